What follows belongs to an exercise in optimizing a design on an open flow for small area, a short achievable clock period and few clock cycles per item; a production flow would make more cautious choices. In this exercise RTL edits were held to simulation tests only and were not proved equivalent to the original. Order is by start time. A run may have started before the one above it ended, and the first run may already hold edits. Not every run is shown, and edits may drop behaviour that the tests do not exercise. Power is estimated from default activity; no workload was simulated.

**design/flow/design.v**
```verilog
module qoi_decompressor (
    input  wire        rstn,
    input  wire        clk,
    output wire        i_tready,
    input  wire        i_tvalid,
    input  wire        i_tlast,
    input  wire [31:0] i_tdata,      
    input  wire        o_tready,
    output reg         o_tvalid,
    output reg         o_tlast,
    output reg  [ 7:0] o_R, o_G, o_B,
    output wire [31:0] o_width, o_height
);
localparam [2:0] S_INIT   = 3'd0,
                 S_IDLE   = 3'd1,
                 S_WIDTH  = 3'd2,
                 S_HEIGHT = 3'd3,
                 S_2BYTE  = 3'd4,
                 S_WORK   = 3'd5,
                 S_RUN    = 3'd6;
reg  [ 2:0] state;
reg         finished;  
reg  [ 6:0] cnt;
reg  [ 5:0] run;
reg  [31:0] width, height;
assign {o_width, o_height} = {width, height};
reg  [ 1:0] rem_cnt;          
reg  [23:0] rem_bytes;        
reg         code_en;
reg  [31:0] code;
wire [55:0] m_bytes = (rem_cnt == 2'd0) ? {24'h0, i_tdata                 } :
                      (rem_cnt == 2'd1) ? {16'h0, i_tdata, rem_bytes[ 7:0]} :
                      (rem_cnt == 2'd2) ? { 8'h0, i_tdata, rem_bytes[15:0]} :
                                          {       i_tdata, rem_bytes      } ;
reg  [ 2:0] consume_cnt;    
always @(*) begin
    if      (m_bytes[7:6] == 2'b00) consume_cnt = 3'd1;   
    else if (m_bytes[7:6] == 2'b01) consume_cnt = 3'd1;   
    else if (m_bytes[7:6] == 2'b10) consume_cnt = 3'd2;   
    else if (m_bytes[5:0] <  6'h3E) consume_cnt = 3'd1;   
    else                            consume_cnt = 3'd4;   
end
wire [23:0] new_rem_bytes = (consume_cnt==3'd1) ? m_bytes[31: 8] :
                            (consume_cnt==3'd2) ? m_bytes[39:16] :
                                                  m_bytes[55:32] ;
wire is_run = (m_bytes[7:6] == 2'b11 && m_bytes[5:0] < 6'h3E);
wire enough = ({1'b0,rem_cnt} >= consume_cnt);   
always @ (posedge clk or negedge rstn)
    if (~rstn) begin
        state     <= S_INIT;
        finished  <= 1'b0;
        cnt       <= 7'd0;
        width     <= 0;
        height    <= 0;
        run       <= 6'd0;
        rem_cnt   <= 2'd0;
        rem_bytes <= 24'h0;
        code_en   <= 1'b0;
        code      <= 0;
    end else begin
        if (~o_tvalid | o_tready)
            code_en <= 1'b0;
        case (state)
            S_INIT : begin     
                if (cnt < 7'd72) begin
                    cnt <= cnt + 7'd1;
                end else begin
                    cnt <= 7'd0;
                    state <= S_IDLE;
                end
                code[5:0] <= cnt[5:0] + 6'd1;   
            end
            S_IDLE :
                if (i_tvalid && i_tdata==32'h66_69_6f_71)   
                    state <= i_tlast ? S_IDLE : S_WIDTH;
            S_WIDTH : begin
                if (i_tvalid)
                    state <= i_tlast ? S_IDLE : S_HEIGHT;
                width  <= {i_tdata[7:0], i_tdata[15:8], i_tdata[23:16], i_tdata[31:24]};
            end
            S_HEIGHT : begin
                if (i_tvalid)
                    state <= i_tlast ? S_IDLE : S_2BYTE;
                height <= {i_tdata[7:0], i_tdata[15:8], i_tdata[23:16], i_tdata[31:24]};
            end
            S_2BYTE : begin
                if (i_tvalid)
                    state <= i_tlast ? S_IDLE : S_WORK;
                rem_cnt   <= 2'd2;
                rem_bytes <= {8'h0, i_tdata[31:16]};
                finished  <= 1'b0;
            end
            S_WORK :
                if (enough) begin                
                    if  (~code_en | ~o_tvalid | o_tready) begin
                        if (is_run) begin
                            run <= m_bytes[5:0];
                            if (m_bytes[5:0]>6'd0) state <= S_RUN;
                        end
                        rem_cnt   <= rem_cnt - consume_cnt[1:0];
                        rem_bytes <= new_rem_bytes;
                        code_en   <= 1'b1;
                        code      <= m_bytes[31:0];
                    end
                end else if (~finished) begin    
                    if  (~code_en | ~o_tvalid | o_tready) begin
                        if (i_tvalid) begin
                            finished <= i_tlast;
                            if (is_run) begin
                                run <= m_bytes[5:0];
                                if (m_bytes[5:0]>6'd0) state <= S_RUN;
                            end
                            rem_cnt   <= rem_cnt - consume_cnt[1:0];
                            rem_bytes <= new_rem_bytes;
                            code_en   <= 1'b1;
                            code      <= m_bytes[31:0];
                        end
                    end
                end else begin
                    if (~code_en & ~o_tvalid)
                        state <= S_INIT;
                end
            default    :
                if (~code_en | ~o_tvalid | o_tready) begin
                    code_en   <= 1'b1;
                    if (run > 6'd1) run <= run - 6'd1;
                    else            state <= S_WORK;
                end
        endcase
    end
assign i_tready = (state == S_IDLE  ) ? 1'b1 :
                  (state == S_WIDTH ) ? 1'b1 :
                  (state == S_HEIGHT) ? 1'b1 :
                  (state == S_2BYTE ) ? 1'b1 :
                  (state == S_WORK  ) ? (~enough & ~finished & (~code_en | ~o_tvalid | o_tready)) :
                                        1'b0;
reg  [23:0] HASH_TAB [63:0];
wire [ 7:0] dR = o_R + code[5:4] - 8'd2;
wire [ 7:0] dG = o_G + code[3:2] - 8'd2;
wire [ 7:0] dB = o_B + code[1:0] - 8'd2;
wire [ 7:0] xG = o_G + code[5:0]               - 8'd32;
wire [ 7:0] xR = o_R + code[5:0] + code[15:12] - 8'd40;
wire [ 7:0] xB = o_B + code[5:0] + code[11: 8] - 8'd40;
wire [ 7:0] R, G, B;
assign {R, G, B} = (code[7] == 1'b0) ? {dR, dG, dB}  :
                   (code[6] == 1'b0) ? {xR, xG, xB}  :
                   (code[5:0]<6'h3E) ? {o_R,o_G,o_B} :
                                       {code[15:8], code[23:16], code[31:24]} ;
wire [ 5:0] hash = 6'd53 +
                   R[5:0] + {R[4:0],1'b0} +                  
                   G[5:0] + {G[3:0],2'b0} +                  
                   B[5:0] + {B[4:0],1'b0} + {B[3:0],2'b0};   
reg  [31:0] xpos, ypos;
always @ (posedge clk)
    if (state == S_INIT) begin
        HASH_TAB[code[5:0]] <= 24'h0;
        {o_R, o_G, o_B} <= 24'h0;
        xpos <= 1;
        ypos <= 1;
        o_tvalid <= 1'b0;
        o_tlast  <= 1'b0;
    end else if (~o_tvalid | o_tready) begin
        o_tvalid <= code_en && (ypos <= height);
        if (code_en) begin
            o_tlast <= (ypos == height) && (xpos == width);
            if (xpos < width) begin
                xpos <= xpos + 1;
            end else begin
                xpos <= 1;
                ypos <= (ypos<=height) ? (ypos+1) : ypos;
            end
            if (code[7:6] == 2'd0) begin
                {o_R, o_G, o_B} <= HASH_TAB[code[5:0]];
            end else begin
                {o_R, o_G, o_B} <= {R, G, B};
                HASH_TAB[hash]  <= {R, G, B};
            end
        end
    end
endmodule
```
**design/flow/run.sh**
```bash
#!/bin/bash
# synth_recipe.tcl (not shown) runs the flow's synth.tcl, then flattens the netlist and writes it again
# the make line also repeats each setting of config.mk as NAME=value (left out here)
make -C /OpenROAD-flow-scripts/flow DESIGN_CONFIG=/design/flow/config.mk WORK_HOME=/design/flow/orfs CLKGATE_MAP_FILE= SYNTH_SCRIPT=/design/flow/synth_recipe.tcl finish
```
**design/flow/config.mk**
```make
export PLATFORM = sky130hd
export DESIGN_NAME = qoi_decompressor
export DESIGN_NICKNAME = qoi_decompressor
export VERILOG_FILES = /design/flow/design.v
export SDC_FILE = /design/flow/constraint.sdc
export NUM_CORES = 4
export LEC_CHECK = 0
export CAP_MARGIN = 20
export CORE_MARGIN = 2
export CORE_UTILIZATION = 40
export SLEW_MARGIN = 20
```
**design/flow/constraint.sdc**
```tcl
create_clock -name core_clock -period 10.0 [get_ports {clk}]
set_input_delay 2.0000 -clock core_clock [delete_from_list [all_inputs] [get_ports {clk}]]
set_output_delay 2.0000 -clock core_clock [all_outputs]
set_load 0.01 [all_outputs]
```
==> flow_metrics.py, run 1 <==
metrics = {
    "logic_synthesis": {
        "synth_compound_area_share_pct": 3.95,
        "synth_top_family_by_area": "multiplexers",
        "synthAdderAreaFrac_pct": 3.21,
        "synth_top_flop_cell": "edfxtp_1",
        "synth_common_cells": "1536 x edfxtp_1, 504 x mux4_2, 233 x nor2_1",
        "yosys_warnings": 1,
        "muxShareOfSynthArea_pct": 16.9,
        "yosys.area_share.simple_pct": 4.11,
        "ys_seq_elements": 1766,
        "synth_area_leaders": "edfxtp_1 62%, mux4_2 15%, dfrtp_1 4.7%",
        "synth_top_area_share_pct": 61.6,
        "synth-async-reset-ratio_pct": 7.93,
        "synth_xor_area_share_pct": 1.13,
        "syn_area_sq_um": 74900,
        "synth.most_common_cell": "edfxtp_1",
        "netlist_instances": 4186,
        "synth_top_cell_by_area": "edfxtp_1",
        "ys_seq_area_share_pct": 68.7,
        "synthDistinctLibCells": 80,
        "avgSynthCellArea_sq_um": 17.9,
        "synth-edff-count": 1536,
    },
    "cts": {
        "htreeDepth": 4,
        "cts.path.max_buffers": 3,
        "worstSkewPairLatency_ns": 0.82,
        "cts_tree": "yes",
        "postCtsSetupRepairBufs": 0,
        "cts_made_buffers": 182,
        "hold_buffers": 0,
        "cts_root_buf": "clkbuf_16",
        "postCtsResizedCells": 0,
        "cts.sinks": 1766,
        "clk_pin_slew_ns": 0.06,
    },
    "routing": {
        "drt-initial-drc-count": 4801,
        "drc": 0,
        "drtPass1Iterations": 6,
        "ant_nets": 0,
        "wire_per_inst_um": 29.5,
        "via_count": 40400,
        "vias_per_cell": 5.78,
        "wl_mm": 206,
    },
    "floorplan": {
        "die_area_sq_um": 191000,
        "rows": 158,
        "ioPinCount": 128,
        "initial_utilization_pct": 40.3,
        "core_sq_um": 186000,
        "floorplan.die.width_um": 437,
        "die_y_um": 437,
    },
    "sta": {
        "period_minus_slack_ns": 8.65,
        "tns_ns": 0,
        "final-max-slew-violation-count": 0,
        "tightest_slew_ns": 1.11,
        "slew_headroom_pct": 25.8,
        "fmax_mhz": 116,
        "final_hold_viol_count": 0,
        "rsz0062_at_grt": "false",
        "setup_violations": 0,
        "fin_worst_skew_ns": 0.0666,
        "fin_ws_ns": 1.35,
        "period_share_pct": 86.5,
    },
    "critical_path": {
        "r2r_cells": 27,
        "startpoint": "code[2]$_DFFE_PN0P_",
        "r2r-start": "code[2]$_DFFE_PN0P_",
        "crit_fanout": 30,
        "end_kind": "flop",
        "crit_end": "HASH_TAB[12][9]$_DFFE_PP_",
        "worstSetupPathType": "reg -> reg",
        "cp-start-kind": "flop",
        "reg2reg_slack_ns": 1.35,
        "required_ns": 10.41,
        "r2r_end": "HASH_TAB[12][9]$_DFFE_PP_",
        "timing.critical_path.arrival_ns": 9.07,
    },
    "global_routing": {
        "track_usage_pct": 21.5,
        "overflow": 0,
        "grt_pass1_wl_mm": 296,
        "grt_pass1_vias": 39600,
        "antenna_found_initial": 15,
        "grt_max_degree": 119,
    },
    "run": {
        "drv_cap": 0,
    },
    "cells_and_area": {
        "nets": 4577,
        "area_growth_pct": 14.4,
        "drive_above_1_share_pct": 23.0,
    },
    "place": {
        "globalplace.congestion": 0.872,
        "io_buffers": 127,
        "pre_cts_slack_ns": 1.36,
        "dpl.hpwl_mm": 134,
    },
    "worst_hold_path": {
        "min_path_type": "reg -> reg",
    },
    "run_status": {
        "outcome": "complete, no violations",
    },
}
critical path: stages (launching register included):
cell and delay [ns]:
dfrtp_4 0.73, inv_1 0.22, fa_1 0.54, inv_1 0.04, ha_1 0.26, ha_1 0.15, inv_1 0.06, fa_1 0.53
mux2i_1 0.12, a21oi_1 0.49, inv_1 0.14, ha_1 0.30, inv_1 0.05, fa_1 0.51, fa_1 0.52, fa_1 0.50
inv_1 0.07, ha_1 0.14, inv_1 0.04, fa_1 0.37, xnor2_1 0.14, xnor2_1 0.21, xnor2_1 0.16, xnor2_1 0.10
xnor2_1 0.25, xor3_1 0.38, a21oi_2 0.90, nor2_4 0.36
routing by layer:
layer / routed length (um) / vias to the layer above / GRT usage (%)
met3: 16000 / 300 / 4.16
met5: 112 / - / 0
met2: 96700 / 1631 / 33.8
met4: 5850 / 10 / 6.14
li1: - / 17000 / -
met1: 87600 / 21400 / 30.6
sequential cells by signal, indices dropped and copies added, names as in the netlist:
| signal | flops |
|---|---|
| rem_bytes | 24 |
| o_R | 8 |
| finished | 1 |
| o_tvalid | 1 |
| width | 32 |
| xpos | 32 |
| ypos | 32 |
| rem_cnt | 2 |
| code_en | 1 |
| height | 32 |
| cnt | 7 |
| run | 6 |
| o_B | 8 |
| o_tlast | 1 |
| HASH_TAB | 1536 |
| code | 32 |
| state | 3 |
| o_G | 8 |
logic make-up after synthesis:
group / Yosys count
buffers and inverters: 383
XOR/XNOR: 93
multiplexers: 624
adder cells (fa/ha/maj): 176
AO/OA/AOI/OAI: 472
AND/OR/NAND/NOR: 672
flip-flops: 1766
area by class of cell:
class | count | area, sq um
Fill cell | 15700 | 100000
Sequential cell | 1766 | 51400
Multi-Input combinational cell | 2037 | 22600
Clock buffer | 237 | 4860
Tap cell | 2480 | 3100
Timing Repair Buffer | 205 | 1940
Clock inverter | 90 | 1010
Inverter | 172 | 653
Antenna cell | 6 | 15.0
layout by cell type, fill, tap and decap left out, types with 22 or more instances in the layout:
cell type,n
a21o_1,34
a21oi_1,132
and3_1,22
buf_4,72
clkbuf_1,46
clkbuf_16,183
clkdlybuf4s50_1,126
clkinv_1,32
dfrtp_1,134
dfxtp_1,90
edfxtp_1,1536
fa_1,27
ha_1,149
inv_1,170
mux2_2,60
mux2i_1,59
mux4_2,504
nand2_1,194
nand3_1,57
nand4_1,22
nor2_1,147
nor2_4,85
nor3_1,25
o211ai_1,35
o21ai_0,150
xnor2_1,46
xor2_1,45
worst min path at each step:
stage | startpoint | to | slack [ns] | cells past startpoint
CTS | rem_bytes[13]$_DFFE_PN0P_ | rem_bytes[13]$_DFFE_PN0P_ | 0.48 | 2
global route | rem_bytes[19]$_DFFE_PN0P_ | rem_bytes[19]$_DFFE_PN0P_ | 0.51 | 2
detailed placement | rem_bytes[13]$_DFFE_PN0P_ | rem_bytes[13]$_DFFE_PN0P_ | 0.47 | 2
floorplan | rem_bytes[21]$_DFFE_PN0P_ | rem_bytes[21]$_DFFE_PN0P_ | 0.44 | 2
finish | rem_bytes[13]$_DFFE_PN0P_ | rem_bytes[13]$_DFFE_PN0P_ | 0.48 | 2
global placement | rem_bytes[11]$_DFFE_PN0P_ | rem_bytes[11]$_DFFE_PN0P_ | 0.46 | 2
per-stage QoR:
step                std cells  hold slack [ns]  utilization, %  instance area, sq um
floorplan                4186            0.443               -                 74900
global placement         6658            0.462            42.9                 79700
detailed placement       6659            0.466            43.0                 79700
CTS                      6986            0.480            46.1                 85600
global route             6987            0.506            46.1                 85600
finish                   6993            0.477            46.1                 85600
Testbench counts, summed over its fixed seeds: cycles 56,922, pixels 48,510.
Power of run 1 is not shown: the default activity estimate is doubtful for this run.
==> run 2: changes to the inputs <==
==> design/flow/design.v (replaced) <==
module qoi_decompressor (
    input  wire        rstn,
    input  wire        clk,
    output wire        i_tready,
    input  wire        i_tvalid,
    input  wire        i_tlast,
    input  wire [31:0] i_tdata,      
    input  wire        o_tready,
    output reg         o_tvalid,
    output reg         o_tlast,
    output reg  [ 7:0] o_R, o_G, o_B,
    output wire [31:0] o_width, o_height
);
localparam [2:0] H_MAGIC = 3'd0,
                 H_WIDTH = 3'd1,
                 H_HEIGHT= 3'd2,
                 H_2BYTE = 3'd3,
                 S_DATA  = 3'd4,
                 S_FLUSH = 3'd5;
reg  [ 2:0] state;
reg         finished;       
reg  [15:0] width, height;
assign o_width  = {16'd0, width};
assign o_height = {16'd0, height};
reg  [23:0] prev;           
reg  [ 5:0] hp;             
reg  [15:0] xr, yr;         
reg         done;           
reg         skid_v, skid_last;
reg         c1v;
reg  [31:0] c1;             
reg         c2v;
reg         c2_add;         
reg         c2_idx;         
reg  [23:0] c2_opnd;
reg  [ 5:0] c2_hv;          
reg  [ 5:0] c2_run;         
wire fire    = c2v & ~skid_v & ~done;
wire run0    = (c2_run == 6'd0);
wire c2_take = fire & run0;
wire c2_free = ~c2v | c2_take;
wire s2_adv  = c1v & c2_free;
wire c1_free = ~c1v | s2_adv;
reg  [ 1:0] rem_cnt;
reg  [23:0] rem;
function [2:0] clen_of(input [7:0] b);
    clen_of = (b[7:6] == 2'b10) ? 3'd2 :
              (b[7:1] == 7'b1111111) ? 3'd4 : 3'd1;
endfunction
wire [2:0] clen_rem = clen_of(rem[7:0]);
wire       enough   = ({1'b0, rem_cnt} >= clen_rem);
wire [55:0] m = (rem_cnt == 2'd0) ? {24'h0, i_tdata                } :
                (rem_cnt == 2'd1) ? {16'h0, i_tdata, rem[ 7:0]} :
                (rem_cnt == 2'd2) ? { 8'h0, i_tdata, rem[15:0]} :
                                    {       i_tdata, rem      } ;
wire [2:0] clen = clen_of(m[7:0]);
wire data_rdy = ~finished & ~enough & c1_free & ~done;
assign i_tready = (state == H_WIDTH) ? ~o_tvalid :
                  (state == S_DATA ) ? data_rdy  : 1'b1;
wire in_take = i_tvalid & i_tready;
wire s1_fire = (state == S_DATA) & ~done & c1_free & (enough | (i_tvalid & data_rdy));
wire [15:0] in_be = {i_tdata[23:16], i_tdata[31:24]};    
always @(posedge clk or negedge rstn)
    if (~rstn) begin
        state    <= H_MAGIC;
        finished <= 1'b0;
        rem_cnt  <= 2'd0;
        c1v      <= 1'b0;
    end else begin
        if (s1_fire)     c1v <= 1'b1;
        else if (s2_adv) c1v <= 1'b0;
        case (state)
            H_MAGIC : if (in_take) state <= H_WIDTH;
            H_WIDTH : if (in_take) state <= H_HEIGHT;
            H_HEIGHT: if (in_take) state <= H_2BYTE;
            H_2BYTE : if (in_take) begin
                state    <= S_DATA;
                rem_cnt  <= 2'd2;
                finished <= 1'b0;
            end
            S_DATA  : if (done) begin
                state   <= finished ? H_MAGIC : S_FLUSH;
                rem_cnt <= 2'd0;
                c1v     <= 1'b0;
            end else if (s1_fire) begin
                rem_cnt <= rem_cnt - clen[1:0];    
                if (~enough) finished <= i_tlast;
            end
            default : if (in_take & i_tlast) state <= H_MAGIC;    
        endcase
    end
always @(posedge clk) begin
    if (state == H_WIDTH && in_take) width  <= in_be;
    if (state == H_HEIGHT && in_take) height <= in_be;
    if (state == H_2BYTE) rem <= {8'h0, i_tdata[31:16]};
    else if (s1_fire) begin
        c1  <= m[31:0];
        rem <= (clen == 3'd1) ? m[31: 8] :
               (clen == 3'd2) ? m[39:16] : m[55:32];
    end
end
reg  [17:0] tab [0:63];     
function [5:0] hash6(input [23:0] p);
    hash6 = p[21:16] * 6'd3 + p[13:8] * 6'd5 + p[5:0] * 6'd7 + 6'd53;
endfunction
wire [ 7:0] t0 = c1[7:0];
wire [ 5:0] ci = t0[5:0];
wire [17:0] te = tab[ci];
wire [ 5:0] tb6 = (ci - 6'd53 - te[17:10] * 6'd3 - te[9:2] * 6'd5) * 6'd55;
wire [23:0] tv  = (ci == hp) ? prev : {te[17:2], te[1:0], tb6};
wire [ 7:0] df_r = {6'd0, t0[5:4]} - 8'd2;
wire [ 7:0] df_g = {6'd0, t0[3:2]} - 8'd2;
wire [ 7:0] df_b = {6'd0, t0[1:0]} - 8'd2;
wire [ 7:0] lu_g = {2'd0, t0[5:0]} - 8'd32;
wire [ 7:0] lu_r = lu_g + {4'd0, c1[15:12]} - 8'd8;
wire [ 7:0] lu_b = lu_g + {4'd0, c1[11: 8]} - 8'd8;
wire [23:0] rgb_lit = {c1[15:8], c1[23:16], c1[31:24]};
always @(posedge clk or negedge rstn)
    if (~rstn) c2v <= 1'b0;
    else if (done) c2v <= 1'b0;
    else if (s2_adv) c2v <= 1'b1;
    else if (c2_take) c2v <= 1'b0;
always @(posedge clk)
    if (s2_adv) begin
        c2_run <= 6'd0;
        case (t0[7:6])
            2'b00: begin
                c2_add <= 1'b0; c2_idx <= 1'b1;
                c2_opnd <= tv;
                c2_hv <= ci;
            end
            2'b01: begin
                c2_add <= 1'b1; c2_idx <= 1'b0;
                c2_opnd <= {df_r, df_g, df_b};
                c2_hv <= df_r[5:0] * 6'd3 + df_g[5:0] * 6'd5 + df_b[5:0] * 6'd7;
            end
            2'b10: begin
                c2_add <= 1'b1; c2_idx <= 1'b0;
                c2_opnd <= {lu_r, lu_g, lu_b};
                c2_hv <= lu_r[5:0] * 6'd3 + lu_g[5:0] * 6'd5 + lu_b[5:0] * 6'd7;
            end
            default: if (t0[5:1] != 5'b11111) begin
                c2_add <= 1'b1; c2_idx <= 1'b0;
                c2_opnd <= 24'd0;
                c2_hv <= 6'd0;
                c2_run <= ci;
            end else begin
                c2_add <= 1'b0; c2_idx <= 1'b0;
                c2_opnd <= rgb_lit;
                c2_hv <= hash6(rgb_lit);
            end
        endcase
    end else if (fire & ~run0)
        c2_run <= c2_run - 6'd1;
wire [ 7:0] a_r = prev[23:16] + c2_opnd[23:16];
wire [ 7:0] a_g = prev[15: 8] + c2_opnd[15: 8];
wire [ 7:0] a_b = prev[ 7: 0] + c2_opnd[ 7: 0];
wire        fwd = c2_idx & (c2_hv == hp);
wire [23:0] p   = c2_add ? {a_r, a_g, a_b} : fwd ? prev : c2_opnd;
wire [ 5:0] hpn = c2_add ? hp + c2_hv : c2_hv;
wire        xz  = (xr == 16'd0);
wire        last = xz & (yr == 16'd0);
always @(posedge clk)
    if (state == H_HEIGHT && in_take) begin
        prev <= 24'd0;
        hp   <= 6'd53;
        xr   <= width - 16'd1;
        yr   <= in_be - 16'd1;
    end else if (fire) begin
        prev <= p;
        hp   <= hpn;
        if (xz) begin
            xr <= width - 16'd1;
            yr <= yr - 16'd1;
        end else
            xr <= xr - 16'd1;
    end
always @(posedge clk or negedge rstn)
    if (~rstn) done <= 1'b1;
    else if (state == H_HEIGHT && in_take) done <= 1'b0;
    else if (fire & last) done <= 1'b1;
always @(posedge clk)
    tab[hp] <= {prev[23:8], prev[7:6]};
wire o_free = ~o_tvalid | o_tready;
always @(posedge clk or negedge rstn)
    if (~rstn) begin
        o_tvalid <= 1'b0;
        skid_v   <= 1'b0;
    end else if (o_free) begin
        o_tvalid <= skid_v | fire;
        skid_v   <= 1'b0;
    end else if (fire)
        skid_v   <= 1'b1;
always @(posedge clk)
    if (o_free) begin
        {o_R, o_G, o_B} <= skid_v ? prev : p;
        o_tlast         <= skid_v ? skid_last : last;
    end else if (fire)
        skid_last <= last;
endmodule
==> flow_metrics.py, run 2 <==
metrics = {
    "run_status": {
        "outcome": "complete, no violations",
    },
    "floorplan": {
        "die_area_sq_um": 156000,
        "ioPinCount": 128,
        "core_sq_um": 152000,
        "die_y_um": 394,
        "initial_utilization_pct": 40.2,
        "rows": 143,
        "floorplan.die.width_um": 394,
    },
    "critical_path": {
        "crit_fanout": 28,
        "cp-start-kind": "flop",
        "cp_slowest_cell": "dfxtp_4",
        "end_kind": "flop",
        "critPathMaxStageDelay_ns": 0.76,
        "worstSetupPathType": "reg -> reg",
        "timing.critical_path.arrival_ns": 9.21,
        "required_ns": 10.52,
    },
    "cells_and_area": {
        "nFillCells": 13000,
        "largest_reg_flops": 1152,
        "top_register": "tab",
        "final_area_sq_um": 69600,
        "largest_registers": "tab x1152, c1 x32",
        "area_growth_pct": 14.2,
        "mostFrequentLayoutCell": "edfxtp_1",
        "nets": 3901,
        "layout_common_cells": "1328 x edfxtp_1, 353 x mux4_2, 172 x nand2_1",
        "multi_input_area_sq_um": 18800,
        "seq_area_sq_um": 41100,
        "drive_above_1_share_pct": 21.4,
    },
    "sta": {
        "period_minus_slack_ns": 8.69,
        "final-max-slew-violation-count": 0,
        "fin_worst_skew_ns": 0.0729,
        "slew_headroom_pct": 28.0,
        "tns_ns": 0,
        "period_share_pct": 86.9,
        "fin_ws_ns": 1.31,
        "fmax_mhz": 115,
        "tightest_slew_ns": 1.07,
        "rsz0062_at_grt": "false",
        "setup_violations": 0,
        "final_hold_viol_count": 0,
    },
    "global_routing": {
        "antenna_found_initial": 9,
        "use_met2_pct": 32.4,
        "grt_pass1_vias": 32900,
        "top_usage_layer": "met2",
        "grt_max_degree": 74,
        "grt_use_met1_pct": 29.2,
        "grt_util_met3_pct": 3.48,
        "track_usage_pct": 20.5,
        "grt_pass1_wl_mm": 232,
        "overflow": 0,
    },
    "place": {
        "dpl-instance-area_sq_um": 64800,
        "io_buffers": 95,
        "globalplace.congestion": 0.872,
        "pre_cts_slack_ns": 1.22,
        "dpl.hpwl_mm": 96.2,
    },
    "logic_synthesis": {
        "ys_seq_area_share_pct": 67.3,
        "yosys_warnings": 1,
        "synth.most_common_cell": "edfxtp_1",
        "synth_compound_area_share_pct": 4.23,
        "muxShareOfSynthArea_pct": 15.3,
        "synth_top_flop_cell": "edfxtp_1",
        "netlist_instances": 3521,
        "yosys.area_share.simple_pct": 4.10,
        "synth_top_family_by_area": "multiplexers",
        "synth_common_cells": "1328 x edfxtp_1, 353 x mux4_2, 210 x nor2_1",
        "synth_top_cell_by_area": "edfxtp_1",
        "synth_area_leaders": "edfxtp_1 65%, mux4_2 13%, ha_1 2.5%",
        "syn_area_sq_um": 61000,
        "avgSynthCellArea_sq_um": 17.3,
        "synthDistinctLibCells": 67,
        "synth_xor_area_share_pct": 2.07,
        "synth_top_area_share_pct": 65.4,
        "synth-async-reset-ratio_pct": 0.795,
        "synthAdderAreaFrac_pct": 4.40,
        "synth-edff-count": 1328,
        "ys_seq_elements": 1383,
    },
    "routing": {
        "vias_per_cell": 5.68,
        "drc": 0,
        "via_count": 33200,
        "drt-initial-drc-count": 3901,
        "drtPass1Iterations": 8,
        "ant_nets": 0,
        "wire_per_inst_um": 27.3,
        "wl_mm": 159,
    },
    "cts": {
        "hold_buffers": 0,
        "cts_tree": "yes",
        "htreeDepth": 4,
        "cts.path.max_buffers": 3,
        "cts_root_buf": "clkbuf_16",
        "worstSkewPairLatency_ns": 0.81,
        "cts.sinks": 1383,
        "postCtsSetupRepairBufs": 0,
        "cts_made_buffers": 148,
        "clk_pin_slew_ns": 0.06,
        "postCtsResizedCells": 0,
    },
    "run": {
        "drv_cap": 0,
    },
    "worst_hold_path": {
        "min_path_type": "reg -> reg",
    },
}
[run 2: metrics by stage]
step	hold WS [ns]	instances	utilization, %
after floorplan	0.444	3552	-
after global placement	0.457	5565	42.7
after detailed placement	0.464	5565	42.7
after CTS	0.476	5834	45.9
after global routing	0.500	5834	45.9
final	0.473	5838	45.9
[run 2: worst paths after layout]
kind | end | depth (start not counted) | startpoint | slack (ns)
hold / removal | rem[22]$_SDFFE_PP0P_ | 2 | rem[22]$_SDFFE_PP0P_ | 0.47
setup reg to reg | c2_opnd[5]$_DFFE_PP_ | 28 | flop | 1.31
hold reg to reg | rem[22]$_SDFFE_PP0P_ | 2 | rem[22]$_SDFFE_PP0P_ | 0.47
min in group asynchronous | rem_cnt[1]$_DFFE_PN0P_ | 1 | rstn | 1.58
setup / recovery | c2_opnd[5]$_DFFE_PP_ | 28 | flop | 1.31
max in group asynchronous | rem_cnt[0]$_DFFE_PN0P_ | 1 | rstn | 8.00
[run 2: cells by family after synthesis]
kind of cell	after synthesis
AO/OA/AOI/OAI	427
XOR/XNOR	142
AND/OR/NAND/NOR	557
flip-flops	1383
adder cells (fa/ha/maj)	179
buffers and inverters	358
multiplexers	474
other	1
[run 2: layout make-up]
cell class	count	area share [%]
sequential	1383	59.0
clock buffer	188	5.61
tap	2030	3.65
inverter	137	0.739
clock inverter	81	1.27
antenna	4	0.0144
timing repair buffer	204	2.67
multi-input combinational	1811	27.1
[run 2: critical path: cells and delay by family, from the launching register on]
family	cells	cell delay, ns
XOR/XNOR	9	1.74
AO/OA/AOI/OAI	4	0.92
adder cells (fa/ha/maj)	8	3.23
buffers and inverters	4	0.89
multiplexers	1	0.55
AND/OR/NAND/NOR	2	0.28
flip-flops	1	0.76
[run 2: layer usage]
| layer | up-vias | wire length (um) |
|---|---|---|
| li1 | 14100 | - |
| met3 | 226 | 12100 |
| met2 | 1441 | 75600 |
| met5 | - | 19 |
| met4 | 2 | 3900 |
| met1 | 17400 | 67600 |
Testbench counts for the RTL of run 2, summed over its fixed seeds: cycles 49,317, pixels 48,510.
Power of run 2 is not shown: the default activity estimate is doubtful for this run.
==> run 3: changes to the inputs <==
--- a/design/flow/design.v
+++ b/design/flow/design.v
@@ -33,11 +33,20 @@
 reg         c2_add;         
 reg         c2_idx;         
+reg         c2_rec;         
 reg  [23:0] c2_opnd;
 reg  [ 5:0] c2_hv;          
+reg  [ 5:0] c2_hv2;
 reg  [ 5:0] c2_run;         
-wire fire    = c2v & ~skid_v & ~done;
-wire run0    = (c2_run == 6'd0);
-wire c2_take = fire & run0;
-wire c2_free = ~c2v | c2_take;
+reg         c3v;
+reg         c3_add, c3_idx;
+reg  [23:0] c3_opnd;
+reg  [ 5:0] c3_hv;
+reg  [ 5:0] c3_run;         
+reg         c3_run0;        
+wire fire    = c3v & ~skid_v & ~done;
+wire c3_take = fire & c3_run0;
+wire c3_free = ~c3v | c3_take;
+wire c2_adv  = c2v & c3_free;
+wire c2_free = ~c2v | c3_free;
 wire s2_adv  = c1v & c2_free;
 wire c1_free = ~c1v | s2_adv;
@@ -101,30 +110,37 @@
 end
 reg  [17:0] tab [0:63];     
-function [5:0] hash6(input [23:0] p);
-    hash6 = p[21:16] * 6'd3 + p[13:8] * 6'd5 + p[5:0] * 6'd7 + 6'd53;
-endfunction
 wire [ 7:0] t0 = c1[7:0];
 wire [ 5:0] ci = t0[5:0];
 wire [17:0] te = tab[ci];
-wire [ 5:0] tb6 = (ci - 6'd53 - te[17:10] * 6'd3 - te[9:2] * 6'd5) * 6'd55;
-wire [23:0] tv  = (ci == hp) ? prev : {te[17:2], te[1:0], tb6};
+wire        f2 = (ci == hp);
+wire [23:0] tv = f2 ? prev : {te, ci - 6'd53};
 wire [ 7:0] df_r = {6'd0, t0[5:4]} - 8'd2;
 wire [ 7:0] df_g = {6'd0, t0[3:2]} - 8'd2;
 wire [ 7:0] df_b = {6'd0, t0[1:0]} - 8'd2;
-wire [ 7:0] lu_g = {2'd0, t0[5:0]} - 8'd32;
-wire [ 7:0] lu_r = lu_g + {4'd0, c1[15:12]} - 8'd8;
-wire [ 7:0] lu_b = lu_g + {4'd0, c1[11: 8]} - 8'd8;
+wire [ 5:0] df_h = {4'd0, t0[5:4]} * 6'd3 + {4'd0, t0[3:2]} * 6'd5 + {4'd0, t0[1:0]} * 6'd7 + 6'd34;
+wire [ 5:0] lu_u = t0[5:0];
+wire [ 3:0] lu_1 = c1[15:12];
+wire [ 3:0] lu_2 = c1[11: 8];
+wire [ 7:0] lu_g = {2'd0, lu_u} - 8'd32;
+wire [ 7:0] lu_r = {2'd0, lu_u} + {4'd0, lu_1} - 8'd40;
+wire [ 7:0] lu_b = {2'd0, lu_u} + {4'd0, lu_2} - 8'd40;
+wire [ 5:0] lu_h1 = lu_u * 6'd15 + 6'd16;
+wire [ 5:0] lu_h2 = {2'd0, lu_1} * 6'd3 + {2'd0, lu_2} * 6'd7;
 wire [23:0] rgb_lit = {c1[15:8], c1[23:16], c1[31:24]};
+wire [ 5:0] rgb_h1 = c1[13:8] * 6'd3 + c1[21:16] * 6'd5;
+wire [ 5:0] rgb_h2 = c1[29:24] * 6'd7 + 6'd53;
 always @(posedge clk or negedge rstn)
     if (~rstn) c2v <= 1'b0;
     else if (done) c2v <= 1'b0;
     else if (s2_adv) c2v <= 1'b1;
-    else if (c2_take) c2v <= 1'b0;
+    else if (c2_adv) c2v <= 1'b0;
 always @(posedge clk)
     if (s2_adv) begin
         c2_run <= 6'd0;
+        c2_rec <= 1'b0;
+        c2_hv2 <= 6'd0;
         case (t0[7:6])
             2'b00: begin
-                c2_add <= 1'b0; c2_idx <= 1'b1;
+                c2_add <= 1'b0; c2_idx <= 1'b1; c2_rec <= ~f2;
                 c2_opnd <= tv;
                 c2_hv <= ci;
@@ -133,10 +149,10 @@
                 c2_add <= 1'b1; c2_idx <= 1'b0;
                 c2_opnd <= {df_r, df_g, df_b};
-                c2_hv <= df_r[5:0] * 6'd3 + df_g[5:0] * 6'd5 + df_b[5:0] * 6'd7;
+                c2_hv <= df_h;
             end
             2'b10: begin
                 c2_add <= 1'b1; c2_idx <= 1'b0;
                 c2_opnd <= {lu_r, lu_g, lu_b};
-                c2_hv <= lu_r[5:0] * 6'd3 + lu_g[5:0] * 6'd5 + lu_b[5:0] * 6'd7;
+                c2_hv <= lu_h1; c2_hv2 <= lu_h2;
             end
             default: if (t0[5:1] != 5'b11111) begin
@@ -148,28 +164,52 @@
                 c2_add <= 1'b0; c2_idx <= 1'b0;
                 c2_opnd <= rgb_lit;
-                c2_hv <= hash6(rgb_lit);
+                c2_hv <= rgb_h1; c2_hv2 <= rgb_h2;
             end
         endcase
-    end else if (fire & ~run0)
-        c2_run <= c2_run - 6'd1;
-wire [ 7:0] a_r = prev[23:16] + c2_opnd[23:16];
-wire [ 7:0] a_g = prev[15: 8] + c2_opnd[15: 8];
-wire [ 7:0] a_b = prev[ 7: 0] + c2_opnd[ 7: 0];
-wire        fwd = c2_idx & (c2_hv == hp);
-wire [23:0] p   = c2_add ? {a_r, a_g, a_b} : fwd ? prev : c2_opnd;
-wire [ 5:0] hpn = c2_add ? hp + c2_hv : c2_hv;
-wire        xz  = (xr == 16'd0);
-wire        last = xz & (yr == 16'd0);
+    end
+wire [ 5:0] e_l1 = c2_opnd[21:16];
+wire [ 5:0] e_l2 = c2_opnd[13: 8];
+wire [ 5:0] e_h  = c2_opnd[ 5: 0];
+wire [ 5:0] e_r  = {e_h[4:0], 1'b0} - {e_l1[3:0], 2'b0} - e_l2;
+wire [ 5:0] e_g  = e_l1 + {e_l2[4:0], 1'b0} - e_h;
+wire [ 5:0] e_b  = e_l1 - e_l2;
+wire [23:0] e_v  = {c2_opnd[23:22], e_r, c2_opnd[15:14], e_g, c2_opnd[7:6], e_b};
+wire        f3  = c2_idx & (c2_hv == hp);
+always @(posedge clk or negedge rstn)
+    if (~rstn) c3v <= 1'b0;
+    else if (done) c3v <= 1'b0;
+    else if (c2_adv) c3v <= 1'b1;
+    else if (c3_take) c3v <= 1'b0;
+always @(posedge clk)
+    if (c2_adv) begin
+        c3_add  <= c2_add;
+        c3_idx  <= c2_idx;
+        c3_hv   <= c2_hv + c2_hv2;
+        c3_run  <= c2_run;
+        c3_run0 <= (c2_run == 6'd0);
+        c3_opnd <= f3 ? prev : c2_rec ? e_v : c2_opnd;
+    end else if (fire & ~c3_run0) begin
+        c3_run  <= c3_run - 6'd1;
+        c3_run0 <= (c3_run == 6'd1);
+    end
+wire [ 7:0] a_r = prev[23:16] + c3_opnd[23:16];
+wire [ 7:0] a_g = prev[15: 8] + c3_opnd[15: 8];
+wire [ 7:0] a_b = prev[ 7: 0] + c3_opnd[ 7: 0];
+wire        fwd = c3_idx & (c3_hv == hp);
+wire [23:0] p   = c3_add ? {a_r, a_g, a_b} : fwd ? prev : c3_opnd;
+wire [ 5:0] hpn = c3_add ? hp + c3_hv : c3_hv;
+wire        x1  = (xr == 16'd1);
+wire        last = x1 & (yr == 16'd1);
 always @(posedge clk)
     if (state == H_HEIGHT && in_take) begin
         prev <= 24'd0;
         hp   <= 6'd53;
-        xr   <= width - 16'd1;
-        yr   <= in_be - 16'd1;
+        xr   <= width;
+        yr   <= in_be;
     end else if (fire) begin
         prev <= p;
         hp   <= hpn;
-        if (xz) begin
-            xr <= width - 16'd1;
+        if (x1) begin
+            xr <= width;
             yr <= yr - 16'd1;
         end else
@@ -180,6 +220,8 @@
     else if (state == H_HEIGHT && in_take) done <= 1'b0;
     else if (fire & last) done <= 1'b1;
-always @(posedge clk)
-    tab[hp] <= {prev[23:8], prev[7:6]};
+wire [ 5:0] w_l2 = prev[21:16] + {prev[12:8] + prev[4:0], 1'b0};
+wire [ 5:0] w_l1 = w_l2 + prev[5:0];
+always @(posedge clk)
+    tab[hp] <= {prev[23:22], w_l1, prev[15:14], w_l2, prev[7:6]};
 wire o_free = ~o_tvalid | o_tready;
 always @(posedge clk or negedge rstn)
==> flow_metrics.py, run 3 <==
metrics = {
    "cells_and_area": {
        "multi_input_area_sq_um": 19600,
        "diodes": 0,
        "largest_registers": "tab x1152, c1 x32",
        "nFillCells": 13600,
        "drive_above_1_share_pct": 20.0,
        "largest_reg_flops": 1152,
        "area_growth_pct": 13.9,
        "mostFrequentLayoutCell": "edfxtp_1",
        "seq_area_sq_um": 42500,
        "top_register": "tab",
        "layout_common_cells": "1374 x edfxtp_1, 288 x mux4_2, 178 x nand2_1",
        "nets": 4258,
    },
    "critical_path": {
        "cp_slowest_cell": "clkdlybuf4s50_1",
        "critPathMaxStageDelay_ns": 0.53,
        "cp_common_cell": "a21oi_1",
        "startpoint": "rem_cnt[0]$_DFFE_PN0P_",
        "end_kind": "output port",
        "worstSetupPathType": "reg -> out",
        "cp-start-kind": "flop",
        "required_ns": 8.00,
        "critPathBufInv": 3,
        "reg2reg_slack_ns": 5.24,
        "r2r-start": "prev[0]$_SDFFE_PP0P_",
        "crit_family": "buffers and inverters",
        "timing.critical_path.arrival_ns": 4.08,
        "critical_path.cell_chain": "buf_4 -> inv_1 -> ha_1 -> nand2b_1 -> a21oi_1 -> a21oi_1 -> or2_2 -> or3b_2 -> nand3b_1 -> a21o_1 -> clkdlybuf4s50_1",
        "crit_fanout": 36,
    },
    "global_routing": {
        "grt_pass1_wl_mm": 243,
        "antenna_found_initial": 3,
        "grt_pass1_vias": 34800,
        "track_usage_pct": 20.4,
        "grt_max_degree": 97,
        "overflow": 0,
    },
    "cts": {
        "postCtsSetupRepairBufs": 0,
        "worstSkewPairLatency_ns": 0.78,
        "clk_pin_slew_ns": 0.06,
        "cts.path.max_buffers": 3,
        "cts.sinks": 1430,
        "hold_buffers": 0,
        "htreeDepth": 4,
        "cts_tree": "yes",
        "postCtsResizedCells": 0,
        "cts_root_buf": "clkbuf_16",
        "cts_made_buffers": 156,
    },
    "floorplan": {
        "die_y_um": 402,
        "initial_utilization_pct": 40.2,
        "die_area_sq_um": 162000,
        "floorplan.die.width_um": 402,
        "core_sq_um": 158000,
        "ioPinCount": 128,
        "rows": 146,
    },
    "sta": {
        "fmax_mhz": 165,
        "final-max-slew-violation-count": 0,
        "final_hold_viol_count": 0,
        "fin_worst_skew_ns": 0.0353,
        "tightest_slew_ns": 1.15,
        "rsz0062_at_grt": "false",
        "tns_ns": 0,
        "slew_headroom_pct": 23.1,
        "period_share_pct": 60.8,
        "setup_violations": 0,
        "period_minus_slack_ns": 6.08,
    },
    "routing": {
        "wl_mm": 165,
        "vias_per_cell": 5.64,
        "wire_per_inst_um": 26.6,
        "drt-initial-drc-count": 3879,
        "ant_nets": 0,
        "drc": 0,
        "via_count": 35100,
        "drtPass1Iterations": 6,
    },
    "logic_synthesis": {
        "synth_common_cells": "1374 x edfxtp_1, 288 x mux4_2, 200 x nor2_1",
        "yosys_warnings": 1,
        "synth-async-reset-ratio_pct": 0.839,
        "synth-edff-count": 1374,
        "ys_seq_area_share_pct": 66.9,
        "ys_seq_elements": 1430,
        "syn_area_sq_um": 63500,
        "synth_top_area_share_pct": 65.0,
        "avgSynthCellArea_sq_um": 16.5,
        "synth.most_common_cell": "edfxtp_1",
        "synth_top_flop_cell": "edfxtp_1",
        "netlist_instances": 3834,
        "synth_top_cell_by_area": "edfxtp_1",
        "synthDistinctLibCells": 78,
        "synth_area_leaders": "edfxtp_1 65%, mux4_2 10%, ha_1 2.8%",
    },
    "run": {
        "drv_cap": 0,
    },
    "place": {
        "globalplace.congestion": 0.876,
        "dpl.hpwl_mm": 103,
        "io_buffers": 95,
    },
    "run_status": {
        "outcome": "complete, no violations",
    },
    "worst_hold_path": {
        "min_path_type": "reg -> reg",
        "holdCritStartpoint": "c2_add$_DFFE_PP_",
    },
}
-- run 3: worst paths after layout --
kind / end / cells past startpoint
max: i_tready / 11
min: c3_add$_DFFE_PP_ / 0
min in group asynchronous: state[1]$_DFFE_PN0P_ / 1
max reg2reg: tab[61][13]$_DFFE_PP_ / 9
min reg2reg: c3_add$_DFFE_PP_ / 0
max in group asynchronous: o_tvalid$_DFFE_PN0N_ / 1
-- run 3: kinds of logic after synthesis --
group | count (synthesis) | synth area share [%]
XOR/XNOR | 135 | 1.86
multiplexers | 492 | 13.6
other | 1 | 0.00591
flip-flops | 1430 | 66.9
buffers and inverters | 390 | 2.87
AO/OA/AOI/OAI | 606 | 6.16
adder cells (fa/ha/maj) | 193 | 4.39
AND/OR/NAND/NOR | 587 | 4.26
-- run 3: through the flow --
stage,utilization (%),area (sq um),setup slack (ns),hold slack (ns),std cells
finish,45.7,72300,3.92,0.439,6227
detailed placement,42.6,67300,4.76,0.407,5940
floorplan,-,63600,3.47,0.400,3865
global placement,42.6,67300,4.71,0.407,5940
global route,45.7,72300,3.70,0.452,6227
CTS,45.7,72200,3.87,0.437,6225
-- run 3: cell type report --
cell class | count | share of cell area (%)
clock inverters | 98 | 1.28
flip-flops and latches | 1430 | 58.8
clock buffers | 187 | 5.58
repair buffers | 238 | 2.88
multi-input cells | 2045 | 27.1
well taps | 2072 | 3.59
inverters | 157 | 0.816
-- run 3: layer usage --
layer  vias up  track usage, %  share of wire (%)
met5         -               0                  0
met4         0            5.88                2.7
met3       244            3.97                7.6
met2      1365            32.3                 47
met1     18100            28.7                 43
li1      15400               -                  -
Testbench counts for the RTL of run 3, summed over its fixed seeds: cycles 49,382, pixels 48,510.
Power of run 3 is not shown: the default activity estimate is doubtful for this run.
==> run 4: changes to the inputs <==
--- a/design/flow/config.mk
+++ b/design/flow/config.mk
@@ -9,3 +9,4 @@
 export CORE_MARGIN = 2
 export CORE_UTILIZATION = 40
+export SETUP_SLACK_MARGIN = 5
 export SLEW_MARGIN = 20
==> flow_metrics.py, run 4 <==
metrics = {
    "logic_synthesis": {
        "synthDistinctLibCells": 78,
        "synth-async-reset-ratio_pct": 0.839,
        "ys_seq_area_share_pct": 66.9,
        "yosys_warnings": 1,
        "synth_common_cells": "1374 x edfxtp_1, 288 x mux4_2, 200 x nor2_1",
        "syn_area_sq_um": 63500,
        "synth_top_flop_cell": "edfxtp_1",
        "ys_seq_elements": 1430,
        "muxShareOfSynthArea_pct": 13.6,
        "synth_top_area_share_pct": 65.0,
        "synth_area_leaders": "edfxtp_1 65%, mux4_2 10%, ha_1 2.8%",
        "synth_top_family_by_area": "multiplexers",
        "synth_xor_area_share_pct": 1.86,
        "avgSynthCellArea_sq_um": 16.5,
        "synth.most_common_cell": "edfxtp_1",
        "synth-edff-count": 1374,
        "yosys.area_share.simple_pct": 4.26,
        "synth_compound_area_share_pct": 6.16,
        "netlist_instances": 3834,
        "synthAdderAreaFrac_pct": 4.39,
        "synth_top_cell_by_area": "edfxtp_1",
    },
    "critical_path": {
        "r2r_end": "tab[44][15]$_DFFE_PP_",
        "timing.critical_path.arrival_ns": 3.11,
        "required_ns": 8.00,
        "r2r_cells": 12,
        "crit_fanout": 3,
        "r2r-start": "prev[0]$_SDFFE_PP0P_",
        "worstSetupPathType": "reg -> out",
        "startpoint": "rem[7]$_DFFE_PP_",
        "crit_end": "i_tready",
        "end_kind": "output port",
        "reg2reg_slack_ns": 5.25,
        "cp-start-kind": "flop",
    },
    "cells_and_area": {
        "largest_registers": "tab x1152, c1 x32",
        "fin_cells": 6208,
        "mostFrequentLayoutCell": "edfxtp_1",
        "top_register": "tab",
        "layout_common_cells": "1374 x edfxtp_1, 288 x mux4_2, 178 x nand2_1",
        "nets": 4251,
        "drive_above_1_share_pct": 20.0,
        "largest_reg_flops": 1152,
        "area_growth_pct": 14.0,
    },
    "sta": {
        "period_minus_slack_ns": 5.11,
        "fin_ws_ns": 4.89,
        "tns_ns": 0,
        "rsz0062_at_grt": "true",
        "final_hold_viol_count": 0,
        "tightest_slew_ns": 1.04,
        "holdWs_ns": 0.422,
        "fmax_mhz": 196,
        "setup_violations": 0,
        "period_share_pct": 51.1,
        "final-max-slew-violation-count": 0,
        "slew_headroom_pct": 30.3,
        "fin_worst_skew_ns": 0.0401,
    },
    "global_routing": {
        "grt_max_degree": 96,
        "top_usage_layer": "met2",
        "grt_util_met3_pct": 3.64,
        "grt_use_met1_pct": 28.9,
        "overflow": 0,
        "grt_pass1_wl_mm": 243,
        "track_usage_pct": 20.4,
        "grt_pass1_vias": 34900,
        "antenna_found_initial": 4,
        "use_met2_pct": 32.4,
    },
    "cts": {
        "cts.sinks": 1430,
        "worstSkewPairLatency_ns": 0.78,
        "clk_pin_slew_ns": 0.06,
        "htreeDepth": 4,
        "hold_buffers": 0,
        "cts_tree": "yes",
        "cts.path.max_buffers": 3,
        "cts_root_buf": "clkbuf_16",
        "cts_made_buffers": 151,
    },
    "floorplan": {
        "floorplan.die.width_um": 402,
        "die_y_um": 402,
        "die_area_sq_um": 162000,
        "rows": 146,
        "initial_utilization_pct": 40.2,
        "core_sq_um": 158000,
        "ioPinCount": 128,
    },
    "place": {
        "placed_cells": 5934,
        "pre_cts_slack_ns": 4.79,
        "dpl.hpwl_mm": 103,
        "io_buffers": 95,
        "globalplace.congestion": 0.853,
    },
    "routing": {
        "drtPass1Iterations": 6,
        "wire_per_inst_um": 26.8,
        "ant_nets": 0,
        "drt-initial-drc-count": 3797,
        "vias_per_cell": 5.69,
        "via_count": 35300,
        "wl_mm": 166,
        "drc": 0,
    },
    "run_status": {
        "outcome": "complete, no violations",
    },
    "run": {
        "drv_cap": 0,
    },
    "worst_hold_path": {
        "min_path_type": "reg -> reg",
    },
}
## run 4: critical path, stage by stage (launching register included)
cell and delay (ns):
edfxtp_1 0.40, nand4_1 0.17, nor2_4 0.14, a21boi_2 0.06, ha_1 0.27, nand2b_4 0.14
a21oi_2 0.12, a21oi_2 0.07, or2_4 0.24, or3b_4 0.37, nand3b_1 0.10, a21o_1 0.11
buf_2 0.12
## run 4: cells by family after synthesis
| logic type | count (synthesis) |
|---|---|
| other | 1 |
| AND/OR/NAND/NOR | 587 |
| buffers and inverters | 390 |
| flip-flops | 1430 |
| multiplexers | 492 |
| AO/OA/AOI/OAI | 606 |
| adder cells (fa/ha/maj) | 193 |
| XOR/XNOR | 135 |
## run 4: how the worst min path moves through the flow
stage,slack [ns],cells after the start,startpoint,to
floorplan,0.40,0,c2_add$_DFFE_PP_,c3_add$_DFFE_PP_
detailed placement,0.41,0,c2_add$_DFFE_PP_,c3_add$_DFFE_PP_
global route,0.44,0,c2_add$_DFFE_PP_,c3_add$_DFFE_PP_
global placement,0.41,0,c2_add$_DFFE_PP_,c3_add$_DFFE_PP_
CTS,0.42,0,c2_add$_DFFE_PP_,c3_add$_DFFE_PP_
finish,0.42,0,c2_add$_DFFE_PP_,c3_add$_DFFE_PP_
## run 4: layer usage
metal  routed length (um)  vias to the layer above
met1                71700                    18400
met5                    0                        -
met2                78300                     1336
met3                11700                      269
met4                 4710                        0
li1                     -                    15300
## run 4: timing repair
item	in CTS	in global routing
buffers inserted	3	1
gates cloned	1	0
resized for setup	16	2
endpoints found under the setup margin	1	1
endpoints found under the hold margin	0	0
pin swaps	3	3
## run 4: stage by stage
stage / util [%] / cell area, sq um
2_1_floorplan: - / 63600
3_3_place_gp: 42.6 / 67300
3_5_place_dp: 42.6 / 67300
4_1_cts: 45.7 / 72300
5_1_grt: 45.8 / 72300
6_report: 45.8 / 72300
## run 4: layout make-up
type                    instances  area (sq um)
repair buffers                236          2100
clock buffers                 196          4090
flip-flops and latches       1430         42500
inverters                     157           589
well taps                    2072          2590
clock inverters                71           764
diodes                          1          2.50
multi-input cells            2045         19700
fillers                     13500         85700
Power of run 4 is not shown: the default activity estimate is doubtful for this run.
==> run 5: changes to the inputs <==
==> design/flow/flow/run.sh (new file) <==
#!/bin/bash
set -euo pipefail
bash standard.sh SETUP_SLACK_MARGIN=6.5 finish > flow_make.log 2>&1
==> design/flow/standard.sh (new file) <==
#!/bin/bash
# synth_recipe.tcl (not shown) runs the flow's synth.tcl, then flattens the netlist and writes it again
# the make line also repeats each setting of config.mk as NAME=value (left out here)
make -C /OpenROAD-flow-scripts/flow DESIGN_CONFIG=/design/flow/config.mk WORK_HOME=/design/flow/orfs CLKGATE_MAP_FILE= SYNTH_SCRIPT=/design/flow/synth_recipe.tcl "${@:-finish}"
--- a/design/flow/config.mk
+++ b/design/flow/config.mk
@@ -9,4 +9,3 @@
 export CORE_MARGIN = 2
 export CORE_UTILIZATION = 40
-export SETUP_SLACK_MARGIN = 5
 export SLEW_MARGIN = 20
removed: design/flow/run.sh
==> flow_metrics.py, run 5 <==
metrics = {
    "run_status": {
        "outcome": "complete, no violations",
    },
    "logic_synthesis": {
        "synth_top_flop_cell": "edfxtp_1",
        "synth-async-reset-ratio_pct": 0.839,
        "synth_top_cell_by_area": "edfxtp_1",
        "netlist_instances": 3834,
        "synth_area_leaders": "edfxtp_1 65%, mux4_2 10%, ha_1 2.8%",
        "synth_common_cells": "1374 x edfxtp_1, 288 x mux4_2, 200 x nor2_1",
        "synth-edff-count": 1374,
        "ys_seq_area_share_pct": 66.9,
        "syn_area_sq_um": 63500,
        "yosys_warnings": 1,
        "synth.most_common_cell": "edfxtp_1",
        "ys_seq_elements": 1430,
        "avgSynthCellArea_sq_um": 16.5,
        "synth_top_area_share_pct": 65.0,
        "synthDistinctLibCells": 78,
    },
    "sta": {
        "final_hold_viol_count": 0,
        "fin_worst_skew_ns": 0.0502,
        "final-max-slew-violation-count": 0,
        "tightest_slew_ns": 1.03,
        "tns_ns": 0,
        "slew_headroom_pct": 31.4,
        "period_share_pct": 50.8,
        "setup_violations": 0,
        "rsz0062_at_grt": "true",
        "fmax_mhz": 197,
        "period_minus_slack_ns": 5.08,
    },
    "cts": {
        "hold_buffers": 0,
        "worstSkewPairLatency_ns": 0.82,
        "clk_pin_slew_ns": 0.06,
        "cts_tree": "yes",
        "cts.sinks": 1430,
        "htreeDepth": 4,
        "cts.path.max_buffers": 3,
        "cts_made_buffers": 152,
        "cts_root_buf": "clkbuf_16",
    },
    "floorplan": {
        "die_y_um": 402,
        "die_area_sq_um": 162000,
        "core_sq_um": 158000,
        "rows": 146,
        "initial_utilization_pct": 40.2,
        "floorplan.die.width_um": 402,
        "ioPinCount": 128,
    },
    "cells_and_area": {
        "nets": 4311,
        "largest_registers": "tab x1152, c1 x32",
        "nFillCells": 13400,
        "area_growth_pct": 15.5,
        "diodes": 0,
        "drive_above_1_share_pct": 22.7,
        "top_register": "tab",
        "layout_common_cells": "1374 x edfxtp_1, 288 x mux4_2, 176 x nand2_1",
        "mostFrequentLayoutCell": "edfxtp_1",
        "largest_reg_flops": 1152,
    },
    "routing": {
        "wire_per_inst_um": 27.2,
        "ant_nets": 0,
        "wl_mm": 170,
        "drtPass1Iterations": 6,
        "vias_per_cell": 5.72,
        "via_count": 35900,
        "drc": 0,
        "drt-initial-drc-count": 4105,
    },
    "global_routing": {
        "overflow": 0,
        "track_usage_pct": 20.9,
        "grt_pass1_vias": 34700,
        "grt_pass1_wl_mm": 247,
        "antenna_found_initial": 6,
        "grt_max_degree": 85,
    },
    "worst_hold_path": {
        "min_path_type": "reg -> reg",
    },
    "critical_path": {
        "cp-start-kind": "flop",
        "timing.critical_path.arrival_ns": 3.08,
        "required_ns": 8.00,
        "worstSetupPathType": "reg -> out",
        "crit_fanout": 2,
        "end_kind": "output port",
    },
    "place": {
        "dpl.hpwl_mm": 104,
        "io_buffers": 95,
        "globalplace.congestion": 0.853,
    },
    "run": {
        "drv_cap": 0,
    },
}
[run 5: cell counts after synthesis]
No cell type changed its count.
[run 5: layout make-up]
type                       count  area, sq um  area share (%)
clock buffer                 190         4020            5.48
tap                         2072         2590            3.54
inverter                     157          612           0.835
clock inverter                89          848            1.16
timing repair inverter         3         20.0          0.0273
sequential                  1430        42500            57.9
timing repair buffer         292         2760            3.76
multi-input combinational   2045        20000            27.3
[run 5: timing repair]
item                       in CTS  in global routing
setup endpoints to repair     502                236
buffers inserted               36                 20
pin swaps                      10                 11
resized for setup             205                 31
cloned                          6                  2
[run 5: per-stage QoR]
step	cell area (sq um)	utilization (%)	cells	hold WS, ns	worst slack (ns)
floorplan	63900	-	3865	0.400	5.80
global placement	67500	42.7	5935	0.404	5.10
detailed placement	67500	42.7	5935	0.406	5.08
CTS	73000	46.2	6256	0.419	4.91
global route	73300	46.4	6278	0.427	4.79
finish	73300	46.4	6278	0.419	4.92
[run 5: path summary, 6_finish.rpt]
| check | from | to | slack (ns) | cells past startpoint |
|---|---|---|---|---|
| worst max-delay path | rem[7]$_DFFE_PP_ | i_tready | 4.92 | 12 |
| worst min-delay path | c2_add$_DFFE_PP_ | c3_add$_DFFE_PP_ | 0.42 | 0 |
| worst max register to register | c1[1]$_DFFE_PP_ | c2_hv[5]$_DFFE_PP_ | 6.20 | 15 |
| worst min register to register | c2_add$_DFFE_PP_ | c3_add$_DFFE_PP_ | 0.42 | 0 |
| max in group asynchronous | rstn | rem_cnt[0]$_DFFE_PN0P_ | 7.97 | 1 |
| min in group asynchronous | rstn | rem_cnt[1]$_DFFE_PN0P_ | 1.59 | 1 |
[run 5: cells by family (layout without fill, tap and decap cells)]
kind of cell,count (synthesis),count (layout),share of synthesized area (%)
compound gates,606,606,6.16
xor+xnor,135,135,1.86
fa+ha+maj,193,193,4.39
buf+inv,390,731,2.87
flops,1430,1430,66.9
mux,492,492,13.6
other cells,1,32,0.00591
simple gates,587,587,4.26
[run 5: worst max-delay path: stages, from the launching register on]
cell	delay [ns]
edfxtp_1	0.42
buf_6	0.15
nand2b_4	0.05
a21boi_2	0.15
ha_1	0.24
nand2b_4	0.14
a21oi_2	0.14
a21oi_2	0.06
or2_4	0.24
or3b_4	0.37
nand3b_1	0.09
a21o_1	0.11
buf_2	0.12
[run 5: metal layers]
layer,global-route usage [%],wire (um),vias to the layer above
met1,30.3,73300,18600
met4,5.92,4350,0
met5,0,0,-
met3,3.53,13100,235
li1,-,-,15500
met2,32.5,79700,1573
Power of run 5 is not shown: the default activity estimate is doubtful for this run.
==> run 6: changes to the inputs <==
--- a/design/flow/design.v
+++ b/design/flow/design.v
@@ -36,5 +36,5 @@
 reg  [23:0] c2_opnd;
 reg  [ 5:0] c2_hv;          
-reg  [ 5:0] c2_hv2;
+reg  [ 5:0] c2_hv2, c2_hv3;
 reg  [ 5:0] c2_run;         
 reg         c3v;
@@ -57,6 +57,7 @@
               (b[7:1] == 7'b1111111) ? 3'd4 : 3'd1;
 endfunction
-wire [2:0] clen_rem = clen_of(rem[7:0]);
-wire       enough   = ({1'b0, rem_cnt} >= clen_rem);
+wire       rem_rgb  = (rem[7:1] == 7'b1111111);
+wire       rem_luma = (rem[7:6] == 2'b10);
+wire       enough   = ~rem_rgb & (rem_luma ? rem_cnt[1] : (rem_cnt != 2'd0));
 wire [55:0] m = (rem_cnt == 2'd0) ? {24'h0, i_tdata                } :
                 (rem_cnt == 2'd1) ? {16'h0, i_tdata, rem[ 7:0]} :
@@ -64,9 +65,10 @@
                                     {       i_tdata, rem      } ;
 wire [2:0] clen = clen_of(m[7:0]);
-wire data_rdy = ~finished & ~enough & c1_free & ~done;
-assign i_tready = (state == H_WIDTH) ? ~o_tvalid :
-                  (state == S_DATA ) ? data_rdy  : 1'b1;
+reg         st_any, st_w, st_d;    
+wire c1_free_d = ~c1v | ~c2v | ~c3v | (~skid_v & c3_run0);
+wire data_rdy = st_d & ~enough & c1_free_d;
+assign i_tready = st_any | (st_w & ~o_tvalid) | data_rdy;
 wire in_take = i_tvalid & i_tready;
-wire s1_fire = (state == S_DATA) & ~done & c1_free & (enough | (i_tvalid & data_rdy));
+wire s1_fire = (state == S_DATA) & ~done & c1_free & (enough | (i_tvalid & ~finished));
 wire [15:0] in_be = {i_tdata[23:16], i_tdata[31:24]};    
 always @(posedge clk or negedge rstn)
@@ -77,25 +79,40 @@
         c1v      <= 1'b0;
     end else begin
-        if (s1_fire)     c1v <= 1'b1;
-        else if (s2_adv) c1v <= 1'b0;
-        case (state)
-            H_MAGIC : if (in_take) state <= H_WIDTH;
-            H_WIDTH : if (in_take) state <= H_HEIGHT;
-            H_HEIGHT: if (in_take) state <= H_2BYTE;
-            H_2BYTE : if (in_take) begin
-                state    <= S_DATA;
-                rem_cnt  <= 2'd2;
-                finished <= 1'b0;
-            end
-            S_DATA  : if (done) begin
-                state   <= finished ? H_MAGIC : S_FLUSH;
+        if (c1_free) c1v <= s1_fire;
+        state    <= state_n;
+        finished <= finished_n;
+        if (state == H_2BYTE) rem_cnt <= 2'd2;
+        else if (state == S_DATA) begin
+            if (done) begin
                 rem_cnt <= 2'd0;
                 c1v     <= 1'b0;
-            end else if (s1_fire) begin
+            end else if (s1_fire)
                 rem_cnt <= rem_cnt - clen[1:0];    
-                if (~enough) finished <= i_tlast;
-            end
-            default : if (in_take & i_tlast) state <= H_MAGIC;    
-        endcase
+        end
+    end
+reg  [2:0] state_n;
+reg        finished_n;
+always @(*) begin
+    state_n    = state;
+    finished_n = finished;
+    case (state)
+        H_MAGIC : if (in_take) state_n = H_WIDTH;
+        H_WIDTH : if (in_take) state_n = H_HEIGHT;
+        H_HEIGHT: if (in_take) state_n = H_2BYTE;
+        H_2BYTE : if (in_take) begin state_n = S_DATA; finished_n = 1'b0; end
+        S_DATA  : if (done) state_n = finished ? H_MAGIC : S_FLUSH;
+                  else if (s1_fire & ~enough) finished_n = i_tlast;
+        default : if (in_take & i_tlast) state_n = H_MAGIC;
+    endcase
+end
+always @(posedge clk or negedge rstn)
+    if (~rstn) begin
+        st_any <= 1'b1;
+        st_w   <= 1'b0;
+        st_d   <= 1'b0;
+    end else begin
+        st_any <= (state_n != H_WIDTH) & (state_n != S_DATA);
+        st_w   <= (state_n == H_WIDTH);
+        st_d   <= (state_n == S_DATA) & ~finished_n & ~(done | (fire & last));
     end
 always @(posedge clk) begin
@@ -103,9 +120,8 @@
     if (state == H_HEIGHT && in_take) height <= in_be;
     if (state == H_2BYTE) rem <= {8'h0, i_tdata[31:16]};
-    else if (s1_fire) begin
-        c1  <= m[31:0];
+    else if (s1_fire)
         rem <= (clen == 3'd1) ? m[31: 8] :
                (clen == 3'd2) ? m[39:16] : m[55:32];
-    end
+    if (c1_free) c1 <= m[31:0];
 end
 reg  [17:0] tab [0:63];     
@@ -118,5 +134,7 @@
 wire [ 7:0] df_g = {6'd0, t0[3:2]} - 8'd2;
 wire [ 7:0] df_b = {6'd0, t0[1:0]} - 8'd2;
-wire [ 5:0] df_h = {4'd0, t0[5:4]} * 6'd3 + {4'd0, t0[3:2]} * 6'd5 + {4'd0, t0[1:0]} * 6'd7 + 6'd34;
+wire [ 5:0] df_h1 = {3'd0, t0[5:4], 1'b0} + {4'd0, t0[5:4]};                 
+wire [ 5:0] df_h2 = {2'd0, t0[3:2], 2'b0} + {4'd0, t0[3:2]};                 
+wire [ 5:0] df_h3 = {1'b0, t0[1:0], 3'b0} + 6'd34 - {4'd0, t0[1:0]};         
 wire [ 5:0] lu_u = t0[5:0];
 wire [ 3:0] lu_1 = c1[15:12];
@@ -125,9 +143,11 @@
 wire [ 7:0] lu_r = {2'd0, lu_u} + {4'd0, lu_1} - 8'd40;
 wire [ 7:0] lu_b = {2'd0, lu_u} + {4'd0, lu_2} - 8'd40;
-wire [ 5:0] lu_h1 = lu_u * 6'd15 + 6'd16;
-wire [ 5:0] lu_h2 = {2'd0, lu_1} * 6'd3 + {2'd0, lu_2} * 6'd7;
+wire [ 5:0] lu_h1 = {lu_u[1:0] + 2'd1, 4'd0} - lu_u;                        
+wire [ 5:0] lu_h2 = {1'b0, lu_1, 1'b0} + {2'd0, lu_1};                       
+wire [ 5:0] lu_h3 = {lu_2[2:0], 3'd0} - {2'd0, lu_2};                        
 wire [23:0] rgb_lit = {c1[15:8], c1[23:16], c1[31:24]};
-wire [ 5:0] rgb_h1 = c1[13:8] * 6'd3 + c1[21:16] * 6'd5;
-wire [ 5:0] rgb_h2 = c1[29:24] * 6'd7 + 6'd53;
+wire [ 5:0] rgb_h1 = {c1[12:8], 1'b0} + c1[13:8];                           
+wire [ 5:0] rgb_h2 = {c1[19:16], 2'b0} + c1[21:16];                         
+wire [ 5:0] rgb_h3 = {c1[26:24] + 3'd6, 3'd5} - c1[29:24];                  
 always @(posedge clk or negedge rstn)
     if (~rstn) c2v <= 1'b0;
@@ -136,8 +156,9 @@
     else if (c2_adv) c2v <= 1'b0;
 always @(posedge clk)
-    if (s2_adv) begin
+    if (c2_free) begin
         c2_run <= 6'd0;
         c2_rec <= 1'b0;
         c2_hv2 <= 6'd0;
+        c2_hv3 <= 6'd0;
         case (t0[7:6])
             2'b00: begin
@@ -149,10 +170,10 @@
                 c2_add <= 1'b1; c2_idx <= 1'b0;
                 c2_opnd <= {df_r, df_g, df_b};
-                c2_hv <= df_h;
+                c2_hv <= df_h1; c2_hv2 <= df_h2; c2_hv3 <= df_h3;
             end
             2'b10: begin
                 c2_add <= 1'b1; c2_idx <= 1'b0;
                 c2_opnd <= {lu_r, lu_g, lu_b};
-                c2_hv <= lu_h1; c2_hv2 <= lu_h2;
+                c2_hv <= lu_h1; c2_hv2 <= lu_h2; c2_hv3 <= lu_h3;
             end
             default: if (t0[5:1] != 5'b11111) begin
@@ -164,5 +185,5 @@
                 c2_add <= 1'b0; c2_idx <= 1'b0;
                 c2_opnd <= rgb_lit;
-                c2_hv <= rgb_h1; c2_hv2 <= rgb_h2;
+                c2_hv <= rgb_h1; c2_hv2 <= rgb_h2; c2_hv3 <= rgb_h3;
             end
         endcase
@@ -182,8 +203,8 @@
     else if (c3_take) c3v <= 1'b0;
 always @(posedge clk)
-    if (c2_adv) begin
+    if (c3_free) begin
         c3_add  <= c2_add;
         c3_idx  <= c2_idx;
-        c3_hv   <= c2_hv + c2_hv2;
+        c3_hv   <= c2_hv + c2_hv2 + c2_hv3;
         c3_run  <= c2_run;
         c3_run0 <= (c2_run == 6'd0);
==> flow_metrics.py, run 6 <==
metrics = {
    "sta": {
        "setup_violations": 0,
        "fmax_mhz": 249,
        "fin_ws_ns": 5.98,
        "fin_worst_skew_ns": 0.0530,
        "period_share_pct": 40.2,
        "tightest_slew_ns": 1.03,
        "final-max-slew-violation-count": 0,
        "rsz0062_at_grt": "true",
        "slew_headroom_pct": 31.3,
        "final_hold_viol_count": 0,
        "tns_ns": 0,
        "period_minus_slack_ns": 4.02,
    },
    "critical_path": {
        "r2r-start": "prev[0]$_SDFFE_PP0P_",
        "timing.critical_path.arrival_ns": 2.02,
        "end_kind": "output port",
        "required_ns": 8.00,
        "critPathBufInv": 2,
        "reg2reg_slack_ns": 6.44,
        "crit_fanout": 4,
        "r2r_end": "tab[60][15]$_DFFE_PP_",
        "critPathMaxStageDelay_ns": 0.40,
        "worstSetupPathType": "reg -> out",
        "cp_slowest_cell": "edfxtp_1",
        "cp-start-kind": "flop",
        "critical_path.cell_chain": "nand4_1 -> nor3_4 -> buf_6 -> o21ai_4 -> nand2_1 -> buf_2",
        "crit_family": "flip-flops",
        "r2r_cells": 14,
    },
    "cts": {
        "cts_made_buffers": 151,
        "cts.path.max_buffers": 3,
        "worstSkewPairLatency_ns": 0.81,
        "htreeDepth": 4,
        "cts.sinks": 1439,
        "cts_tree": "yes",
        "cts_root_buf": "clkbuf_16",
        "hold_buffers": 0,
        "clk_pin_slew_ns": 0.06,
    },
    "floorplan": {
        "die_y_um": 400,
        "die_area_sq_um": 160000,
        "rows": 145,
        "initial_utilization_pct": 40.2,
        "ioPinCount": 128,
        "floorplan.die.width_um": 400,
        "core_sq_um": 156000,
    },
    "run_status": {
        "outcome": "complete, no violations",
    },
    "place": {
        "dpl-instance-area_sq_um": 66600,
        "io_buffers": 95,
        "pre_cts_slack_ns": 5.33,
        "globalplace.congestion": 0.874,
        "dpl.hpwl_mm": 98.7,
    },
    "global_routing": {
        "grt_pass1_vias": 34600,
        "grt_max_degree": 108,
        "overflow": 0,
        "grt_pass1_wl_mm": 244,
        "track_usage_pct": 20.7,
        "antenna_found_initial": 4,
    },
    "cells_and_area": {
        "layout_common_cells": "1380 x edfxtp_1, 308 x mux4_2, 205 x nand2_1",
        "largest_registers": "tab x1152, c1 x32",
        "nets": 4163,
        "utilization_pct": 46.6,
        "top_register": "tab",
        "mostFrequentLayoutCell": "edfxtp_1",
        "drive_above_1_share_pct": 22.5,
        "diodes": 0,
        "final_area_sq_um": 72800,
        "area_growth_pct": 15.9,
        "largest_reg_flops": 1152,
    },
    "logic_synthesis": {
        "yosys_warnings": 1,
        "synth_top_flop_cell": "edfxtp_1",
        "synth-edff-count": 1380,
        "synth-async-reset-ratio_pct": 1.04,
        "synth_top_cell_by_area": "edfxtp_1",
        "ys_seq_area_share_pct": 68.0,
        "synth_common_cells": "1380 x edfxtp_1, 308 x mux4_2, 225 x nor2_1",
        "ys_seq_elements": 1439,
        "synth_area_leaders": "edfxtp_1 66%, mux4_2 11%, ha_1 2.2%",
        "avgSynthCellArea_sq_um": 16.6,
        "synth_top_area_share_pct": 66.0,
        "netlist_instances": 3778,
        "syn_area_sq_um": 62800,
        "synth.most_common_cell": "edfxtp_1",
        "synthDistinctLibCells": 80,
    },
    "routing": {
        "wl_mm": 168,
        "drtPass1Iterations": 6,
        "via_count": 35400,
        "vias_per_cell": 5.73,
        "drt-initial-drc-count": 4058,
        "wire_per_inst_um": 27.2,
        "drc": 0,
        "ant_nets": 0,
    },
    "worst_hold_path": {
        "holdPathEnd": "c3_idx$_DFFE_PP_",
        "min_path_type": "reg -> reg",
        "min_path_cells": 0,
        "holdCritStartpoint": "c2_idx$_DFFE_PP_",
    },
    "run": {
        "drv_cap": 0,
    },
}
==> run 6: cell types whose count changed after synthesis, moves of 14 or more <==
cell	change
ha_1	-35
o21ai_0	+14
nor2_1	+25
mux4_2	+20
a211oi_1	-18
buf_2	+21
a22o_1	+17
fa_1	-21
mux2i_1	-24
inv_1	-43
and3_1	-20
nand2_1	+31
==> run 6: metal layers <==
| layer | wire [um] | track usage [%] | vias to the layer above |
|---|---|---|---|
| li1 | - | - | 15300 |
| met4 | 4580 | 6.17 | 2 |
| met5 | 11 | 0 | - |
| met2 | 79600 | 32.9 | 1432 |
| met1 | 72200 | 29.4 | 18400 |
| met3 | 11800 | 3.40 | 239 |
==> run 6: through the flow <==
stage                     hold slack, ns  instances
after floorplan                    0.400       3809
after global placement             0.433       5840
after detailed placement           0.434       5840
after CTS                          0.457       6158
after global routing               0.471       6173
final                              0.462       6173
==> run 6: worst max path at each step <==
| stage | startpoint | slack, ns | cells past startpoint | to |
|---|---|---|---|---|
| 5_1_grt | rem[2]$_DFFE_PP_ | 5.89 | 6 | i_tready |
| 3_3_place_gp | i_tvalid | 5.37 | 7 | xr[0]$_DFFE_PP_ |
| 4_1_cts | rem[1]$_DFFE_PP_ | 5.84 | 5 | i_tready |
| 6_report | rem[2]$_DFFE_PP_ | 5.98 | 6 | i_tready |
| 2_1_floorplan | prev[0]$_SDFFE_PP0P_ | 4.60 | 11 | tab[0][15]$_DFFE_PP_ |
| 3_5_place_dp | i_tvalid | 5.33 | 7 | xr[0]$_DFFE_PP_ |
==> run 6: cell families (layout without fill, tap and decap cells) <==
family / count (synthesis) / count (layout) / share of synthesized area, %
muxes: 479 / 479 / 13.9
adders and majority gates: 137 / 137 / 3.06
other: 1 / 32 / 0.00597
DFF: 1439 / 1439 / 68.0
xor gates and xnor gates: 121 / 121 / 1.69
buffers and inverters: 350 / 655 / 2.64
AOI/OAI and AO/OA: 583 / 583 / 5.85
and+or+nand+nor: 668 / 669 / 4.87
==> run 6: layout make-up <==
cell class | instances | area, sq um
clock buffer | 189 | 3990
clock inverter | 90 | 1050
sequential | 1439 | 42700
tap | 2058 | 2570
timing repair buffer | 261 | 2710
multi-input combinational | 2021 | 19300
inverter | 115 | 435
fill | 13100 | 83200
==> run 6: repair_timing <==
action,in CTS,in global routing
endpoints found under the setup margin,408,222
gates resized for setup,215,33
cloned,10,4
buffers inserted,29,11
endpoints found under the hold margin,0,0
pin swaps,13,9
Testbench counts for the RTL of run 6, summed over its fixed seeds: cycles 49,382, pixels 48,510.
Power of run 6 is not shown: the default activity estimate is doubtful for this run.
==> run 7: changes to the inputs <==
==> design/flow/flow/run.sh (replaced) <==
#!/bin/bash
set -euo pipefail
bash standard.sh SETUP_SLACK_MARGIN=7 finish > flow_make.log 2>&1
--- a/design/flow/config.mk
+++ b/design/flow/config.mk
@@ -9,3 +9,4 @@
 export CORE_MARGIN = 2
 export CORE_UTILIZATION = 40
+export CTS_CLUSTER_SIZE = 24
 export SLEW_MARGIN = 20
==> flow_metrics.py, run 7 <==
metrics = {
    "run_status": {
        "outcome": "complete, no violations",
    },
    "routing": {
        "drc": 0,
        "drtPass1Iterations": 6,
        "ant_nets": 0,
        "wl_mm": 175,
        "via_count": 36000,
        "vias_per_cell": 5.73,
        "drt-initial-drc-count": 4222,
        "wire_per_inst_um": 27.8,
    },
    "place": {
        "dpl-instance-area_sq_um": 66800,
        "dpl.hpwl_mm": 98.6,
        "globalplace.congestion": 0.870,
        "io_buffers": 95,
        "placed_cells": 5846,
    },
    "sta": {
        "final-max-slew-violation-count": 0,
        "holdWs_ns": 0.444,
        "rsz0062_at_grt": "true",
        "fin_worst_skew_ns": 0.0568,
        "period_minus_slack_ns": 3.98,
        "tns_ns": 0,
        "fmax_mhz": 251,
        "slew_headroom_pct": 31.0,
        "tightest_slew_ns": 1.03,
        "final_hold_viol_count": 0,
        "setup_violations": 0,
        "period_share_pct": 39.8,
    },
    "floorplan": {
        "core_sq_um": 156000,
        "rows": 145,
        "initial_utilization_pct": 40.2,
        "die_area_sq_um": 160000,
        "die_y_um": 400,
        "floorplan.die.width_um": 400,
        "ioPinCount": 128,
    },
    "critical_path": {
        "crit_fanout": 2,
        "worstSetupPathType": "reg -> out",
        "timing.critical_path.arrival_ns": 1.98,
        "end_kind": "output port",
        "required_ns": 8.00,
        "cp-start-kind": "flop",
    },
    "worst_hold_path": {
        "min_path_type": "reg -> reg",
    },
    "logic_synthesis": {
        "ys_seq_area_share_pct": 68.0,
        "synth.most_common_cell": "edfxtp_1",
        "synth_top_cell_by_area": "edfxtp_1",
        "synth_common_cells": "1380 x edfxtp_1, 308 x mux4_2, 225 x nor2_1",
        "synth_top_area_share_pct": 66.0,
        "synth_top_flop_cell": "edfxtp_1",
        "syn_area_sq_um": 62800,
        "yosys_warnings": 1,
        "avgSynthCellArea_sq_um": 16.6,
        "ys_seq_elements": 1439,
        "synth-edff-count": 1380,
        "synthDistinctLibCells": 80,
        "synth-async-reset-ratio_pct": 1.04,
        "synth_area_leaders": "edfxtp_1 66%, mux4_2 11%, ha_1 2.2%",
        "netlist_instances": 3778,
    },
    "cts": {
        "worstSkewPairLatency_ns": 0.81,
        "cts_tree": "yes",
        "clk_pin_slew_ns": 0.06,
        "cts.path.max_buffers": 3,
        "cts_made_buffers": 151,
        "htreeDepth": 4,
        "cts.sinks": 1439,
        "hold_buffers": 0,
        "cts_root_buf": "clkbuf_16",
    },
    "global_routing": {
        "antenna_found_initial": 6,
        "grt_pass1_vias": 35600,
        "grt_pass1_wl_mm": 251,
        "grt_max_degree": 107,
        "track_usage_pct": 21.4,
        "overflow": 0,
    },
    "cells_and_area": {
        "layout_common_cells": "1380 x edfxtp_1, 308 x mux4_2, 203 x nand2_1",
        "final_area_sq_um": 74700,
        "drive_above_1_share_pct": 26.6,
        "nets": 4272,
        "area_growth_pct": 18.9,
        "largest_reg_flops": 1152,
        "fin_cells": 6280,
        "top_register": "tab",
        "mostFrequentLayoutCell": "edfxtp_1",
        "largest_registers": "tab x1152, c1 x32",
    },
    "run": {
        "drv_cap": 0,
    },
}
[run 7: changes by cell type in the layout (fill, tap and decap cells not counted), sizes merged]
| cell | delta |
|---|---|
| dlymetal6s2s | +5 |
| bufinv | +1 |
| dlygate4sd2 | +1 |
| clkdlybuf4s50 | -18 |
| a21oi | +1 |
| buf | +143 |
| clkinvlp | +3 |
| clkbuf | -1 |
| bufbuf | +3 |
| diode | +2 |
| clkdlybuf4s15 | -36 |
| clkinv | +3 |
[run 7: worst paths after layout]
path | start | endpoint | slack, ns | cells after the start
max | rem[2]$_DFFE_PP_ | i_tready | 6.02 | 6
min | c2_idx$_DFFE_PP_ | c3_idx$_DFFE_PP_ | 0.44 | 0
max reg2reg | prev[8]$_SDFFE_PP0P_ | tab[32][15]$_DFFE_PP_ | 6.50 | 14
min reg2reg | c2_idx$_DFFE_PP_ | c3_idx$_DFFE_PP_ | 0.44 | 0
max in group asynchronous | rstn | rem_cnt[1]$_DFFE_PN0P_ | 7.76 | 1
min in group asynchronous | rstn | state[2]$_DFF_PN0_ | 1.68 | 1
[run 7: critical path, stage by stage (launching register included)]
cell and delay (ns):
edfxtp_1 0.43, nand4_1 0.22, nor3_4 0.06, buf_12 0.13, o21ai_4 0.14, nand2_2 0.07
buf_6 0.14
[run 7: cells by family (layout without fill, tap and decap cells)]
| group | after synthesis | count (layout) | synth area share [%] |
|---|---|---|---|
| muxes | 479 | 479 | 13.9 |
| buffers and inverters | 350 | 759 | 2.64 |
| AOI/OAI and AO/OA | 583 | 584 | 5.85 |
| and+or+nand+nor | 668 | 669 | 4.87 |
| other | 1 | 34 | 0.00597 |
| xor gates and xnor gates | 121 | 121 | 1.69 |
| adders and majority gates | 137 | 137 | 3.06 |
| DFF | 1439 | 1439 | 68.0 |
[run 7: what timing repair did]
| action | CTS | global route |
|---|---|---|
| endpoints found under the setup margin | 714 | 418 |
| gates resized for setup | 425 | 60 |
| pin swaps | 26 | 20 |
| buffers inserted | 80 | 30 |
| gates cloned | 38 | 9 |
[run 7: area by class of cell]
type                       count  area (sq um)
multi-input combinational   2022         19600
timing repair inverter         2          15.0
timing repair buffer         367          4260
tap                         2058          2570
clock buffer                 180          3930
antenna                        2          5.00
clock inverter                95          1110
fill                       13000         81300
sequential                  1439         42700
inverter                     115           450
[run 7: stage by stage]
step | worst slack, ns | util [%]
after floorplan | 4.60 | -
after global placement | 5.06 | 42.8
after detailed placement | 5.02 | 42.8
after CTS | 5.91 | 47.5
after global routing | 5.93 | 47.9
final | 6.02 | 47.9
[run 7: per-layer routing]
metal	vias to the layer above	wire length, um	track usage (%)
met3	304	13200	3.75
met4	2	5520	6.71
met2	1575	83400	34.2
li1	15500	-	-
met5	-	13	0
met1	18600	72600	29.8
Power of run 7 is not shown: the default activity estimate is doubtful for this run.
==> run 8: changes to the inputs <==
--- a/design/flow/design.v
+++ b/design/flow/design.v
@@ -57,7 +57,8 @@
               (b[7:1] == 7'b1111111) ? 3'd4 : 3'd1;
 endfunction
-wire       rem_rgb  = (rem[7:1] == 7'b1111111);
-wire       rem_luma = (rem[7:6] == 2'b10);
-wire       enough   = ~rem_rgb & (rem_luma ? rem_cnt[1] : (rem_cnt != 2'd0));
+function enough_of(input [7:0] b, input [1:0] n);    
+    enough_of = (b[7:1] != 7'b1111111) & ((b[7:6] == 2'b10) ? n[1] : (n != 2'd0));
+endfunction
+reg         enough;         
 wire [55:0] m = (rem_cnt == 2'd0) ? {24'h0, i_tdata                } :
                 (rem_cnt == 2'd1) ? {16'h0, i_tdata, rem[ 7:0]} :
@@ -69,7 +70,37 @@
 wire data_rdy = st_d & ~enough & c1_free_d;
 assign i_tready = st_any | (st_w & ~o_tvalid) | data_rdy;
-wire in_take = i_tvalid & i_tready;
 wire s1_fire = (state == S_DATA) & ~done & c1_free & (enough | (i_tvalid & ~finished));
 wire [15:0] in_be = {i_tdata[23:16], i_tdata[31:24]};    
+reg  [ 2:0] state_n;
+reg         finished_n;
+reg  [ 1:0] rem_cnt_n;
+reg  [23:0] rem_n;
+always @(*) begin
+    state_n    = state;
+    finished_n = finished;
+    rem_cnt_n  = rem_cnt;
+    rem_n      = rem;
+    case (state)
+        H_MAGIC : if (i_tvalid) state_n = H_WIDTH;
+        H_WIDTH : if (i_tvalid & ~o_tvalid) state_n = H_HEIGHT;
+        H_HEIGHT: if (i_tvalid) state_n = H_2BYTE;
+        H_2BYTE : if (i_tvalid) begin
+            state_n    = S_DATA;
+            finished_n = 1'b0;
+            rem_cnt_n  = 2'd2;
+            rem_n      = {8'h0, i_tdata[31:16]};
+        end
+        S_DATA  : if (done) begin
+            state_n   = finished ? H_MAGIC : S_FLUSH;
+            rem_cnt_n = 2'd0;
+        end else if (s1_fire) begin
+            if (~enough) finished_n = i_tlast;
+            rem_cnt_n = rem_cnt - clen[1:0];    
+            rem_n     = (clen == 3'd1) ? m[31: 8] :
+                        (clen == 3'd2) ? m[39:16] : m[55:32];
+        end
+        default : if (i_tvalid & i_tlast) state_n = H_MAGIC;    
+    endcase
+end
 always @(posedge clk or negedge rstn)
     if (~rstn) begin
@@ -77,50 +108,24 @@
         finished <= 1'b0;
         rem_cnt  <= 2'd0;
+        enough   <= 1'b0;
         c1v      <= 1'b0;
+        st_any   <= 1'b1;
+        st_w     <= 1'b0;
+        st_d     <= 1'b0;
     end else begin
-        if (c1_free) c1v <= s1_fire;
         state    <= state_n;
         finished <= finished_n;
-        if (state == H_2BYTE) rem_cnt <= 2'd2;
-        else if (state == S_DATA) begin
-            if (done) begin
-                rem_cnt <= 2'd0;
-                c1v     <= 1'b0;
-            end else if (s1_fire)
-                rem_cnt <= rem_cnt - clen[1:0];    
-        end
-    end
-reg  [2:0] state_n;
-reg        finished_n;
-always @(*) begin
-    state_n    = state;
-    finished_n = finished;
-    case (state)
-        H_MAGIC : if (in_take) state_n = H_WIDTH;
-        H_WIDTH : if (in_take) state_n = H_HEIGHT;
-        H_HEIGHT: if (in_take) state_n = H_2BYTE;
-        H_2BYTE : if (in_take) begin state_n = S_DATA; finished_n = 1'b0; end
-        S_DATA  : if (done) state_n = finished ? H_MAGIC : S_FLUSH;
-                  else if (s1_fire & ~enough) finished_n = i_tlast;
-        default : if (in_take & i_tlast) state_n = H_MAGIC;
-    endcase
-end
-always @(posedge clk or negedge rstn)
-    if (~rstn) begin
-        st_any <= 1'b1;
-        st_w   <= 1'b0;
-        st_d   <= 1'b0;
-    end else begin
-        st_any <= (state_n != H_WIDTH) & (state_n != S_DATA);
-        st_w   <= (state_n == H_WIDTH);
-        st_d   <= (state_n == S_DATA) & ~finished_n & ~(done | (fire & last));
+        rem_cnt  <= rem_cnt_n;
+        enough   <= enough_of(rem_n[7:0], rem_cnt_n);
+        if (c1_free) c1v <= s1_fire;
+        if (state == S_DATA && done) c1v <= 1'b0;
+        st_any   <= (state_n != H_WIDTH) & (state_n != S_DATA);
+        st_w     <= (state_n == H_WIDTH);
+        st_d     <= (state_n == S_DATA) & ~finished_n & ~(done | (fire & last));
     end
 always @(posedge clk) begin
-    if (state == H_WIDTH && in_take) width  <= in_be;
-    if (state == H_HEIGHT && in_take) height <= in_be;
-    if (state == H_2BYTE) rem <= {8'h0, i_tdata[31:16]};
-    else if (s1_fire)
-        rem <= (clen == 3'd1) ? m[31: 8] :
-               (clen == 3'd2) ? m[39:16] : m[55:32];
+    if (state == H_WIDTH && i_tvalid && ~o_tvalid) width <= in_be;
+    if (state == H_HEIGHT && i_tvalid) height <= in_be;
+    rem <= rem_n;
     if (c1_free) c1 <= m[31:0];
 end
@@ -223,5 +228,5 @@
 wire        last = x1 & (yr == 16'd1);
 always @(posedge clk)
-    if (state == H_HEIGHT && in_take) begin
+    if (state == H_HEIGHT && i_tvalid) begin
         prev <= 24'd0;
         hp   <= 6'd53;
@@ -239,5 +244,5 @@
 always @(posedge clk or negedge rstn)
     if (~rstn) done <= 1'b1;
-    else if (state == H_HEIGHT && in_take) done <= 1'b0;
+    else if (state == H_HEIGHT && i_tvalid) done <= 1'b0;
     else if (fire & last) done <= 1'b1;
 wire [ 5:0] w_l2 = prev[21:16] + {prev[12:8] + prev[4:0], 1'b0};
==> design/flow/flow/run.sh (replaced) <==
#!/bin/bash
set -euo pipefail
bash standard.sh SETUP_SLACK_MARGIN=6.5 finish > flow_make.log 2>&1
--- a/design/flow/config.mk
+++ b/design/flow/config.mk
@@ -9,4 +9,3 @@
 export CORE_MARGIN = 2
 export CORE_UTILIZATION = 40
-export CTS_CLUSTER_SIZE = 24
 export SLEW_MARGIN = 20
==> flow_metrics.py, run 8 <==
metrics = {
    "sta": {
        "period_share_pct": 39.0,
        "slew_headroom_pct": 27.5,
        "tightest_slew_ns": 1.08,
        "setup_violations": 0,
        "fmax_mhz": 256,
        "rsz0062_at_grt": "true",
        "final-max-slew-violation-count": 0,
        "fin_worst_skew_ns": 0.0307,
        "period_minus_slack_ns": 3.90,
        "holdWs_ns": 0.437,
        "tns_ns": 0,
        "final_hold_viol_count": 0,
    },
    "cts": {
        "cts_made_buffers": 151,
        "worstSkewPairLatency_ns": 0.81,
        "htreeDepth": 4,
        "hold_buffers": 0,
        "clk_pin_slew_ns": 0.06,
        "cts.path.max_buffers": 3,
        "cts.sinks": 1440,
        "cts_root_buf": "clkbuf_16",
        "cts_tree": "yes",
    },
    "floorplan": {
        "ioPinCount": 128,
        "die_area_sq_um": 159000,
        "die_y_um": 399,
        "core_sq_um": 154000,
        "rows": 144,
        "initial_utilization_pct": 40.4,
        "floorplan.die.width_um": 399,
    },
    "cells_and_area": {
        "largest_reg_flops": 1152,
        "area_growth_pct": 15.0,
        "nets": 3927,
        "top_register": "tab",
        "mostFrequentLayoutCell": "edfxtp_1",
        "drive_above_1_share_pct": 23.9,
        "layout_common_cells": "1381 x edfxtp_1, 361 x mux4_2, 155 x clkbuf_16",
        "largest_registers": "tab x1152, c1 x32",
    },
    "global_routing": {
        "track_usage_pct": 20.2,
        "grt_pass1_vias": 33100,
        "overflow": 0,
        "grt_pass1_wl_mm": 233,
        "grt_max_degree": 73,
        "antenna_found_initial": 6,
    },
    "logic_synthesis": {
        "synth_area_leaders": "edfxtp_1 67%, mux4_2 13%, ha_1 2.2%",
        "yosys_warnings": 1,
        "synth-async-reset-ratio_pct": 1.11,
        "synth-edff-count": 1381,
        "avgSynthCellArea_sq_um": 17.5,
        "netlist_instances": 3552,
        "synthDistinctLibCells": 75,
        "synth_common_cells": "1381 x edfxtp_1, 361 x mux4_2, 219 x nor2_1",
        "synth_top_cell_by_area": "edfxtp_1",
        "ys_seq_area_share_pct": 68.6,
        "ys_seq_elements": 1440,
        "synth_top_flop_cell": "edfxtp_1",
        "syn_area_sq_um": 62300,
        "synth.most_common_cell": "edfxtp_1",
        "synth_top_area_share_pct": 66.6,
    },
    "routing": {
        "via_count": 33600,
        "drtPass1Iterations": 5,
        "vias_per_cell": 5.69,
        "drt-initial-drc-count": 3940,
        "ant_nets": 0,
        "wl_mm": 161,
        "drc": 0,
        "wire_per_inst_um": 27.2,
    },
    "critical_path": {
        "required_ns": 8.00,
        "timing.critical_path.arrival_ns": 1.90,
        "worstSetupPathType": "reg -> out",
        "cp-start-kind": "flop",
        "end_kind": "output port",
        "crit_fanout": 2,
        "r2r_cells": 7,
    },
    "worst_hold_path": {
        "min_path_cells": 0,
        "min_path_type": "reg -> reg",
    },
    "place": {
        "io_buffers": 95,
        "globalplace.congestion": 0.873,
        "dpl.hpwl_mm": 92.9,
    },
    "run": {
        "drv_cap": 0,
    },
    "run_status": {
        "outcome": "complete, no violations",
    },
}
## run 8: cell types whose count changed after synthesis, sizes merged, moves of 22 or more
cell / change
mux2i: -64
buf: -41
o21ai: -32
nand3: -22
mux4: +53
mux2: +34
nand2: -59
## run 8: area by class of cell
cell class	instances	area, sq um
Clock buffer	204	4060
Fill cell	13100	82600
Tap cell	2044	2560
Clock inverter	60	573
Antenna cell	2	5.00
Inverter	133	515
Timing Repair Buffer	224	2270
Sequential cell	1440	42800
Multi-Input combinational cell	1801	18800
Timing Repair inverter	2	12.5
## run 8: cells by family after synthesis
group	share of synthesized area [%]
XOR/XNOR	1.65
multiplexers	15.5
AO/OA/AOI/OAI	4.66
AND/OR/NAND/NOR	4.02
flip-flops	68.6
adder cells (fa/ha/maj)	3.09
other	0.00602
buffers and inverters	2.44
## run 8: critical path, cell delays in order, from the launching register on
cell	delay (ns)
dfrtp_2	0.38
buf_12	0.10
nand2b_4	0.11
nand2b_1	0.06
a311o_1	0.33
buf_2	0.15
## run 8: repair_timing
item                                    CTS  global route
setup buffers                            24            10
pin swaps                                 6             6
gates resized for setup                 166            39
cloned                                   11             3
endpoints found under the setup margin  433           197
## run 8: final timing paths
check                           slack [ns]                    end               start
worst min-delay path                  0.44       c3_add$_DFFE_PP_    c2_add$_DFFE_PP_
worst min register to register        0.44       c3_add$_DFFE_PP_    c2_add$_DFFE_PP_
min in group asynchronous             1.68   rem_cnt[0]$_DFF_PN0_                rstn
max in group asynchronous             7.73        c3v$_DFFE_PN0P_                rstn
worst max register to register        6.56  c2_opnd[16]$_DFFE_PP_                flop
worst max-delay path                  6.10               i_tready  skid_v$_DFFE_PN0P_
## run 8: metal layers
metal  share of wire [%]  track usage, %
met5                   0               0
met4                 2.4            5.48
met3                 6.9            3.21
met2                  47            31.9
met1                  43            29.2
## run 8: metrics by stage
stage	setup WS (ns)	util (%)	area, sq um	std cells
after floorplan	6.03	-	62600	3583
after global placement	4.88	42.9	66200	5596
after detailed placement	4.85	42.9	66200	5596
after CTS	6.05	46.3	71400	5895
after global routing	6.02	46.4	71600	5908
final	6.10	46.4	71600	5910
Testbench counts for the RTL of run 8, summed over its fixed seeds: cycles 49,382, pixels 48,510.
Power of run 8 is not shown: the default activity estimate is doubtful for this run.
==> run 9: changes to the inputs <==
--- a/design/flow/config.mk
+++ b/design/flow/config.mk
@@ -9,3 +9,4 @@
 export CORE_MARGIN = 2
 export CORE_UTILIZATION = 40
+export CTS_BUF_LIST = sky130_fd_sc_hd__clkbuf_8
 export SLEW_MARGIN = 20
==> flow_metrics.py, run 9 <==
metrics = {
    "sta": {
        "tightest_slew_ns": 1.10,
        "rsz0062_at_grt": "true",
        "period_share_pct": 40.8,
        "holdWs_ns": 0.419,
        "final-max-slew-violation-count": 0,
        "tns_ns": 0,
        "slew_headroom_pct": 26.5,
        "setup_violations": 0,
        "final_hold_viol_count": 0,
        "fmax_mhz": 245,
        "fin_worst_skew_ns": 0.0720,
        "period_minus_slack_ns": 4.08,
    },
    "cells_and_area": {
        "largest_reg_flops": 1152,
        "top_register": "tab",
        "seq_area_sq_um": 42800,
        "multi_input_area_sq_um": 18800,
        "area_growth_pct": 14.4,
        "layout_common_cells": "1381 x edfxtp_1, 361 x mux4_2, 234 x clkbuf_8",
        "final_area_sq_um": 71200,
        "drive_above_1_share_pct": 26.9,
        "nets": 4006,
        "nFillCells": 13200,
        "utilization_pct": 46.2,
        "mostFrequentLayoutCell": "edfxtp_1",
        "largest_registers": "tab x1152, c1 x32",
    },
    "logic_synthesis": {
        "synth_top_flop_cell": "edfxtp_1",
        "synth_top_area_share_pct": 66.6,
        "avgSynthCellArea_sq_um": 17.5,
        "netlist_instances": 3552,
        "synth-async-reset-ratio_pct": 1.11,
        "muxShareOfSynthArea_pct": 15.5,
        "syn_area_sq_um": 62300,
        "synth_compound_area_share_pct": 4.66,
        "synthAdderAreaFrac_pct": 3.09,
        "yosys.area_share.simple_pct": 4.02,
        "ys_seq_elements": 1440,
        "synth_area_leaders": "edfxtp_1 67%, mux4_2 13%, ha_1 2.2%",
        "yosys_warnings": 1,
        "synth_xor_area_share_pct": 1.65,
        "synth_top_family_by_area": "multiplexers",
        "synth_common_cells": "1381 x edfxtp_1, 361 x mux4_2, 219 x nor2_1",
        "synth_top_cell_by_area": "edfxtp_1",
        "ys_seq_area_share_pct": 68.6,
        "synth.most_common_cell": "edfxtp_1",
        "synthDistinctLibCells": 75,
        "synth-edff-count": 1381,
    },
    "worst_hold_path": {
        "min_path_type": "reg -> reg",
        "min_path_cells": 0,
    },
    "global_routing": {
        "track_usage_pct": 20.2,
        "overflow": 0,
        "antenna_found_initial": 9,
        "grt_util_met3_pct": 3.52,
        "top_usage_layer": "met2",
        "grt_use_met1_pct": 29.0,
        "grt_pass1_vias": 33700,
        "grt_max_degree": 73,
        "grt_pass1_wl_mm": 233,
        "use_met2_pct": 31.7,
    },
    "floorplan": {
        "initial_utilization_pct": 40.4,
        "core_sq_um": 154000,
        "rows": 144,
        "ioPinCount": 128,
        "die_area_sq_um": 159000,
        "die_y_um": 399,
        "floorplan.die.width_um": 399,
    },
    "critical_path": {
        "worstSetupPathType": "reg -> out",
        "critical_path.cell_chain": "buf_12 -> nand2b_4 -> nand2b_1 -> a311o_1 -> buf_2",
        "r2r_cells": 10,
        "cp_slowest_cell": "dfrtp_2",
        "critPathMaxStageDelay_ns": 0.38,
        "cp-start-kind": "flop",
        "end_kind": "output port",
        "crit_fanout": 2,
        "critPathBufInv": 2,
        "crit_family": "flip-flops",
        "timing.critical_path.arrival_ns": 2.08,
        "required_ns": 8.00,
        "critical_path_depth": 5,
    },
    "routing": {
        "ant_nets": 0,
        "drc": 0,
        "vias_per_cell": 5.61,
        "drtPass1Iterations": 6,
        "via_count": 34000,
        "wire_per_inst_um": 26.6,
        "drt-initial-drc-count": 3539,
        "wl_mm": 161,
    },
    "cts": {
        "cts_root_buf": "clkbuf_8",
        "hold_buffers": 0,
        "cts.sinks": 1440,
        "cts_tree": "yes",
        "clk_pin_slew_ns": 0.06,
        "cts_made_buffers": 228,
        "cts.path.max_buffers": 3,
        "htreeDepth": 4,
        "worstSkewPairLatency_ns": 0.99,
    },
    "run_status": {
        "outcome": "complete, no violations",
    },
    "place": {
        "globalplace.congestion": 0.873,
        "dpl.hpwl_mm": 92.9,
        "dpl-instance-area_sq_um": 66200,
        "io_buffers": 95,
    },
    "run": {
        "drv_cap": 0,
    },
}
==> run 9: cell counts after synthesis <==
No cell type changed its count.
==> run 9: final cells by class <==
class	count	share of cell area (%)
Sequential cell	1440	60.1
Multi-Input combinational cell	1801	26.5
Clock buffer	234	4.52
Tap cell	2044	3.59
Timing Repair Buffer	226	2.89
Clock inverter	183	1.72
Inverter	133	0.721
Timing Repair inverter	2	0.0176
Antenna cell	1	0.00352
==> run 9: kinds of logic (layout without fill, tap and decap cells) <==
kind of cell             Yosys count  after routing
AO/OA/AOI/OAI                    462            463
XOR/XNOR                         117            117
adder cells (fa/ha/maj)          137            137
buffers and inverters            345            778
flip-flops                      1440           1440
multiplexers                     502            502
other                              1             33
AND/OR/NAND/NOR                  548            550
==> run 9: final timing paths <==
path                                    endpoint                 start  slack (ns)
max                                     i_tready    skid_v$_DFFE_PN0P_        5.92
min                             c3_add$_DFFE_PP_      c2_add$_DFFE_PP_        0.42
max reg2reg                tab[30][15]$_DFFE_PP_  prev[0]$_SDFFE_PP0P_        6.59
min reg2reg                     c3_add$_DFFE_PP_      c2_add$_DFFE_PP_        0.42
max in group asynchronous        c3v$_DFFE_PN0P_                  rstn        7.91
min in group asynchronous     state[0]$_DFF_PN0_                  rstn        1.51
==> run 9: worst register-to-register path: stages (launching register included) <==
cell	delay (ns)
dfxtp_2	0.49
ha_4	0.19
fa_1	0.45
ha_1	0.29
a21o_1	0.18
a21oi_1	0.35
xnor2_4	0.17
ha_1	0.32
a21oi_2	0.26
xnor2_4	0.12
bufbuf_16	0.33
==> run 9: metal layers <==
| layer | wire [um] | vias up |
|---|---|---|
| met5 | 0 | - |
| met1 | 69600 | 17700 |
| met2 | 76300 | 1383 |
| met4 | 4060 | 0 |
| li1 | - | 14700 |
| met3 | 11500 | 238 |
==> run 9: through the flow <==
stage | setup slack, ns | std cells
2_1_floorplan | 6.03 | 3583
6_report | 5.92 | 6064
5_1_grt | 5.83 | 6064
3_3_place_gp | 4.88 | 5596
4_1_cts | 5.82 | 6043
3_5_place_dp | 4.85 | 5596
==> run 9: what timing repair did <==
action / in CTS / in global routing
gates resized for setup: 287 / 20
buffers inserted: 22 / 16
gates cloned: 8 / 4
endpoints found under the setup margin: 402 / 204
pin swaps: 3 / 6
endpoints found under the hold margin: 0 / 0
Power of run 9 is not shown: the default activity estimate is doubtful for this run.
==> run 10: changes to the inputs <==
--- a/design/flow/design.v
+++ b/design/flow/design.v
@@ -66,7 +66,18 @@
                                     {       i_tdata, rem      } ;
 wire [2:0] clen = clen_of(m[7:0]);
-reg         st_any, st_w, st_d;    
+wire [6:0] m_rgb, m_luma;
+genvar gi;
+generate for (gi = 0; gi < 7; gi = gi + 1) begin : g_tag
+    assign m_rgb[gi]  = (m[8*gi+7:8*gi+1] == 7'b1111111);
+    assign m_luma[gi] = (m[8*gi+7:8*gi+6] == 2'b10);
+end endgenerate
+wire [1:0] cnt_f = rem_cnt - clen[1:0];    
+wire       rgb_f  = (clen == 3'd1) ? m_rgb[1]  : (clen == 3'd2) ? m_rgb[2]  : m_rgb[4];
+wire       luma_f = (clen == 3'd1) ? m_luma[1] : (clen == 3'd2) ? m_luma[2] : m_luma[4];
+wire       enough_f = ~rgb_f & (luma_f ? cnt_f[1] : (cnt_f != 2'd0));
+reg         st_any, st_w;    
+reg         st_dn;           
 wire c1_free_d = ~c1v | ~c2v | ~c3v | (~skid_v & c3_run0);
-wire data_rdy = st_d & ~enough & c1_free_d;
+wire data_rdy = st_dn & c1_free_d;
 assign i_tready = st_any | (st_w & ~o_tvalid) | data_rdy;
 wire s1_fire = (state == S_DATA) & ~done & c1_free & (enough | (i_tvalid & ~finished));
@@ -76,4 +87,5 @@
 reg  [ 1:0] rem_cnt_n;
 reg  [23:0] rem_n;
+reg         enough_n;
 always @(*) begin
     state_n    = state;
@@ -81,4 +93,5 @@
     rem_cnt_n  = rem_cnt;
     rem_n      = rem;
+    enough_n   = enough;
     case (state)
         H_MAGIC : if (i_tvalid) state_n = H_WIDTH;
@@ -90,8 +103,10 @@
             rem_cnt_n  = 2'd2;
             rem_n      = {8'h0, i_tdata[31:16]};
+            enough_n   = enough_of(i_tdata[23:16], 2'd2);
         end
         S_DATA  : if (done) begin
             state_n   = finished ? H_MAGIC : S_FLUSH;
             rem_cnt_n = 2'd0;
+            enough_n  = 1'b0;
         end else if (s1_fire) begin
             if (~enough) finished_n = i_tlast;
@@ -99,4 +114,5 @@
             rem_n     = (clen == 3'd1) ? m[31: 8] :
                         (clen == 3'd2) ? m[39:16] : m[55:32];
+            enough_n  = enough_f;
         end
         default : if (i_tvalid & i_tlast) state_n = H_MAGIC;    
@@ -112,19 +128,19 @@
         st_any   <= 1'b1;
         st_w     <= 1'b0;
-        st_d     <= 1'b0;
+        st_dn    <= 1'b0;
     end else begin
         state    <= state_n;
         finished <= finished_n;
         rem_cnt  <= rem_cnt_n;
-        enough   <= enough_of(rem_n[7:0], rem_cnt_n);
+        enough   <= enough_n;
         if (c1_free) c1v <= s1_fire;
         if (state == S_DATA && done) c1v <= 1'b0;
         st_any   <= (state_n != H_WIDTH) & (state_n != S_DATA);
         st_w     <= (state_n == H_WIDTH);
-        st_d     <= (state_n == S_DATA) & ~finished_n & ~(done | (fire & last));
+        st_dn    <= (state_n == S_DATA) & ~finished_n & ~(done | (fire & last)) & ~enough_n;
     end
 always @(posedge clk) begin
-    if (state == H_WIDTH && i_tvalid && ~o_tvalid) width <= in_be;
-    if (state == H_HEIGHT && i_tvalid) height <= in_be;
+    if (state == H_WIDTH && ~o_tvalid) width <= in_be;
+    if (state == H_HEIGHT) height <= in_be;
     rem <= rem_n;
     if (c1_free) c1 <= m[31:0];
@@ -228,5 +244,5 @@
 wire        last = x1 & (yr == 16'd1);
 always @(posedge clk)
-    if (state == H_HEIGHT && i_tvalid) begin
+    if (state == H_HEIGHT) begin
         prev <= 24'd0;
         hp   <= 6'd53;
@@ -244,5 +260,5 @@
 always @(posedge clk or negedge rstn)
     if (~rstn) done <= 1'b1;
-    else if (state == H_HEIGHT && i_tvalid) done <= 1'b0;
+    else if (state == H_HEIGHT) done <= 1'b0;
     else if (fire & last) done <= 1'b1;
 wire [ 5:0] w_l2 = prev[21:16] + {prev[12:8] + prev[4:0], 1'b0};
==> flow_metrics.py, run 10 <==
metrics = {
    "logic_synthesis": {
        "synth_area_leaders": "edfxtp_1 67%, mux4_2 11%, ha_1 2.2%",
        "syn_area_sq_um": 62600,
        "avgSynthCellArea_sq_um": 16.6,
        "synth.most_common_cell": "edfxtp_1",
        "ys_seq_elements": 1440,
        "yosys_warnings": 1,
        "synth_top_flop_cell": "edfxtp_1",
        "synth_top_cell_by_area": "edfxtp_1",
        "synthDistinctLibCells": 78,
        "ys_seq_area_share_pct": 68.4,
        "synth-edff-count": 1388,
        "synth_top_area_share_pct": 66.6,
        "netlist_instances": 3762,
        "synth_common_cells": "1388 x edfxtp_1, 301 x mux4_2, 258 x nand2_1",
        "synth-async-reset-ratio_pct": 1.11,
    },
    "sta": {
        "fmax_mhz": 250,
        "slew_headroom_pct": 24.1,
        "rsz0062_at_grt": "true",
        "tns_ns": 0,
        "tightest_slew_ns": 1.13,
        "fin_worst_skew_ns": 0.0933,
        "period_share_pct": 40.1,
        "final_hold_viol_count": 0,
        "final-max-slew-violation-count": 0,
        "period_minus_slack_ns": 4.01,
        "setup_violations": 0,
    },
    "floorplan": {
        "rows": 145,
        "die_area_sq_um": 160000,
        "die_y_um": 400,
        "core_sq_um": 156000,
        "ioPinCount": 128,
        "floorplan.die.width_um": 400,
        "initial_utilization_pct": 40.2,
    },
    "global_routing": {
        "grt_pass1_vias": 35900,
        "overflow": 0,
        "grt_pass1_wl_mm": 248,
        "antenna_found_initial": 6,
        "grt_max_degree": 94,
        "track_usage_pct": 21.4,
    },
    "critical_path": {
        "timing.critical_path.arrival_ns": 2.01,
        "cp-start-kind": "flop",
        "r2r_cells": 15,
        "worstSetupPathType": "reg -> out",
        "end_kind": "output port",
        "critPathMaxStageDelay_ns": 0.42,
        "crit_fanout": 2,
        "critical_path.cell_chain": "buf_12 -> clkinvlp_4 -> a21oi_4 -> o21ai_2 -> buf_2",
        "cp_slowest_cell": "dfrtp_2",
        "required_ns": 8.00,
    },
    "cells_and_area": {
        "mostFrequentLayoutCell": "edfxtp_1",
        "area_growth_pct": 15.3,
        "top_register": "tab",
        "largest_registers": "tab x1152, c1 x32",
        "layout_common_cells": "1388 x edfxtp_1, 301 x mux4_2, 256 x nand2_1",
        "nFillCells": 13300,
        "drive_above_1_share_pct": 25.1,
        "nets": 4293,
        "largest_reg_flops": 1152,
    },
    "cts": {
        "cts.sinks": 1440,
        "clk_pin_slew_ns": 0.06,
        "cts_root_buf": "clkbuf_8",
        "cts_made_buffers": 228,
        "htreeDepth": 4,
        "worstSkewPairLatency_ns": 0.99,
        "cts.path.max_buffers": 3,
        "cts_tree": "yes",
    },
    "place": {
        "globalplace.congestion": 0.877,
        "io_buffers": 95,
        "dpl.hpwl_mm": 99.1,
    },
    "run": {
        "drv_cap": 0,
    },
    "routing": {
        "vias_per_cell": 5.72,
        "wl_mm": 173,
        "wire_per_inst_um": 27.2,
        "ant_nets": 0,
        "drc": 0,
        "drtPass1Iterations": 6,
        "via_count": 36400,
        "drt-initial-drc-count": 4256,
    },
    "run_status": {
        "outcome": "complete, no violations",
    },
    "worst_hold_path": {
        "min_path_cells": 0,
        "min_path_type": "reg -> reg",
    },
}
## run 10: cell type report
class                      instances  area (sq um)  share of cell area, %
sequential                      1440         42800                   59.3
inverter                         110           420                  0.582
antenna                            3          7.51                 0.0104
clock inverter                   186          1070                   1.48
timing repair buffer             333          3320                   4.60
tap                             2058          2570                   3.57
multi-input combinational       2006         18800                   26.0
clock buffer                     232          3190                   4.42
## run 10: metrics by stage
step	cell area (sq um)	util, %	worst slack (ns)	instances	hold slack (ns)
global route	72200	46.3	5.90	6367	0.483
floorplan	62900	-	4.56	3793	0.400
CTS	71800	46.1	5.90	6337	0.464
global placement	66500	42.7	5.11	5847	0.440
detailed placement	66500	42.7	5.18	5847	0.448
finish	72200	46.3	5.99	6368	0.466
## run 10: layer usage
layer	up-vias	part of all wire (%)	wire length [um]	track usage (%)
met1	18900	41	71000	29.6
li1	15600	-	-	-
met3	280	8.4	14600	4.12
met5	-	0	0	0
met2	1690	48	82400	34.2
met4	0	2.9	5010	6.93
## run 10: timing repair
action / CTS / global route
buffers inserted: 53 / 23
setup endpoints to repair: 345 / 215
gates cloned: 19 / 5
hold buffers: 0 / 0
gates resized for setup: 309 / 31
pin swaps: 13 / 11
## run 10: kinds of logic after synthesis
group | count (synthesis) | synth area share [%]
AO/OA/AOI/OAI | 644 | 6.73
flip-flops | 1440 | 68.4
adder cells (fa/ha/maj) | 137 | 3.07
multiplexers | 403 | 12.6
AND/OR/NAND/NOR | 662 | 4.83
other | 1 | 0.00599
XOR/XNOR | 127 | 1.78
buffers and inverters | 348 | 2.69
## run 10: final timing paths
path	from	to	slack [ns]
min in group asynchronous	rstn	skid_v$_DFFE_PN0P_	1.50
setup reg to reg	prev[0]$_SDFFE_PP0P_	tab[6][15]$_DFFE_PP_	6.38
max in group asynchronous	rstn	o_tvalid$_DFFE_PN0N_	7.94
hold reg to reg	c2_idx$_DFFE_PP_	c3_idx$_DFFE_PP_	0.47
hold / removal	c2_idx$_DFFE_PP_	c3_idx$_DFFE_PP_	0.47
setup / recovery	skid_v$_DFFE_PN0P_	i_tready	5.99
## run 10: critical path: cells and delay by family (launching register included)
kind	cells	cell delay, ns
AOI/OAI and AO/OA	2	0.21
DFF	1	0.42
buffers and inverters	3	0.38
Testbench counts for the RTL of run 10, summed over its fixed seeds: cycles 49,382, pixels 48,510.
Power of run 10 is not shown: the default activity estimate is doubtful for this run.
==> run 11: changes to the inputs <==
--- a/design/flow/config.mk
+++ b/design/flow/config.mk
@@ -9,4 +9,3 @@
 export CORE_MARGIN = 2
 export CORE_UTILIZATION = 40
-export CTS_BUF_LIST = sky130_fd_sc_hd__clkbuf_8
 export SLEW_MARGIN = 20
==> flow_metrics.py, run 11 <==
metrics = {
    "run_status": {
        "outcome": "complete, no violations",
    },
    "cells_and_area": {
        "largest_registers": "tab x1152, c1 x32",
        "layout_common_cells": "1388 x edfxtp_1, 301 x mux4_2, 256 x nand2_1",
        "utilization_pct": 46.8,
        "drive_above_1_share_pct": 23.1,
        "area_growth_pct": 16.5,
        "mostFrequentLayoutCell": "edfxtp_1",
        "top_register": "tab",
        "nets": 4210,
        "largest_reg_flops": 1152,
        "final_area_sq_um": 73000,
    },
    "logic_synthesis": {
        "synthAdderAreaFrac_pct": 3.07,
        "ys_seq_area_share_pct": 68.4,
        "synth_common_cells": "1388 x edfxtp_1, 301 x mux4_2, 258 x nand2_1",
        "synth_top_family_by_area": "multiplexers",
        "muxShareOfSynthArea_pct": 12.6,
        "synth.most_common_cell": "edfxtp_1",
        "synthDistinctLibCells": 78,
        "synth_area_leaders": "edfxtp_1 67%, mux4_2 11%, ha_1 2.2%",
        "syn_area_sq_um": 62600,
        "ys_seq_elements": 1440,
        "netlist_instances": 3762,
        "avgSynthCellArea_sq_um": 16.6,
        "yosys_warnings": 1,
        "synth_top_flop_cell": "edfxtp_1",
        "synth_xor_area_share_pct": 1.78,
        "synth_compound_area_share_pct": 6.73,
        "synth_top_cell_by_area": "edfxtp_1",
        "synth-edff-count": 1388,
        "synth_top_area_share_pct": 66.6,
        "synth-async-reset-ratio_pct": 1.11,
        "yosys.area_share.simple_pct": 4.83,
    },
    "critical_path": {
        "required_ns": 8.00,
        "end_kind": "output port",
        "crit_family": "flip-flops",
        "timing.critical_path.arrival_ns": 1.80,
        "critPathBufInv": 3,
        "crit_fanout": 2,
        "critPathMaxStageDelay_ns": 0.42,
        "worstSetupPathType": "reg -> out",
        "critical_path.cell_chain": "buf_12 -> clkinvlp_4 -> a21oi_4 -> o21ai_2 -> buf_2",
        "cp-start-kind": "flop",
        "cp_slowest_cell": "dfrtp_2",
    },
    "sta": {
        "rsz0062_at_grt": "true",
        "tightest_slew_ns": 1.03,
        "tns_ns": 0,
        "period_minus_slack_ns": 3.80,
        "final-max-slew-violation-count": 0,
        "fin_worst_skew_ns": 0.0460,
        "final_hold_viol_count": 0,
        "slew_headroom_pct": 31.1,
        "setup_violations": 0,
        "period_share_pct": 38.0,
        "fmax_mhz": 263,
    },
    "floorplan": {
        "die_area_sq_um": 160000,
        "floorplan.die.width_um": 400,
        "core_sq_um": 156000,
        "initial_utilization_pct": 40.2,
        "ioPinCount": 128,
        "rows": 145,
        "die_y_um": 400,
    },
    "cts": {
        "htreeDepth": 4,
        "cts_tree": "yes",
        "cts_made_buffers": 153,
        "cts.sinks": 1440,
        "cts_root_buf": "clkbuf_16",
        "worstSkewPairLatency_ns": 0.80,
        "clk_pin_slew_ns": 0.06,
        "cts.path.max_buffers": 3,
        "hold_buffers": 0,
    },
    "routing": {
        "drc": 0,
        "ant_nets": 0,
        "drtPass1Iterations": 6,
        "drt-initial-drc-count": 3989,
        "wl_mm": 172,
        "vias_per_cell": 5.77,
        "wire_per_inst_um": 27.7,
        "via_count": 35800,
    },
    "run": {
        "drv_cap": 0,
    },
    "global_routing": {
        "grt_max_degree": 94,
        "overflow": 0,
        "grt_pass1_wl_mm": 246,
        "track_usage_pct": 21.2,
        "grt_pass1_vias": 35300,
        "antenna_found_initial": 2,
    },
    "place": {
        "io_buffers": 95,
        "globalplace.congestion": 0.877,
        "dpl.hpwl_mm": 99.1,
        "dpl-instance-area_sq_um": 66500,
    },
    "worst_hold_path": {
        "min_path_type": "reg -> reg",
    },
}
run 11: timing repair:
item                                    in CTS  in global routing
endpoints found under the setup margin     349                180
pin swaps                                   14                 14
gates resized for setup                    193                 46
cloned                                      19                  6
endpoints found under the hold margin        0                  0
buffers inserted                            55                 12
run 11: per-layer routing:
layer	vias to the layer above	GRT usage, %	share of wire, %
met1	18600	29.3	41
met5	-	0	0
met4	0	7.00	3.1
met2	1549	33.8	48
met3	292	4.14	8.0
li1	15400	-	-
run 11: worst paths after layout:
kind / to / cells after the start / from / slack (ns)
min reg2reg: c3_idx$_DFFE_PP_ / 0 / c2_idx$_DFFE_PP_ / 0.48
max reg2reg: tab[13][15]$_DFFE_PP_ / 16 / prev[8]$_SDFFE_PP0P_ / 6.23
min: c3_idx$_DFFE_PP_ / 0 / c2_idx$_DFFE_PP_ / 0.48
min in group asynchronous: state[0]$_DFF_PN0_ / 1 / rstn / 1.68
max: i_tready / 5 / skid_v$_DFFE_PN0P_ / 6.20
max in group asynchronous: o_tvalid$_DFFE_PN0N_ / 1 / rstn / 7.75
run 11: cell type report:
class                      instances  area [sq um]
sequential                      1440         42800
clock inverter                    69           688
inverter                         110           420
timing repair buffer             324          3420
clock buffer                     201          4170
fill                           13100         82900
multi-input combinational       2007         18900
antenna                            1          2.50
tap                             2058          2570
run 11: worst reg2reg max path, cell delays in order (launching register included):
cell and delay (ns):
dfxtp_4 0.37, ha_4 0.17, fa_1 0.53, inv_2 0.05, fa_2 0.56, clkinvlp_4 0.11, buf_12 0.14, ha_4 0.22
a21oi_4 0.12, o21bai_1 0.11, a21oi_2 0.18, xor2_2 0.28, xnor2_4 0.12, buf_12 0.16, buf_4 0.15, buf_6 0.11
buf_16 0.13
run 11: cell families (layout without fill, tap and decap cells):
group                      count (synthesis)  after routing
adders and majority gates                137            137
AOI/OAI and AO/OA                        644            644
and+or+nand+nor                          662            664
muxes                                    403            403
buffers and inverters                    348            704
xor gates and xnor gates                 127            127
DFF                                     1440           1440
other                                      1             33
run 11: stage by stage:
step                      worst slack, ns  std cells  hold WS [ns]
after floorplan                      4.56       3793         0.400
after global placement               5.11       5847         0.440
after detailed placement             5.18       5847         0.448
after CTS                            6.15       6191         0.473
after global routing                 6.11       6209         0.486
final                                6.20       6210         0.475
Power of run 11 is not shown: the default activity estimate is doubtful for this run.
==> run 12: changes to the inputs <==
--- a/design/flow/config.mk
+++ b/design/flow/config.mk
@@ -8,4 +8,5 @@
 export CAP_MARGIN = 20
 export CORE_MARGIN = 2
-export CORE_UTILIZATION = 40
+export CORE_UTILIZATION = 55
+export PLACE_DENSITY = 0.65
 export SLEW_MARGIN = 20
==> flow_metrics.py, run 12 <==
metrics = {
    "floorplan": {
        "floorplan.die.width_um": 341,
        "core_sq_um": 113000,
        "die_y_um": 341,
        "initial_utilization_pct": 55.6,
        "ioPinCount": 128,
        "die_area_sq_um": 117000,
        "rows": 123,
    },
    "routing": {
        "wl_met2_mm": 80.5,
        "met1_length_mm": 70.2,
        "ant_nets": 0,
        "drt-initial-drc-count": 4751,
        "via_count": 36300,
        "drtPass1Iterations": 8,
        "highest_layer": "met5",
        "wire_per_inst_um": 30.1,
        "wl_met3_mm": 14.7,
        "drc": 0,
        "vias_per_cell": 6.44,
        "wl_mm": 170,
    },
    "logic_synthesis": {
        "netlist_instances": 3762,
        "synth_top_cell_by_area": "edfxtp_1",
        "synth_top_flop_cell": "edfxtp_1",
        "synth-async-reset-ratio_pct": 1.11,
        "avgSynthCellArea_sq_um": 16.6,
        "synth_top_area_share_pct": 66.6,
        "synth_common_cells": "1388 x edfxtp_1, 301 x mux4_2, 258 x nand2_1",
        "ys_seq_area_share_pct": 68.4,
        "yosys_warnings": 1,
        "syn_area_sq_um": 62600,
        "synth-edff-count": 1388,
        "synth.most_common_cell": "edfxtp_1",
        "ys_seq_elements": 1440,
        "synth_area_leaders": "edfxtp_1 67%, mux4_2 11%, ha_1 2.2%",
        "synthDistinctLibCells": 78,
    },
    "sta": {
        "tightest_slew_ns": 1.06,
        "setup_violations": 0,
        "final-max-slew-violation-count": 0,
        "period_minus_slack_ns": 3.77,
        "fin_worst_skew_ns": 0.0290,
        "tns_ns": 0,
        "rsz0062_at_grt": "true",
        "holdWs_ns": 0.451,
        "slew_headroom_pct": 29.4,
        "final_hold_viol_count": 0,
        "fmax_mhz": 265,
        "period_share_pct": 37.7,
    },
    "cells_and_area": {
        "final_area_sq_um": 71900,
        "seq_area_sq_um": 42800,
        "multi_input_area_sq_um": 18800,
        "nFillCells": 7927,
        "top_register": "tab",
        "drive_above_1_share_pct": 22.3,
        "area_growth_pct": 14.8,
        "fin_cells": 5636,
        "mostFrequentLayoutCell": "edfxtp_1",
        "largest_reg_flops": 1152,
        "largest_registers": "tab x1152, c1 x32",
        "nets": 4195,
        "layout_common_cells": "1388 x edfxtp_1, 301 x mux4_2, 256 x nand2_1",
    },
    "place": {
        "globalplace.congestion": 0.892,
        "dpl-instance-area_sq_um": 65800,
        "dpl.hpwl_mm": 97.4,
        "io_buffers": 95,
        "placed_cells": 5288,
    },
    "cts": {
        "hold_buffers": 0,
        "worstSkewPairLatency_ns": 0.76,
        "clk_pin_slew_ns": 0.06,
        "htreeDepth": 4,
        "cts.path.max_buffers": 3,
        "cts.sinks": 1440,
        "cts_tree": "yes",
        "cts_root_buf": "clkbuf_16",
        "cts_made_buffers": 149,
    },
    "worst_hold_path": {
        "holdCritStartpoint": "c2_add$_DFFE_PP_",
        "min_path_type": "reg -> reg",
    },
    "global_routing": {
        "antenna_found_initial": 10,
        "grt_pass1_wl_mm": 244,
        "track_usage_pct": 29.0,
        "overflow": 0,
        "grt_pass1_vias": 34900,
        "grt_max_degree": 92,
    },
    "critical_path": {
        "crit_fanout": 2,
        "worstSetupPathType": "reg -> out",
        "r2r-start": "prev[0]$_SDFFE_PP0P_",
        "cp-start-kind": "flop",
        "startpoint": "skid_v$_DFFE_PN0P_",
        "required_ns": 8.00,
        "end_kind": "output port",
        "timing.critical_path.arrival_ns": 1.77,
    },
    "power": {
        "leakagePower_nw": 24.5,
        "powerDensity_nw_per_um2": 377,
        "report.power.total_mw": 27.1,
        "ir_worst_vdd_mv": 0.642,
    },
    "run": {
        "drv_cap": 0,
    },
    "run_status": {
        "outcome": "complete, no violations",
    },
}
## run 12: cell counts after synthesis
No cell type changed its count.
## run 12: area by class of cell
cell class                      instances  area share (%)
Multi-Input combinational cell       2007            26.1
Clock inverter                         66           0.826
Tap cell                             1500            2.61
Sequential cell                      1440            59.6
Timing Repair Buffer                  313            4.69
Antenna cell                            2         0.00696
Clock buffer                          198            5.59
Inverter                              110           0.588
## run 12: critical path: stages (launching register included)
cell	delay, ns
dfrtp_2	0.38
buf_12	0.12
clkinvlp_4	0.13
a21oi_4	0.17
o21ai_1	0.07
buf_2	0.14
## run 12: final timing paths
kind                                               to  slack, ns  depth (start not counted)
worst min register to register       c3_add$_DFFE_PP_       0.45                          0
max in group asynchronous        o_tvalid$_DFFE_PN0N_       7.80                          1
worst max register to register  tab[61][15]$_DFFE_PP_       6.32                         15
worst min-delay path                 c3_add$_DFFE_PP_       0.45                          0
worst max-delay path                         i_tready       6.23                          5
min in group asynchronous              st_w$_DFF_PN0_       1.68                          1
## run 12: cell families (layout without fill, tap and decap cells)
group                    after synthesis  count (layout)  synth area share [%]
multiplexers                         403             403                  12.6
AND/OR/NAND/NOR                      662             664                  4.83
adder cells (fa/ha/maj)              137             137                  3.07
buffers and inverters                348             687                  2.69
AO/OA/AOI/OAI                        644             644                  6.73
flip-flops                          1440            1440                  68.4
XOR/XNOR                             127             127                  1.78
other                                  1              34               0.00599
## run 12: where the power goes
group | switching, mW | internal [mW] | total, mW
Sequential | 0.547 | 10.3 | 10.8
Combinational | 6.56 | 4.38 | 10.9
Clock | 2.29 | 3.03 | 5.32
## run 12: per-stage QoR
step | util (%) | setup slack, ns
after floorplan | - | 4.56
after global placement | 58.4 | 5.15
after detailed placement | 58.4 | 5.17
after CTS | 63.5 | 6.15
after global routing | 63.8 | 6.17
final | 63.8 | 6.23
## run 12: metal layers
| metal | GRT usage, % | up-vias |
|---|---|---|
| met5 | 0 | - |
| met4 | 7.60 | 2 |
| met3 | 4.48 | 224 |
| met2 | 45.8 | 1841 |
| met1 | 42.7 | 18900 |
| li1 | - | 15400 |
## run 12: what timing repair did
action                                  4_1_cts  5_1_grt
pin swaps                                    12       14
cloned                                       19        6
buffers inserted                             41       16
endpoints found under the setup margin      343      293
gates resized for setup                     142       36
==> run 13: changes to the inputs <==
--- a/design/flow/config.mk
+++ b/design/flow/config.mk
@@ -8,5 +8,5 @@
 export CAP_MARGIN = 20
 export CORE_MARGIN = 2
-export CORE_UTILIZATION = 55
-export PLACE_DENSITY = 0.65
+export CORE_UTILIZATION = 65
+export PLACE_DENSITY = 0.72
 export SLEW_MARGIN = 20
==> flow_metrics.py, run 13 <==
metrics = {
    "power": {
        "switching_share_pct": 35.4,
        "p_comb_share_pct": 38.8,
        "switchingPower_mw": 9.33,
        "leakagePower_nw": 24.2,
        "p_int_mw": 17.0,
        "p_clk_share_pct": 19.8,
        "sequentialPowerShare_pct": 41.3,
        "ir_worst_vdd_mv": 0.890,
        "report.power.total_mw": 26.3,
        "powerDensity_nw_per_um2": 371,
    },
    "floorplan": {
        "initial_utilization_pct": 65.7,
        "rows": 113,
        "floorplan.die.width_um": 314,
        "die_area_sq_um": 98800,
        "core_sq_um": 95300,
        "die_y_um": 314,
        "ioPinCount": 128,
    },
    "cells_and_area": {
        "utilization_pct": 74.5,
        "nFillCells": 5612,
        "mostFrequentLayoutCell": "edfxtp_1",
        "largest_reg_flops": 1152,
        "largest_registers": "tab x1152, c1 x32",
        "nets": 4167,
        "area_growth_pct": 13.4,
        "top_register": "tab",
        "layout_common_cells": "1388 x edfxtp_1, 301 x mux4_2, 255 x nand2_1",
        "drive_above_1_share_pct": 21.4,
    },
    "cts": {
        "cts_root_buf": "clkbuf_16",
        "htreeDepth": 4,
        "cts_made_buffers": 144,
        "cts.sinks": 1440,
        "cts_tree": "yes",
        "cts.path.max_buffers": 3,
        "hold_buffers": 0,
        "worstSkewPairLatency_ns": 0.78,
        "clk_pin_slew_ns": 0.06,
    },
    "sta": {
        "final-max-slew-violation-count": 0,
        "rsz0062_at_grt": "true",
        "final_hold_viol_count": 0,
        "tightest_slew_ns": 1.13,
        "setup_violations": 0,
        "fin_worst_skew_ns": 0.0318,
        "fin_ws_ns": 6.24,
        "tns_ns": 0,
        "fmax_mhz": 266,
        "period_minus_slack_ns": 3.76,
        "period_share_pct": 37.6,
        "slew_headroom_pct": 24.6,
    },
    "logic_synthesis": {
        "syn_area_sq_um": 62600,
        "synth_top_cell_by_area": "edfxtp_1",
        "synth.most_common_cell": "edfxtp_1",
        "synth_top_flop_cell": "edfxtp_1",
        "ys_seq_area_share_pct": 68.4,
        "avgSynthCellArea_sq_um": 16.6,
        "synth_area_leaders": "edfxtp_1 67%, mux4_2 11%, ha_1 2.2%",
        "synth-async-reset-ratio_pct": 1.11,
        "yosys_warnings": 1,
        "ys_seq_elements": 1440,
        "synth-edff-count": 1388,
        "synthDistinctLibCells": 78,
        "netlist_instances": 3762,
        "synth_top_area_share_pct": 66.6,
        "synth_common_cells": "1388 x edfxtp_1, 301 x mux4_2, 258 x nand2_1",
    },
    "routing": {
        "vias_per_cell": 6.89,
        "wire_per_inst_um": 31.9,
        "via_count": 37000,
        "drt-initial-drc-count": 5207,
        "ant_nets": 0,
        "drtPass1Iterations": 7,
        "wl_mm": 171,
        "drc": 0,
    },
    "critical_path": {
        "critPathMaxStageDelay_ns": 0.38,
        "crit_family": "buffers and inverters",
        "end_kind": "output port",
        "worstSetupPathType": "reg -> out",
        "critPathBufInv": 3,
        "cp-start-kind": "flop",
        "crit_fanout": 2,
        "required_ns": 8.00,
        "timing.critical_path.arrival_ns": 1.76,
        "critical_path.cell_chain": "buf_12 -> clkinvlp_4 -> a21oi_4 -> o21ai_1 -> buf_2",
        "cp_slowest_cell": "dfrtp_2",
    },
    "place": {
        "dpl.hpwl_mm": 97.6,
        "pre_cts_slack_ns": 5.17,
        "globalplace.congestion": 0.927,
        "io_buffers": 95,
    },
    "run": {
        "drv_cap": 0,
    },
    "global_routing": {
        "grt_pass1_vias": 37100,
        "track_usage_pct": 35.1,
        "grt_max_degree": 73,
        "overflow": 0,
        "antenna_found_initial": 3,
        "grt_pass1_wl_mm": 249,
    },
    "run_status": {
        "outcome": "complete, no violations",
    },
    "worst_hold_path": {
        "min_path_type": "reg -> reg",
    },
}
==> run 13: power groups by stage <==
stage	clock network (mW)	registers [mW]	logic, mW
final	5.22	10.9	10.2
after global routing	5.48	10.9	10.8
after CTS	5.25	10.9	9.45
after detailed placement	0	11.0	8.18
after global placement	0	11.0	7.74
after floorplan	0	11.0	5.04
==> run 13: stage by stage <==
step	cells	hold WS [ns]	area (sq um)
2_1_floorplan	3793	0.400	62900
3_3_place_gp	5046	0.443	65400
3_5_place_dp	5047	0.452	65400
4_1_cts	5353	0.470	70700
5_1_grt	5370	0.470	71000
6_report	5371	0.463	71000
==> run 13: kinds of logic (layout without fill, tap and decap cells) <==
group	count (synthesis)	after routing	synth area share (%)
and+or+nand+nor	662	664	4.83
DFF	1440	1440	68.4
other	1	33	0.00599
adders and majority gates	137	137	3.07
buffers and inverters	348	656	2.69
xor gates and xnor gates	127	127	1.78
AOI/OAI and AO/OA	644	646	6.73
muxes	403	403	12.6
==> run 13: layer usage <==
| layer | vias to the layer above | part of all wire, % | global-route usage, % |
|---|---|---|---|
| li1 | 15300 | - | - |
| met1 | 18900 | 37 | 48.3 |
| met2 | 2468 | 49 | 56.3 |
| met3 | 408 | 11 | 6.86 |
| met4 | 4 | 3.8 | 13.9 |
| met5 | - | 0.016 | 0 |
==> run 13: worst paths after layout <==
check                      slack [ns]               endpoint                 start  depth (start not counted)
max reg2reg                      6.46  tab[24][15]$_DFFE_PP_  prev[0]$_SDFFE_PP0P_                         13
min reg2reg                      0.46       c3_idx$_DFFE_PP_      c2_idx$_DFFE_PP_                          0
max in group asynchronous        7.79     skid_v$_DFFE_PN0P_                  rstn                          1
min in group asynchronous        1.69   o_tvalid$_DFFE_PN0N_                  rstn                          1
min                              0.46       c3_idx$_DFFE_PP_      c2_idx$_DFFE_PP_                          0
max                              6.24               i_tready    skid_v$_DFFE_PN0P_                          5
==> run 13: area by class of cell <==
cell class                 count  area [sq um]  area share, %
multi-input combinational   2009         18800           26.5
sequential                  1440         42800           60.3
timing repair inverter         2          12.5         0.0176
timing repair buffer         286          2900           4.08
clock inverter                75           644          0.907
antenna                        1          2.50        0.00352
inverter                     110           420          0.592
tap                         1265          1580           2.23
clock buffer                 183          3840           5.41
==> run 13: what timing repair did <==
item                                    CTS  global route
setup buffers                            31            10
endpoints found under the setup margin  360           136
gates cloned                             17             7
gates resized for setup                 136            38
pin swaps                                14            15
==> run 14: changes to the inputs <==
--- a/design/flow/design.v
+++ b/design/flow/design.v
@@ -51,4 +51,11 @@
 wire s2_adv  = c1v & c2_free;
 wire c1_free = ~c1v | s2_adv;
+wire o_free  = ~o_tvalid | o_tready;
+wire c1v_n      = (state == S_DATA && done) ? 1'b0 : c1_free ? s1_fire : c1v;
+wire c2v_n      = done ? 1'b0 : s2_adv ? 1'b1 : c2_adv ? 1'b0 : c2v;
+wire c3v_n      = done ? 1'b0 : c2_adv ? 1'b1 : c3_take ? 1'b0 : c3v;
+wire c3_run0_n  = c3_free ? (c2_run == 6'd0) : (fire & ~c3_run0) ? (c3_run == 6'd1) : c3_run0;
+wire skid_v_n   = o_free ? 1'b0 : fire ? 1'b1 : skid_v;
+wire o_tvalid_n = o_free ? (skid_v | fire) : o_tvalid;
 reg  [ 1:0] rem_cnt;
 reg  [23:0] rem;
@@ -78,7 +85,7 @@
 reg         st_any, st_w;    
 reg         st_dn;           
-wire c1_free_d = ~c1v | ~c2v | ~c3v | (~skid_v & c3_run0);
-wire data_rdy = st_dn & c1_free_d;
-assign i_tready = st_any | (st_w & ~o_tvalid) | data_rdy;
+reg         stw_r;           
+reg         c1fd_r;          
+assign i_tready = st_any | stw_r | (st_dn & c1fd_r);
 wire s1_fire = (state == S_DATA) & ~done & c1_free & (enough | (i_tvalid & ~finished));
 wire [15:0] in_be = {i_tdata[23:16], i_tdata[31:24]};    
@@ -129,4 +136,6 @@
         st_w     <= 1'b0;
         st_dn    <= 1'b0;
+        stw_r    <= 1'b0;
+        c1fd_r   <= 1'b1;
     end else begin
         state    <= state_n;
@@ -134,8 +143,9 @@
         rem_cnt  <= rem_cnt_n;
         enough   <= enough_n;
-        if (c1_free) c1v <= s1_fire;
-        if (state == S_DATA && done) c1v <= 1'b0;
+        c1v      <= c1v_n;
         st_any   <= (state_n != H_WIDTH) & (state_n != S_DATA);
         st_w     <= (state_n == H_WIDTH);
+        stw_r    <= (state_n == H_WIDTH) & ~o_tvalid_n;
+        c1fd_r   <= ~c1v_n | ~c2v_n | ~c3v_n | (~skid_v_n & c3_run0_n);
         st_dn    <= (state_n == S_DATA) & ~finished_n & ~(done | (fire & last)) & ~enough_n;
     end
@@ -173,7 +183,5 @@
 always @(posedge clk or negedge rstn)
     if (~rstn) c2v <= 1'b0;
-    else if (done) c2v <= 1'b0;
-    else if (s2_adv) c2v <= 1'b1;
-    else if (c2_adv) c2v <= 1'b0;
+    else c2v <= c2v_n;
 always @(posedge clk)
     if (c2_free) begin
@@ -220,7 +228,5 @@
 always @(posedge clk or negedge rstn)
     if (~rstn) c3v <= 1'b0;
-    else if (done) c3v <= 1'b0;
-    else if (c2_adv) c3v <= 1'b1;
-    else if (c3_take) c3v <= 1'b0;
+    else c3v <= c3v_n;
 always @(posedge clk)
     if (c3_free) begin
@@ -262,18 +268,16 @@
     else if (state == H_HEIGHT) done <= 1'b0;
     else if (fire & last) done <= 1'b1;
-wire [ 5:0] w_l2 = prev[21:16] + {prev[12:8] + prev[4:0], 1'b0};
-wire [ 5:0] w_l1 = w_l2 + prev[5:0];
+wire [ 5:0] w_l2 = prev[21:16] + {prev[12:8], 1'b0} + {prev[4:0], 1'b0};
+wire [ 5:0] w_l1 = prev[21:16] + {prev[12:8], 1'b0} + {prev[4:0], 1'b0} + prev[5:0];
 always @(posedge clk)
     tab[hp] <= {prev[23:22], w_l1, prev[15:14], w_l2, prev[7:6]};
-wire o_free = ~o_tvalid | o_tready;
 always @(posedge clk or negedge rstn)
     if (~rstn) begin
         o_tvalid <= 1'b0;
         skid_v   <= 1'b0;
-    end else if (o_free) begin
-        o_tvalid <= skid_v | fire;
-        skid_v   <= 1'b0;
-    end else if (fire)
-        skid_v   <= 1'b1;
+    end else begin
+        o_tvalid <= o_tvalid_n;
+        skid_v   <= skid_v_n;
+    end
 always @(posedge clk)
     if (o_free) begin
==> flow_metrics.py, run 14 <==
metrics = {
    "critical_path": {
        "crit_end": "i_tready",
        "required_ns": 8.00,
        "r2r-start": "hp[2]$_SDFFE_PP1P_",
        "startpoint": "st_dn$_DFF_PN0_",
        "cp-start-kind": "flop",
        "crit_fanout": 1,
        "worstSetupPathType": "reg -> out",
        "r2r_end": "c2_opnd[8]$_DFFE_PP_",
        "end_kind": "output port",
        "reg2reg_slack_ns": 6.55,
        "r2r_cells": 6,
        "timing.critical_path.arrival_ns": 1.58,
    },
    "sta": {
        "tns_ns": 0,
        "rsz0062_at_grt": "true",
        "period_share_pct": 35.8,
        "fin_worst_skew_ns": 0.0310,
        "slew_headroom_pct": 21.1,
        "fmax_mhz": 280,
        "period_minus_slack_ns": 3.58,
        "final-max-slew-violation-count": 0,
        "final_hold_viol_count": 0,
        "tightest_slew_ns": 1.18,
        "setup_violations": 0,
    },
    "cells_and_area": {
        "mostFrequentLayoutCell": "edfxtp_1",
        "nets": 4104,
        "drive_above_1_share_pct": 21.1,
        "nFillCells": 5501,
        "multi_input_area_sq_um": 18900,
        "layout_common_cells": "1387 x edfxtp_1, 314 x mux4_2, 197 x nand2_1",
        "largest_reg_flops": 1152,
        "seq_area_sq_um": 42900,
        "area_growth_pct": 12.6,
        "fin_cells": 5312,
        "top_register": "tab",
        "largest_registers": "tab x1152, c1 x32",
    },
    "run_status": {
        "outcome": "complete, no violations",
    },
    "global_routing": {
        "grt_max_degree": 91,
        "antenna_found_initial": 2,
        "overflow": 0,
        "track_usage_pct": 35.4,
        "grt_pass1_wl_mm": 249,
        "grt_pass1_vias": 36600,
    },
    "worst_hold_path": {
        "min_path_type": "reg -> reg",
    },
    "logic_synthesis": {
        "synth.most_common_cell": "edfxtp_1",
        "synth_common_cells": "1387 x edfxtp_1, 314 x mux4_2, 200 x nand2_1",
        "synth-edff-count": 1387,
        "ys_seq_elements": 1441,
        "ys_seq_area_share_pct": 68.2,
        "synth-async-reset-ratio_pct": 1.18,
        "netlist_instances": 3726,
        "synthDistinctLibCells": 77,
        "synth_area_leaders": "edfxtp_1 66%, mux4_2 11%, ha_1 2.1%",
        "synth_top_cell_by_area": "edfxtp_1",
        "yosys_warnings": 1,
        "syn_area_sq_um": 62700,
        "synth_top_flop_cell": "edfxtp_1",
        "synth_top_area_share_pct": 66.4,
        "avgSynthCellArea_sq_um": 16.8,
    },
    "routing": {
        "drt-initial-drc-count": 5034,
        "ant_nets": 0,
        "wire_per_inst_um": 32.5,
        "vias_per_cell": 6.88,
        "drc": 0,
        "wl_mm": 173,
        "via_count": 36600,
        "drtPass1Iterations": 10,
    },
    "floorplan": {
        "initial_utilization_pct": 65.8,
        "die_y_um": 315,
        "die_area_sq_um": 99000,
        "ioPinCount": 128,
        "core_sq_um": 95300,
        "rows": 113,
        "floorplan.die.width_um": 315,
    },
    "cts": {
        "worstSkewPairLatency_ns": 0.78,
        "cts_root_buf": "clkbuf_16",
        "clk_pin_slew_ns": 0.06,
        "cts_made_buffers": 144,
        "htreeDepth": 4,
        "cts_tree": "yes",
        "cts.path.max_buffers": 3,
        "cts.sinks": 1441,
    },
    "place": {
        "io_buffers": 95,
        "globalplace.congestion": 0.927,
        "dpl.hpwl_mm": 99.3,
        "placed_cells": 5000,
    },
    "run": {
        "drv_cap": 0,
    },
}
## run 14: changes by cell type in the layout (fill, tap and decap cells not counted), moves of 11 or more
cell / change
mux2i_1: +24
a31oi_1: +14
nand2_1: -58
nor2b_1: +14
a21oi_1: -26
nor2_1: +14
o21ai_0: -12
a22oi_1: -24
a211oi_1: +22
buf_4: -15
mux4_2: +13
a22o_1: -27
nand3_1: -14
o211ai_1: +11
## run 14: critical path, stage by stage, from the launching register on
cell	delay [ns]
dfrtp_1	0.41
a211o_1	0.26
buf_2	0.13
## run 14: how the worst min path moves through the flow
stage,from,to,slack [ns],cells past startpoint
floorplan,c2_add$_DFFE_PP_,c3_add$_DFFE_PP_,0.40,0
global placement,c2_add$_DFFE_PP_,c3_add$_DFFE_PP_,0.42,0
detailed placement,c2_add$_DFFE_PP_,c3_add$_DFFE_PP_,0.42,0
CTS,c2_add$_DFFE_PP_,c3_add$_DFFE_PP_,0.44,0
global route,c2_add$_DFFE_PP_,c3_add$_DFFE_PP_,0.45,0
finish,c2_add$_DFFE_PP_,c3_add$_DFFE_PP_,0.44,0
## run 14: cells by family (layout without fill, tap and decap cells)
family | after synthesis | after routing | synth area share [%]
simple gates | 639 | 640 | 4.82
mux | 444 | 444 | 13.4
flops | 1441 | 1441 | 68.2
compound gates | 597 | 598 | 6.11
buf+inv | 343 | 628 | 2.55
other cells | 1 | 35 | 0.00598
xor+xnor | 126 | 126 | 1.76
fa+ha+maj | 135 | 135 | 3.06
## run 14: metal layers
layer	part of all wire [%]	wire, um	up-vias	track usage (%)
li1	-	-	15100	-
met1	36	61500	18600	46.4
met2	49	84400	2408	56.9
met3	10	17400	465	7.62
met4	5.5	9510	2	17.7
met5	0.0075	13	-	0
## run 14: layout make-up
cell class / count / share of cell area, %
diodes: 3 / 0.0106
clock buffers: 178 / 5.31
clock inverters: 80 / 0.965
inverters: 108 / 0.579
multi-input cells: 1975 / 26.7
flip-flops and latches: 1441 / 60.7
well taps: 1265 / 2.24
repair buffers: 260 / 3.49
repair inverters: 2 / 0.0177
## run 14: what timing repair did
item                                    4_1_cts  5_1_grt
gates resized for setup                     136       31
pin swaps                                     7        3
hold buffers                                  0        0
gates cloned                                  6        2
setup buffers                                24       19
endpoints found under the setup margin      356      225
## run 14: metrics by stage
step / worst slack (ns) / area, sq um / util (%) / hold WS [ns]
global placement: 5.07 / 65400 / 68.7 / 0.416
floorplan: 5.81 / 63100 / - / 0.400
detailed placement: 5.02 / 65500 / 68.7 / 0.424
CTS: 6.38 / 70300 / 73.8 / 0.439
finish: 6.42 / 70600 / 74.1 / 0.439
global route: 6.39 / 70600 / 74.1 / 0.448
Testbench counts for the RTL of run 14, summed over its fixed seeds: cycles 49,382, pixels 48,510.
Power of run 14 is not shown: the default activity estimate is doubtful for this run.
==> run 15: changes to the inputs <==
==> design/flow/flow/run.sh (replaced) <==
#!/bin/bash
set -euo pipefail
bash standard.sh 'BUFFER_PORTS_ARGS=-buffer_cell sky130_fd_sc_hd__buf_4' SETUP_SLACK_MARGIN=6.5 finish > flow_make.log 2>&1
==> flow_metrics.py, run 15 <==
metrics = {
    "sta": {
        "holdWs_ns": 0.432,
        "tns_ns": 0,
        "rsz0062_at_grt": "true",
        "slew_headroom_pct": 22.0,
        "fin_ws_ns": 6.42,
        "fin_worst_skew_ns": 0.0232,
        "final-max-slew-violation-count": 0,
        "setup_violations": 0,
        "tightest_slew_ns": 1.16,
        "period_minus_slack_ns": 3.58,
        "final_hold_viol_count": 0,
        "fmax_mhz": 280,
        "period_share_pct": 35.8,
    },
    "floorplan": {
        "initial_utilization_pct": 65.8,
        "die_y_um": 315,
        "ioPinCount": 128,
        "core_sq_um": 95300,
        "die_area_sq_um": 99000,
        "rows": 113,
        "floorplan.die.width_um": 315,
    },
    "run_status": {
        "outcome": "complete, no violations",
    },
    "cells_and_area": {
        "layout_common_cells": "1387 x edfxtp_1, 314 x mux4_2, 200 x buf_4",
        "drive_above_1_share_pct": 22.5,
        "top_register": "tab",
        "largest_registers": "tab x1152, c1 x32",
        "area_growth_pct": 12.1,
        "largest_reg_flops": 1152,
        "mostFrequentLayoutCell": "edfxtp_1",
        "nFillCells": 5654,
        "nets": 4070,
        "final_area_sq_um": 70300,
    },
    "critical_path": {
        "cp_slowest_cell": "dfrtp_1",
        "end_kind": "output port",
        "critical_path.cell_chain": "a211o_1 -> buf_6",
        "critPathBufInv": 1,
        "crit_fanout": 1,
        "worstSetupPathType": "reg -> out",
        "reg2reg_slack_ns": 6.56,
        "r2r_end": "c2_opnd[6]$_DFFE_PP_",
        "cp-start-kind": "flop",
        "critPathMaxStageDelay_ns": 0.42,
        "required_ns": 8.00,
        "r2r_cells": 8,
        "timing.critical_path.arrival_ns": 1.58,
        "crit_family": "flip-flops",
    },
    "routing": {
        "drt-initial-drc-count": 4581,
        "wire_per_inst_um": 31.7,
        "ant_nets": 0,
        "via_count": 36000,
        "vias_per_cell": 6.82,
        "drtPass1Iterations": 6,
        "drc": 0,
        "wl_mm": 167,
    },
    "global_routing": {
        "track_usage_pct": 34.2,
        "grt_max_degree": 114,
        "grt_pass1_wl_mm": 241,
        "grt_pass1_vias": 35500,
        "antenna_found_initial": 8,
        "overflow": 0,
    },
    "cts": {
        "htreeDepth": 4,
        "cts_root_buf": "clkbuf_16",
        "cts.sinks": 1441,
        "clk_pin_slew_ns": 0.06,
        "cts_made_buffers": 144,
        "cts_tree": "yes",
        "cts.path.max_buffers": 3,
        "worstSkewPairLatency_ns": 0.76,
        "hold_buffers": 0,
    },
    "place": {
        "io_buffers": 95,
        "pre_cts_slack_ns": 5.43,
        "globalplace.congestion": 0.937,
        "dpl.hpwl_mm": 98.7,
        "dpl-instance-area_sq_um": 65200,
    },
    "worst_hold_path": {
        "holdCritStartpoint": "c2_add$_DFFE_PP_",
        "min_path_cells": 0,
        "min_path_type": "reg -> reg",
        "holdPathEnd": "c3_add$_DFFE_PP_",
    },
    "logic_synthesis": {
        "synth_top_cell_by_area": "edfxtp_1",
        "ys_seq_area_share_pct": 68.2,
        "synth_top_family_by_area": "multiplexers",
        "synthDistinctLibCells": 77,
        "netlist_instances": 3726,
        "synth_top_flop_cell": "edfxtp_1",
        "syn_area_sq_um": 62700,
        "synth_compound_area_share_pct": 6.11,
        "muxShareOfSynthArea_pct": 13.4,
        "synth.most_common_cell": "edfxtp_1",
        "avgSynthCellArea_sq_um": 16.8,
        "synth-edff-count": 1387,
        "yosys.area_share.simple_pct": 4.82,
        "synth_area_leaders": "edfxtp_1 66%, mux4_2 11%, ha_1 2.1%",
        "synth-async-reset-ratio_pct": 1.18,
        "synth_top_area_share_pct": 66.4,
        "synthAdderAreaFrac_pct": 3.06,
        "synth_common_cells": "1387 x edfxtp_1, 314 x mux4_2, 200 x nand2_1",
        "ys_seq_elements": 1441,
        "yosys_warnings": 1,
        "synth_xor_area_share_pct": 1.76,
    },
    "run": {
        "drv_cap": 0,
    },
}
run 15: cell counts after synthesis:
No cell type changed its count.
run 15: metal layers:
layer / GRT usage [%] / vias up / part of all wire, %
met5: 0 / - / 0.033
met4: 16.1 / 8 / 5.0
met3: 7.44 / 410 / 9.8
met2: 55.2 / 2136 / 49
met1: 45.1 / 18400 / 36
li1: - / 15000 / -
run 15: worst max path at each step:
stage | startpoint | end | slack [ns] | cells after the start
after floorplan | i_tdata[6] | st_dn$_DFF_PN0_ | 5.81 | 9
after detailed placement | prev[2]$_SDFFE_PP0P_ | tab[16][15]$_DFFE_PP_ | 5.43 | 10
after global routing | st_dn$_DFF_PN0_ | i_tready | 6.40 | 2
after global placement | i_tdata[4] | st_dn$_DFF_PN0_ | 5.60 | 9
after CTS | flop | c2_opnd[23]$_DFFE_PP_ | 6.34 | 8
final | st_dn$_DFF_PN0_ | i_tready | 6.42 | 2
run 15: kinds of logic after synthesis:
family	count (synthesis)
AND/OR/NAND/NOR	639
other	1
multiplexers	444
AO/OA/AOI/OAI	597
buffers and inverters	343
adder cells (fa/ha/maj)	135
flip-flops	1441
XOR/XNOR	126
run 15: cell type report:
| type | count | area [sq um] | area share [%] |
|---|---|---|---|
| Timing Repair inverter | 2 | 12.5 | 0.0178 |
| Inverter | 108 | 409 | 0.582 |
| Clock buffer | 188 | 3960 | 5.62 |
| Tap cell | 1265 | 1580 | 2.25 |
| Timing Repair Buffer | 227 | 2040 | 2.90 |
| Sequential cell | 1441 | 42800 | 60.9 |
| Clock inverter | 74 | 631 | 0.897 |
| Antenna cell | 1 | 2.50 | 0.00356 |
| Multi-Input combinational cell | 1974 | 18800 | 26.8 |
run 15: per-stage QoR:
step	instances	utilization (%)
floorplan	3757	-
global placement	4999	68.4
detailed placement	5000	68.4
CTS	5274	73.6
global route	5279	73.8
finish	5280	73.8
run 15: repair_timing:
item                                    CTS  global route
buffers inserted                          7             4
cloned                                    5             1
resized for setup                        30            21
endpoints found under the setup margin  277           207
pin swaps                                 2             2
Power of run 15 is not shown: the default activity estimate is doubtful for this run.
==> run 16: changes to the inputs <==
==> design/flow/flow/run.sh (replaced) <==
#!/bin/bash
set -euo pipefail
bash standard.sh 'BUFFER_PORTS_ARGS=-buffer_cell sky130_fd_sc_hd__buf_4' SETUP_SLACK_MARGIN=7 finish > flow_make.log 2>&1
==> flow_metrics.py, run 16 <==
metrics = {
    "run_status": {
        "outcome": "complete, no violations",
    },
    "worst_hold_path": {
        "min_path_type": "reg -> reg",
    },
    "routing": {
        "vias_per_cell": 7.18,
        "drtPass1Iterations": 8,
        "drt-initial-drc-count": 6073,
        "wl_met3_mm": 23.9,
        "wl_met2_mm": 93.6,
        "wl_mm": 198,
        "highest_layer": "met5",
        "met1_length_mm": 65.9,
        "via_count": 39000,
        "ant_nets": 0,
        "drc": 0,
        "wire_per_inst_um": 36.4,
    },
    "sta": {
        "slew_headroom_pct": 26.9,
        "fin_ws_ns": 6.43,
        "tns_ns": 0,
        "tightest_slew_ns": 1.09,
        "final_hold_viol_count": 0,
        "fmax_mhz": 280,
        "period_minus_slack_ns": 3.57,
        "period_share_pct": 35.7,
        "holdWs_ns": 0.420,
        "fin_worst_skew_ns": 0.0401,
        "setup_violations": 0,
        "rsz0062_at_grt": "true",
        "final-max-slew-violation-count": 0,
    },
    "cells_and_area": {
        "utilization_pct": 76.7,
        "mostFrequentLayoutCell": "edfxtp_1",
        "nets": 4210,
        "largest_registers": "tab x1152, c1 x32",
        "largest_reg_flops": 1152,
        "layout_common_cells": "1387 x edfxtp_1, 314 x mux4_2, 204 x buf_4",
        "top_register": "tab",
        "area_growth_pct": 16.5,
        "drive_above_1_share_pct": 26.5,
    },
    "cts": {
        "cts.sinks": 1441,
        "worstSkewPairLatency_ns": 0.79,
        "htreeDepth": 4,
        "cts_tree": "yes",
        "cts_made_buffers": 144,
        "hold_buffers": 0,
        "cts.path.max_buffers": 3,
        "cts_root_buf": "clkbuf_16",
        "clk_pin_slew_ns": 0.06,
    },
    "global_routing": {
        "overflow": 0,
        "track_usage_pct": 38.5,
        "antenna_found_initial": 9,
        "grt_pass1_wl_mm": 268,
        "grt_pass1_vias": 37800,
        "grt_max_degree": 74,
    },
    "logic_synthesis": {
        "netlist_instances": 3726,
        "ys_seq_elements": 1441,
        "ys_seq_area_share_pct": 68.2,
        "avgSynthCellArea_sq_um": 16.8,
        "syn_area_sq_um": 62700,
        "synth_area_leaders": "edfxtp_1 66%, mux4_2 11%, ha_1 2.1%",
        "synth_top_area_share_pct": 66.4,
        "synth-edff-count": 1387,
        "synth.most_common_cell": "edfxtp_1",
        "synth_top_flop_cell": "edfxtp_1",
        "synthDistinctLibCells": 77,
        "yosys_warnings": 1,
        "synth_common_cells": "1387 x edfxtp_1, 314 x mux4_2, 200 x nand2_1",
        "synth_top_cell_by_area": "edfxtp_1",
        "synth-async-reset-ratio_pct": 1.18,
    },
    "floorplan": {
        "core_sq_um": 95300,
        "floorplan.die.width_um": 315,
        "initial_utilization_pct": 65.8,
        "die_y_um": 315,
        "die_area_sq_um": 99000,
        "rows": 113,
        "ioPinCount": 128,
    },
    "critical_path": {
        "end_kind": "output port",
        "worstSetupPathType": "reg -> out",
        "timing.critical_path.arrival_ns": 1.57,
        "required_ns": 8.00,
        "reg2reg_slack_ns": 6.67,
        "crit_end": "i_tready",
        "r2r-start": "prev[1]$_SDFFE_PP0P_",
        "r2r_end": "tab[57][14]$_DFFE_PP_",
        "crit_fanout": 1,
        "startpoint": "st_dn$_DFF_PN0_",
        "r2r_cells": 13,
        "cp-start-kind": "flop",
    },
    "run": {
        "drv_cap": 0,
    },
    "place": {
        "io_buffers": 95,
        "dpl.hpwl_mm": 100,
        "pre_cts_slack_ns": 5.50,
        "globalplace.congestion": 0.933,
    },
}
## run 16: cell type report
cell class,count,area [sq um]
Sequential cell,1441,42900
Clock buffer,177,3770
Clock inverter,87,706
Tap cell,1265,1580
Antenna cell,3,7.51
Multi-Input combinational cell,1975,19100
Inverter,108,409
Timing Repair Buffer,368,4630
Fill cell,5228,22200
## run 16: critical path, stage by stage (launching register included)
cell and delay, ns:
dfrtp_1 0.41, a211o_1 0.29, buf_6 0.12
## run 16: timing repair
item	4_1_cts	5_1_grt
pin swaps	20	26
hold endpoints to repair	0	0
gates resized for setup	177	95
cloned	38	9
setup buffers	68	44
setup endpoints to repair	525	377
## run 16: worst min-delay path by stage
stage                     cells after the start          endpoint              from  slack (ns)
after floorplan                               0  c3_add$_DFFE_PP_  c2_add$_DFFE_PP_        0.40
after global placement                        0  c3_add$_DFFE_PP_  c2_add$_DFFE_PP_        0.41
after detailed placement                      0  c3_add$_DFFE_PP_  c2_add$_DFFE_PP_        0.41
after CTS                                     0  c3_add$_DFFE_PP_  c2_add$_DFFE_PP_        0.42
after global routing                          0  c3_add$_DFFE_PP_  c2_add$_DFFE_PP_        0.44
final                                         0  c3_add$_DFFE_PP_  c2_add$_DFFE_PP_        0.42
## run 16: routing by layer
metal  vias up  GRT usage, %
li1      15400             -
met1     19600          49.1
met2      3281          60.9
met3       770          9.88
met4         8          22.2
met5         -             0
## run 16: kinds of logic (layout without fill, tap and decap cells)
group	Yosys count	count (layout)	synth area share (%)
buf+inv	343	740	2.55
other cells	1	35	0.00598
flops	1441	1441	68.2
mux	444	444	13.4
fa+ha+maj	135	135	3.06
simple gates	639	640	4.82
xor+xnor	126	126	1.76
compound gates	597	598	6.11
## run 16: stage by stage
stage          instances  instance area, sq um
3_3_place_gp        4998                 65200
3_5_place_dp        4998                 65200
2_1_floorplan       3757                 63100
6_report            5424                 73100
5_1_grt             5421                 73100
4_1_cts             5368                 72100
Power of run 16 is not shown: the default activity estimate is doubtful for this run.
==> run 17: changes to the inputs <==
==> design/flow/flow/run.sh (replaced) <==
#!/bin/bash
set -euo pipefail
bash standard.sh 'BUFFER_PORTS_ARGS=-buffer_cell sky130_fd_sc_hd__buf_4' \
    'CTS_ARGS=-sink_clustering_enable -repair_clock_nets -dont_use_dummy_load' \
    SETUP_SLACK_MARGIN=6.5 finish > flow_make.log 2>&1
==> flow_metrics.py, run 17 <==
metrics = {
    "run_status": {
        "outcome": "complete, no violations",
    },
    "critical_path": {
        "reg2reg_slack_ns": 6.44,
        "cp-start-kind": "flop",
        "r2r_end": "c2_opnd[8]$_DFFE_PP_",
        "cp_slowest_cell": "dfrtp_1",
        "crit_fanout": 1,
        "worstSetupPathType": "reg -> out",
        "r2r_cells": 6,
        "timing.critical_path.arrival_ns": 1.56,
        "critPathMaxStageDelay_ns": 0.42,
        "r2r-start": "c1[4]$_DFFE_PN_",
        "required_ns": 8.00,
        "critPathBufInv": 1,
        "crit_family": "flip-flops",
        "critical_path.cell_chain": "a211o_1 -> buf_6",
        "end_kind": "output port",
    },
    "routing": {
        "wl_mm": 165,
        "ant_nets": 0,
        "drtPass1Iterations": 6,
        "via_count": 35700,
        "wire_per_inst_um": 32.0,
        "drc": 0,
        "drt-initial-drc-count": 4299,
        "vias_per_cell": 6.91,
    },
    "floorplan": {
        "initial_utilization_pct": 65.8,
        "core_sq_um": 95300,
        "die_y_um": 315,
        "floorplan.die.width_um": 315,
        "die_area_sq_um": 99000,
        "ioPinCount": 128,
        "rows": 113,
    },
    "logic_synthesis": {
        "synth_top_cell_by_area": "edfxtp_1",
        "synth-edff-count": 1387,
        "netlist_instances": 3726,
        "avgSynthCellArea_sq_um": 16.8,
        "ys_seq_area_share_pct": 68.2,
        "ys_seq_elements": 1441,
        "syn_area_sq_um": 62700,
        "synth_area_leaders": "edfxtp_1 66%, mux4_2 11%, ha_1 2.1%",
        "yosys_warnings": 1,
        "synth-async-reset-ratio_pct": 1.18,
        "synth_common_cells": "1387 x edfxtp_1, 314 x mux4_2, 200 x nand2_1",
        "synth.most_common_cell": "edfxtp_1",
        "synthDistinctLibCells": 77,
        "synth_top_flop_cell": "edfxtp_1",
        "synth_top_area_share_pct": 66.4,
    },
    "cells_and_area": {
        "drive_above_1_share_pct": 21.6,
        "largest_registers": "tab x1152, c1 x32",
        "area_growth_pct": 10.4,
        "largest_reg_flops": 1152,
        "layout_common_cells": "1387 x edfxtp_1, 314 x mux4_2, 200 x buf_4",
        "final_area_sq_um": 69300,
        "nets": 4070,
        "diodes": 0,
        "mostFrequentLayoutCell": "edfxtp_1",
        "top_register": "tab",
    },
    "worst_hold_path": {
        "min_path_type": "reg -> reg",
        "holdPathEnd": "c3_add$_DFFE_PP_",
        "min_path_cells": 0,
        "holdCritStartpoint": "c2_add$_DFFE_PP_",
    },
    "sta": {
        "period_share_pct": 35.6,
        "tightest_slew_ns": 1.15,
        "fmax_mhz": 281,
        "final_hold_viol_count": 0,
        "final-max-slew-violation-count": 0,
        "setup_violations": 0,
        "rsz0062_at_grt": "true",
        "period_minus_slack_ns": 3.56,
        "slew_headroom_pct": 22.8,
        "fin_worst_skew_ns": 0.0591,
        "tns_ns": 0,
        "holdWs_ns": 0.423,
    },
    "cts": {
        "cts_made_buffers": 144,
        "clk_pin_slew_ns": 0.06,
        "cts.path.max_buffers": 3,
        "worstSkewPairLatency_ns": 0.76,
        "cts_root_buf": "clkbuf_16",
        "htreeDepth": 4,
        "cts.sinks": 1441,
        "cts_tree": "yes",
    },
    "place": {
        "dpl.hpwl_mm": 98.7,
        "globalplace.congestion": 0.937,
        "dpl-instance-area_sq_um": 65200,
        "io_buffers": 95,
    },
    "run": {
        "drv_cap": 0,
    },
    "global_routing": {
        "grt_pass1_vias": 35500,
        "grt_max_degree": 113,
        "antenna_found_initial": 4,
        "track_usage_pct": 34.1,
        "grt_pass1_wl_mm": 240,
        "overflow": 0,
    },
}
## run 17: cell counts after synthesis
Identical to the previous run, type by type.
## run 17: metal layers
layer	global-route usage [%]	part of all wire [%]
met2	55.1	49
met5	0	0.0079
met3	6.62	9.4
met1	45.7	36
met4	15.7	4.8
## run 17: how the worst max path moves through the flow
| stage | start | to | slack (ns) | cells past startpoint |
|---|---|---|---|---|
| 3_5_place_dp | prev[2]$_SDFFE_PP0P_ | tab[16][15]$_DFFE_PP_ | 5.43 | 10 |
| 5_1_grt | st_dn$_DFF_PN0_ | i_tready | 6.42 | 2 |
| 6_report | st_dn$_DFF_PN0_ | i_tready | 6.44 | 2 |
| 2_1_floorplan | i_tdata[6] | st_dn$_DFF_PN0_ | 5.81 | 9 |
| 4_1_cts | st_dn$_DFF_PN0_ | i_tready | 6.41 | 2 |
| 3_3_place_gp | i_tdata[4] | st_dn$_DFF_PN0_ | 5.60 | 9 |
## run 17: logic make-up (layout without fill, tap and decap cells)
kind of cell,Yosys count,in the layout,share of synthesized area [%]
compound gates,597,598,6.11
fa+ha+maj,135,135,3.06
xor+xnor,126,126,1.76
mux,444,444,13.4
simple gates,639,639,4.82
flops,1441,1441,68.2
buf+inv,343,481,2.55
other cells,1,32,0.00598
## run 17: per-stage QoR
stage / util, % / cells / setup WS, ns
after global placement: 68.4 / 4999 / 5.60
after CTS: 72.6 / 5159 / 6.41
after global routing: 72.7 / 5161 / 6.42
after floorplan: - / 3757 / 5.81
final: 72.7 / 5161 / 6.44
after detailed placement: 68.4 / 5000 / 5.43
## run 17: what timing repair did
item	4_1_cts	5_1_grt
hold buffers	0	0
setup buffers	10	2
gates resized for setup	28	24
pin swaps	2	2
setup endpoints to repair	277	205
cloned	5	0
endpoints found under the hold margin	0	0
## run 17: final cells by class
| cell class | count | area, sq um |
|---|---|---|
| sequential | 1441 | 42800 |
| timing repair inverter | 2 | 12.5 |
| fill | 5772 | 26000 |
| timing repair buffer | 227 | 2000 |
| clock buffer | 144 | 3600 |
| multi-input combinational | 1974 | 18800 |
| inverter | 108 | 409 |
| tap | 1265 | 1580 |
Power of run 17 is not shown: the default activity estimate is doubtful for this run.
==> run 18: changes to the inputs <==
--- a/design/flow/design.v
+++ b/design/flow/design.v
@@ -79,13 +79,13 @@
     assign m_luma[gi] = (m[8*gi+7:8*gi+6] == 2'b10);
 end endgenerate
-wire [1:0] cnt_f = rem_cnt - clen[1:0];    
-wire       rgb_f  = (clen == 3'd1) ? m_rgb[1]  : (clen == 3'd2) ? m_rgb[2]  : m_rgb[4];
-wire       luma_f = (clen == 3'd1) ? m_luma[1] : (clen == 3'd2) ? m_luma[2] : m_luma[4];
-wire       enough_f = ~rgb_f & (luma_f ? cnt_f[1] : (cnt_f != 2'd0));
-reg         st_any, st_w;    
-reg         st_dn;           
-reg         stw_r;           
-reg         c1fd_r;          
-assign i_tready = st_any | stw_r | (st_dn & c1fd_r);
+wire [1:0] cnt_1 = rem_cnt - 2'd1;
+wire [1:0] cnt_2 = rem_cnt - 2'd2;
+wire       en_1  = ~m_rgb[1] & (m_luma[1] ? cnt_1[1] : (cnt_1 != 2'd0));
+wire       en_2  = ~m_rgb[2] & (m_luma[2] ? cnt_2[1] : (cnt_2 != 2'd0));
+wire       en_4  = ~m_rgb[4] & (m_luma[4] ? rem_cnt[1] : (rem_cnt != 2'd0));
+wire [1:0] cnt_f    = m_luma[0] ? cnt_2 : m_rgb[0] ? rem_cnt : cnt_1;
+wire       enough_f = m_luma[0] ? en_2  : m_rgb[0] ? en_4    : en_1;
+reg         it_r;            
+assign i_tready = it_r;
 wire s1_fire = (state == S_DATA) & ~done & c1_free & (enough | (i_tvalid & ~finished));
 wire [15:0] in_be = {i_tdata[23:16], i_tdata[31:24]};    
@@ -118,7 +118,6 @@
         end else if (s1_fire) begin
             if (~enough) finished_n = i_tlast;
-            rem_cnt_n = rem_cnt - clen[1:0];    
-            rem_n     = (clen == 3'd1) ? m[31: 8] :
-                        (clen == 3'd2) ? m[39:16] : m[55:32];
+            rem_cnt_n = cnt_f;    
+            rem_n     = m_luma[0] ? m[39:16] : m_rgb[0] ? m[55:32] : m[31:8];
             enough_n  = enough_f;
         end
@@ -133,9 +132,5 @@
         enough   <= 1'b0;
         c1v      <= 1'b0;
-        st_any   <= 1'b1;
-        st_w     <= 1'b0;
-        st_dn    <= 1'b0;
-        stw_r    <= 1'b0;
-        c1fd_r   <= 1'b1;
+        it_r     <= 1'b1;
     end else begin
         state    <= state_n;
@@ -144,9 +139,8 @@
         enough   <= enough_n;
         c1v      <= c1v_n;
-        st_any   <= (state_n != H_WIDTH) & (state_n != S_DATA);
-        st_w     <= (state_n == H_WIDTH);
-        stw_r    <= (state_n == H_WIDTH) & ~o_tvalid_n;
-        c1fd_r   <= ~c1v_n | ~c2v_n | ~c3v_n | (~skid_v_n & c3_run0_n);
-        st_dn    <= (state_n == S_DATA) & ~finished_n & ~(done | (fire & last)) & ~enough_n;
+        it_r     <= ((state_n != H_WIDTH) & (state_n != S_DATA)) |
+                    ((state_n == H_WIDTH) & ~o_tvalid_n) |
+                    ((state_n == S_DATA) & ~finished_n & ~(done | (fire & last)) & ~enough_n &
+                     (~c1v_n | ~c2v_n | ~c3v_n | (~skid_v_n & c3_run0_n)));
     end
 always @(posedge clk) begin
==> design/flow/flow/run.sh (replaced) <==
#!/bin/bash
set -euo pipefail
bash standard.sh 'BUFFER_PORTS_ARGS=-buffer_cell sky130_fd_sc_hd__buf_4' SETUP_SLACK_MARGIN=6.5 finish > flow_make.log 2>&1
==> flow_metrics.py, run 18 <==
metrics = {
    "floorplan": {
        "core_sq_um": 96300,
        "floorplan.die.width_um": 315,
        "rows": 114,
        "ioPinCount": 128,
        "die_y_um": 315,
        "initial_utilization_pct": 65.4,
        "die_area_sq_um": 99300,
    },
    "logic_synthesis": {
        "yosys_warnings": 1,
        "synth_top_area_share_pct": 66.2,
        "synth_common_cells": "1387 x edfxtp_1, 297 x mux4_2, 264 x nand2_1",
        "syn_area_sq_um": 62900,
        "synth.most_common_cell": "edfxtp_1",
        "netlist_instances": 3850,
        "synth_area_leaders": "edfxtp_1 66%, mux4_2 11%, ha_1 2.1%",
        "synth_top_flop_cell": "edfxtp_1",
        "synthDistinctLibCells": 81,
        "synth-edff-count": 1387,
        "avgSynthCellArea_sq_um": 16.3,
        "synth_top_cell_by_area": "edfxtp_1",
        "synth-async-reset-ratio_pct": 0.974,
        "ys_seq_elements": 1438,
        "ys_seq_area_share_pct": 67.9,
    },
    "place": {
        "pre_cts_slack_ns": 5.58,
        "dpl.hpwl_mm": 98.5,
        "io_buffers": 95,
        "globalplace.congestion": 0.975,
    },
    "routing": {
        "drt-initial-drc-count": 5228,
        "wire_per_inst_um": 30.7,
        "drc": 0,
        "drtPass1Iterations": 10,
        "ant_nets": 0,
        "via_count": 36700,
        "wl_mm": 166,
        "vias_per_cell": 6.78,
    },
    "critical_path": {
        "timing.critical_path.arrival_ns": 4.03,
        "required_ns": 10.47,
        "end_kind": "flop",
        "cp-start-kind": "flop",
        "worstSetupPathType": "reg -> reg",
        "reg2reg_slack_ns": 6.44,
        "crit_fanout": 16,
    },
    "cts": {
        "cts.sinks": 1438,
        "htreeDepth": 4,
        "cts_tree": "yes",
        "worstSkewPairLatency_ns": 0.76,
        "clk_pin_slew_ns": 0.06,
        "cts.path.max_buffers": 3,
        "cts_root_buf": "clkbuf_16",
        "cts_made_buffers": 144,
    },
    "sta": {
        "tightest_slew_ns": 1.09,
        "rsz0062_at_grt": "true",
        "setup_violations": 0,
        "fin_ws_ns": 6.44,
        "fin_worst_skew_ns": 0.0260,
        "fmax_mhz": 281,
        "tns_ns": 0,
        "final_hold_viol_count": 0,
        "final-max-slew-violation-count": 0,
        "slew_headroom_pct": 25.6,
        "period_minus_slack_ns": 3.56,
        "period_share_pct": 35.6,
    },
    "cells_and_area": {
        "largest_registers": "tab x1152, c1 x32",
        "largest_reg_flops": 1152,
        "utilization_pct": 73.2,
        "area_growth_pct": 11.9,
        "top_register": "tab",
        "mostFrequentLayoutCell": "edfxtp_1",
        "layout_common_cells": "1387 x edfxtp_1, 297 x mux4_2, 260 x nand2_1",
        "nets": 4202,
        "drive_above_1_share_pct": 21.4,
    },
    "worst_hold_path": {
        "min_path_type": "reg -> reg",
    },
    "global_routing": {
        "grt_pass1_wl_mm": 241,
        "overflow": 0,
        "antenna_found_initial": 4,
        "track_usage_pct": 33.8,
        "grt_max_degree": 127,
        "grt_pass1_vias": 36000,
    },
    "run_status": {
        "outcome": "complete, no violations",
    },
    "run": {
        "drv_cap": 0,
    },
}
==> run 18: cell count changes in the layout (fill, tap and decap cells not counted), sizes merged, moves of 20 or more <==
cell,before,now
o21ai,148,203
a21oi,139,160
mux2,50,19
a22oi,42,72
mux2i,80,100
clkbuf,144,189
clkinv,0,49
inv,107,132
nand2,200,264
==> run 18: per-layer routing <==
layer	vias to the layer above	track usage, %	wire length [um]
met5	-	0	0
met4	0	11.6	5600
met3	348	6.41	16800
met2	2215	53.7	80700
met1	18700	47.7	62900
li1	15400	-	-
==> run 18: final cells by class <==
cell class / count / area [sq um]
inverters: 124 / 465
clock inverters: 69 / 623
flip-flops and latches: 1438 / 42800
multi-input cells: 2076 / 19000
diodes: 1 / 2.50
well taps: 1276 / 1600
repair buffers: 244 / 2130
fillers: 5851 / 25800
clock buffers: 188 / 3890
==> run 18: critical path, stage by stage (launching register included) <==
cell       delay, ns
dfxtp_1         0.78
xor2_1          0.14
nor4_1          0.53
nand2_2         0.38
nand2_2         0.35
a21oi_1         0.14
a2111oi_1       0.73
a221oi_1        0.21
==> run 18: kinds of logic (layout without fill, tap and decap cells) <==
kind of cell | count (synthesis) | count (layout) | share of synthesized area [%]
buffers and inverters | 368 | 625 | 2.81
other | 1 | 33 | 0.00596
AND/OR/NAND/NOR | 684 | 685 | 4.95
adder cells (fa/ha/maj) | 138 | 138 | 3.11
XOR/XNOR | 122 | 122 | 1.70
AO/OA/AOI/OAI | 680 | 680 | 6.83
flip-flops | 1438 | 1438 | 67.9
multiplexers | 419 | 419 | 12.7
==> run 18: path summary, 6_finish.rpt <==
check,startpoint,end,cells past startpoint
max,hp[5]$_SDFFE_PP1P_,c2_opnd[8]$_DFFE_PP_,7
min reg2reg,c2_add$_DFFE_PP_,c3_add$_DFFE_PP_,0
max in group asynchronous,rstn,it_r$_DFF_PN1_,1
min,c2_add$_DFFE_PP_,c3_add$_DFFE_PP_,0
min in group asynchronous,rstn,c2v$_DFF_PN0_,1
max reg2reg,hp[5]$_SDFFE_PP1P_,c2_opnd[8]$_DFFE_PP_,7
==> run 18: metrics by stage <==
step | hold slack, ns | instance area (sq um) | instances
global placement | 0.404 | 65400 | 5137
global route | 0.444 | 70500 | 5415
floorplan | 0.400 | 63200 | 3881
CTS | 0.441 | 70300 | 5405
finish | 0.438 | 70500 | 5416
detailed placement | 0.426 | 65400 | 5138
==> run 18: repair_timing <==
action | CTS | global route
hold buffers | 0 | 0
cloned | 2 | 1
pin swaps | 3 | 2
setup buffers | 8 | 9
resized for setup | 38 | 13
setup endpoints to repair | 239 | 168
Testbench counts for the RTL of run 18, summed over its fixed seeds: cycles 49,382, pixels 48,510.
Power of run 18 is not shown: the default activity estimate is doubtful for this run.
==> run 19: changes to the inputs <==
==> design/flow/flow/run.sh (replaced) <==
#!/bin/bash
set -euo pipefail
bash standard.sh 'BUFFER_PORTS_ARGS=-buffer_cell sky130_fd_sc_hd__buf_4' SETUP_SLACK_MARGIN=6.8 finish > flow_make.log 2>&1
==> flow_metrics.py, run 19 <==
metrics = {
    "run_status": {
        "outcome": "complete, no violations",
    },
    "floorplan": {
        "die_y_um": 315,
        "core_sq_um": 96300,
        "rows": 114,
        "ioPinCount": 128,
        "initial_utilization_pct": 65.4,
        "die_area_sq_um": 99300,
        "floorplan.die.width_um": 315,
    },
    "logic_synthesis": {
        "synth-edff-count": 1387,
        "synth_top_area_share_pct": 66.2,
        "netlist_instances": 3850,
        "synth-async-reset-ratio_pct": 0.974,
        "synthDistinctLibCells": 81,
        "syn_area_sq_um": 62900,
        "synth_area_leaders": "edfxtp_1 66%, mux4_2 11%, ha_1 2.1%",
        "avgSynthCellArea_sq_um": 16.3,
        "synth_top_flop_cell": "edfxtp_1",
        "synth_top_cell_by_area": "edfxtp_1",
        "synth.most_common_cell": "edfxtp_1",
        "ys_seq_area_share_pct": 67.9,
        "ys_seq_elements": 1438,
        "yosys_warnings": 1,
        "synth_common_cells": "1387 x edfxtp_1, 297 x mux4_2, 264 x nand2_1",
    },
    "sta": {
        "fin_worst_skew_ns": 0.0300,
        "period_minus_slack_ns": 3.37,
        "tns_ns": 0,
        "final_hold_viol_count": 0,
        "fmax_mhz": 297,
        "slew_headroom_pct": 30.0,
        "period_share_pct": 33.7,
        "tightest_slew_ns": 1.05,
        "fin_ws_ns": 6.63,
        "setup_violations": 0,
        "final-max-slew-violation-count": 0,
        "holdWs_ns": 0.416,
        "rsz0062_at_grt": "true",
    },
    "routing": {
        "vias_per_cell": 6.87,
        "drc": 0,
        "wl_mm": 175,
        "wire_per_inst_um": 31.8,
        "ant_nets": 0,
        "drt-initial-drc-count": 5852,
        "via_count": 37800,
        "drtPass1Iterations": 6,
    },
    "cts": {
        "cts_tree": "yes",
        "htreeDepth": 4,
        "clk_pin_slew_ns": 0.06,
        "cts.path.max_buffers": 3,
        "worstSkewPairLatency_ns": 0.76,
        "hold_buffers": 0,
        "cts_made_buffers": 147,
        "cts.sinks": 1438,
        "cts_root_buf": "clkbuf_16",
    },
    "critical_path": {
        "crit_family": "flip-flops",
        "worstSetupPathType": "reg -> out",
        "cp_slowest_cell": "dfstp_2",
        "critical_path_depth": 1,
        "critPathBufInv": 1,
        "crit_fanout": 1,
        "end_kind": "output port",
        "required_ns": 8.00,
        "r2r_cells": 11,
        "critPathMaxStageDelay_ns": 0.53,
        "cp-start-kind": "flop",
        "timing.critical_path.arrival_ns": 1.37,
        "critical_path.cell_chain": "buf_6",
    },
    "cells_and_area": {
        "top_register": "tab",
        "nets": 4271,
        "largest_reg_flops": 1152,
        "mostFrequentLayoutCell": "edfxtp_1",
        "largest_registers": "tab x1152, c1 x32",
        "area_growth_pct": 14.6,
        "drive_above_1_share_pct": 23.4,
        "layout_common_cells": "1387 x edfxtp_1, 297 x mux4_2, 261 x nand2_1",
        "final_area_sq_um": 72100,
    },
    "global_routing": {
        "grt_pass1_vias": 36700,
        "antenna_found_initial": 7,
        "grt_max_degree": 72,
        "track_usage_pct": 35.2,
        "grt_pass1_wl_mm": 250,
        "overflow": 0,
    },
    "worst_hold_path": {
        "min_path_cells": 0,
        "min_path_type": "reg -> reg",
    },
    "place": {
        "dpl.hpwl_mm": 100,
        "dpl-instance-area_sq_um": 65400,
        "globalplace.congestion": 0.932,
        "pre_cts_slack_ns": 5.49,
        "io_buffers": 95,
    },
    "run": {
        "drv_cap": 0,
    },
}
-- run 19: cell counts after synthesis --
No cell type changed its count.
-- run 19: what timing repair did --
item                                    CTS  global route
pin swaps                                12            12
endpoints found under the setup margin  434           250
buffers inserted                         61            12
gates cloned                              9             8
resized for setup                       115            61
-- run 19: metal layers --
layer	wire length [um]	share of wire (%)	GRT usage, %
met5	57	0.033	0
met4	7970	4.6	15.2
met3	19400	11	8.01
met2	83000	48	54.6
met1	64200	37	48.7
-- run 19: kinds of logic after synthesis --
logic type / synth area share, %
XOR/XNOR: 1.70
AND/OR/NAND/NOR: 4.95
multiplexers: 12.7
adder cells (fa/ha/maj): 3.11
buffers and inverters: 2.81
other: 0.00596
AO/OA/AOI/OAI: 6.83
flip-flops: 67.9
-- run 19: cell type report --
| class | instances | area [sq um] |
|---|---|---|
| Multi-Input combinational cell | 2076 | 19200 |
| Timing Repair Buffer | 310 | 3320 |
| Tap cell | 1276 | 1600 |
| Fill cell | 5606 | 24100 |
| Antenna cell | 4 | 10.0 |
| Clock buffer | 189 | 4040 |
| Clock inverter | 76 | 698 |
| Sequential cell | 1438 | 42800 |
| Inverter | 124 | 475 |
-- run 19: through the flow --
stage | instances | utilization (%)
global placement | 5132 | 67.9
global route | 5489 | 74.9
detailed placement | 5134 | 68.0
finish | 5493 | 74.9
floorplan | 3881 | -
CTS | 5469 | 74.3
-- run 19: path summary, 6_finish.rpt --
| path | from | endpoint | slack (ns) |
|---|---|---|---|
| hold reg to reg | c2_add$_DFFE_PP_ | c3_add$_DFFE_PP_ | 0.42 |
| max in group asynchronous | rstn | it_r$_DFF_PN1_ | 8.67 |
| setup reg to reg | prev[1]$_SDFFE_PP0P_ | tab[31][15]$_DFFE_PP_ | 6.73 |
| setup / recovery | it_r$_DFF_PN1_ | i_tready | 6.63 |
| min in group asynchronous | rstn | skid_v$_DFF_PN0_ | 1.09 |
| hold / removal | c2_add$_DFFE_PP_ | c3_add$_DFFE_PP_ | 0.42 |
Power of run 19 is not shown: the default activity estimate is doubtful for this run.
==> run 20: changes to the inputs <==
==> design/flow/flow/run.sh (replaced) <==
#!/bin/bash
set -euo pipefail
bash standard.sh 'BUFFER_PORTS_ARGS=-buffer_cell sky130_fd_sc_hd__buf_4' SETUP_SLACK_MARGIN=6.7 finish > flow_make.log 2>&1
==> flow_metrics.py, run 20 <==
metrics = {
    "global_routing": {
        "antenna_found_initial": 10,
        "grt_pass1_wl_mm": 248,
        "grt_max_degree": 72,
        "track_usage_pct": 34.9,
        "grt_pass1_vias": 36600,
        "overflow": 0,
    },
    "run": {
        "drv_cap": 0,
    },
    "sta": {
        "rsz0062_at_grt": "true",
        "final_hold_viol_count": 0,
        "slew_headroom_pct": 32.1,
        "setup_violations": 0,
        "fin_worst_skew_ns": 0.0221,
        "final-max-slew-violation-count": 0,
        "tightest_slew_ns": 1.02,
        "fmax_mhz": 296,
        "period_share_pct": 33.8,
        "tns_ns": 0,
        "period_minus_slack_ns": 3.38,
    },
    "cts": {
        "cts.sinks": 1438,
        "htreeDepth": 4,
        "cts_tree": "yes",
        "cts.path.max_buffers": 3,
        "worstSkewPairLatency_ns": 0.75,
        "clk_pin_slew_ns": 0.06,
        "cts_root_buf": "clkbuf_16",
        "cts_made_buffers": 146,
    },
    "logic_synthesis": {
        "synth_area_leaders": "edfxtp_1 66%, mux4_2 11%, ha_1 2.1%",
        "yosys_warnings": 1,
        "ys_seq_area_share_pct": 67.9,
        "ys_seq_elements": 1438,
        "synth_common_cells": "1387 x edfxtp_1, 297 x mux4_2, 264 x nand2_1",
        "synth-async-reset-ratio_pct": 0.974,
        "synth-edff-count": 1387,
        "synth_top_flop_cell": "edfxtp_1",
        "avgSynthCellArea_sq_um": 16.3,
        "synth_top_cell_by_area": "edfxtp_1",
        "netlist_instances": 3850,
        "synthDistinctLibCells": 81,
        "syn_area_sq_um": 62900,
        "synth.most_common_cell": "edfxtp_1",
        "synth_top_area_share_pct": 66.2,
    },
    "critical_path": {
        "crit_end": "i_tready",
        "crit_fanout": 1,
        "cp_slowest_cell": "dfstp_2",
        "required_ns": 8.00,
        "startpoint": "it_r$_DFF_PN1_",
        "worstSetupPathType": "reg -> out",
        "critPathMaxStageDelay_ns": 0.53,
        "critical_path.cell_chain": "buf_6",
        "crit_family": "flip-flops",
        "cp-start-kind": "flop",
        "critical_path_depth": 1,
        "r2r_cells": 9,
        "timing.critical_path.arrival_ns": 1.38,
        "reg2reg_slack_ns": 6.73,
        "end_kind": "output port",
        "r2r_end": "c2_opnd[18]$_DFFE_PP_",
        "critPathBufInv": 1,
    },
    "routing": {
        "met1_length_mm": 62.9,
        "highest_layer": "met5",
        "wl_met2_mm": 83.6,
        "wire_per_inst_um": 31.6,
        "wl_mm": 173,
        "wl_met3_mm": 19.4,
        "drc": 0,
        "vias_per_cell": 6.85,
        "drtPass1Iterations": 6,
        "drt-initial-drc-count": 5492,
        "via_count": 37600,
        "ant_nets": 0,
    },
    "cells_and_area": {
        "layout_common_cells": "1387 x edfxtp_1, 297 x mux4_2, 260 x nand2_1",
        "largest_reg_flops": 1152,
        "nFillCells": 5674,
        "fin_cells": 5483,
        "mostFrequentLayoutCell": "edfxtp_1",
        "area_growth_pct": 13.8,
        "seq_area_sq_um": 42800,
        "top_register": "tab",
        "diodes": 0,
        "multi_input_area_sq_um": 19100,
        "nets": 4263,
        "final_area_sq_um": 71600,
        "drive_above_1_share_pct": 22.8,
        "largest_registers": "tab x1152, c1 x32",
    },
    "floorplan": {
        "die_area_sq_um": 99300,
        "initial_utilization_pct": 65.4,
        "ioPinCount": 128,
        "rows": 114,
        "floorplan.die.width_um": 315,
        "die_y_um": 315,
        "core_sq_um": 96300,
    },
    "place": {
        "io_buffers": 95,
        "placed_cells": 5134,
        "globalplace.congestion": 0.932,
        "dpl-instance-area_sq_um": 65400,
        "dpl.hpwl_mm": 99.2,
    },
    "run_status": {
        "outcome": "complete, no violations",
    },
    "worst_hold_path": {
        "min_path_type": "reg -> reg",
    },
}
==> run 20: logic make-up (layout without fill, tap and decap cells) <==
family,after synthesis,count (layout),synth area share [%]
AO/OA/AOI/OAI,680,680,6.83
other,1,32,0.00596
AND/OR/NAND/NOR,684,685,4.95
XOR/XNOR,122,122,1.70
flip-flops,1438,1438,67.9
adder cells (fa/ha/maj),138,138,3.11
multiplexers,419,419,12.7
buffers and inverters,368,693,2.81
==> run 20: worst min-delay path by stage <==
stage	startpoint	to	slack [ns]	depth (start not counted)
after CTS	c2_add$_DFFE_PP_	c3_add$_DFFE_PP_	0.42	0
final	c2_add$_DFFE_PP_	c3_add$_DFFE_PP_	0.42	0
after global placement	c2_add$_DFFE_PP_	c3_add$_DFFE_PP_	0.41	0
after global routing	c2_add$_DFFE_PP_	c3_add$_DFFE_PP_	0.42	0
after detailed placement	c2_add$_DFFE_PP_	c3_add$_DFFE_PP_	0.41	0
after floorplan	c2_add$_DFFE_PP_	c3_add$_DFFE_PP_	0.40	0
==> run 20: cell type report <==
class | instances | share of cell area, %
clock buffers | 191 | 5.51
clock inverters | 75 | 0.962
inverters | 124 | 0.650
multi-input cells | 2076 | 26.6
flip-flops and latches | 1438 | 59.7
well taps | 1276 | 2.23
repair buffers | 303 | 4.31
==> run 20: layer usage <==
| layer | vias to the layer above | track usage, % |
|---|---|---|
| met5 | - | 0 |
| met4 | 10 | 13.8 |
| met3 | 429 | 7.64 |
| met2 | 2482 | 55.5 |
| met1 | 19100 | 47.9 |
| li1 | 15600 | - |
==> run 20: what timing repair did <==
item | 4_1_cts | 5_1_grt
endpoints found under the setup margin | 426 | 256
gates resized for setup | 106 | 41
pin swaps | 13 | 8
cloned | 9 | 5
setup buffers | 44 | 25
hold buffers | 0 | 0
==> run 20: metrics by stage <==
step | setup WS, ns | hold WS, ns | util, %
2_1_floorplan | 6.34 | 0.400 | -
3_3_place_gp | 5.09 | 0.405 | 67.9
3_5_place_dp | 5.45 | 0.410 | 68.0
4_1_cts | 6.58 | 0.422 | 73.9
5_1_grt | 6.59 | 0.423 | 74.4
6_report | 6.62 | 0.417 | 74.4
Power of run 20 is not shown: the default activity estimate is doubtful for this run.
==> run 21: changes to the inputs <==
==> design/flow/flow/run.sh (replaced) <==
#!/bin/bash
set -euo pipefail
bash standard.sh 'BUFFER_PORTS_ARGS=-buffer_cell sky130_fd_sc_hd__buf_4' \
    'CTS_ARGS=-sink_clustering_enable -repair_clock_nets -dont_use_dummy_load' \
    SETUP_SLACK_MARGIN=6.8 finish > flow_make.log 2>&1
==> flow_metrics.py, run 21 <==
metrics = {
    "run_status": {
        "outcome": "complete, no violations",
    },
    "cells_and_area": {
        "mostFrequentLayoutCell": "edfxtp_1",
        "multi_input_area_sq_um": 19200,
        "layout_common_cells": "1387 x edfxtp_1, 297 x mux4_2, 261 x nand2_1",
        "largest_reg_flops": 1152,
        "seq_area_sq_um": 42800,
        "area_growth_pct": 13.0,
        "drive_above_1_share_pct": 22.6,
        "fin_cells": 5380,
        "largest_registers": "tab x1152, c1 x32",
        "nets": 4277,
        "top_register": "tab",
        "nFillCells": 5724,
    },
    "critical_path": {
        "worstSetupPathType": "reg -> out",
        "timing.critical_path.arrival_ns": 1.35,
        "critPathMaxStageDelay_ns": 0.53,
        "cp-start-kind": "flop",
        "crit_family": "flip-flops",
        "required_ns": 8.00,
        "critical_path.cell_chain": "buf_6",
        "crit_fanout": 1,
        "cp_slowest_cell": "dfstp_2",
        "end_kind": "output port",
        "critPathBufInv": 1,
    },
    "floorplan": {
        "ioPinCount": 128,
        "initial_utilization_pct": 65.4,
        "die_area_sq_um": 99300,
        "floorplan.die.width_um": 315,
        "die_y_um": 315,
        "rows": 114,
        "core_sq_um": 96300,
    },
    "cts": {
        "cts_tree": "yes",
        "hold_buffers": 0,
        "cts.sinks": 1438,
        "clk_pin_slew_ns": 0.05,
        "cts_root_buf": "clkbuf_16",
        "cts_made_buffers": 147,
        "htreeDepth": 4,
        "cts.path.max_buffers": 3,
        "worstSkewPairLatency_ns": 0.77,
    },
    "global_routing": {
        "grt_max_degree": 72,
        "grt_pass1_vias": 36400,
        "grt_pass1_wl_mm": 248,
        "track_usage_pct": 35.0,
        "overflow": 0,
        "antenna_found_initial": 10,
    },
    "logic_synthesis": {
        "synth_top_flop_cell": "edfxtp_1",
        "synth_xor_area_share_pct": 1.70,
        "ys_seq_area_share_pct": 67.9,
        "synth_area_leaders": "edfxtp_1 66%, mux4_2 11%, ha_1 2.1%",
        "synth_common_cells": "1387 x edfxtp_1, 297 x mux4_2, 264 x nand2_1",
        "synth_top_family_by_area": "multiplexers",
        "synthAdderAreaFrac_pct": 3.11,
        "avgSynthCellArea_sq_um": 16.3,
        "synth_compound_area_share_pct": 6.83,
        "syn_area_sq_um": 62900,
        "ys_seq_elements": 1438,
        "yosys_warnings": 1,
        "synth-edff-count": 1387,
        "synth.most_common_cell": "edfxtp_1",
        "synthDistinctLibCells": 81,
        "yosys.area_share.simple_pct": 4.95,
        "synth_top_cell_by_area": "edfxtp_1",
        "muxShareOfSynthArea_pct": 12.7,
        "synth_top_area_share_pct": 66.2,
        "netlist_instances": 3850,
        "synth-async-reset-ratio_pct": 0.974,
    },
    "place": {
        "io_buffers": 95,
        "globalplace.congestion": 0.932,
        "dpl.hpwl_mm": 100,
        "placed_cells": 5134,
    },
    "sta": {
        "fin_worst_skew_ns": 0.0580,
        "tightest_slew_ns": 1.05,
        "slew_headroom_pct": 29.7,
        "setup_violations": 0,
        "final_hold_viol_count": 0,
        "rsz0062_at_grt": "true",
        "period_minus_slack_ns": 3.35,
        "tns_ns": 0,
        "period_share_pct": 33.5,
        "final-max-slew-violation-count": 0,
        "fmax_mhz": 299,
    },
    "routing": {
        "drc": 0,
        "wl_mm": 174,
        "wire_per_inst_um": 32.3,
        "via_count": 37500,
        "vias_per_cell": 6.96,
        "drtPass1Iterations": 8,
        "ant_nets": 0,
        "drt-initial-drc-count": 5612,
    },
    "run": {
        "drv_cap": 0,
    },
    "worst_hold_path": {
        "min_path_type": "reg -> reg",
    },
}
==> run 21: layer usage <==
metal  part of all wire, %  wire length, um  global-route usage, %  up-vias
li1                      -                -                      -    15500
met1                    36            62600                   48.5    18900
met2                    48            82500                   54.5     2656
met3                    12            20500                   7.58      456
met4                   4.6             7940                   15.1        4
met5                 0.052               90                      0        -
==> run 21: logic make-up (layout without fill, tap and decap cells) <==
| kind of cell | after synthesis | after routing |
|---|---|---|
| multiplexers | 419 | 419 |
| adder cells (fa/ha/maj) | 138 | 138 |
| buffers and inverters | 368 | 587 |
| AO/OA/AOI/OAI | 680 | 680 |
| other | 1 | 35 |
| XOR/XNOR | 122 | 123 |
| flip-flops | 1438 | 1438 |
| AND/OR/NAND/NOR | 684 | 684 |
==> run 21: worst paths after layout <==
path / startpoint / endpoint / slack, ns / cells past startpoint
worst max-delay path: it_r$_DFF_PN1_ / i_tready / 6.65 / 1
worst min-delay path: c2_add$_DFFE_PP_ / c3_add$_DFFE_PP_ / 0.42 / 0
worst max register to register: prev[18]$_SDFFE_PP0P_ / tab[46][15]$_DFFE_PP_ / 6.74 / 11
worst min register to register: c2_add$_DFFE_PP_ / c3_add$_DFFE_PP_ / 0.42 / 0
max in group asynchronous: rstn / it_r$_DFF_PN1_ / 8.64 / 1
min in group asynchronous: rstn / skid_v$_DFF_PN0_ / 1.11 / 1
==> run 21: layout make-up <==
cell class / instances / share of cell area (%)
tap: 1276 / 2.24
timing repair buffer: 316 / 4.76
antenna: 3 / 0.0106
clock buffer: 147 / 5.17
inverter: 124 / 0.668
multi-input combinational: 2076 / 27.0
sequential: 1438 / 60.2
==> run 21: through the flow <==
stage          util, %  cell area [sq um]  worst slack (ns)  hold slack (ns)
6_report          73.9              71100              6.65            0.416
5_1_grt           73.9              71100              6.61            0.428
4_1_cts           73.3              70600              6.62            0.416
3_5_place_dp      68.0              65400              5.49            0.405
3_3_place_gp      67.9              65400              5.50            0.409
2_1_floorplan        -              63300              6.34            0.400
==> run 21: timing repair <==
item / CTS / global route
setup endpoints to repair: 434 / 289
resized for setup: 116 / 63
cloned: 13 / 5
pin swaps: 12 / 11
endpoints found under the hold margin: 0 / 0
setup buffers: 60 / 18
Power of run 21 is not shown: the default activity estimate is doubtful for this run.
==> run 22: changes to the inputs <==
==> design/flow/flow/run.sh (replaced) <==
#!/bin/bash
set -euo pipefail
bash standard.sh 'BUFFER_PORTS_ARGS=-buffer_cell sky130_fd_sc_hd__buf_4' \
    'CTS_ARGS=-sink_clustering_enable -repair_clock_nets -sink_clustering_size 24 -sink_clustering_max_diameter 100 -sink_buffer_max_cap_derate 0.05' \
    SETUP_SLACK_MARGIN=6.7 finish > flow_make.log 2>&1
==> flow_metrics.py, run 22 <==
metrics = {
    "routing": {
        "ant_nets": 0,
        "via_count": 36500,
        "wire_per_inst_um": 31.4,
        "drtPass1Iterations": 8,
        "vias_per_cell": 6.86,
        "drc": 0,
        "wl_mm": 167,
        "drt-initial-drc-count": 5134,
    },
    "sta": {
        "tightest_slew_ns": 1.03,
        "slew_headroom_pct": 31.6,
        "rsz0062_at_grt": "true",
        "fmax_mhz": 288,
        "period_share_pct": 34.7,
        "final_hold_viol_count": 0,
        "tns_ns": 0,
        "setup_violations": 0,
        "fin_worst_skew_ns": 0.0340,
        "final-max-slew-violation-count": 0,
        "period_minus_slack_ns": 3.47,
    },
    "place": {
        "placed_cells": 5134,
        "dpl.hpwl_mm": 99.2,
        "io_buffers": 95,
        "globalplace.congestion": 0.932,
        "dpl-instance-area_sq_um": 65400,
    },
    "cells_and_area": {
        "final_area_sq_um": 69000,
        "multi_input_area_sq_um": 19100,
        "mostFrequentLayoutCell": "edfxtp_1",
        "seq_area_sq_um": 42800,
        "layout_common_cells": "1387 x edfxtp_1, 297 x mux4_2, 260 x nand2_1",
        "nets": 4187,
        "nFillCells": 6034,
        "area_growth_pct": 9.56,
        "top_register": "tab",
        "fin_cells": 5323,
        "drive_above_1_share_pct": 20.8,
        "largest_registers": "tab x1152, c1 x32",
        "utilization_pct": 71.6,
        "largest_reg_flops": 1152,
    },
    "cts": {
        "cts.path.max_buffers": 3,
        "cts_root_buf": "clkbuf_8",
        "htreeDepth": 3,
        "clk_pin_slew_ns": 0.10,
        "hold_buffers": 0,
        "cts.sinks": 1438,
        "cts_tree": "yes",
        "worstSkewPairLatency_ns": 0.83,
        "cts_made_buffers": 70,
    },
    "floorplan": {
        "core_sq_um": 96300,
        "rows": 114,
        "die_y_um": 315,
        "die_area_sq_um": 99300,
        "initial_utilization_pct": 65.4,
        "ioPinCount": 128,
        "floorplan.die.width_um": 315,
    },
    "logic_synthesis": {
        "syn_area_sq_um": 62900,
        "synth_common_cells": "1387 x edfxtp_1, 297 x mux4_2, 264 x nand2_1",
        "ys_seq_area_share_pct": 67.9,
        "synth_top_flop_cell": "edfxtp_1",
        "synth_area_leaders": "edfxtp_1 66%, mux4_2 11%, ha_1 2.1%",
        "avgSynthCellArea_sq_um": 16.3,
        "ys_seq_elements": 1438,
        "synth-async-reset-ratio_pct": 0.974,
        "synth_top_cell_by_area": "edfxtp_1",
        "yosys_warnings": 1,
        "netlist_instances": 3850,
        "synth_top_area_share_pct": 66.2,
        "synth-edff-count": 1387,
        "synthDistinctLibCells": 81,
        "synth.most_common_cell": "edfxtp_1",
    },
    "critical_path": {
        "timing.critical_path.arrival_ns": 1.47,
        "end_kind": "output port",
        "required_ns": 8.00,
        "critPathBufInv": 1,
        "cp_slowest_cell": "dfstp_2",
        "critical_path_depth": 1,
        "crit_family": "flip-flops",
        "r2r-start": "prev[10]$_SDFFE_PP0P_",
        "crit_fanout": 1,
        "r2r_end": "tab[36][15]$_DFFE_PP_",
        "r2r_cells": 9,
        "worstSetupPathType": "reg -> out",
        "critical_path.cell_chain": "buf_6",
        "cp-start-kind": "flop",
        "critPathMaxStageDelay_ns": 0.54,
        "reg2reg_slack_ns": 6.77,
    },
    "worst_hold_path": {
        "holdCritStartpoint": "c2_add$_DFFE_PP_",
        "min_path_cells": 0,
        "min_path_type": "reg -> reg",
        "holdPathEnd": "c3_add$_DFFE_PP_",
    },
    "global_routing": {
        "antenna_found_initial": 9,
        "grt_pass1_wl_mm": 240,
        "grt_pass1_vias": 35200,
        "overflow": 0,
        "track_usage_pct": 33.7,
        "grt_max_degree": 72,
    },
    "run_status": {
        "outcome": "complete, no violations",
    },
    "run": {
        "drv_cap": 0,
    },
}
run 22: cell type report:
class / instances / share of cell area [%]
sequential: 1438 / 62.1
multi-input combinational: 2076 / 27.6
timing repair buffer: 303 / 4.49
clock buffer: 92 / 2.62
tap: 1276 / 2.32
inverter: 124 / 0.675
clock inverter: 9 / 0.172
antenna: 5 / 0.0181
run 22: worst max-delay path by stage:
stage	from	end	slack [ns]
global route	it_r$_DFF_PN1_	i_tready	6.48
detailed placement	i_tdata[2]	rem[0]$_DFFE_PP_	5.45
finish	it_r$_DFF_PN1_	i_tready	6.53
CTS	it_r$_DFF_PN1_	i_tready	6.47
global placement	flop	c2_opnd[9]$_DFFE_PP_	5.09
floorplan	prev[1]$_SDFFE_PP0P_	tab[0][15]$_DFFE_PP_	6.34
run 22: layer usage:
layer  up-vias  track usage (%)  part of all wire [%]
met2      2175             53.7                    48
met3       337             6.24                    11
met1     18700             47.7                    37
li1      15300                -                     -
met5         -                0                 0.025
met4         6             11.4                   3.9
run 22: what timing repair did:
action,in CTS,in global routing
buffers inserted,41,29
setup endpoints to repair,436,262
resized for setup,109,42
gates cloned,9,4
pin swaps,12,9
run 22: kinds of logic after synthesis:
kind of cell	synth area share, %
flops	67.9
mux	12.7
other cells	0.00596
buf+inv	2.81
compound gates	6.83
simple gates	4.95
fa+ha+maj	3.11
xor+xnor	1.70
run 22: through the flow:
step	hold slack [ns]	worst slack, ns
finish	0.429	6.53
global route	0.433	6.48
CTS	0.432	6.47
detailed placement	0.410	5.45
global placement	0.405	5.09
floorplan	0.400	6.34
Power of run 22 is not shown: the default activity estimate is doubtful for this run.
==> run 23: changes to the inputs <==
==> design/flow/flow/run.sh (replaced) <==
#!/bin/bash
set -euo pipefail
bash standard.sh 'BUFFER_PORTS_ARGS=-buffer_cell sky130_fd_sc_hd__buf_4' \
    'CTS_ARGS=-sink_clustering_enable -repair_clock_nets -sink_clustering_size 24 -sink_clustering_max_diameter 100 -sink_buffer_max_cap_derate 0.05 -dont_use_dummy_load' \
    SETUP_SLACK_MARGIN=6.8 finish > flow_make.log 2>&1
==> flow_metrics.py, run 23 <==
metrics = {
    "run_status": {
        "outcome": "complete, no violations",
    },
    "critical_path": {
        "critPathMaxStageDelay_ns": 0.55,
        "critPathBufInv": 1,
        "timing.critical_path.arrival_ns": 1.38,
        "end_kind": "output port",
        "cp_slowest_cell": "dfstp_2",
        "worstSetupPathType": "reg -> out",
        "crit_fanout": 1,
        "cp-start-kind": "flop",
        "crit_family": "flip-flops",
        "critical_path.cell_chain": "buf_6",
        "required_ns": 8.00,
    },
    "logic_synthesis": {
        "synth.most_common_cell": "edfxtp_1",
        "muxShareOfSynthArea_pct": 12.7,
        "avgSynthCellArea_sq_um": 16.3,
        "synth_top_cell_by_area": "edfxtp_1",
        "synth_top_area_share_pct": 66.2,
        "synth_top_flop_cell": "edfxtp_1",
        "syn_area_sq_um": 62900,
        "yosys_warnings": 1,
        "synth_area_leaders": "edfxtp_1 66%, mux4_2 11%, ha_1 2.1%",
        "synth_compound_area_share_pct": 6.83,
        "synth_xor_area_share_pct": 1.70,
        "yosys.area_share.simple_pct": 4.95,
        "synthDistinctLibCells": 81,
        "netlist_instances": 3850,
        "synth_common_cells": "1387 x edfxtp_1, 297 x mux4_2, 264 x nand2_1",
        "ys_seq_area_share_pct": 67.9,
        "synthAdderAreaFrac_pct": 3.11,
        "synth-async-reset-ratio_pct": 0.974,
        "synth-edff-count": 1387,
        "ys_seq_elements": 1438,
        "synth_top_family_by_area": "multiplexers",
    },
    "routing": {
        "drt-initial-drc-count": 5520,
        "wire_per_inst_um": 31.7,
        "wl_mm": 168,
        "ant_nets": 0,
        "drc": 0,
        "via_count": 36500,
        "drtPass1Iterations": 8,
        "vias_per_cell": 6.89,
    },
    "sta": {
        "fmax_mhz": 295,
        "slew_headroom_pct": 28.9,
        "fin_worst_skew_ns": 0.0947,
        "tightest_slew_ns": 1.06,
        "period_share_pct": 33.8,
        "setup_violations": 0,
        "final-max-slew-violation-count": 0,
        "tns_ns": 0,
        "final_hold_viol_count": 0,
        "period_minus_slack_ns": 3.38,
        "rsz0062_at_grt": "true",
    },
    "floorplan": {
        "ioPinCount": 128,
        "rows": 114,
        "die_y_um": 315,
        "die_area_sq_um": 99300,
        "initial_utilization_pct": 65.4,
        "core_sq_um": 96300,
        "floorplan.die.width_um": 315,
    },
    "place": {
        "io_buffers": 95,
        "globalplace.congestion": 0.932,
        "dpl.hpwl_mm": 100,
    },
    "global_routing": {
        "grt_util_met3_pct": 6.64,
        "use_met2_pct": 53.2,
        "antenna_found_initial": 11,
        "grt_pass1_wl_mm": 240,
        "top_usage_layer": "met2",
        "grt_max_degree": 72,
        "grt_use_met1_pct": 47.1,
        "grt_pass1_vias": 35600,
        "overflow": 0,
        "track_usage_pct": 33.6,
    },
    "cts": {
        "cts_tree": "yes",
        "cts.sinks": 1438,
        "htreeDepth": 3,
        "cts_made_buffers": 70,
        "clk_pin_slew_ns": 0.09,
        "cts.path.max_buffers": 3,
        "cts_root_buf": "clkbuf_8",
        "hold_buffers": 0,
        "worstSkewPairLatency_ns": 0.81,
    },
    "cells_and_area": {
        "largest_reg_flops": 1152,
        "top_register": "tab",
        "area_growth_pct": 9.88,
        "layout_common_cells": "1387 x edfxtp_1, 297 x mux4_2, 261 x nand2_1",
        "nets": 4205,
        "mostFrequentLayoutCell": "edfxtp_1",
        "largest_registers": "tab x1152, c1 x32",
        "drive_above_1_share_pct": 21.2,
    },
    "worst_hold_path": {
        "min_path_type": "reg -> reg",
    },
    "run": {
        "drv_cap": 0,
    },
}
## run 23: changes by cell type in the layout (fill, tap and decap cells not counted), moves of 4 or more
cell / delta
clkbuf_1: -18
buf_6: +10
o21ai_0: -9
buf_12: +8
o21ai_1: +8
buf_4: -7
buf_16: +5
bufbuf_16: -5
buf_8: +4
dfxtp_1: +4
## run 23: what timing repair did
item | 4_1_cts | 5_1_grt
pin swaps | 12 | 10
setup endpoints to repair | 427 | 256
gates resized for setup | 119 | 60
gates cloned | 9 | 10
setup buffers | 55 | 27
## run 23: per-stage QoR
step                util, %  hold slack (ns)  area [sq um]  setup WS (ns)  cells
floorplan                 -            0.400         63300           6.34   3881
global placement       67.9            0.409         65400           5.50   5132
detailed placement     68.0            0.405         65400           5.49   5134
CTS                    71.1            0.426         68400           6.55   5268
global route           71.8            0.439         69200           6.56   5306
finish                 71.8            0.425         69200           6.62   5308
## run 23: final timing paths
check | startpoint | endpoint | slack [ns] | cells past startpoint
min in group asynchronous | rstn | skid_v$_DFF_PN0_ | 1.08 | 1
min reg2reg | c2_add$_DFFE_PP_ | c3_add$_DFFE_PP_ | 0.42 | 0
min | c2_add$_DFFE_PP_ | c3_add$_DFFE_PP_ | 0.42 | 0
max reg2reg | prev[1]$_SDFFE_PP0P_ | tab[45][15]$_DFFE_PP_ | 6.62 | 12
max in group asynchronous | rstn | it_r$_DFF_PN1_ | 8.68 | 1
max | it_r$_DFF_PN1_ | i_tready | 6.62 | 1
## run 23: layout make-up
type | instances | area, sq um
Inverter | 124 | 475
Timing Repair Buffer | 321 | 3450
Clock buffer | 70 | 1650
Antenna cell | 3 | 7.51
Multi-Input combinational cell | 2076 | 19200
Fill cell | 5985 | 27100
Tap cell | 1276 | 1600
Sequential cell | 1438 | 42800
## run 23: logic make-up (layout without fill, tap and decap cells)
family                     count (synthesis)  in the layout
DFF                                     1438           1438
and+or+nand+nor                          684            684
AOI/OAI and AO/OA                        680            680
muxes                                    419            419
buffers and inverters                    368            515
adders and majority gates                138            138
xor gates and xnor gates                 122            123
other                                      1             35
## run 23: per-layer routing
metal  vias up  wire [um]
li1      15300          -
met3       371      18900
met4         6       6800
met5         -         41
met1     18600      61700
met2      2298      80900
Power of run 23 is not shown: the default activity estimate is doubtful for this run.
==> run 24: changes to the inputs <==
==> design/flow/flow/run.sh (replaced) <==
#!/bin/bash
set -euo pipefail
bash standard.sh 'BUFFER_PORTS_ARGS=-buffer_cell sky130_fd_sc_hd__buf_4' \
    'CTS_ARGS=-sink_clustering_enable -repair_clock_nets -sink_clustering_size 24 -sink_clustering_max_diameter 100 -sink_buffer_max_cap_derate 0.05' \
    SETUP_SLACK_MARGIN=7.0 finish > flow_make.log 2>&1
==> flow_metrics.py, run 24 <==
metrics = {
    "global_routing": {
        "grt_pass1_wl_mm": 247,
        "grt_pass1_vias": 36000,
        "overflow": 0,
        "grt_max_degree": 72,
        "track_usage_pct": 34.8,
        "antenna_found_initial": 3,
    },
    "cells_and_area": {
        "largest_reg_flops": 1152,
        "drive_above_1_share_pct": 22.6,
        "mostFrequentLayoutCell": "edfxtp_1",
        "layout_common_cells": "1387 x edfxtp_1, 297 x mux4_2, 259 x nand2_1",
        "largest_registers": "tab x1152, c1 x32",
        "area_growth_pct": 11.8,
        "nets": 4247,
        "top_register": "tab",
    },
    "floorplan": {
        "die_area_sq_um": 99300,
        "rows": 114,
        "core_sq_um": 96300,
        "die_y_um": 315,
        "ioPinCount": 128,
        "floorplan.die.width_um": 315,
        "initial_utilization_pct": 65.4,
    },
    "logic_synthesis": {
        "synth_compound_area_share_pct": 6.83,
        "synth_top_flop_cell": "edfxtp_1",
        "synth_top_family_by_area": "multiplexers",
        "muxShareOfSynthArea_pct": 12.7,
        "synthAdderAreaFrac_pct": 3.11,
        "avgSynthCellArea_sq_um": 16.3,
        "ys_seq_elements": 1438,
        "synthDistinctLibCells": 81,
        "yosys_warnings": 1,
        "syn_area_sq_um": 62900,
        "synth-edff-count": 1387,
        "synth.most_common_cell": "edfxtp_1",
        "netlist_instances": 3850,
        "synth_common_cells": "1387 x edfxtp_1, 297 x mux4_2, 264 x nand2_1",
        "synth-async-reset-ratio_pct": 0.974,
        "ys_seq_area_share_pct": 67.9,
        "yosys.area_share.simple_pct": 4.95,
        "synth_area_leaders": "edfxtp_1 66%, mux4_2 11%, ha_1 2.1%",
        "synth_xor_area_share_pct": 1.70,
        "synth_top_cell_by_area": "edfxtp_1",
        "synth_top_area_share_pct": 66.2,
    },
    "sta": {
        "final_hold_viol_count": 0,
        "period_minus_slack_ns": 3.49,
        "period_share_pct": 34.9,
        "fin_worst_skew_ns": 0.0686,
        "tightest_slew_ns": 1.00,
        "rsz0062_at_grt": "true",
        "slew_headroom_pct": 33.3,
        "fmax_mhz": 287,
        "setup_violations": 0,
        "tns_ns": 0,
        "final-max-slew-violation-count": 0,
    },
    "critical_path": {
        "end_kind": "output port",
        "r2r-start": "prev[1]$_SDFFE_PP0P_",
        "r2r_cells": 12,
        "worstSetupPathType": "reg -> out",
        "cp_slowest_cell": "dfstp_2",
        "critPathBufInv": 1,
        "r2r_end": "tab[21][15]$_DFFE_PP_",
        "cp-start-kind": "flop",
        "crit_fanout": 1,
        "reg2reg_slack_ns": 6.63,
        "critPathMaxStageDelay_ns": 0.56,
        "required_ns": 8.00,
        "timing.critical_path.arrival_ns": 1.49,
        "critical_path.cell_chain": "buf_6",
        "crit_family": "flip-flops",
    },
    "worst_hold_path": {
        "holdCritStartpoint": "c2_add$_DFFE_PP_",
        "min_path_cells": 0,
        "holdPathEnd": "c3_add$_DFFE_PP_",
        "min_path_type": "reg -> reg",
    },
    "routing": {
        "wire_per_inst_um": 32.5,
        "wl_mm": 175,
        "drt-initial-drc-count": 5610,
        "via_count": 37300,
        "drtPass1Iterations": 8,
        "vias_per_cell": 6.93,
        "ant_nets": 0,
        "drc": 0,
    },
    "place": {
        "io_buffers": 95,
        "dpl.hpwl_mm": 97.8,
        "globalplace.congestion": 0.948,
    },
    "cts": {
        "worstSkewPairLatency_ns": 0.84,
        "cts_root_buf": "clkbuf_8",
        "cts.path.max_buffers": 3,
        "htreeDepth": 3,
        "clk_pin_slew_ns": 0.10,
        "hold_buffers": 0,
        "cts_tree": "yes",
        "cts_made_buffers": 70,
        "cts.sinks": 1438,
    },
    "run": {
        "drv_cap": 0,
    },
    "run_status": {
        "outcome": "complete, no violations",
    },
}
==> run 24: cell types whose count changed in the layout (fill, tap and decap cells not counted), moves of 5 or more <==
| cell | previous run | this run |
|---|---|---|
| buf_4 | 198 | 210 |
| buf_16 | 13 | 35 |
| dfxtp_1 | 19 | 14 |
| clkbuf_1 | 0 | 21 |
| buf_6 | 70 | 75 |
==> run 24: how the worst max path moves through the flow <==
| stage | cells after the start | end | slack [ns] | from |
|---|---|---|---|---|
| finish | 1 | i_tready | 6.51 | it_r$_DFF_PN1_ |
| global route | 1 | i_tready | 6.45 | it_r$_DFF_PN1_ |
| CTS | 1 | i_tready | 6.45 | it_r$_DFF_PN1_ |
| detailed placement | 8 | tab[11][15]$_DFFE_PP_ | 5.72 | prev[9]$_SDFFE_PP0P_ |
| global placement | 6 | c2_opnd[9]$_DFFE_PP_ | 5.59 | flop |
| floorplan | 8 | tab[0][15]$_DFFE_PP_ | 6.34 | prev[1]$_SDFFE_PP0P_ |
==> run 24: repair_timing <==
action,in CTS,in global routing
pin swaps,18,11
buffers inserted,70,35
gates cloned,29,9
hold endpoints to repair,0,0
endpoints found under the setup margin,531,320
resized for setup,165,74
==> run 24: per-stage QoR <==
stage | instance area (sq um) | utilization [%] | hold WS (ns) | worst slack (ns) | cells
final | 70400 | 73.1 | 0.433 | 6.51 | 5382
after global routing | 70400 | 73.1 | 0.463 | 6.45 | 5381
after CTS | 69600 | 72.3 | 0.434 | 6.45 | 5335
after detailed placement | 65500 | 68.0 | 0.410 | 5.72 | 5134
after global placement | 65500 | 68.0 | 0.406 | 5.59 | 5134
after floorplan | 63300 | - | 0.400 | 6.34 | 3881
==> run 24: routing by layer <==
metal	GRT usage [%]	wire [um]	vias up
met4	12.7	6700	2
met1	48.4	63800	19100
met3	6.76	19100	333
met2	55.7	85100	2397
li1	-	-	15400
met5	0	13	-
==> run 24: cell families after synthesis <==
group,count (synthesis)
XOR/XNOR,122
other,1
adder cells (fa/ha/maj),138
flip-flops,1438
AO/OA/AOI/OAI,680
AND/OR/NAND/NOR,684
buffers and inverters,368
multiplexers,419
==> run 24: cell type report <==
class	instances	area [sq um]
Clock inverter	5	66.3
Tap cell	1276	1600
Timing Repair Buffer	363	4290
Multi-Input combinational cell	2076	19300
Inverter	124	485
Clock buffer	97	1850
Antenna cell	3	7.51
Sequential cell	1438	42800
Fill cell	5759	25900
Power of run 24 is not shown: the default activity estimate is doubtful for this run.
==> run 25: changes to the inputs <==
==> design/flow/flow/run.sh (replaced) <==
#!/bin/bash
set -euo pipefail
bash standard.sh 'BUFFER_PORTS_ARGS=-buffer_cell sky130_fd_sc_hd__buf_4' \
    'CTS_ARGS=-sink_clustering_enable -repair_clock_nets -sink_clustering_size 24 -sink_clustering_max_diameter 100 -sink_buffer_max_cap_derate 0.05 -dont_use_dummy_load' \
    SETUP_SLACK_MARGIN=7.0 finish > flow_make.log 2>&1
==> flow_metrics.py, run 25 <==
metrics = {
    "run_status": {
        "outcome": "complete, no violations",
    },
    "logic_synthesis": {
        "synthDistinctLibCells": 81,
        "avgSynthCellArea_sq_um": 16.3,
        "ys_seq_elements": 1438,
        "synth_top_flop_cell": "edfxtp_1",
        "synth.most_common_cell": "edfxtp_1",
        "synth_top_area_share_pct": 66.2,
        "ys_seq_area_share_pct": 67.9,
        "synth-edff-count": 1387,
        "yosys_warnings": 1,
        "synth_area_leaders": "edfxtp_1 66%, mux4_2 11%, ha_1 2.1%",
        "netlist_instances": 3850,
        "synth_common_cells": "1387 x edfxtp_1, 297 x mux4_2, 264 x nand2_1",
        "synth_top_cell_by_area": "edfxtp_1",
        "syn_area_sq_um": 62900,
        "synth-async-reset-ratio_pct": 0.974,
    },
    "cts": {
        "cts_tree": "yes",
        "worstSkewPairLatency_ns": 0.83,
        "cts_root_buf": "clkbuf_8",
        "cts.path.max_buffers": 3,
        "clk_pin_slew_ns": 0.10,
        "cts_made_buffers": 70,
        "cts.sinks": 1438,
        "htreeDepth": 3,
    },
    "sta": {
        "period_minus_slack_ns": 3.48,
        "tns_ns": 0,
        "tightest_slew_ns": 1.01,
        "period_share_pct": 34.8,
        "fin_worst_skew_ns": 0.0996,
        "final-max-slew-violation-count": 0,
        "fmax_mhz": 287,
        "setup_violations": 0,
        "final_hold_viol_count": 0,
        "rsz0062_at_grt": "true",
        "slew_headroom_pct": 32.9,
    },
    "floorplan": {
        "initial_utilization_pct": 65.4,
        "rows": 114,
        "die_area_sq_um": 99300,
        "die_y_um": 315,
        "floorplan.die.width_um": 315,
        "core_sq_um": 96300,
        "ioPinCount": 128,
    },
    "critical_path": {
        "end_kind": "output port",
        "crit_family": "flip-flops",
        "required_ns": 8.00,
        "critPathMaxStageDelay_ns": 0.57,
        "crit_fanout": 1,
        "cp-start-kind": "flop",
        "cp_slowest_cell": "dfstp_2",
        "critPathBufInv": 1,
        "critical_path.cell_chain": "buf_6",
        "timing.critical_path.arrival_ns": 1.48,
        "worstSetupPathType": "reg -> out",
    },
    "global_routing": {
        "grt_pass1_vias": 35900,
        "grt_pass1_wl_mm": 245,
        "track_usage_pct": 34.5,
        "antenna_found_initial": 5,
        "grt_max_degree": 72,
        "overflow": 0,
    },
    "place": {
        "io_buffers": 95,
        "dpl.hpwl_mm": 97.8,
        "globalplace.congestion": 0.948,
    },
    "cells_and_area": {
        "largest_reg_flops": 1152,
        "largest_registers": "tab x1152, c1 x32",
        "top_register": "tab",
        "drive_above_1_share_pct": 22.7,
        "layout_common_cells": "1387 x edfxtp_1, 297 x mux4_2, 259 x nand2_1",
        "nets": 4250,
        "mostFrequentLayoutCell": "edfxtp_1",
        "area_growth_pct": 11.7,
    },
    "routing": {
        "via_count": 37600,
        "ant_nets": 0,
        "wire_per_inst_um": 32.8,
        "wl_mm": 176,
        "drt-initial-drc-count": 5722,
        "drc": 0,
        "vias_per_cell": 7.02,
        "drtPass1Iterations": 6,
    },
    "worst_hold_path": {
        "min_path_type": "reg -> reg",
    },
    "run": {
        "drv_cap": 0,
    },
}
-- run 25: cell types whose count changed in the layout (fill, tap and decap cells not counted), sizes merged --
cell    change
diode       +1
bufbuf      -1
clkbuf     -21
inv         -1
buf         -2
clkinv      -4
-- run 25: routing by layer --
metal  part of all wire, %  track usage [%]  routed length [um]
met5                 0.049            0.629                  86
met4                   4.3             12.4                7530
met3                    11             6.30               18900
met2                    49             55.6               85300
met1                    36             47.9               63800
-- run 25: final cells by class --
cell class,instances,area [sq um]
diodes,4,10.0
clock buffers,70,1650
well taps,1276,1600
multi-input cells,2076,19300
inverters,124,485
fillers,5789,26000
repair buffers,366,4450
flip-flops and latches,1438,42800
-- run 25: worst paths after layout --
check | slack (ns) | cells after the start | to | start
min reg2reg | 0.43 | 0 | c3_add$_DFFE_PP_ | c2_add$_DFFE_PP_
max | 6.52 | 1 | i_tready | it_r$_DFF_PN1_
max reg2reg | 6.67 | 12 | tab[27][15]$_DFFE_PP_ | prev[8]$_SDFFE_PP0P_
max in group asynchronous | 8.66 | 1 | done$_DFFE_PN1P_ | rstn
min in group asynchronous | 1.02 | 1 | state[0]$_DFF_PN0_ | rstn
min | 0.43 | 0 | c3_add$_DFFE_PP_ | c2_add$_DFFE_PP_
-- run 25: worst reg2reg max path, cell delays in order (launching register included) --
cell      delay, ns
dfxtp_4        0.37
fa_4           0.53
ha_4           0.19
fa_4           0.79
ha_4           0.23
inv_4          0.06
o21bai_4       0.06
a21oi_4        0.18
xor2_4         0.10
buf_12         0.16
buf_8          0.14
buf_12         0.12
buf_16         0.12
-- run 25: kinds of logic (layout without fill, tap and decap cells) --
logic type               after synthesis  after routing  share of synthesized area, %
flip-flops                          1438           1438                          67.9
AND/OR/NAND/NOR                      684            684                          4.95
AO/OA/AOI/OAI                        680            681                          6.83
multiplexers                         419            419                          12.7
buffers and inverters                368            560                          2.81
adder cells (fa/ha/maj)              138            138                          3.11
XOR/XNOR                             122            122                          1.70
other                                  1             36                       0.00596
-- run 25: timing repair --
| action | 4_1_cts | 5_1_grt |
|---|---|---|
| setup buffers | 62 | 44 |
| resized for setup | 163 | 84 |
| endpoints found under the setup margin | 554 | 406 |
| pin swaps | 18 | 12 |
| hold buffers | 0 | 0 |
| cloned | 26 | 14 |
-- run 25: metrics by stage --
stage | setup slack [ns] | hold WS [ns] | cell area, sq um | utilization, % | instances
after global placement | 5.59 | 0.406 | 65500 | 68.0 | 5134
final | 6.52 | 0.433 | 70300 | 73.0 | 5354
after CTS | 6.47 | 0.433 | 69200 | 71.9 | 5292
after global routing | 6.49 | 0.463 | 70300 | 73.0 | 5351
after detailed placement | 5.72 | 0.410 | 65500 | 68.0 | 5134
after floorplan | 6.34 | 0.400 | 63300 | - | 3881
Power of run 25 is not shown: the default activity estimate is doubtful for this run.
==> run 26: changes to the inputs <==
==> design/flow/flow/run.sh (replaced) <==
#!/bin/bash
set -euo pipefail
bash standard.sh 'BUFFER_PORTS_ARGS=-buffer_cell sky130_fd_sc_hd__buf_4' \
    'CTS_ARGS=-sink_clustering_enable -repair_clock_nets -sink_clustering_size 24 -sink_clustering_max_diameter 100 -sink_buffer_max_cap_derate 0.05 -dont_use_dummy_load' \
    SETUP_SLACK_MARGIN=6.8 finish > flow_make.log 2>&1
--- a/design/flow/config.mk
+++ b/design/flow/config.mk
@@ -8,5 +8,5 @@
 export CAP_MARGIN = 20
 export CORE_MARGIN = 2
-export CORE_UTILIZATION = 65
-export PLACE_DENSITY = 0.72
+export CORE_UTILIZATION = 70
+export PLACE_DENSITY = 0.76
 export SLEW_MARGIN = 20
==> flow_metrics.py, run 26 <==
metrics = {
    "critical_path": {
        "r2r_cells": 8,
        "critical_path_depth": 1,
        "cp_slowest_cell": "dfstp_2",
        "crit_fanout": 1,
        "critical_path.cell_chain": "buf_6",
        "critPathMaxStageDelay_ns": 0.54,
        "worstSetupPathType": "reg -> out",
        "crit_family": "flip-flops",
        "timing.critical_path.arrival_ns": 1.62,
        "critPathBufInv": 1,
        "crit_end": "i_tready",
        "required_ns": 8.00,
        "end_kind": "output port",
        "cp-start-kind": "flop",
        "reg2reg_slack_ns": 6.84,
        "r2r_end": "c2_opnd[18]$_DFFE_PP_",
        "startpoint": "it_r$_DFF_PN1_",
    },
    "logic_synthesis": {
        "synth_xor_area_share_pct": 1.70,
        "synth-async-reset-ratio_pct": 0.974,
        "muxShareOfSynthArea_pct": 12.7,
        "netlist_instances": 3850,
        "synth_top_flop_cell": "edfxtp_1",
        "synth-edff-count": 1387,
        "yosys_warnings": 1,
        "synth_top_family_by_area": "multiplexers",
        "synthDistinctLibCells": 81,
        "syn_area_sq_um": 62900,
        "yosys.area_share.simple_pct": 4.95,
        "avgSynthCellArea_sq_um": 16.3,
        "synth_compound_area_share_pct": 6.83,
        "synth_area_leaders": "edfxtp_1 66%, mux4_2 11%, ha_1 2.1%",
        "synth_top_cell_by_area": "edfxtp_1",
        "synthAdderAreaFrac_pct": 3.11,
        "ys_seq_elements": 1438,
        "synth_top_area_share_pct": 66.2,
        "synth_common_cells": "1387 x edfxtp_1, 297 x mux4_2, 264 x nand2_1",
        "synth.most_common_cell": "edfxtp_1",
        "ys_seq_area_share_pct": 67.9,
    },
    "place": {
        "io_buffers": 95,
        "dpl.hpwl_mm": 97.5,
        "globalplace.congestion": 0.940,
    },
    "cells_and_area": {
        "multi_input_area_sq_um": 19100,
        "mostFrequentLayoutCell": "edfxtp_1",
        "area_growth_pct": 9.25,
        "largest_reg_flops": 1152,
        "seq_area_sq_um": 42800,
        "nets": 4211,
        "layout_common_cells": "1387 x edfxtp_1, 297 x mux4_2, 260 x nand2_1",
        "drive_above_1_share_pct": 21.1,
        "nFillCells": 4792,
        "top_register": "tab",
        "largest_registers": "tab x1152, c1 x32",
    },
    "cts": {
        "htreeDepth": 3,
        "clk_pin_slew_ns": 0.09,
        "cts_root_buf": "clkbuf_4",
        "cts.sinks": 1438,
        "worstSkewPairLatency_ns": 1.12,
        "cts_made_buffers": 70,
        "cts.path.max_buffers": 3,
        "cts_tree": "yes",
    },
    "floorplan": {
        "ioPinCount": 128,
        "initial_utilization_pct": 70.9,
        "die_area_sq_um": 92300,
        "die_y_um": 304,
        "floorplan.die.width_um": 304,
        "core_sq_um": 88800,
        "rows": 109,
    },
    "sta": {
        "tns_ns": 0,
        "rsz0062_at_grt": "true",
        "period_minus_slack_ns": 3.62,
        "fmax_mhz": 276,
        "tightest_slew_ns": 1.03,
        "setup_violations": 0,
        "fin_worst_skew_ns": 0.179,
        "final-max-slew-violation-count": 0,
        "holdWs_ns": 0.469,
        "final_hold_viol_count": 0,
        "slew_headroom_pct": 31.3,
        "period_share_pct": 36.2,
    },
    "routing": {
        "wl_mm": 175,
        "drt-initial-drc-count": 6168,
        "ant_nets": 0,
        "wire_per_inst_um": 33.6,
        "via_count": 38000,
        "drc": 0,
        "drtPass1Iterations": 8,
        "vias_per_cell": 7.29,
    },
    "global_routing": {
        "grt_pass1_vias": 36900,
        "grt_pass1_wl_mm": 249,
        "overflow": 0,
        "antenna_found_initial": 6,
        "grt_max_degree": 72,
        "track_usage_pct": 37.2,
    },
    "worst_hold_path": {
        "min_path_type": "reg -> reg",
    },
    "run": {
        "drv_cap": 0,
    },
    "run_status": {
        "outcome": "complete, no violations",
    },
}
## run 26: cell counts after synthesis
Identical to the previous run, type by type.
## run 26: how the worst min path moves through the flow
stage	end	cells past startpoint	startpoint	slack, ns
after global placement	c3_add$_DFFE_PP_	0	c2_add$_DFFE_PP_	0.41
after global routing	c3_idx$_DFFE_PP_	0	c2_idx$_DFFE_PP_	0.48
final	c3_add$_DFFE_PP_	0	c2_add$_DFFE_PP_	0.47
after CTS	c3_idx$_DFFE_PP_	0	c2_idx$_DFFE_PP_	0.47
after floorplan	c3_add$_DFFE_PP_	0	c2_add$_DFFE_PP_	0.40
after detailed placement	c3_add$_DFFE_PP_	0	c2_add$_DFFE_PP_	0.41
## run 26: final cells by class
type / instances / share of cell area (%)
Tap cell: 1165 / 2.12
Timing Repair Buffer: 328 / 4.81
Antenna cell: 7 / 0.0255
Sequential cell: 1438 / 62.2
Multi-Input combinational cell: 2075 / 27.8
Inverter: 124 / 0.693
Clock buffer: 70 / 2.32
## run 26: layer usage
layer | vias to the layer above | global-route usage, % | share of wire (%)
li1 | 15300 | - | -
met1 | 19000 | 50.5 | 34
met3 | 562 | 7.26 | 12
met2 | 3046 | 59.8 | 48
met4 | 2 | 16.3 | 5.5
met5 | - | 0 | 0.011
## run 26: stage by stage
stage | cells | util [%] | setup WS [ns] | instance area [sq um]
2_1_floorplan | 3881 | - | 6.34 | 63300
3_3_place_gp | 5025 | 73.5 | 5.22 | 65300
3_5_place_dp | 5025 | 73.5 | 5.52 | 65300
4_1_cts | 5149 | 76.7 | 6.31 | 68100
5_1_grt | 5201 | 77.4 | 6.33 | 68700
6_report | 5207 | 77.4 | 6.38 | 68800
## run 26: logic make-up (layout without fill, tap and decap cells)
logic type      after synthesis  in the layout
buf+inv                     368            522
compound gates              680            680
other cells                   1             39
simple gates                684            684
flops                      1438           1438
mux                         419            419
xor+xnor                    122            122
fa+ha+maj                   138            138
## run 26: what timing repair did
action / in CTS / in global routing
pin swaps: 11 / 9
setup endpoints to repair: 454 / 223
hold buffers: 0 / 0
buffers inserted: 45 / 45
gates cloned: 9 / 5
gates resized for setup: 128 / 27
Power of run 26 is not shown: the default activity estimate is doubtful for this run.
==> run 27: changes to the inputs <==
==> design/flow/flow/run.sh (replaced) <==
#!/bin/bash
set -euo pipefail
bash standard.sh 'BUFFER_PORTS_ARGS=-buffer_cell sky130_fd_sc_hd__buf_4' \
    'CTS_ARGS=-sink_clustering_enable -repair_clock_nets -sink_clustering_size 20 -sink_clustering_max_diameter 80 -sink_buffer_max_cap_derate 0.05 -dont_use_dummy_load' \
    SETUP_SLACK_MARGIN=6.8 finish > flow_make.log 2>&1
--- a/design/flow/config.mk
+++ b/design/flow/config.mk
@@ -8,5 +8,5 @@
 export CAP_MARGIN = 20
 export CORE_MARGIN = 2
-export CORE_UTILIZATION = 70
-export PLACE_DENSITY = 0.76
+export CORE_UTILIZATION = 65
+export PLACE_DENSITY = 0.72
 export SLEW_MARGIN = 20
==> flow_metrics.py, run 27 <==
metrics = {
    "floorplan": {
        "floorplan.die.width_um": 315,
        "initial_utilization_pct": 65.4,
        "ioPinCount": 128,
        "die_y_um": 315,
        "rows": 114,
        "die_area_sq_um": 99300,
        "core_sq_um": 96300,
    },
    "logic_synthesis": {
        "syn_area_sq_um": 62900,
        "synth_top_area_share_pct": 66.2,
        "yosys_warnings": 1,
        "synth_top_flop_cell": "edfxtp_1",
        "synth-async-reset-ratio_pct": 0.974,
        "ys_seq_area_share_pct": 67.9,
        "synth.most_common_cell": "edfxtp_1",
        "synth_top_cell_by_area": "edfxtp_1",
        "synth_area_leaders": "edfxtp_1 66%, mux4_2 11%, ha_1 2.1%",
        "avgSynthCellArea_sq_um": 16.3,
        "netlist_instances": 3850,
        "ys_seq_elements": 1438,
        "synthDistinctLibCells": 81,
        "synth_common_cells": "1387 x edfxtp_1, 297 x mux4_2, 264 x nand2_1",
        "synth-edff-count": 1387,
    },
    "routing": {
        "via_count": 36400,
        "wl_mm": 167,
        "drt-initial-drc-count": 5324,
        "wire_per_inst_um": 31.5,
        "ant_nets": 0,
        "drc": 0,
        "vias_per_cell": 6.88,
        "drtPass1Iterations": 9,
    },
    "global_routing": {
        "grt_max_degree": 72,
        "track_usage_pct": 33.6,
        "antenna_found_initial": 10,
        "grt_pass1_vias": 35400,
        "grt_pass1_wl_mm": 240,
        "overflow": 0,
    },
    "sta": {
        "setup_violations": 0,
        "period_minus_slack_ns": 3.44,
        "final_hold_viol_count": 0,
        "slew_headroom_pct": 29.6,
        "tns_ns": 0,
        "fin_worst_skew_ns": 0.0935,
        "period_share_pct": 34.4,
        "fmax_mhz": 291,
        "tightest_slew_ns": 1.06,
        "final-max-slew-violation-count": 0,
        "rsz0062_at_grt": "true",
    },
    "worst_hold_path": {
        "holdCritStartpoint": "c2_add$_DFFE_PP_",
        "min_path_type": "reg -> reg",
    },
    "critical_path": {
        "cp-start-kind": "flop",
        "required_ns": 8.00,
        "cp_slowest_cell": "dfstp_2",
        "crit_family": "flip-flops",
        "critPathMaxStageDelay_ns": 0.55,
        "end_kind": "output port",
        "crit_fanout": 1,
        "timing.critical_path.arrival_ns": 1.44,
        "critical_path.cell_chain": "buf_6",
        "startpoint": "it_r$_DFF_PN1_",
        "critPathBufInv": 1,
        "worstSetupPathType": "reg -> out",
    },
    "cells_and_area": {
        "multi_input_area_sq_um": 19200,
        "mostFrequentLayoutCell": "edfxtp_1",
        "layout_common_cells": "1387 x edfxtp_1, 297 x mux4_2, 261 x nand2_1",
        "nFillCells": 6050,
        "drive_above_1_share_pct": 20.9,
        "nets": 4187,
        "seq_area_sq_um": 42800,
        "largest_registers": "tab x1152, c1 x32",
        "top_register": "tab",
        "largest_reg_flops": 1152,
        "area_growth_pct": 9.47,
    },
    "cts": {
        "cts.sinks": 1438,
        "htreeDepth": 3,
        "cts_tree": "yes",
        "cts_made_buffers": 83,
        "worstSkewPairLatency_ns": 0.85,
        "cts.path.max_buffers": 3,
        "clk_pin_slew_ns": 0.09,
        "cts_root_buf": "clkbuf_8",
        "hold_buffers": 0,
    },
    "run": {
        "drv_cap": 0,
    },
    "run_status": {
        "outcome": "complete, no violations",
    },
    "place": {
        "dpl.hpwl_mm": 100,
        "globalplace.congestion": 0.932,
        "io_buffers": 95,
    },
}
-- run 27: cell counts after synthesis --
Identical to the previous run, type by type.
-- run 27: area by class of cell --
| type | count | share of cell area [%] |
|---|---|---|
| well taps | 1276 | 2.32 |
| clock buffers | 83 | 2.87 |
| inverters | 124 | 0.690 |
| repair buffers | 290 | 4.20 |
| flip-flops and latches | 1438 | 62.1 |
| diodes | 3 | 0.0109 |
| multi-input cells | 2076 | 27.8 |
-- run 27: final timing paths --
check / endpoint / slack [ns] / cells after the start
min in group asynchronous: c3v$_DFF_PN0_ / 1.03 / 1
min: c3_add$_DFFE_PP_ / 0.42 / 0
max in group asynchronous: done$_DFFE_PN1P_ / 8.74 / 1
max: i_tready / 6.56 / 1
max reg2reg: c2_opnd[6]$_DFFE_PP_ / 6.77 / 6
min reg2reg: c3_add$_DFFE_PP_ / 0.42 / 0
-- run 27: kinds of logic (layout without fill, tap and decap cells) --
group / Yosys count / count (layout) / synth area share [%]
muxes: 419 / 419 / 12.7
DFF: 1438 / 1438 / 67.9
and+or+nand+nor: 684 / 684 / 4.95
buffers and inverters: 368 / 497 / 2.81
AOI/OAI and AO/OA: 680 / 680 / 6.83
other: 1 / 35 / 0.00596
adders and majority gates: 138 / 138 / 3.11
xor gates and xnor gates: 122 / 123 / 1.70
-- run 27: timing repair --
item | CTS | global route
pin swaps | 11 | 7
setup buffers | 54 | 10
resized for setup | 109 | 53
setup endpoints to repair | 433 | 229
gates cloned | 4 | 2
-- run 27: per-stage QoR --
step	setup slack [ns]	cell area, sq um	hold slack [ns]	util, %	std cells
after detailed placement	5.49	65400	0.405	68.0	5134
after global placement	5.50	65400	0.409	67.9	5132
after floorplan	6.34	63300	0.400	-	3881
after global routing	6.50	68900	0.436	71.6	5288
after CTS	6.50	68500	0.424	71.2	5275
final	6.56	68900	0.423	71.6	5290
-- run 27: metal layers --
layer  routed length (um)  vias up  GRT usage, %
li1                     -    15300             -
met1                61500    18500          47.4
met2                80000     2238          53.3
met3                18100      408          6.41
met4                 6990        8          11.9
met5                   54        -             0
Power of run 27 is not shown: the default activity estimate is doubtful for this run.
==> run 28: changes to the inputs <==
==> design/flow/flow/run.sh (replaced) <==
#!/bin/bash
set -euo pipefail
bash standard.sh 'BUFFER_PORTS_ARGS=-buffer_cell sky130_fd_sc_hd__buf_4' \
    'CTS_ARGS=-sink_clustering_enable -repair_clock_nets -sink_clustering_size 24 -sink_clustering_max_diameter 100 -sink_buffer_max_cap_derate 0.05 -dont_use_dummy_load' \
    SETUP_SLACK_MARGIN=6.8 finish > flow_make.log 2>&1
--- a/design/flow/config.mk
+++ b/design/flow/config.mk
@@ -11,2 +11,3 @@
 export PLACE_DENSITY = 0.72
 export SLEW_MARGIN = 20
+export TNS_END_PERCENT = 20
==> flow_metrics.py, run 28 <==
metrics = {
    "run_status": {
        "outcome": "complete, no violations",
    },
    "sta": {
        "final-max-slew-violation-count": 0,
        "setup_violations": 0,
        "slew_headroom_pct": 29.1,
        "period_minus_slack_ns": 3.45,
        "tightest_slew_ns": 1.06,
        "holdWs_ns": 0.405,
        "fmax_mhz": 290,
        "rsz0062_at_grt": "true",
        "fin_worst_skew_ns": 0.0912,
        "tns_ns": 0,
        "period_share_pct": 34.5,
        "final_hold_viol_count": 0,
    },
    "critical_path": {
        "timing.critical_path.arrival_ns": 1.45,
        "critPathMaxStageDelay_ns": 0.55,
        "required_ns": 8.00,
        "crit_fanout": 1,
        "critical_path_depth": 1,
        "r2r_end": "tab[56][15]$_DFFE_PP_",
        "r2r-start": "prev[1]$_SDFFE_PP0P_",
        "crit_family": "flip-flops",
        "reg2reg_slack_ns": 6.71,
        "cp-start-kind": "flop",
        "critical_path.cell_chain": "buf_6",
        "crit_end": "i_tready",
        "worstSetupPathType": "reg -> out",
        "end_kind": "output port",
        "r2r_cells": 11,
        "cp_slowest_cell": "dfstp_2",
        "startpoint": "it_r$_DFF_PN1_",
        "critPathBufInv": 1,
    },
    "logic_synthesis": {
        "synth.most_common_cell": "edfxtp_1",
        "synthDistinctLibCells": 81,
        "yosys_warnings": 1,
        "synth-edff-count": 1387,
        "synth-async-reset-ratio_pct": 0.974,
        "synth_common_cells": "1387 x edfxtp_1, 297 x mux4_2, 264 x nand2_1",
        "netlist_instances": 3850,
        "synth_top_cell_by_area": "edfxtp_1",
        "synth_area_leaders": "edfxtp_1 66%, mux4_2 11%, ha_1 2.1%",
        "ys_seq_elements": 1438,
        "ys_seq_area_share_pct": 67.9,
        "synth_top_area_share_pct": 66.2,
        "syn_area_sq_um": 62900,
        "synth_top_flop_cell": "edfxtp_1",
        "avgSynthCellArea_sq_um": 16.3,
    },
    "cells_and_area": {
        "mostFrequentLayoutCell": "edfxtp_1",
        "utilization_pct": 71.2,
        "layout_common_cells": "1387 x edfxtp_1, 297 x mux4_2, 261 x buf_4",
        "nets": 4190,
        "top_register": "tab",
        "drive_above_1_share_pct": 20.8,
        "fin_cells": 5293,
        "area_growth_pct": 8.86,
        "largest_registers": "tab x1152, c1 x32",
        "largest_reg_flops": 1152,
    },
    "run": {
        "drv_cap": 0,
    },
    "cts": {
        "cts_root_buf": "clkbuf_8",
        "cts_made_buffers": 70,
        "htreeDepth": 3,
        "worstSkewPairLatency_ns": 0.83,
        "hold_buffers": 0,
        "cts_tree": "yes",
        "cts.sinks": 1438,
        "cts.path.max_buffers": 3,
        "clk_pin_slew_ns": 0.11,
    },
    "global_routing": {
        "antenna_found_initial": 6,
        "overflow": 0,
        "grt_pass1_vias": 35200,
        "track_usage_pct": 33.2,
        "grt_max_degree": 119,
        "grt_pass1_wl_mm": 237,
    },
    "place": {
        "io_buffers": 95,
        "globalplace.congestion": 0.928,
        "dpl.hpwl_mm": 99.4,
        "placed_cells": 5140,
    },
    "floorplan": {
        "floorplan.die.width_um": 315,
        "die_y_um": 315,
        "ioPinCount": 128,
        "core_sq_um": 96300,
        "rows": 114,
        "die_area_sq_um": 99300,
        "initial_utilization_pct": 65.4,
    },
    "routing": {
        "met1_length_mm": 62.3,
        "wl_met3_mm": 18.5,
        "wl_met2_mm": 79.8,
        "drc": 0,
        "wire_per_inst_um": 31.5,
        "vias_per_cell": 6.94,
        "drtPass1Iterations": 8,
        "drt-initial-drc-count": 5679,
        "wl_mm": 167,
        "via_count": 36700,
        "highest_layer": "met5",
        "ant_nets": 0,
    },
    "worst_hold_path": {
        "min_path_cells": 0,
        "min_path_type": "reg -> reg",
    },
}
==> run 28: cell count changes in the layout (fill, tap and decap cells not counted), moves of 4 or more <==
cell       change
o21ai_0       +46
a21oi_2        -4
buf_6         -62
buf_12         -6
buf_4         +71
o21ai_1       -47
clkbuf_16      -6
buf_16         +4
==> run 28: final cells by class <==
class	instances	area [sq um]
fill	6067	27800
tap	1276	1600
inverter	124	469
sequential	1438	42800
multi-input combinational	2077	19100
clock buffer	70	1650
timing repair buffer	305	2920
antenna	3	7.51
==> run 28: repair_timing <==
item,4_1_cts,5_1_grt
cloned,7,11
pin swaps,8,12
resized for setup,57,46
buffers inserted,15,47
setup endpoints to repair,423,377
==> run 28: per-layer routing <==
layer	track usage, %	vias up
met1	47.3	18700
met3	5.93	324
met4	11.9	4
li1	-	15300
met5	0	-
met2	52.4	2364
==> run 28: worst min path at each step <==
stage                startpoint               end  slack (ns)
6_report       c2_add$_DFFE_PP_  c3_add$_DFFE_PP_        0.41
2_1_floorplan  c2_add$_DFFE_PP_  c3_add$_DFFE_PP_        0.40
5_1_grt        c2_add$_DFFE_PP_  c3_add$_DFFE_PP_        0.41
3_5_place_dp   c2_add$_DFFE_PP_  c3_add$_DFFE_PP_        0.42
3_3_place_gp   c2_add$_DFFE_PP_  c3_add$_DFFE_PP_        0.42
4_1_cts        c2_add$_DFFE_PP_  c3_add$_DFFE_PP_        0.41
==> run 28: through the flow <==
step	worst slack [ns]	area [sq um]
floorplan	6.34	63200
global placement	5.56	65400
detailed placement	5.51	65500
CTS	6.46	67700
global route	6.50	68500
finish	6.55	68500
==> run 28: kinds of logic (layout without fill, tap and decap cells) <==
| kind of cell | after synthesis | count (layout) | synth area share [%] |
|---|---|---|---|
| compound gates | 680 | 681 | 6.83 |
| buf+inv | 368 | 499 | 2.81 |
| xor+xnor | 122 | 122 | 1.70 |
| simple gates | 684 | 685 | 4.95 |
| flops | 1438 | 1438 | 67.9 |
| other cells | 1 | 35 | 0.00596 |
| mux | 419 | 419 | 12.7 |
| fa+ha+maj | 138 | 138 | 3.11 |
Power of run 28 is not shown: the default activity estimate is doubtful for this run.
==> run 29: changes to the inputs <==
--- a/design/flow/config.mk
+++ b/design/flow/config.mk
@@ -11,3 +11,3 @@
 export PLACE_DENSITY = 0.72
 export SLEW_MARGIN = 20
-export TNS_END_PERCENT = 20
+export TNS_END_PERCENT = 5
==> flow_metrics.py, run 29 <==
metrics = {
    "floorplan": {
        "initial_utilization_pct": 65.4,
        "rows": 114,
        "ioPinCount": 128,
        "core_sq_um": 96300,
        "floorplan.die.width_um": 315,
        "die_y_um": 315,
        "die_area_sq_um": 99300,
    },
    "critical_path": {
        "timing.critical_path.arrival_ns": 1.46,
        "required_ns": 8.00,
        "crit_family": "flip-flops",
        "cp-start-kind": "flop",
        "crit_fanout": 1,
        "critPathBufInv": 1,
        "critPathMaxStageDelay_ns": 0.55,
        "cp_slowest_cell": "dfstp_2",
        "worstSetupPathType": "reg -> out",
        "critical_path.cell_chain": "buf_6",
        "end_kind": "output port",
    },
    "sta": {
        "tns_ns": 0,
        "final_hold_viol_count": 0,
        "slew_headroom_pct": 30.1,
        "final-max-slew-violation-count": 0,
        "fmax_mhz": 289,
        "period_minus_slack_ns": 3.46,
        "period_share_pct": 34.6,
        "tightest_slew_ns": 1.05,
        "rsz0062_at_grt": "true",
        "setup_violations": 0,
        "fin_worst_skew_ns": 0.0815,
    },
    "routing": {
        "ant_nets": 0,
        "wl_mm": 166,
        "drc": 0,
        "drt-initial-drc-count": 5450,
        "vias_per_cell": 6.91,
        "via_count": 36600,
        "drtPass1Iterations": 8,
        "wire_per_inst_um": 31.4,
    },
    "cells_and_area": {
        "nets": 4184,
        "area_growth_pct": 8.67,
        "largest_reg_flops": 1152,
        "largest_registers": "tab x1152, c1 x32",
        "layout_common_cells": "1387 x edfxtp_1, 297 x mux4_2, 260 x nand2_1",
        "mostFrequentLayoutCell": "edfxtp_1",
        "top_register": "tab",
        "drive_above_1_share_pct": 20.6,
    },
    "logic_synthesis": {
        "avgSynthCellArea_sq_um": 16.3,
        "yosys_warnings": 1,
        "synth_top_flop_cell": "edfxtp_1",
        "netlist_instances": 3850,
        "synth-async-reset-ratio_pct": 0.974,
        "syn_area_sq_um": 62900,
        "synth.most_common_cell": "edfxtp_1",
        "synthDistinctLibCells": 81,
        "synth-edff-count": 1387,
        "synth_top_area_share_pct": 66.2,
        "ys_seq_elements": 1438,
        "synth_common_cells": "1387 x edfxtp_1, 297 x mux4_2, 264 x nand2_1",
        "synth_area_leaders": "edfxtp_1 66%, mux4_2 11%, ha_1 2.1%",
        "synth_top_cell_by_area": "edfxtp_1",
        "ys_seq_area_share_pct": 67.9,
    },
    "global_routing": {
        "track_usage_pct": 32.9,
        "antenna_found_initial": 5,
        "grt_pass1_wl_mm": 236,
        "grt_pass1_vias": 35100,
        "overflow": 0,
        "grt_max_degree": 119,
    },
    "cts": {
        "cts_root_buf": "clkbuf_8",
        "clk_pin_slew_ns": 0.10,
        "cts_made_buffers": 70,
        "htreeDepth": 3,
        "cts.path.max_buffers": 3,
        "cts.sinks": 1438,
        "cts_tree": "yes",
        "hold_buffers": 0,
        "worstSkewPairLatency_ns": 0.83,
    },
    "place": {
        "globalplace.congestion": 0.928,
        "dpl.hpwl_mm": 99.4,
        "io_buffers": 95,
    },
    "run": {
        "drv_cap": 0,
    },
    "run_status": {
        "outcome": "complete, no violations",
    },
    "worst_hold_path": {
        "min_path_type": "reg -> reg",
    },
}
## run 29: layout make-up
class | count | area, sq um
Sequential cell | 1438 | 42800
Fill cell | 6094 | 27900
Multi-Input combinational cell | 2077 | 19100
Timing Repair Buffer | 299 | 2820
Clock buffer | 70 | 1650
Tap cell | 1276 | 1600
Inverter | 124 | 469
Antenna cell | 3 | 7.51
## run 29: metrics by stage
step                hold slack, ns  cell area, sq um  util (%)  cells  setup WS, ns
detailed placement           0.421             65500      68.0   5140          5.51
finish                       0.409             68400      71.0   5287          6.54
global placement             0.415             65400      68.0   5140          5.56
CTS                          0.413             67500      70.1   5221          6.46
global route                 0.412             68400      71.0   5285          6.50
floorplan                    0.400             63200         -   3881          6.34
## run 29: final timing paths
check | slack (ns) | endpoint | from | cells past startpoint
min in group asynchronous | 1.02 | finished$_DFF_PN0_ | rstn | 1
worst max-delay path | 6.54 | i_tready | it_r$_DFF_PN1_ | 1
max in group asynchronous | 8.73 | done$_DFFE_PN1P_ | rstn | 1
worst min register to register | 0.41 | c3_add$_DFFE_PP_ | c2_add$_DFFE_PP_ | 0
worst min-delay path | 0.41 | c3_add$_DFFE_PP_ | c2_add$_DFFE_PP_ | 0
worst max register to register | 6.61 | c2_opnd[23]$_DFFE_PP_ | flop | 6
## run 29: per-layer routing
layer,track usage [%],vias up,part of all wire [%]
li1,-,15200,-
met1,46.6,18700,38
met2,52.1,2282,48
met3,6.14,310,11
met4,11.9,4,3.5
met5,0,-,0.016
## run 29: kinds of logic (layout without fill, tap and decap cells)
logic type	count (synthesis)	in the layout	synth area share, %
DFF	1438	1438	67.9
and+or+nand+nor	684	685	4.95
AOI/OAI and AO/OA	680	681	6.83
muxes	419	419	12.7
buffers and inverters	368	493	2.81
adders and majority gates	138	138	3.11
xor gates and xnor gates	122	122	1.70
other	1	35	0.00596
## run 29: timing repair
action | 4_1_cts | 5_1_grt
resized for setup | 40 | 56
pin swaps | 4 | 15
buffers inserted | 8 | 51
cloned | 3 | 12
endpoints found under the setup margin | 423 | 377
Power of run 29 is not shown: the default activity estimate is doubtful for this run.
==> run 30: changes to the inputs <==
==> design/flow/flow/run.sh (replaced) <==
#!/bin/bash
set -euo pipefail
bash standard.sh 'BUFFER_PORTS_ARGS=-buffer_cell sky130_fd_sc_hd__buf_4' \
    'CTS_ARGS=-sink_clustering_enable -repair_clock_nets -sink_clustering_size 20 -sink_clustering_max_diameter 80 -sink_buffer_max_cap_derate 0.05 -dont_use_dummy_load' \
    SETUP_SLACK_MARGIN=6.8 finish > flow_make.log 2>&1
--- a/design/flow/config.mk
+++ b/design/flow/config.mk
@@ -11,3 +11,3 @@
 export PLACE_DENSITY = 0.72
 export SLEW_MARGIN = 20
-export TNS_END_PERCENT = 5
+export TNS_END_PERCENT = 20
==> flow_metrics.py, run 30 <==
metrics = {
    "routing": {
        "vias_per_cell": 6.89,
        "wl_mm": 165,
        "via_count": 36400,
        "drt-initial-drc-count": 5303,
        "ant_nets": 0,
        "drtPass1Iterations": 9,
        "drc": 0,
        "wire_per_inst_um": 31.2,
    },
    "logic_synthesis": {
        "synth_common_cells": "1387 x edfxtp_1, 297 x mux4_2, 264 x nand2_1",
        "synthDistinctLibCells": 81,
        "avgSynthCellArea_sq_um": 16.3,
        "synth.most_common_cell": "edfxtp_1",
        "synth-async-reset-ratio_pct": 0.974,
        "synth_top_flop_cell": "edfxtp_1",
        "ys_seq_elements": 1438,
        "syn_area_sq_um": 62900,
        "synth_top_cell_by_area": "edfxtp_1",
        "synth_top_area_share_pct": 66.2,
        "ys_seq_area_share_pct": 67.9,
        "synth_area_leaders": "edfxtp_1 66%, mux4_2 11%, ha_1 2.1%",
        "yosys_warnings": 1,
        "synth-edff-count": 1387,
        "netlist_instances": 3850,
    },
    "global_routing": {
        "grt_pass1_wl_mm": 238,
        "overflow": 0,
        "grt_pass1_vias": 35400,
        "track_usage_pct": 33.3,
        "grt_max_degree": 119,
        "antenna_found_initial": 9,
    },
    "sta": {
        "period_minus_slack_ns": 3.44,
        "final-max-slew-violation-count": 0,
        "tns_ns": 0,
        "rsz0062_at_grt": "true",
        "period_share_pct": 34.4,
        "fmax_mhz": 291,
        "fin_worst_skew_ns": 0.134,
        "fin_ws_ns": 6.56,
        "slew_headroom_pct": 29.8,
        "tightest_slew_ns": 1.05,
        "final_hold_viol_count": 0,
        "setup_violations": 0,
    },
    "critical_path": {
        "crit_family": "flip-flops",
        "crit_fanout": 1,
        "required_ns": 8.00,
        "critical_path.cell_chain": "buf_6",
        "critPathBufInv": 1,
        "critPathMaxStageDelay_ns": 0.55,
        "end_kind": "output port",
        "cp_slowest_cell": "dfstp_2",
        "worstSetupPathType": "reg -> out",
        "cp-start-kind": "flop",
        "timing.critical_path.arrival_ns": 1.44,
    },
    "floorplan": {
        "ioPinCount": 128,
        "rows": 114,
        "floorplan.die.width_um": 315,
        "die_area_sq_um": 99300,
        "core_sq_um": 96300,
        "die_y_um": 315,
        "initial_utilization_pct": 65.4,
    },
    "run": {
        "drv_cap": 0,
    },
    "cells_and_area": {
        "largest_registers": "tab x1152, c1 x32",
        "nFillCells": 6082,
        "multi_input_area_sq_um": 19100,
        "drive_above_1_share_pct": 20.3,
        "layout_common_cells": "1387 x edfxtp_1, 297 x mux4_2, 260 x nand2_1",
        "largest_reg_flops": 1152,
        "mostFrequentLayoutCell": "edfxtp_1",
        "seq_area_sq_um": 42800,
        "top_register": "tab",
        "nets": 4176,
        "fin_cells": 5281,
        "area_growth_pct": 8.82,
    },
    "cts": {
        "cts_tree": "yes",
        "htreeDepth": 3,
        "clk_pin_slew_ns": 0.09,
        "cts_made_buffers": 83,
        "cts_root_buf": "clkbuf_8",
        "cts.sinks": 1438,
        "worstSkewPairLatency_ns": 0.88,
        "cts.path.max_buffers": 3,
    },
    "place": {
        "pre_cts_slack_ns": 5.51,
        "globalplace.congestion": 0.928,
        "dpl.hpwl_mm": 99.4,
        "placed_cells": 5140,
        "io_buffers": 95,
    },
    "worst_hold_path": {
        "min_path_type": "reg -> reg",
    },
    "run_status": {
        "outcome": "complete, no violations",
    },
}
[run 30: kinds of logic after synthesis]
family	Yosys count	share of synthesized area, %
DFF	1438	67.9
and+or+nand+nor	684	4.95
AOI/OAI and AO/OA	680	6.83
muxes	419	12.7
buffers and inverters	368	2.81
adders and majority gates	138	3.11
xor gates and xnor gates	122	1.70
other	1	0.00596
[run 30: final cells by class]
type	instances	share of cell area, %
clock buffers	83	2.88
inverters	124	0.680
diodes	5	0.0183
repair buffers	278	3.78
well taps	1276	2.33
multi-input cells	2077	27.8
flip-flops and latches	1438	62.5
[run 30: metrics by stage]
stage | cell area (sq um) | hold slack, ns | util [%]
after global placement | 65400 | 0.415 | 68.0
after CTS | 68200 | 0.441 | 70.8
after floorplan | 63200 | 0.400 | -
after global routing | 68500 | 0.443 | 71.1
after detailed placement | 65500 | 0.421 | 68.0
final | 68500 | 0.438 | 71.1
[run 30: repair_timing]
| action | in CTS | in global routing |
|---|---|---|
| setup endpoints to repair | 430 | 354 |
| gates resized for setup | 68 | 26 |
| cloned | 8 | 2 |
| hold buffers | 0 | 0 |
| buffers inserted | 22 | 21 |
| pin swaps | 9 | 7 |
[run 30: path summary, 6_finish.rpt]
check / cells past startpoint / from / end / slack, ns
setup / recovery: 1 / it_r$_DFF_PN1_ / i_tready / 6.56
hold / removal: 0 / c2_add$_DFFE_PP_ / c3_add$_DFFE_PP_ / 0.44
setup reg to reg: 5 / flop / c2_opnd[23]$_DFFE_PP_ / 6.68
hold reg to reg: 0 / c2_add$_DFFE_PP_ / c3_add$_DFFE_PP_ / 0.44
max in group asynchronous: 1 / rstn / done$_DFFE_PN1P_ / 8.72
min in group asynchronous: 1 / rstn / rem_cnt[1]$_DFFE_PN0P_ / 1.04
[run 30: routing by layer]
metal  GRT usage, %  vias to the layer above  routed length (um)
met3           6.35                      326               16700
li1               -                    15200                   -
met4           12.3                        4                6550
met1           47.0                    18600               62100
met5              0                        -                  30
met2           52.7                     2216               79300
Power of run 30 is not shown: the default activity estimate is doubtful for this run.

[static timing again, ports no longer ideal]
No port has a modelled driver above. Below, the same layouts with a new extraction and two added sets of constraints. Step 1 assumes that a clkbuf_16 drives the clock port and a buf_2 every other input. Step 2, shift: input delay + t, output delay - t, t = (earliest + latest rising clock arrival at the registers) / 2. This alone moves slack from input paths to output paths. a / b / c = ideal / step 1 / step 2; a / b = the first two.
run	t, ns	setup WS [ns]	hold slack, ns	worst setup path after step 2
run 1	0.865	1.349 / 1.349 / 1.349	0.477 / 0.477 / 0.477	register to register
run 2	0.844	1.311 / 1.311 / 1.311	0.473 / 0.473 / 0.473	register to register
run 3	0.847	3.924 / 3.844 / 4.690	0.439 / 0.439 / 0.439	register to output
run 4	0.837	4.886 / 4.810 / 5.147	0.422 / 0.422 / 0.422	input to register
run 5	0.871	4.923 / 4.845 / 5.551	0.419 / 0.419 / 0.419	input to register
run 6	0.863	5.977 / 5.901 / 5.687	0.462 / 0.462 / 0.462	input to register
run 7	0.857	6.016 / 5.938 / 6.235	0.444 / 0.444 / 0.444	input to register
run 8	0.871	6.098 / 6.017 / 5.705	0.437 / 0.437 / 0.437	input to register
run 9	1.034	5.916 / 5.835 / 5.551	0.419 / 0.419 / 0.419	input to register
run 10	1.024	5.994 / 5.921 / 5.584	0.466 / 0.466 / 0.466	input to register
run 11	0.855	6.202 / 6.126 / 5.770	0.475 / 0.475 / 0.475	input to register
run 12	0.822	6.233 / 6.158 / 5.777	0.451 / 0.451 / 0.451	input to register
run 13	0.840	6.243 / 6.167 / 5.729	0.463 / 0.463 / 0.463	input to register
run 14	0.838	6.424 / 6.350 / 5.726	0.439 / 0.439 / 0.439	input to register
run 15	0.817	6.423 / 6.352 / 5.773	0.432 / 0.432 / 0.432	input to register
run 16	0.845	6.430 / 6.349 / 5.893	0.420 / 0.420 / 0.420	input to register
run 17	0.804	6.438 / 6.363 / 5.786	0.423 / 0.423 / 0.423	input to register
run 18	0.823	6.442 / 6.442 / 5.947	0.438 / 0.438 / 0.438	input to register
run 19	0.828	6.631 / 6.550 / 6.033	0.416 / 0.416 / 0.416	input to register
run 20	0.821	6.622 / 6.548 / 6.041	0.417 / 0.417 / 0.417	input to register
run 21	0.816	6.650 / 6.574 / 6.052	0.416 / 0.416 / 0.416	input to register
run 22	0.883	6.533 / 6.466 / 6.005	0.429 / 0.429 / 0.429	input to register
run 23	0.830	6.616 / 6.548 / 6.048	0.425 / 0.425 / 0.425	input to register
run 24	0.877	6.511 / 6.444 / 6.184	0.433 / 0.433 / 0.433	input to register
run 25	0.845	6.518 / 6.450 / 6.236	0.433 / 0.433 / 0.433	input to register
run 26	1.109	6.380 / 6.304 / 5.971	0.469 / 0.469 / 0.469	input to register
run 27	0.869	6.561 / 6.491 / 5.944	0.423 / 0.423 / 0.423	input to register
run 28	0.852	6.548 / 6.483 / 6.037	0.405 / 0.405 / 0.405	input to register
run 29	0.852	6.540 / 6.474 / 6.077	0.409 / 0.409 / 0.409	input to register
run 30	0.879	6.560 / 6.495 / 6.076	0.438 / 0.438 / 0.438	input to register
After both steps setup and hold are still met in every run listed. For run 14, which loses most, drivers alone change the setup slack by -0.074 ns; drivers and shift together by -0.698 ns.
